What follows belongs to an exercise in optimizing a design on an open flow for small area, a short achievable clock period and few clock cycles; a production flow would make more cautious choices.
Only simulation tests tie the RTL to the original design; equivalence was not proved.
The runs stand in the order in which they began. Some may have run side by side, so a run need not build on the results above it, and the first need not be the original design.
Some runs may be left out. An edit can pass the tests and still lose a function that they never use.

<file path="flow/run.sh">
#!/bin/bash
# synth_recipe.tcl (not shown) runs the flow's synth.tcl, then flattens the netlist and writes it again
# the make line also repeats each setting of config.mk as NAME=value (left out here)
make -C /OpenROAD-flow-scripts/flow DESIGN_CONFIG=/design/flow/config.mk WORK_HOME=/design/flow/orfs CLKGATE_MAP_FILE= SYNTH_SCRIPT=/design/flow/synth_recipe.tcl finish
</file>
<file path="flow/config.mk">
export PLATFORM = sky130hd
export DESIGN_NAME = matriz_determ5x5
export DESIGN_NICKNAME = matriz_determ5x5
export VERILOG_FILES = /design/flow/design.v
export SDC_FILE = /design/flow/constraint.sdc
export NUM_CORES = 4
export LEC_CHECK = 0
export CAP_MARGIN = 20
export CORE_MARGIN = 2
export CORE_UTILIZATION = 20
export PLACE_DENSITY = 0.3
export SLEW_MARGIN = 20
</file>
<file path="flow/constraint.sdc">
create_clock -name core_clock -period 30.0 [get_ports {clk}]
set_input_delay 6.0000 -clock core_clock [delete_from_list [all_inputs] [get_ports {clk}]]
set_output_delay 6.0000 -clock core_clock [all_outputs]
set_load 0.01 [all_outputs]
</file>
<file path="flow/design.v">
module matriz_determ5x5 (
	input wire [199:0] matriz_A,
	input clk,
	input start,
	output reg done,
	output reg [31:0] det
);
	wire [7:0] mat [4:0][4:0]; 
	reg [31:0] tp [4:0];
	reg [2:0] count;
	genvar i, j;
	function [31:0] det_4x4;
		input [7:0] a, b, c, d, e, f, g, h, i, j, k, l, m, n, o, p;
		begin
			det_4x4 = a * det_3x3(f, g, h, j, k, l, n, o, p) - 
						 b * det_3x3(e, g, h, i, k, l, m, o, p) + 
						 c * det_3x3(e, f, h, i, j, l, m, n, p) - 
						 d * det_3x3(e, f, g, i, j, k, m, n, o);
		end
	endfunction
	function [31:0] det_3x3;
		input [7:0] a, b, c, d, e, f, g, h, i;
		begin
			det_3x3 = a * (e * i - f * h) -
						 b * (d * i - f * g) +
						 c * (d * h - e * g);
		end
	endfunction
	generate begin
		for (i = 0; i < 5; i = i + 1) begin : asdasd
			for (j = 0; j < 5; j = j + 1) begin: aksdkaskd
				 assign mat[i][j] = matriz_A[(i * 40) + (j * 8) +: 8];
		end end end
	endgenerate
	always @(posedge clk) begin
		  if(start) begin
			  if (count < 5) begin
					tp[count] = mat[0][count] * det_4x4(
							mat[1][(count+1)%5], mat[1][(count+2)%5], mat[1][(count+3)%5], mat[1][(count+4)%5],
							mat[2][(count+1)%5], mat[2][(count+2)%5], mat[2][(count+3)%5], mat[2][(count+4)%5],
							mat[3][(count+1)%5], mat[3][(count+2)%5], mat[3][(count+3)%5], mat[3][(count+4)%5],
							mat[4][(count+1)%5], mat[4][(count+2)%5], mat[4][(count+3)%5], mat[4][(count+4)%5]
			      );
			  end else begin
					det = tp[0] + tp[1] + tp[2] + tp[3] + tp[4];
					done = 1;
			  end
			  count <= count + 1;
		  end else begin
			done = 0;
			det = 0;
			count = 0;
		  end
	end
endmodule
</file>
==> out/summary.md, run 1 <==
The tools report the relative slew slack as 0.0990. The overall die area was 0.756 mm2; the count of flip-flops with a built-in enable after synthesis was 160. Clock-pin slew was measured on the worst setup and hold paths at 90 ps. Leaving out fill and tap cells, the most frequent cells in the layout are sky130_fd_sc_hd__fa_1, sky130_fd_sc_hd__buf_4, sky130_fd_sc_hd__inv_1. Final period demand of the worst path: 29350 ps.

The detail route stage leaves a number of antenna-violating nets equal to 0. The number of standard cells in the layout, taps in and fillers out was 29900; the width of the die was 870 um. The flow ran to the end and the layout has no timing, DRC or antenna violations. Synthesized instance count: 17200.

The most prevalent standard cell on the critical path is sky130_fd_sc_hd__fa_1. The tree is rooted in a sky130_fd_sc_hd__clkbuf_16. The portion of the clock cycle consumed by the worst path in the final layout was 0.978; the share of synthesized flip-flops with an asynchronous set or reset was 0. After the last flow step, the layout net total stands at 24500.

The tools report the detailed router's first-iteration violation count as 15300. In this design, the stage delay of the slowest critical-path cell is 610 ps. For the final weighted congestion in routability-driven placement, the log shows 1.02. Counting the buffers created by CTS gives 25.

Setup violations remaining at the end of the flow were counted as 0. For the clock network latency to the later pin of the worst-skew pair, the log shows 520 ps. Fill cells in the final layout number 81400.

After detailed routing, the average wire length per cell comes to 36.7 um. The area of the core came out at 0.748 mm2. The tools report the initial core utilization as 0.200. Origin of the worst setup path: matriz_A[102]. The worst setup skew after layout was 27.0 ps. Class of the most critical setup path: in -> reg.

The clock net in this run drives a total of 196 sinks. For this run the aggregate overflow at the end of global routing stands at 0. The run gives 919000 um as the post-detailed-placement half-perimeter wirelength. The tool flagged a number of max-cap violations equal to 0. The most common cell after layout, fill and taps aside was sky130_fd_sc_hd__fa_1. Buffer depth of the longest clock path: 3.

In the routed design, unresolved DRC markers number 0. Vertical extent of the die: 870 um. The largest individual stage delay along the critical path comes from the cell sky130_fd_sc_hd__fa_1. The synthesized netlist contains 124 unique library cells. The first TritonRoute pass finished after 10 iterations. The logs give 0.150 mm2 for the netlist area before placement and 0 for the hold buffer count at cts. For this run, the leading register cell type out of synthesis is sky130_fd_sc_hd__edfxtp_1. The final-report max-slew violation count is 0. TritonCTS built the clock tree. The logs give 154000 for the via count of the first global-routing pass and 29700 for the number of instances in the placed design.

The logs give 0.285 for the global-route usage over all layers and 56 for the largest net degree at the start of global routing. Type of element launching the critical path: an input pin. The synthesized design contains 196 register bits.

STA classifies the critical path endpoint as a flip-flop. The measured slew at the worst slew-check pin was 1350 ps. The worst hold path begins at det[1]$_SDFFE_PN0P_. The run gives 148000 as the via count of the routed design. The tools report the startpoint of the lowest-slack register-to-register path as count[1]$_SDFF_PN0_. The initialized floorplan defines 318 standard-cell rows. The average vias per placed instance came out at 4.94.

The share of the core filled with cells in the final layout was 0.266; the mean cell area of the mapped netlist was 8.74 um2. Yosys printed 2 warnings. The class of the tightest hold or removal check was reg -> reg. For the number of antenna violations at the first check in global routing, the log shows 135.

I/O pin count: 235. Number of hold violations in the final report: 0. The depth of the CTS H-tree came out at 4. The share of layout cells above drive strength 1 was 0.227; the arrival time of the worst setup path was 29620 ps. Derived from the worst setup path, the maximum achievable clock frequency is 0.0341 GHz. From synthesis to final layout, the design area changed by 32.8%. For the total routed wirelength, the log shows 1100000 um. Hold is met by 462 ps.

The worst-path maximum fanout is 7. The fraction of the yosys area taken by sequential cells came out at 0.0369. Buffers placed on the I/O ports in this run total 234. The summed negative setup slack over all endpoints is 0 ps, and the global-route wire length before repair is 1470000 um. At the worst endpoint, the required time is 30270 ps.
==> per-stage QoR <==
step                      setup slack, ps  instance area, um2
after global routing                -66.5              199000
after global placement              -2320              194000
after CTS                           0.121              196000
final                                 655              199000
after floorplan                       454              150000
after detailed placement            -2090              194000
==> flip-flops by register name, summed over array words and instances (netlist names) <==
register / cells
count: 3
det: 32
done: 1
tp: 160
==> per-layer routing <==
metal / share of wire / GRT usage
met2: 0.43 / 0.433
met1: 0.44 / 0.389
met5: 0.00045 / 0.00219
met3: 0.064 / 0.0494
met4: 0.063 / 0.142
==> path summary, 6_finish.rpt <==
path	to	slack, ps	cells past startpoint
worst max-delay path	tp[3][31]$_DFFE_PP_	650	92
worst min-delay path	det[1]$_SDFFE_PN0P_	460	2
worst max register to register	tp[3][31]$_DFFE_PP_	1560	108
worst min register to register	det[1]$_SDFFE_PN0P_	460	2
==> worst max-delay path: cells and delay by family <==
kind / cells / cell delay (ps)
fa+ha+maj: 28 / 13430
buf+inv: 26 / 3640
compound gates: 20 / 3460
xor+xnor: 11 / 2080
simple gates: 7 / 900
==> cell families (layout without fill, tap and decap cells) <==
group | count (synthesis) | after routing | share of synthesized area
compound gates | 2649 | 2649 | 0.131
xor+xnor | 452 | 452 | 0.0284
simple gates | 5619 | 5619 | 0.168
other cells | 0 | 97 | 0
flops | 196 | 196 | 0.0369
fa+ha+maj | 4333 | 4333 | 0.533
mux | 103 | 103 | 0.00720
buf+inv | 3800 | 6575 | 0.0958
==> final cells by class <==
| cell class | instances | area [um2] | area share |
|---|---|---|---|
| diodes | 97 | 243 | 0.00122 |
| multi-input cells | 13200 | 134000 | 0.674 |
| repair buffers | 3912 | 36100 | 0.181 |
| inverters | 2630 | 9900 | 0.0497 |
| clock buffers | 30 | 644 | 0.00324 |
| clock inverters | 3 | 16.3 | 0.0000817 |
| well taps | 9920 | 12400 | 0.0623 |
| flip-flops and latches | 196 | 5530 | 0.0278 |
==> repair_timing <==
item                                    in CTS  in global routing
pin swaps                                   95                475
setup buffers                               19                 86
gates resized for setup                    174                540
endpoints found under the setup margin      55                 55
cloned                                       0                  0
==> cells in the mapped netlist (all sizes together) (237+ instances only) <==
cell type / number / area share
a21oi: 464 / 0.016
a22oi: 661 / 0.033
and2: 456 / 0.019
clkbuf: 992 / 0.025
fa: 3422 / 0.46
ha: 911 / 0.076
inv: 2612 / 0.065
nand2: 2206 / 0.055
nand3: 240 / 0.0080
nor2: 1657 / 0.042
o21ai: 237 / 0.0081
xnor2: 314 / 0.019
Testbench counts, summed over its fixed seeds: cycles 2,688.
Power of run 1 is left out: the tool's default activity adds up to more than one toggle a clock period on the data nets, which glitch-free logic cannot reach.
==> inputs of run 2 (changes only) <==
==> flow/design.v (replaced) <==
module matriz_determ5x5 (
	input wire [199:0] matriz_A,
	input clk,
	input start,
	output reg done,
	output reg [31:0] det
);
	reg [199:0] R;           
	reg [3:0] cnt;
	reg v1;                  
	reg signed [16:0] m01a, m01b, k34, k24, k23, k14, k13;
	reg signed [16:0] p01a, p01b;
	reg signed [26:0] q234a, q234b;
	function [7:0] e;
		input [199:0] m;
		input integer r, c;
		e = m[r*40 + c*8 +: 8];
	endfunction
	function signed [16:0] m2;
		input [7:0] a, b, c, d;    
		m2 = {9'd0, a} * {9'd0, d} - {9'd0, b} * {9'd0, c};
	endfunction
	wire signed [8:0] a21 = {1'b0, e(R, 2, 0)};
	wire signed [8:0] a22 = {1'b0, e(R, 2, 1)};
	wire signed [8:0] a23 = {1'b0, e(R, 2, 2)};
	wire signed [8:0] a24 = {1'b0, e(R, 2, 3)};
	wire [199:0] Rrot;
	genvar r, c;
	generate
		for (r = 0; r < 5; r = r + 1) begin : gr
			for (c = 0; c < 5; c = c + 1) begin : gc
				assign Rrot[r*40 + c*8 +: 8] = R[r*40 + ((c + 1) % 5)*8 +: 8];
			end
		end
	endgenerate
	wire signed [31:0] prod_a = p01a * q234a;
	wire signed [31:0] prod_b = p01b * q234b;
	always @(posedge clk) begin
		R <= (cnt == 4'd0) ? matriz_A : Rrot;
		m01a <= m2(e(R,0,0), e(R,0,1), e(R,1,0), e(R,1,1));
		m01b <= m2(e(R,0,2), e(R,0,0), e(R,1,2), e(R,1,0));
		k34  <= m2(e(R,3,3), e(R,3,4), e(R,4,3), e(R,4,4));
		k24  <= m2(e(R,3,2), e(R,3,4), e(R,4,2), e(R,4,4));
		k23  <= m2(e(R,3,2), e(R,3,3), e(R,4,2), e(R,4,3));
		k14  <= m2(e(R,3,1), e(R,3,4), e(R,4,1), e(R,4,4));
		k13  <= m2(e(R,3,1), e(R,3,3), e(R,4,1), e(R,4,3));
		p01a <= (start & v1) ? m01a : 17'sd0;
		p01b <= (start & v1) ? m01b : 17'sd0;
		q234a <= a22 * k34 - a23 * k24 + a24 * k23;
		q234b <= a21 * k34 - a23 * k14 + a24 * k13;
		if (!start) begin
			cnt <= 4'd0;
			v1 <= 1'b0;
			done <= 1'b0;
			det <= 32'd0;
		end else begin
			if (cnt != 4'd8) cnt <= cnt + 4'd1;
			v1 <= (cnt >= 4'd1) && (cnt <= 4'd5);
			done <= (cnt >= 4'd7);
			det <= det + prod_a + prod_b;
		end
	end
endmodule
==> out/summary.md, run 2 <==
The first global-routing pass estimated 507000 um of wire. The total clock buffers created by CTS was 78; the count of cells along the worst hold path was 1. The number of buffers and inverters on the critical path was 1. The relative slew slack is 0.273.

The peak per-stage delay on the critical path is 620 ps. In this run the critical register-to-register path is launched from p01b[10]$_SDFF_PN0_. Walking the worst path, the cells encountered are clkdlybuf4s50_1.

The via count of the routed design was 66100; the netlist area before placement was 0.0984 mm2. Entering global routing, the biggest net connects 77 pins. Type of element launching the critical path: a flip-flop. Ranked by total cell area, the synthesized netlist is headed by sky130_fd_sc_hd__fa_1, sky130_fd_sc_hd__ha_1, sky130_fd_sc_hd__inv_1. The run gives 0.136 as the global-route usage over all layers. The number of optimization iterations in the first detailed-route pass was 5. In this run the core area contains 257 standard-cell rows. The worst hold path belongs to the class reg -> reg. The CTS clock-pin slew for the worst setup and hold paths came out at 60 ps. The root buffer cell chosen for the clock tree is sky130_fd_sc_hd__clkbuf_16. For the worst-skew pair, the clock arrives at the later sink with an insertion delay of 820 ps.

The count of flip-flops with a built-in enable after synthesis is 0, and the number of antenna violations at the first check in global routing is 43. Yosys warning count: 1. The tools report the post-detailed-placement half-perimeter wirelength as 270000 um. The share of synthesized flip-flops with an asynchronous set or reset was 0. The share of layout cells above drive strength 1 is 0.0513. Among all cell types in the netlist, the one instantiated most often is sky130_fd_sc_hd__inv_1. From left edge to right edge, the die measures 706 um. The synthesis-to-layout area growth was 12.9%; the worst setup skew after layout was 61.5 ps. Gates resized during post-CTS repair numbered 0. For hold timing, the worst endpoint is R[17]$_DFF_P_.

The post-detailed-route count of antenna-violating nets came out at 0. Of all cell types, the one taking the most synthesized area is sky130_fd_sc_hd__fa_1. The portion of the clock cycle consumed by the worst path in the final layout was 0.267; the data required time at the worst endpoint was 24000 ps. Area of the core: 0.490 mm2. In the layout the commonest cells are sky130_fd_sc_hd__inv_1, sky130_fd_sc_hd__fa_1, sky130_fd_sc_hd__and2_1. The average vias per placed instance is 3.92. The register with the most flip-flops in the layout has 200 of them. Destination of the worst register-to-register timing path: det[31]$_SDFF_PN0_. The tools report the flop-to-flop setup slack as 22230 ps. Setup repair after global routing left no endpoint under its margin. The initial core utilization was 0.201; the worst-path maximum fanout was 2. The summed negative setup slack over all endpoints was 0 ps; the total routed wirelength was 332000 um. For this run, the post-layout net count is 13700.

For the total overflow reported by the global router, the log shows 0. The flow ran to the end and the layout has no timing, DRC or antenna violations. The die covers 0.498 mm2. The highest-delay cell along the critical path was sky130_fd_sc_hd__clkdlybuf4s50_1.

The commonest cells after synthesis are sky130_fd_sc_hd__inv_1, sky130_fd_sc_hd__fa_1, sky130_fd_sc_hd__and2_1. TritonCTS built the clock tree. Post-CTS timing repair inserted 0 buffers for setup.

The launch point of the worst hold path is R[25]$_DFF_P_. In this run the tool buffered the top-level ports with 234 buffer cells. For the via count of the first global-routing pass, the log shows 76600. Counting flops and latches in the post-synthesis netlist gives 445. Most common cell after layout, fill and taps aside: sky130_fd_sc_hd__inv_1. The mean cell area of the mapped netlist is 9.61 um2.

Measured in cells, the most critical reg-to-reg path has a length of 22. The tool flagged a number of max-cap violations equal to 0. Depth of the CTS H-tree: 3. Grouping stages by cell kind, the critical path spends the most delay in buffers and inverters. 235 I/O pins were placed. Synthesis produced a netlist whose cell count is 10200. The vertical extent of the die was 706 um. In the routed design, unresolved DRC markers number 0. Measured slew at the worst slew-check pin: 1090 ps. Routability-driven placement finished with a final weighted congestion of 0.767. In this run the deepest clock path goes through 4 buffers. The tree built by TritonCTS fans out to 445 sinks.

In the final routed layout, each cell accounts on average for 19.7 um. The routed design could run at a clock period as short as 8000 ps. The logs give 0.0905 for the fraction of the yosys area taken by sequential cells and 0 for the hold buffer count at cts. Final-report max-slew violation count: 0. Kind of end point of the critical path: an output pin. Class of the most critical setup path: reg -> out. Among all flip-flop cells after synthesis, the most frequent one is sky130_fd_sc_hd__dfxtp_1. The area share of the largest cell type after synthesis is 0.462, and the number of endpoints failing setup at the final stage is 0.

Based on the critical path, the design can be clocked at up to 0.125 GHz. The number of hold violations in the final report is 0, and the distinct cell type count of the synthesized netlist is 75. The first routing iteration left 2750 violations. Arrival time of the worst setup path: 2000 ps.
run 2: area by class of cell:
type                       count  area [um2]
fill                       53700      379000
multi-input combinational   6890       78600
inverter                    2533        9510
sequential                   445        8940
tap                         6475        8100
timing repair buffer         375        3400
clock buffer                 103        2210
clock inverter                30         400
antenna                        8        20.0
run 2: how the worst max path moves through the flow:
| stage | depth (start not counted) | slack, ps | start | to |
|---|---|---|---|---|
| 2_1_floorplan | 25 | 23140 | p01b[13]$_SDFF_PN0_ | det[31]$_SDFF_PN0_ |
| 3_3_place_gp | 21 | 22090 | p01a[8]$_SDFF_PN0_ | det[31]$_SDFF_PN0_ |
| 3_5_place_dp | 23 | 22040 | p01b[16]$_SDFF_PN0_ | det[31]$_SDFF_PN0_ |
| 6_report | 1 | 22000 | det[31]$_SDFF_PN0_ | det[31] |
| 4_1_cts | 1 | 21840 | det[31]$_SDFF_PN0_ | det[31] |
| 5_1_grt | 22 | 21830 | p01b[10]$_SDFF_PN0_ | det[31]$_SDFF_PN0_ |
run 2: logic make-up (layout without fill, tap and decap cells):
kind of cell | after synthesis | in the layout | synth area share
fa+ha+maj | 3181 | 3181 | 0.578
flops | 445 | 445 | 0.0905
simple gates | 2914 | 2914 | 0.152
mux | 203 | 203 | 0.0232
compound gates | 355 | 355 | 0.0246
other cells | 0 | 8 | 0
buf+inv | 2913 | 3041 | 0.111
xor+xnor | 237 | 237 | 0.0212
run 2: per-layer routing:
layer	track usage	routed length [um]	vias up
li1	-	-	30000
met1	0.185	152000	35100
met2	0.238	165000	871
met3	0.0133	9730	154
met4	0.0189	4480	8
met5	0	54	-
run 2: worst reg2reg max path, delay by kind of cell, from the launching register on:
family,cells,cell delay [ps]
flops,1,960
buf+inv,4,210
compound gates,5,1270
xor+xnor,1,140
fa+ha+maj,9,4390
simple gates,3,670
run 2: stage by stage:
step / hold slack (ps) / worst slack (ps) / instances / util / cell area (um2)
CTS: 422 / 21840 / 16900 / 0.227 / 111000
floorplan: 434 / 23140 / 10200 / - / 98400
global placement: 438 / 22090 / 16700 / 0.221 / 109000
detailed placement: 442 / 22040 / 16700 / 0.221 / 109000
global route: 438 / 21830 / 16900 / 0.227 / 111000
finish: 446 / 22000 / 16900 / 0.227 / 111000
Testbench counts for the RTL of run 2, summed over its fixed seeds: cycles 3,456.
Power of run 2 is left out for the same reason.
--- run 3: outline of the changes from run 2 ---
flow/design.v: 63 -> 7287 lines; modules unchanged: 0
  matriz_determ5x5: edited, 63 -> 7287 lines, shown in part
==> module matriz_determ5x5, changes in run 3, first 60 of 7301 lines <==
@@ -9,20 +9,7 @@
 	reg [3:0] cnt;
 	reg v1;                  
-	reg signed [16:0] m01a, m01b, k34, k24, k23, k14, k13;
-	reg signed [16:0] p01a, p01b;
-	reg signed [26:0] q234a, q234b;
-	function [7:0] e;
-		input [199:0] m;
-		input integer r, c;
-		e = m[r*40 + c*8 +: 8];
-	endfunction
-	function signed [16:0] m2;
-		input [7:0] a, b, c, d;    
-		m2 = {9'd0, a} * {9'd0, d} - {9'd0, b} * {9'd0, c};
-	endfunction
-	wire signed [8:0] a21 = {1'b0, e(R, 2, 0)};
-	wire signed [8:0] a22 = {1'b0, e(R, 2, 1)};
-	wire signed [8:0] a23 = {1'b0, e(R, 2, 2)};
-	wire signed [8:0] a24 = {1'b0, e(R, 2, 3)};
+	reg [16:0] m01a, m01b, k34, k24, k23, k14, k13;
+	reg [16:0] p01a, p01b;
+	reg [26:0] q234a, q234b;
 	wire [199:0] Rrot;
 	genvar r, c;
@@ -34,19 +21,7256 @@
 		end
 	endgenerate
-	wire signed [31:0] prod_a = p01a * q234a;
-	wire signed [31:0] prod_b = p01b * q234b;
+	wire [16:0] m01a_n;
+	wire [7:0] m01a_a = R[7:0];
+	wire [7:0] m01a_b = R[15:8];
+	wire [7:0] m01a_c = R[47:40];
+	wire [7:0] m01a_d = R[55:48];
+	wire [16:0] m01b_n;
+	wire [7:0] m01b_a = R[23:16];
+	wire [7:0] m01b_b = R[7:0];
+	wire [7:0] m01b_c = R[63:56];
+	wire [7:0] m01b_d = R[47:40];
+	wire [16:0] k34_n;
+	wire [7:0] k34_a = R[151:144];
+	wire [7:0] k34_b = R[159:152];
+	wire [7:0] k34_c = R[191:184];
+	wire [7:0] k34_d = R[199:192];
+	wire [16:0] k24_n;
+	wire [7:0] k24_a = R[143:136];
+	wire [7:0] k24_b = R[159:152];
+	wire [7:0] k24_c = R[183:176];
+	wire [7:0] k24_d = R[199:192];
+	wire [16:0] k23_n;
+	wire [7:0] k23_a = R[143:136];
+	wire [7:0] k23_b = R[151:144];
+	wire [7:0] k23_c = R[183:176];
+	wire [7:0] k23_d = R[191:184];
+	wire [16:0] k14_n;
+	wire [7:0] k14_a = R[135:128];
+	wire [7:0] k14_b = R[159:152];
+	wire [7:0] k14_c = R[175:168];
+	wire [7:0] k14_d = R[199:192];
+	wire [16:0] k13_n;
==> out/summary.md, run 3 <==
Traced cell by cell, the critical path runs through clkdlybuf4s50_1. The via count of the first global-routing pass was 67300; the initial core utilization was 0.201. Counting flops with a built-in enable in the synthesized netlist gives 0. The clock arrives with 71.3 ps of skew.

The area growth from synthesis to layout is 13.8%. For the share of the core filled with cells in the final layout, the log shows 0.228. The kind of end point of the critical path was an output pin. For the global-route track usage on met1, the log shows 0.228. The launch point of the worst hold path was R[37]$_DFF_P_. The arrival time of the worst setup path came out at 1980 ps.

Yosys attributes the largest share of cell area to sky130_fd_sc_hd__fa_1, sky130_fd_sc_hd__and2_1, sky130_fd_sc_hd__dfxtp_1. The total routed wirelength was 349000 um; the hold buffer count at cts was 0. For the relative slew slack, the log shows 0.263.

In the synthesized netlist the dominant register cell turns out to be sky130_fd_sc_hd__dfxtp_1. The highest attainable clock frequency is 0.125 GHz. Width of the die: 661 um. The congestion estimate from routability-driven global placement came to 0.800. The tools report the startpoint of the lowest-slack register-to-register path as q234a[13]$_DFF_P_. The number of max-cap violations is 0. The measured slew at the worst slew-check pin works out to 1100 ps.

The global-route wire length before repair is 506000 um. Peak per-stage delay on the critical path: 630 ps. Gates resized during post-CTS repair numbered 0. After synthesis, the most frequently instantiated cells are sky130_fd_sc_hd__fa_1, sky130_fd_sc_hd__and2_1, sky130_fd_sc_hd__inv_1. The number of endpoints failing setup at the final stage was 0; the number of buffer cells added on primary ports was 234. The tools report the clock root buffer as sky130_fd_sc_hd__clkbuf_16. Entering global routing, the biggest net connects 82 pins. In this run the vertical extent of the chip is 661 um. Broken down by cell family, the worst path's largest delay share belongs to buffers and inverters. The flop-to-flop setup slack is 22450 ps. After detailed routing, the number of vias per cell comes to 3.99.

The finished cells cover 0.0982 mm2. In this run, distinct cell masters in the synthesized netlist total 67. The critical path in this run is classified as reg -> out.

Pin placement for this block handled 235 I/O pins. The run gives 0 as the number of hold violations in the final report. The synthesized design spends more area on one cell type than any other, namely sky130_fd_sc_hd__fa_1. The number of buffers and inverters on the critical path is 1, and the buffer depth of the longest clock path is 4. The routed layout has 57600 vias. The logs give 0 ps for the summed negative setup slack over all endpoints and 50 for the number of antenna violations at the first check in global routing.

The area share of the largest cell type after synthesis was 0.493. In the post-synthesis netlist, the cell with the most instances is sky130_fd_sc_hd__fa_1. The tools report the placement-stage cell area as 0.0957 mm2. TritonCTS built the clock tree. The logs give 0.0165 for the global routing met3 resource utilization and 0 for the post-detailed-route count of antenna-violating nets.

The final net count was 11300. Of all nets on the critical path, the largest fanout is 2. Netlist area before placement: 0.0863 mm2. The global-route usage over all layers is 0.162. The worst path needs 7980 ps of the cycle, external delays included. In the routed design, unresolved DRC markers number 0.

The share of synthesized flip-flops with an asynchronous set or reset is 0. The endpoint identified for the worst register-to-register timing path is det[31]$_SDFF_PN0_. The average wire per cell in the routed design was 24.2 um. Routing usage on met2: 0.270. The die covers 0.437 mm2. The count of cells along the worst hold path works out to 1.

The flow ran to the end and the layout has no timing, DRC or antenna violations. The fraction of the yosys area taken by sequential cells came out at 0.103. Clock latency on the worst-skew pair, taken at its later pin, is 840 ps.

The most common cell after layout, fill and taps aside was sky130_fd_sc_hd__fa_1. After technology mapping, the gate count stands at 8547. Measured in cells, the most critical reg-to-reg path has a length of 21. In this run, synthesis produced a sequential element count of 445. Area of the core: 0.430 mm2. The tools report the Yosys warning count as 1. In this run the most used layer during global routing was met2. For the worst setup path, the data required time is 24000 ps. In this run the number of H-tree levels came out at 3. Clock-pin slew was measured on the worst setup and hold paths at 50 ps. The highest-delay cell along the critical path was sky130_fd_sc_hd__clkdlybuf4s50_1. Mean cell area of the mapped netlist: 10.1 um2.

The number of flip-flops under the largest register name came out at 200. The detailed router's first-iteration violation count was 2841; the total clock buffers created by CTS was 78. Setup repair after global routing left no endpoint under its margin. Type of element launching the critical path: a flip-flop.

The initialized floorplan defines 241 standard-cell rows. The first detailed-routing pass ran for 5 iterations. In the layout the commonest cells are sky130_fd_sc_hd__fa_1, sky130_fd_sc_hd__and2_1, sky130_fd_sc_hd__inv_1. For hold timing, the worst endpoint is R[29]$_DFF_P_.

Class of the tightest hold or removal check: reg -> reg. For this run the aggregate overflow at the end of global routing stands at 0. The clock net sink count was 445; the share of layout cells above drive strength 1 was 0.0632. Once the clock tree was built, the setup fixing pass inserted 0 buffers. Detailed placement finished with a half-perimeter wire length of 266000 um.

Portion of the clock cycle consumed by the worst path in the final layout: 0.266. The final-report max-slew violation count was 0.
## run 3: changes by cell type in the layout (fill, tap and decap cells not counted), moves of 17 or more
| cell | change |
|---|---|
| sky130_fd_sc_hd__a21o_1 | +17 |
| sky130_fd_sc_hd__and2_1 | +756 |
| sky130_fd_sc_hd__and3_1 | -17 |
| sky130_fd_sc_hd__buf_4 | +33 |
| sky130_fd_sc_hd__fa_1 | -149 |
| sky130_fd_sc_hd__ha_1 | -557 |
| sky130_fd_sc_hd__inv_1 | -948 |
| sky130_fd_sc_hd__nand2_1 | -716 |
| sky130_fd_sc_hd__nor2_1 | +19 |
| sky130_fd_sc_hd__nor2b_1 | -25 |
| sky130_fd_sc_hd__o21a_1 | +18 |
| sky130_fd_sc_hd__xor2_1 | -19 |
## run 3: how the worst max path moves through the flow
stage / cells past startpoint / from / end / slack (ps)
2_1_floorplan: 3 / start / v1$_SDFF_PN0_ / 23300
3_3_place_gp: 21 / p01a[10]$_SDFF_PN0_ / det[31]$_SDFF_PN0_ / 22240
3_5_place_dp: 21 / p01a[10]$_SDFF_PN0_ / det[29]$_SDFF_PN0_ / 22340
4_1_cts: 1 / det[14]$_SDFF_PN0_ / det[14] / 21940
5_1_grt: 1 / det[31]$_SDFF_PN0_ / det[31] / 21950
6_report: 1 / det[31]$_SDFF_PN0_ / det[31] / 22020
## run 3: layout make-up
class	instances	area, um2
tap	5710	7140
inverter	1585	5950
multi-input combinational	6146	70000
timing repair buffer	409	3660
clock inverter	35	369
clock buffer	101	2170
fill	46400	332000
sequential	445	8940
antenna	13	32.5
## run 3: metal layers
metal  vias up  wire, um
li1      25300         -
met1     31000    168000
met2      1011    163000
met3       262     11700
met4         4      6370
met5         -        25
## run 3: kinds of logic after synthesis
group | Yosys count | synth area share
xor+xnor | 202 | 0.0205
simple gates | 2886 | 0.190
mux | 203 | 0.0264
buf+inv | 1956 | 0.0864
flops | 445 | 0.103
fa+ha+maj | 2475 | 0.543
compound gates | 380 | 0.0295
## run 3: through the flow
stage,hold slack [ps],worst slack (ps),instances
finish,447,22020,14400
global route,459,21950,14400
global placement,438,22240,14300
detailed placement,442,22340,14300
floorplan,434,23300,8547
CTS,452,21940,14400
Testbench counts for the RTL of run 3, summed over its fixed seeds: cycles 3,456.
Power of run 3 is left out for the same reason.
==> inputs of run 4 (changes only) <==
--- a/flow/config.mk
+++ b/flow/config.mk
@@ -8,5 +8,5 @@
 export CAP_MARGIN = 20
 export CORE_MARGIN = 2
-export CORE_UTILIZATION = 20
-export PLACE_DENSITY = 0.3
+export CORE_UTILIZATION = 45
+export PLACE_DENSITY = 0.6
 export SLEW_MARGIN = 20
==> out/summary.md, run 4 <==
The number of hold violations in the final report is 0, and the buffer depth of the longest clock path is 3. Met1 wire length: 109000 um. The worst setup path is captured at an output pin. The number of gates resized after cts is 0, and the width of the die is 442 um.

TritonCTS built the clock tree. Entering global routing, the biggest net connects 74 pins. From bottom edge to top edge, the die measures 442 um.

The worst setup path is launched from a flip-flop. After technology mapping, the gate count stands at 8547. The first routing iteration left 3992 violations. Setup repair after global routing left no endpoint under its margin. The tree is rooted in a sky130_fd_sc_hd__clkbuf_16. The cell accounting for the most synthesized area was sky130_fd_sc_hd__fa_1. In the final layout, the multi-input gates occupy 0.0700 mm2. The first global-routing pass estimated 408000 um of wire. The area share of the largest cell type after synthesis is 0.493. The logs give 700 ps for the clock network latency to the later pin of the worst-skew pair and 125000 um for the total met2 wirelength after detailed routing. The register with the most flip-flops in the layout has 200 of them.

Number of optimization iterations in the first detailed-route pass: 8. The critical path goes through clkdlybuf4s50_1. Clock-pin slew was measured on the worst setup and hold paths at 60 ps. The worst setup skew after layout is 49.6 ps.

The total met3 wirelength after detailed routing came out at 19400 um. By count the netlist is led by sky130_fd_sc_hd__fa_1, sky130_fd_sc_hd__and2_1, sky130_fd_sc_hd__inv_1. Number of standard cells in the layout, taps in and fillers out: 11200. The tools report the DRC violation count after routing as 0. The run gives 0.453 as the initial core utilization.

The relative slew slack was 0.169. Leaving out fill and tap cells, the most frequent cell in the layout is sky130_fd_sc_hd__fa_1. From synthesis to final layout, the design area changed by 7.96%. The leading register cell type out of synthesis is sky130_fd_sc_hd__dfxtp_1. The tightest min-delay check is of the reg -> reg type.

For the number of max-cap violations, the log shows 0. Based on the critical path, the design can be clocked at up to 0.128 GHz. The routed design could run at a clock period as short as 7800 ps. Registers take 0.00893 mm2. The distinct cell type count of the synthesized netlist is 67. Clock net sink count: 445. The via count of the routed design is 58700, and the fraction of the yosys area taken by sequential cells is 0.103. The buffers inserted during post-CTS setup optimization was 0.

In the layout the commonest cells are sky130_fd_sc_hd__fa_1, sky130_fd_sc_hd__and2_1, sky130_fd_sc_hd__inv_1. The area of the core is 0.190 mm2, and the share of synthesized flip-flops with an asynchronous set or reset is 0. Averaged over all synthesized cells, the footprint is 10.1 um2. The share of layout cells above drive strength 1 is 0.0538.

The cell family contributing the most delay on the critical path is buffers and inverters. The floorplan step defined a die boundary enclosing 0.195 mm2. The tools report the data required time at the worst endpoint as 24000 ps. After synthesis, the cell types taking the most area are sky130_fd_sc_hd__fa_1, sky130_fd_sc_hd__and2_1, sky130_fd_sc_hd__dfxtp_1. Arrival time of the worst setup path: 1800 ps. The top metal layer carrying routed signals is met5. The run gives 0 as the post-detailed-route count of antenna-violating nets.

Peak per-stage delay on the critical path: 640 ps. The hold buffer count at cts was 0; the worst-path maximum fanout was 2. The logs give 0.277 for the global-route usage over all layers and 454 ps for the worst hold margin. Number of antenna violations at the first check in global routing: 9. The tools report the total number of placement rows as 160. The number of buffers and inverters on the critical path is 1, and the count of flip-flops with a built-in enable after synthesis is 0. The measured slew at the worst slew-check pin came out at 1240 ps. For the number of inserted filler cells in the final layout, the log shows 17800.

The via count of the first global-routing pass came out at 66700. The number of buffer cells added on primary ports was 234; the Yosys warning count was 1. The synthesized netlist occupies a cell area of 0.0863 mm2. The portion of the clock cycle consumed by the worst path in the final layout came out at 0.260. The highest-delay cell along the critical path was sky130_fd_sc_hd__clkdlybuf4s50_1. The total overflow reported by the global router is 0, and the flip-flop and latch count after synthesis is 445.

Among all cell types in the netlist, the one instantiated most often is sky130_fd_sc_hd__fa_1. Summed negative setup slack over all endpoints: 0 ps. The H-tree was split into 2 levels.

The average wire per cell in the routed design was 23.5 um; the total routed wirelength was 263000 um. Counting the buffers created by CTS gives 56. In this run, placement finished with an instance count of 11000.

The tools report the final-report max-slew violation count as 0. The final net count was 11300; the post-detailed-placement half-perimeter wirelength was 200000 um. The flow ran to the end and the layout has no timing, DRC or antenna violations. At the end of routability-driven placement, the weighted congestion stood at 0.934. The average vias per placed instance came out at 5.26.

Pin placement for this block handled 235 I/O pins. The worst setup path is of the reg -> out kind. For the number of endpoints failing setup at the final stage, the log shows 0.
-- run 4: layout make-up --
type,count,area share
Antenna cell,8,0.000215
Clock buffer,73,0.0171
Clock inverter,28,0.00348
Inverter,1585,0.0638
Multi-Input combinational cell,6146,0.751
Sequential cell,445,0.0958
Tap cell,2511,0.0337
Timing Repair Buffer,360,0.0352
-- run 4: per-layer routing --
layer	up-vias	global-route usage
li1	25100	-
met1	30800	0.367
met2	2231	0.463
met3	529	0.0444
met4	4	0.0886
met5	-	0
-- run 4: path summary, 6_finish.rpt --
check,depth (start not counted),slack (ps),startpoint,to
hold reg to reg,1,450,R[25]$_DFF_P_,R[17]$_DFF_P_
setup / recovery,1,22200,det[31]$_SDFF_PN0_,det[31]
setup reg to reg,21,22510,p01a[1]$_SDFF_PN0_,det[29]$_SDFF_PN0_
hold / removal,1,450,R[25]$_DFF_P_,R[17]$_DFF_P_
-- run 4: cell families (layout without fill, tap and decap cells) --
group | Yosys count | count (layout) | share of synthesized area
DFF | 445 | 445 | 0.103
xor gates and xnor gates | 202 | 202 | 0.0205
adders and majority gates | 2475 | 2475 | 0.543
and+or+nand+nor | 2886 | 2886 | 0.190
muxes | 203 | 203 | 0.0264
AOI/OAI and AO/OA | 380 | 380 | 0.0295
other | 0 | 8 | 0
buffers and inverters | 1956 | 2046 | 0.0864
-- run 4: through the flow --
step | instance area (um2) | worst slack (ps) | utilization
CTS | 93200 | 22120 | 0.489
finish | 93200 | 22200 | 0.490
floorplan | 86300 | 23300 | -
global placement | 91300 | 22480 | 0.479
global route | 93200 | 22140 | 0.489
detailed placement | 91300 | 22570 | 0.479
Power of run 4 is left out for the same reason.
==> run 5: too many edits to list; what changed since run 4 <==
flow/design.v: 7287 -> 6314 lines; modules unchanged: 0
  det_fa: new, 3 lines
  det_ha: new, 3 lines
  matriz_determ5x5: edited, 7287 -> 6308 lines, shown in part
==> module det_fa as of run 5 <==
module det_fa (input a, input b, input c, output s, output co);
	assign {co, s} = a + b + c;
endmodule
==> module det_ha as of run 5 <==
module det_ha (input a, input b, output s, output co);
	assign {co, s} = a + b;
endmodule
==> module matriz_determ5x5, changes in run 5, first 42 of 8186 lines <==
@@ -10,5 +10,5 @@
 	reg v1;                  
 	reg [16:0] m01a, m01b, k34, k24, k23, k14, k13;
-	reg [16:0] p01a, p01b;
+	reg [8:0] pa_neg, pa_one, pa_two, pb_neg, pb_one, pb_two;
 	reg [26:0] q234a, q234b;
 	wire [199:0] Rrot;
@@ -17,8 +17,23 @@
 		for (r = 0; r < 5; r = r + 1) begin : gr
 			for (c = 0; c < 5; c = c + 1) begin : gc
-				assign Rrot[r*40 + c*8 +: 8] = R[r*40 + ((c + 1) % 5)*8 +: 8];
+				assign Rrot[r*40 + c*8 + 7 -: 8] = R[r*40 + ((c + 1) % 5)*8 + 7 -: 8];
 			end
 		end
 	endgenerate
+	wire [18:0] xa = {m01a[16], m01a, 1'b0};
+	wire [18:0] xb = {m01b[16], m01b, 1'b0};
+	wire [8:0] da_neg, da_one, da_two, db_neg, db_one, db_two;
+	wire vs = v1;
+	genvar i;
+	generate
+		for (i = 0; i < 9; i = i + 1) begin : gb
+			assign da_neg[i] = vs & xa[2*i+2];
+			assign da_one[i] = vs & (xa[2*i+1] ^ xa[2*i]);
+			assign da_two[i] = vs & ((xa[2*i+2] & ~xa[2*i+1] & ~xa[2*i]) | (~xa[2*i+2] & xa[2*i+1] & xa[2*i]));
+			assign db_neg[i] = vs & xb[2*i+2];
+			assign db_one[i] = vs & (xb[2*i+1] ^ xb[2*i]);
+			assign db_two[i] = vs & ((xb[2*i+2] & ~xb[2*i+1] & ~xb[2*i]) | (~xb[2*i+2] & xb[2*i+1] & xb[2*i]));
+		end
+	endgenerate
 	wire [16:0] m01a_n;
 	wire [7:0] m01a_a = R[7:0];
@@ -191,233 +206,233 @@
 	wire h_m01a_128 = ~(m01a_b[7] & m01a_c[7]);
 	wire h_m01a_129, h_m01a_130;
-	assign {h_m01a_130, h_m01a_129} = h_m01a_43 + h_m01a_44 + h_m01a_45;
+	det_fa u_h_m01a_129 (.a(h_m01a_43), .b(h_m01a_44), .c(h_m01a_45), .s(h_m01a_129), .co(h_m01a_130));
 	wire h_m01a_131, h_m01a_132;
-	assign {h_m01a_132, h_m01a_131} = h_m01a_57 + h_m01a_58 + h_m01a_59;
+	det_fa u_h_m01a_131 (.a(h_m01a_57), .b(h_m01a_58), .c(h_m01a_59), .s(h_m01a_131), .co(h_m01a_132));
 	wire h_m01a_133, h_m01a_134;
-	assign {h_m01a_134, h_m01a_133} = h_m01a_60 + h_m01a_61 + h_m01a_62;
--- a/flow/config.mk
+++ b/flow/config.mk
@@ -8,5 +8,6 @@
 export CAP_MARGIN = 20
 export CORE_MARGIN = 2
-export CORE_UTILIZATION = 45
-export PLACE_DENSITY = 0.6
+export CORE_UTILIZATION = 20
+export PLACE_DENSITY = 0.3
 export SLEW_MARGIN = 20
+export SYNTH_HIERARCHICAL = 1
==> out/summary.md, run 5 <==
The share of layout cells above drive strength 1 is 0.0481, and the worst-path maximum fanout is 2. The Yosys step of the flow raised 7 warnings. The worst hold path passes through 2 cells. The initial core utilization is 0.201. Setup repair after global routing left no endpoint under its margin. Dividing the detail-routed via count by the number of cells gives 4.25.

After synthesis, the most frequently instantiated cells are sky130_fd_sc_hd__fa_1, sky130_fd_sc_hd__nand2_1, sky130_fd_sc_hd__and2_1. The hold buffer count at cts came out at 0. The clock passes through at most 4 buffers. The post-detailed-placement half-perimeter wirelength is 237000 um, and the peak per-stage delay on the critical path is 600 ps. The critical path's top delay family was buffers and inverters. The synthesized design spends more area on one cell type than any other, namely sky130_fd_sc_hd__fa_1. The floorplan step defined a die boundary enclosing 0.392 mm2. Setup violations remaining at the end of the flow were counted as 0. Class of the most critical setup path: reg -> out.

Registers take 0.00930 mm2. The number of antenna violations at the first check in global routing was 17. The cell count along the critical path was 1; the number of buffer cells added on primary ports was 234. The number of flip-flops under the largest register name is 200. The global-route wire length before repair was 462000 um; the number of gates resized after cts was 0. The vertical extent of the die was 626 um; the total overflow reported by the global router was 0. The tree is rooted in a sky130_fd_sc_hd__clkbuf_16.

The kind of end point of the critical path was an output pin. For the number of optimization iterations in the first detailed-route pass, the log shows 6. By instance count, the leading cell after synthesis is sky130_fd_sc_hd__fa_1. After filler insertion, the fill cell instance count of the layout stands at 41700.

In this run, the number of DRC markers left after iteration 0 of detailed routing was 3062. Type of element launching the critical path: a flip-flop. The total number of placement rows was 228. The worst path needs 7850 ps of the cycle, external delays included. The area share of the largest cell type after synthesis is 0.484. The final weighted congestion in routability-driven placement was 0.793. Most common cell after layout, fill and taps aside: sky130_fd_sc_hd__fa_1. The region available for standard cell placement spans 0.386 mm2. The run finished with no timing, DRC or antenna violations. Fraction of the yosys area taken by sequential cells: 0.120. For this run, the top clock speed supported by timing is 0.127 GHz. For the global-route usage over all layers, the log shows 0.162. In this run the horizontal extent of the chip is 626 um. TritonCTS built the clock tree. The final net count was 9868; the CTS clock-pin slew for the worst setup and hold paths was 60 ps. At the worst endpoint, the required time is 24000 ps.

Counting the buffers created by CTS gives 75. The post-detailed-route count of antenna-violating nets is 0. The netlist area before placement is 0.0775 mm2, and the DRC violation count after routing is 0. The run gives 0 as the number of max-cap violations. Via count of the first global-routing pass: 62700.

Wires add up to 316000 um. The number of buffers and inverters on the critical path came out at 1. Largest net degree at the start of global routing: 76.

The signal on the critical path passes through clkdlybuf4s50_1. The run gives 235 as the I/O pin count. The clock drives 463 sinks. The footprint of the multi-input gates came out at 0.0660 mm2. After synthesis, the netlist uses 66 different library cells.

The mean cell area of the mapped netlist was 10.4 um2; the share of synthesized flip-flops with an asynchronous set or reset was 0. For the worst setup skew after layout, the log shows 76.4 ps. Summing over every cut layer, the via total after detailed routing is 54100. CTS built an H-tree with a depth of 3. Final-report max-slew violation count: 0. Highest-delay cell along the critical path: sky130_fd_sc_hd__clkdlybuf4s50_1.

The portion of the clock cycle consumed by the worst path in the final layout came out at 0.262. The average wire per cell in the routed design works out to 24.9 um. At the pin with the least slew margin, the transition time is 1080 ps. Sorting the synthesized cells by area gives the leading types as sky130_fd_sc_hd__fa_1, sky130_fd_sc_hd__dfxtp_1, sky130_fd_sc_hd__and2_1.

The arrival time of the worst setup path is 1850 ps, and the relative slew slack is 0.276. The clock reaches the later pin of the worst-skew pair after 800 ps. For the worst flop-to-flop path, the logic depth is 18. The synthesized design contains 463 register bits.

The count of flip-flops with a built-in enable after synthesis works out to 0. The class of the tightest hold or removal check is reg -> reg. The area growth from synthesis to layout is 14.0%. The leading register cell type out of synthesis is sky130_fd_sc_hd__dfxtp_1. The tools report the synthesized instance count as 7475.

Post-CTS timing repair inserted 0 buffers for setup. The number of hold violations in the final report was 0. After routing, the total negative slack on setup checks comes to 0 ps. The library cells used most frequently in the layout, excluding fill and tap cells, are sky130_fd_sc_hd__fa_1, sky130_fd_sc_hd__nand2_1, sky130_fd_sc_hd__and2_1.
==> run 5: cell types whose count changed after synthesis, sizes merged, moves of 252 or more <==
cell	before	now
nand2	523	1476
inv	1585	63
a22oi	0	366
fa	2125	1873
xnor2	159	530
and2	2066	1037
==> run 5: per-layer routing <==
layer  vias to the layer above  GRT usage  share of wire
met5                         -          0              0
met4                         0     0.0397          0.025
met3                       323     0.0159          0.034
met2                      1210      0.271           0.47
met1                     29000      0.224           0.47
li1                      23500          -              -
==> run 5: cell families after synthesis <==
kind of cell	count (synthesis)	synth area share
AND/OR/NAND/NOR	2776	0.172
adder cells (fa/ha/maj)	2195	0.536
AO/OA/AOI/OAI	780	0.0701
buffers and inverters	649	0.0330
XOR/XNOR	606	0.0685
flip-flops	463	0.120
multiplexers	5	0.000646
other	1	0.0000484
==> run 5: final timing paths <==
check | end | start | slack (ps)
worst max-delay path | det[26] | det[26]$_SDFF_PP0_ | 22150
worst min-delay path | R[56]$_DFF_P_ | R[64]$_DFF_P_ | 370
worst max register to register | det[28]$_SDFF_PP0_ | pa_one[3]$_DFF_P_ | 22740
worst min register to register | R[56]$_DFF_P_ | R[64]$_DFF_P_ | 370
==> run 5: cell type report <==
class	instances	share of cell area
Clock buffer	97	0.0239
Antenna cell	7	0.000198
Timing Repair Buffer	425	0.0428
Tap cell	5175	0.0733
Multi-Input combinational cell	6443	0.747
Sequential cell	463	0.105
Inverter	63	0.00268
Clock inverter	33	0.00513
==> run 5: metrics by stage <==
step                utilization  hold WS, ps  std cells  cell area (um2)  setup slack, ps
floorplan                     -          384       7555            77800            23160
global placement          0.222          407      12600            85700            22020
detailed placement        0.222          403      12600            85700            22080
CTS                       0.229          374      12700            88300            22030
global route              0.229          401      12700            88300            22070
finish                    0.229          373      12700            88300            22150
==> run 5: worst min-delay path, stage by stage, from the launching register on <==
cell,delay [ps]
sky130_fd_sc_hd__dfxtp_1,300
sky130_fd_sc_hd__nand2_1,40
sky130_fd_sc_hd__nand2_1,50
==> run 5: per-module statistics from Yosys (local to each module, per instance) <==
module / area [um2] / cells inside
det_fa: 20.0 / 1
matriz_determ5x5: 38500 / 5481
det_ha: 12.5 / 1
Testbench counts for the RTL of run 5, summed over its fixed seeds: cycles 3,456.
Power of run 5 is left out for the same reason.
==> inputs of run 6 (changes only) <==
--- a/flow/config.mk
+++ b/flow/config.mk
@@ -8,6 +8,6 @@
 export CAP_MARGIN = 20
 export CORE_MARGIN = 2
-export CORE_UTILIZATION = 20
-export PLACE_DENSITY = 0.3
+export CORE_UTILIZATION = 45
+export PLACE_DENSITY = 0.6
 export SLEW_MARGIN = 20
 export SYNTH_HIERARCHICAL = 1
==> out/summary.md, run 6 <==
The logs give 242000 um for the total routed wirelength and 0 for the number of endpoints failing setup at the final stage. The critical path starts at det[31]$_SDFF_PP0_. In the routed design, unresolved DRC markers number 0. The logs give 0 for the post-detailed-route count of antenna-violating nets and 9802 for the final net count. The logs give 0 ps for the summed negative setup slack over all endpoints and 463 for the clock net sink count.

In the final routed layout, each cell accounts on average for 24.7 um. The class of the most critical setup path was reg -> out. Leaving out fill and tap cells, the most frequent cell in the layout is sky130_fd_sc_hd__fa_1. For the worst setup path, the data arrival time is 1780 ps. In this run the number of H-tree levels came out at 2. The tools report the clock root buffer as sky130_fd_sc_hd__clkbuf_16. The tools report the number of optimization iterations in the first detailed-route pass as 6. The share of layout cells above drive strength 1 works out to 0.0371. The worst setup skew after layout was 34.9 ps; the width of the die was 419 um. The number of buffers and inverters on the critical path is 1. The mean cell area of the mapped netlist is 10.4 um2, and the average vias per placed instance is 5.68.

After detailed placement, the design holds a cell count of 9655. The cell accounting for the most synthesized area is sky130_fd_sc_hd__fa_1. For the netlist area before placement, the log shows 0.0775 mm2. The synthesized instance count is 7475, and the flip-flop and latch count after synthesis is 463. The synthesis-to-layout area growth works out to 8.11%. Destination of the worst register-to-register timing path: det[28]$_SDFF_PP0_.

After clock tree synthesis, the clock-pin slew on the worst setup and hold paths is 60 ps. The global-route wire length before repair was 373000 um. The tools report the final cell area excluding filler cells as 0.0838 mm2.

The run finished with no timing, DRC or antenna violations. The area share of the largest cell type after synthesis is 0.484. Type of element launching the critical path: a flip-flop.

By area the synthesized netlist is led by sky130_fd_sc_hd__fa_1, sky130_fd_sc_hd__dfxtp_1, sky130_fd_sc_hd__and2_1. The library cell with the highest instance count after synthesis was sky130_fd_sc_hd__fa_1. The highest-delay cell along the critical path is sky130_fd_sc_hd__clkdlybuf4s50_1. The Yosys step of the flow raised 7 warnings. The logs give 10 for the number of antenna violations at the first check in global routing and 0 for the total overflow reported by the global router. STA puts the critical path data required time at 24000 ps. Setup repair after global routing left no endpoint under its margin. The number of hold violations in the final report is 0.

For the final-report max-slew violation count, the log shows 0. TritonCTS built the clock tree. In this design, the largest share of critical-path delay is due to buffers and inverters. The relative slew slack was 0.150. The I/O pin count is 235.

The worst setup path is captured at an output pin. The flop-to-flop setup slack was 22710 ps; the final period demand of the worst path was 7780 ps. The logs give 61400 for the via count of the first global-routing pass and 0.936 for the final weighted congestion in routability-driven placement.

For the pin with the worst max-slew slack, the measured transition is 1270 ps. The tools report the global-route usage over all layers as 0.281. The buffers inserted during post-CTS setup optimization is 0. The die is 419 um tall. The number of gates resized after cts is 0, and the area of the core is 0.171 mm2. The top cell types in the final layout, fill and taps aside, are sky130_fd_sc_hd__fa_1, sky130_fd_sc_hd__nand2_1, sky130_fd_sc_hd__and2_1. Leading register cell type out of synthesis: sky130_fd_sc_hd__dfxtp_1. The critical path ends at det[31]. The critical path goes through clkdlybuf4s50_1. Clock tree synthesis inserted a total of 58 buffers. Ranked by instance count, the synthesized netlist is headed by sky130_fd_sc_hd__fa_1, sky130_fd_sc_hd__nand2_1, sky130_fd_sc_hd__and2_1. The run gives 0.0818 mm2 as the placement-stage cell area.

Cell count along the critical path: 1. The overall die area was 0.175 mm2; the distinct cell type count of the synthesized netlist was 66. The tools report the post-detailed-placement half-perimeter wirelength as 179000 um. The run gives 0.452 as the initial core utilization. Class of the tightest hold or removal check: reg -> reg.

Count of flip-flops with a built-in enable after synthesis: 0. The peak per-stage delay on the critical path came out at 680 ps. The detailed router placed 55400 vias in this run.

The run gives 4703 as the detailed router's first-iteration violation count. The run gives 0 as the number of max-cap violations. In this run, post-CTS hold repair placed 0 buffers. Entering global routing, the biggest net connects 85 pins. The clock passes through at most 3 buffers. The portion of the clock cycle consumed by the worst path in the final layout works out to 0.259. The register with the most flip-flops in the layout has 200 of them. In this run the tool buffered the top-level ports with 234 buffer cells.

The number of standard cells in the layout, taps in and fillers out is 9761, and the total number of placement rows is 152. The highest attainable clock frequency is 0.129 GHz. The startpoint of the lowest-slack register-to-register path is pb_one[5]$_DFF_P_. Along the worst path, the maximum fanout reaches 2. For the fraction of the yosys area taken by sequential cells, the log shows 0.120.

The tightest hold path in the finished design has a slack of 413 ps. The share of synthesized flip-flops with an asynchronous set or reset works out to 0. The depth of the worst register-to-register path is 18.

Clock latency on the worst-skew pair, taken at its later pin, is 710 ps.
[run 6: layout make-up]
type / instances / area [um2]
fill: 15800 / 87600
multi-input combinational: 6443 / 66000
sequential: 463 / 9290
timing repair buffer: 376 / 3410
tap: 2310 / 2890
clock buffer: 70 / 1570
clock inverter: 32 / 402
inverter: 63 / 236
antenna: 4 / 10.0
[run 6: kinds of logic after synthesis]
logic type,synth area share
buf+inv,0.0330
fa+ha+maj,0.536
xor+xnor,0.0685
mux,0.000646
simple gates,0.172
compound gates,0.0701
flops,0.120
other cells,0.0000484
[run 6: per-module statistics from Yosys (local to each module, per instance)]
module	flops+latches	cells	copies in the design	area, um2
det_fa	0	1	1863	20.0
det_ha	0	1	131	12.5
matriz_determ5x5	463	5481	1	38500
[run 6: layer usage]
metal  track usage  up-vias  share of wire
met4         0.112        4          0.046
met2         0.447     2865           0.46
li1              -    23400              -
met3        0.0518      640          0.089
met1         0.380    28500           0.41
met5             0        -        0.00014
[run 6: through the flow]
step	util	setup slack, ps
floorplan	-	23160
global placement	0.477	22270
detailed placement	0.477	22280
CTS	0.489	22090
global route	0.489	22150
finish	0.489	22220
[run 6: how the worst min path moves through the flow]
| stage | from | end | slack [ps] | depth (start not counted) |
|---|---|---|---|---|
| after floorplan | m01a[0]$_DFF_P_ | pa_two[0]$_DFF_P_ | 380 | 1 |
| after global placement | m01b[0]$_DFF_P_ | pb_two[0]$_DFF_P_ | 400 | 1 |
| after detailed placement | m01b[0]$_DFF_P_ | pb_two[0]$_DFF_P_ | 400 | 1 |
| after CTS | m01b[0]$_DFF_P_ | pb_two[0]$_DFF_P_ | 420 | 1 |
| final | m01b[0]$_DFF_P_ | pb_two[0]$_DFF_P_ | 410 | 1 |
| after global routing | R[115]$_DFF_P_ | R[107]$_DFF_P_ | 430 | 2 |
Power of run 6 is left out for the same reason.
==> inputs of run 7 (changes only) <==
--- a/flow/config.mk
+++ b/flow/config.mk
@@ -6,4 +6,5 @@
 export NUM_CORES = 4
 export LEC_CHECK = 0
+export ABC_AREA = 1
 export CAP_MARGIN = 20
 export CORE_MARGIN = 2
==> out/summary.md, run 7 <==
Width of the die: 429 um. The final period demand of the worst path is 7650 ps, and the area share of the largest cell type after synthesis is 0.461. The number of cells on the worst reg-to-reg path is 20.

The share of synthesized flip-flops with an asynchronous set or reset was 0. The run finished with no timing, DRC or antenna violations. The number of max-cap violations was 0.

The final cell area excluding filler cells is 0.0871 mm2. For the worst setup path, the data required time is 24000 ps. After clock tree synthesis, the flow added hold-fix buffers numbering 0.

The destination of the worst register-to-register timing path was det[28]$_SDFF_PP0_. For this run, the top clock speed supported by timing is 0.131 GHz. Sorting the synthesized cells by how often they occur yields sky130_fd_sc_hd__nand2_1, sky130_fd_sc_hd__fa_1, sky130_fd_sc_hd__inv_1. For this design the top-level I/O count stands at 235. On the worst path, the slowest cell contributes a delay of 560 ps. Kind of end point of the critical path: an output pin. The die covers 0.184 mm2. Setup violations remaining at the end of the flow were counted as 0. Clock latency on the worst-skew pair, taken at its later pin, is 750 ps. The portion of the clock cycle consumed by the worst path in the final layout was 0.255. Summing every instance area after synthesis gives 0.0813 mm2.

The CTS clock-pin slew for the worst setup and hold paths is 60 ps, and the number of gates resized after cts is 0. The launch point of the worst hold path was m01a[0]$_DFF_P_. The fraction of the yosys area taken by sequential cells was 0.114.

The total clock buffers created by CTS was 59. The most common cell after layout, fill and taps aside is sky130_fd_sc_hd__nand2_1. Summed over all failing endpoints, the final setup total negative slack is 0 ps. In the final routed layout, each cell accounts on average for 23.4 um. The post-placement worst setup slack came out at 22620 ps. The synthesized design spends more area on one cell type than any other, namely sky130_fd_sc_hd__fa_1. The number of antenna violations at the first check in global routing is 6, and the Yosys warning count is 7. Of all nets on the critical path, the largest fanout is 2. Flip-flop and latch count after synthesis: 463. TritonCTS built the clock tree. The tools report the detailed router's first-iteration violation count as 5539. The library cells used most frequently in the layout, excluding fill and tap cells, are sky130_fd_sc_hd__nand2_1, sky130_fd_sc_hd__fa_1, sky130_fd_sc_hd__inv_1. The relative slew slack is 0.133, and the number of hold violations in the final report is 0. The most critical setup path has its startpoint at det[31]$_SDFF_PP0_.

The share of layout cells above drive strength 1 was 0.0535. After detailed routing, the number of remaining DRC violations is 0. The synthesized design contains 0 enable-type register cells. The run gives 0 as the post-detailed-route count of antenna-violating nets.

The initial core utilization was 0.451. Walking the worst path, the cells encountered are clkdlybuf4s50_1. Class of the most critical setup path: reg -> out. A synthesized cell averages 9.01 um2. Hold is met by 414 ps. In the final design database the tool counted 11300 nets.

For the post-detailed-placement half-perimeter wirelength, the log shows 202000 um. The via count of the first global-routing pass was 67200; the arrival time of the worst setup path was 1650 ps. The average vias per placed instance came out at 5.48. Type of element launching the critical path: a flip-flop. The largest individual stage delay along the critical path comes from the cell sky130_fd_sc_hd__clkdlybuf4s50_1.

Measured slew at the worst slew-check pin: 1290 ps. The min-delay analysis places its worst path in the category reg -> reg. The number of different library cells used by synthesis comes to 50.

The global-route usage over all layers was 0.291; the placement-stage cell area was 0.0850 mm2. Broken down by cell family, the worst path's largest delay share belongs to buffers and inverters. The worst setup skew after layout came out at 63.8 ps.

The tools report the final weighted congestion in routability-driven placement as 0.954. The largest net degree at the start of global routing is 83, and the global-route wire length before repair is 408000 um. The register with the most flip-flops in the layout has 200 of them. The run gives 9 as the number of optimization iterations in the first detailed-route pass. Startpoint of the lowest-slack register-to-register path: pa_one[1]$_DFF_P_. The run gives 17000 as the number of inserted filler cells in the final layout. In the post-synthesis netlist, the biggest area contributors are sky130_fd_sc_hd__fa_1, sky130_fd_sc_hd__dfxtp_1, sky130_fd_sc_hd__nand2_1. The number of buffers and inverters on the critical path is 1, and the depth of the CTS H-tree is 2. Yosys instantiated no cell more often than sky130_fd_sc_hd__nand2_1. From synthesis to final layout, the design area changed by 7.03%. The number of setup buffers added after CTS is 0. The clock net sink count was 463. Clock root buffer: sky130_fd_sc_hd__clkbuf_16. In this run the standard cell core region covers 0.180 mm2. For this run, the leading register cell type out of synthesis is sky130_fd_sc_hd__dfxtp_1. For this block, the via count after detailed routing is 61900. Setup repair after global routing left no endpoint under its margin. For this run the aggregate overflow at the end of global routing stands at 0. The post-layout worst setup margin was 22350 ps. The cell count after synthesis came out at 9026. From bottom edge to top edge, the die measures 429 um. In this run the tool buffered the top-level ports with 234 buffer cells.

For the total number of placement rows, the log shows 156. For the final-report max-slew violation count, the log shows 0. The total routed wirelength is 265000 um. The buffer depth of the longest clock path came out at 3. The setup check on the worst reg-to-reg path leaves a slack of 23340 ps. The worst hold path terminates at pa_two[0]$_DFF_P_.

The count of cells along the worst hold path came out at 1.
==> run 7: changes by cell type in the layout (fill, tap and decap cells not counted), sizes merged, moves of 71 or more <==
| cell | before | now |
|---|---|---|
| mux2 | 0 | 200 |
| xnor2 | 530 | 39 |
| a21oi | 129 | 200 |
| o22ai | 3 | 367 |
| nor2 | 117 | 198 |
| xor2 | 76 | 504 |
| a22oi | 366 | 2 |
| nand2 | 1476 | 2428 |
| and2 | 1037 | 5 |
| nand3 | 39 | 152 |
| inv | 72 | 1385 |
==> run 7: routing by layer <==
layer  routed length (um)  GRT usage  vias to the layer above  part of all wire
met5                   44    0.00156                        -           0.00017
met4                12000      0.118                        4             0.045
met3                24200     0.0579                      628             0.091
met2               124000      0.475                     3177              0.47
met1               104000      0.378                    31400              0.39
li1                     -          -                    26700                 -
==> run 7: worst max path at each step <==
stage                               to  depth (start not counted)
global placement    det[16]$_SDFF_PP0_                          4
finish                         det[31]                          1
CTS                             det[1]                          1
floorplan            det[5]$_SDFF_PP0_                          3
global route                    det[1]                          1
detailed placement  det[10]$_SDFF_PP0_                          4
==> run 7: area by class of cell <==
type	count	area [um2]	area share
tap	2370	2970	0.0341
sequential	463	9280	0.107
timing repair buffer	339	3130	0.0360
clock inverter	38	402	0.00461
multi-input combinational	6607	64400	0.740
inverter	1400	5260	0.0604
clock buffer	74	1610	0.0185
antenna	1	2.50	0.0000287
==> run 7: cells by family after synthesis <==
logic type	Yosys count	synth area share
compound gates	729	0.0538
xor+xnor	543	0.0585
fa+ha+maj	2195	0.511
buf+inv	2036	0.0980
flops	463	0.114
mux	200	0.0277
other cells	1	0.0000461
simple gates	2859	0.138
==> run 7: through the flow <==
| step | utilization | cells |
|---|---|---|
| after floorplan | - | 9106 |
| after global placement | 0.472 | 11200 |
| after detailed placement | 0.472 | 11200 |
| after CTS | 0.483 | 11300 |
| after global routing | 0.483 | 11300 |
| final | 0.483 | 11300 |
==> run 7: Yosys stat by module (local to each module, per instance) <==
module / times used / area [um2] / flip-flops and latches
det_fa: 1863 / 20.0 / 0
det_ha: 131 / 12.5 / 0
matriz_determ5x5: 1 / 42400 / 463
Power of run 7 is left out for the same reason.
==> inputs of run 8 (changes only) <==
==> flow/flow/run.sh (new file) <==
#!/bin/bash
# The standard layout (standard.sh: ORFS from synthesis to the final
# layout), with one change: the buffers that buffer_ports puts on every input
# and output port are sky130_fd_sc_hd__buf_2 cells instead of the delay-buffer
# cells it picks by default.
set -e
cp standard.sh standard_copy.sh.txt
export BUFFER_PORTS_ARGS="-buffer_cell sky130_fd_sc_hd__buf_2"
bash standard.sh > standard.log 2>&1
==> flow/standard.sh (new file) <==
#!/bin/bash
# synth_recipe.tcl (not shown) runs the flow's synth.tcl, then flattens the netlist and writes it again
# the make line also repeats each setting of config.mk as NAME=value (left out here)
make -C /OpenROAD-flow-scripts/flow DESIGN_CONFIG=/design/flow/config.mk WORK_HOME=/design/flow/orfs CLKGATE_MAP_FILE= SYNTH_SCRIPT=/design/flow/synth_recipe.tcl "${@:-finish}"
--- a/flow/config.mk
+++ b/flow/config.mk
@@ -6,5 +6,4 @@
 export NUM_CORES = 4
 export LEC_CHECK = 0
-export ABC_AREA = 1
 export CAP_MARGIN = 20
 export CORE_MARGIN = 2
removed: flow/run.sh
==> out/summary.md, run 8 <==
The worst-path maximum fanout works out to 2. Once layout is done, the placed cells without fillers occupy 0.0823 mm2. The area of the core was 0.171 mm2; the synthesis-to-layout area growth was 6.27%. After synthesis, the cell types taking the most area are sky130_fd_sc_hd__fa_1, sky130_fd_sc_hd__dfxtp_1, sky130_fd_sc_hd__and2_1. The number of max-cap violations came out at 0. Number of buffers and inverters on the critical path: 1.

The portion of the clock cycle consumed by the worst path in the final layout is 0.244, and the share of synthesized flip-flops with an asynchronous set or reset is 0. The clock net sink count is 463, and the number of antenna violations at the first check in global routing is 11. The class of the tightest hold or removal check is reg -> reg. The CTS clock-pin slew for the worst setup and hold paths came out at 70 ps. The DRC violation count after routing was 0. In the final timing run, aggregate negative setup slack is 0 ps. The measured slew at the worst slew-check pin is 1290 ps. The peak per-stage delay on the critical path was 450 ps.

For the via count of the first global-routing pass, the log shows 60900. For the final-report max-slew violation count, the log shows 0. During I/O placement, the number of pins put on the boundary was 235. The synthesized netlist contains 66 unique library cells.

The run gives 0.137 as the relative slew slack. Summed over all instances, the cell type with the most area after synthesis is sky130_fd_sc_hd__fa_1. For the worst setup path, the data arrival time is 1330 ps. The highest attainable clock frequency is 0.136 GHz. The congestion estimate from routability-driven global placement came to 0.933.

The final period demand of the worst path was 7330 ps. The fraction of the yosys area taken by sequential cells came out at 0.120. The final net count was 9771. The run finished with no timing, DRC or antenna violations.

The logs give 0 for the hold buffer count at cts and 3 for the buffer depth of the longest clock path. The die covers 0.175 mm2. Dividing the detail-routed via count by the number of cells gives 5.67. The average wire per cell in the routed design works out to 24.5 um.

The critical path's top delay family is flip-flops. The detailed router's first-iteration violation count came out at 5201. In the post-synthesis netlist, the cell with the most instances is sky130_fd_sc_hd__fa_1. Leaving out fill and tap cells, the most frequent cells in the layout are sky130_fd_sc_hd__fa_1, sky130_fd_sc_hd__nand2_1, sky130_fd_sc_hd__and2_1. The run gives 0.452 as the initial core utilization.

By startpoint and endpoint, the worst setup path is classified as reg -> out. The run gives 369000 um as the global-route wire length before repair. The share of layout cells above drive strength 1 is 0.0654, and the total routed wirelength is 239000 um. The post-detailed-route count of antenna-violating nets is 0, and the post-placement worst setup slack is 22750 ps. For the netlist area before placement, the log shows 0.0775 mm2. TritonCTS built the clock tree.

For this run, the leading register cell type out of synthesis is sky130_fd_sc_hd__dfxtp_1. Post-CTS repair changed the size of 0 cells. Summed over all layers, the global routing overflow is 0. The post-detailed-placement half-perimeter wirelength was 180000 um; the count of flip-flops with a built-in enable after synthesis was 0. In this run the vertical extent of the chip is 419 um. The initialized floorplan defines 152 standard-cell rows. The number of endpoints failing setup at the final stage came out at 0.

Post-CTS timing repair inserted 0 buffers for setup. Across all layers, the routed design uses 55200 vias. The signal on the critical path passes through buf_2. The worst path meets setup with 22670 ps of slack.

The number of clock buffers added by TritonCTS is 58. Among all stages on the critical path, the largest delay is contributed by sky130_fd_sc_hd__dfxtp_1. Counting instances in the post-synthesis netlist gives the leading cell types as sky130_fd_sc_hd__fa_1, sky130_fd_sc_hd__nand2_1, sky130_fd_sc_hd__and2_1.

Clock skew on the completed layout was measured at 103 ps. The number of hold violations in the final report came out at 0. In this run the tool buffered the top-level ports with 234 buffer cells. The area share of the largest cell type after synthesis was 0.484; the depth of the CTS H-tree was 2.

The number of optimization iterations in the first detailed-route pass is 6, and the placement-stage cell area is 0.0804 mm2. The number of flip-flops under the largest register name was 200; the Yosys warning count was 7. Flip-flop and latch count after synthesis: 463. The worst setup path is captured at an output pin.

The clock root buffer was sky130_fd_sc_hd__clkbuf_16. The global-route usage over all layers came out at 0.277. The most common cell after layout, fill and taps aside was sky130_fd_sc_hd__fa_1. For the data required time at the worst endpoint, the log shows 24000 ps.

Setup repair after global routing left no endpoint under its margin. The largest net degree at the start of global routing is 85, and the clock network latency to the later pin of the worst-skew pair is 760 ps. The mean cell area of the mapped netlist works out to 10.4 um2.

Synthesis handed over a netlist of 7475 instances. The floorplan step set the die width to 419 um. STA classifies the critical path startpoint as a flip-flop.
[run 8: per-module statistics from Yosys (local to each module, per instance)]
module	times used	cells	flops+latches	area [um2]
det_fa	1863	1	0	20.0
det_ha	131	1	0	12.5
matriz_determ5x5	1	5481	463	38500
[run 8: kinds of logic (layout without fill, tap and decap cells)]
| kind of cell | after synthesis | after routing | synth area share |
|---|---|---|---|
| compound gates | 780 | 780 | 0.0701 |
| mux | 5 | 5 | 0.000646 |
| fa+ha+maj | 2195 | 2195 | 0.536 |
| other cells | 1 | 85 | 0.0000484 |
| buf+inv | 649 | 515 | 0.0330 |
| flops | 463 | 463 | 0.120 |
| xor+xnor | 606 | 606 | 0.0685 |
| simple gates | 2776 | 2776 | 0.172 |
[run 8: cell type report]
cell class	instances	area, um2
clock buffers	69	1580
clock inverters	38	370
fillers	15800	89000
flip-flops and latches	463	9280
diodes	4	10.0
multi-input cells	6443	66000
inverters	63	236
well taps	2310	2890
repair buffers	345	2000
[run 8: through the flow]
step / utilization / instances / hold slack [ps]
final: 0.480 / 9735 / 413
after global routing: 0.480 / 9735 / 429
after CTS: 0.480 / 9731 / 415
after detailed placement: 0.469 / 9624 / 403
after global placement: 0.469 / 9624 / 397
after floorplan: - / 7555 / 384
[run 8: final timing paths]
path                           from            endpoint  slack, ps  depth (start not counted)
setup / recovery  det[9]$_SDFF_PP0_              det[9]      22670                          1
hold / removal        R[26]$_DFF_P_       R[18]$_DFF_P_        410                          2
setup reg to reg  pa_two[3]$_DFF_P_  det[28]$_SDFF_PP0_      22720                         18
hold reg to reg       R[26]$_DFF_P_       R[18]$_DFF_P_        410                          2
[run 8: routing by layer]
layer  up-vias  wire length, um  part of all wire  global-route usage
met2      2658           111000              0.46               0.443
met3       544            19800             0.083              0.0472
met1     28700            98500              0.41               0.380
met4         0             9390             0.039               0.101
met5         -                0                 0                   0
li1      23300                -                 -                   -
Power of run 8 is left out for the same reason.
--- run 9: outline of the changes from run 8 ---
flow/design.v: 6314 -> 7310 lines; modules unchanged: 2
  matriz_determ5x5: edited, 6308 -> 7304 lines, shown in part
==> module matriz_determ5x5, changes in run 9, first 54 of 2832 lines <==
@@ -9,5 +9,5 @@
 	reg [3:0] cnt;
 	reg v1;                  
-	reg [16:0] m01a, m01b, k34, k24, k23, k14, k13;
+	reg [16:0] k34, k24, k23, k14, k13;
 	reg [8:0] pa_neg, pa_one, pa_two, pb_neg, pb_one, pb_two;
 	reg [26:0] q234a, q234b;
@@ -21,29 +21,5 @@
 		end
 	endgenerate
-	wire [18:0] xa = {m01a[16], m01a, 1'b0};
-	wire [18:0] xb = {m01b[16], m01b, 1'b0};
-	wire [8:0] da_neg, da_one, da_two, db_neg, db_one, db_two;
-	wire vs = v1;
-	genvar i;
-	generate
-		for (i = 0; i < 9; i = i + 1) begin : gb
-			assign da_neg[i] = vs & xa[2*i+2];
-			assign da_one[i] = vs & (xa[2*i+1] ^ xa[2*i]);
-			assign da_two[i] = vs & ((xa[2*i+2] & ~xa[2*i+1] & ~xa[2*i]) | (~xa[2*i+2] & xa[2*i+1] & xa[2*i]));
-			assign db_neg[i] = vs & xb[2*i+2];
-			assign db_one[i] = vs & (xb[2*i+1] ^ xb[2*i]);
-			assign db_two[i] = vs & ((xb[2*i+2] & ~xb[2*i+1] & ~xb[2*i]) | (~xb[2*i+2] & xb[2*i+1] & xb[2*i]));
-		end
-	endgenerate
-	wire [16:0] m01a_n;
-	wire [7:0] m01a_a = R[7:0];
-	wire [7:0] m01a_b = R[15:8];
-	wire [7:0] m01a_c = R[47:40];
-	wire [7:0] m01a_d = R[55:48];
-	wire [16:0] m01b_n;
-	wire [7:0] m01b_a = R[23:16];
-	wire [7:0] m01b_b = R[7:0];
-	wire [7:0] m01b_c = R[63:56];
-	wire [7:0] m01b_d = R[47:40];
+	wire [31:0] det_in = det & {32{cnt != 4'd1}};
 	wire [16:0] k34_n;
 	wire [7:0] k34_a = R[151:144];
@@ -71,4 +47,14 @@
 	wire [7:0] k13_c = R[175:168];
 	wire [7:0] k13_d = R[191:184];
+	wire [16:0] m01a_n;
+	wire [7:0] m01a_a = R[39:32];
+	wire [7:0] m01a_b = R[7:0];
+	wire [7:0] m01a_c = R[79:72];
+	wire [7:0] m01a_d = R[47:40];
+	wire [16:0] m01b_n;
+	wire [7:0] m01b_a = R[15:8];
+	wire [7:0] m01b_b = R[39:32];
+	wire [7:0] m01b_c = R[55:48];
+	wire [7:0] m01b_d = R[79:72];
 	wire [7:0] a21 = R[87:80];
 	wire [7:0] a22 = R[95:88];
@@ -76,727 +62,117 @@
==> out/summary.md, run 9 <==
In the synthesized netlist the dominant register cell turns out to be sky130_fd_sc_hd__dfxtp_1. The first detailed-routing pass took 7 iterations. The run gives 448 ps as the worst hold margin. Synthesis handed over a netlist of 6782 instances. The via count of the routed design is 52500, and the post-detailed-placement half-perimeter wirelength is 186000 um. The kind of end point of the critical path is a flip-flop.

The area share of the largest cell type after synthesis is 0.511, and the worst setup skew after layout is 78.2 ps. Entering global routing, the biggest net connects 161 pins. The buffers inserted during post-CTS setup optimization is 0, and the total clock buffers created by CTS is 56. Leaving out fill and tap cells, the most frequent cells in the layout are sky130_fd_sc_hd__fa_1, sky130_fd_sc_hd__and2_1, sky130_fd_sc_hd__nand2_1. The number of flip-flops under the largest register name was 200; the portion of the clock cycle consumed by the worst path in the final layout was 0.251.

The hold buffer count at cts was 0; the number of hold violations in the final report was 0. The H-tree generated during clock tree synthesis spans 2 levels. The placement-stage cell area is 0.0794 mm2, and the post-layout worst setup margin is 22470 ps. Among the stages of the critical path, the cell type that occurs most often is sky130_fd_sc_hd__fa_1. The first global-routing pass estimated 375000 um of wire. The netlist uses 69 different library cells. The startpoint identified for the worst hold timing path is R[123]$_DFF_P_. In this run the deepest clock path goes through 3 buffers. The routed design could run at a clock period as short as 7530 ps.

Measured along the y axis, the die boundary spans 415 um. The average wire per cell in the routed design was 27.2 um; the share of layout cells above drive strength 1 was 0.103. The via count of the first global-routing pass is 59500. The flow ran to the end and the layout has no timing, DRC or antenna violations. CTS placed an instance of sky130_fd_sc_hd__clkbuf_16 at the clock tree root. By count the netlist is led by sky130_fd_sc_hd__fa_1, sky130_fd_sc_hd__and2_1, sky130_fd_sc_hd__nand2_1. The tools report the I/O pin count as 235. The peak per-stage delay on the critical path is 760 ps, and the number of buffer cells added on primary ports is 234.

The die is 415 um wide. The flop-to-flop setup slack was 22470 ps. The arrival time of the worst setup path is 8130 ps, and the overall die area is 0.173 mm2. The final weighted congestion in routability-driven placement was 0.931.

The final net count was 9218; the post-placement worst setup slack was 22610 ps. Traced cell by cell, the critical path runs through and2_1 > fa_1 > fa_1 > fa_1 > fa_1 > fa_1 > fa_1 > fa_1 > ha_1 > and4_1 > o2bb2ai_1 > a31oi_1 > o211ai_1 > a211o_1 > o2111ai_1 > o21ai_1 > or2_1 > fa_1 > xor2_1. Ranked by total cell area, the synthesized netlist is headed by sky130_fd_sc_hd__fa_1, sky130_fd_sc_hd__dfxtp_1, sky130_fd_sc_hd__and2_1. The average vias per placed instance was 5.83; the count of flip-flops with a built-in enable after synthesis was 0. The DRC violation count after routing was 0. Max-cap violations in this run came to 0. Class of the most critical setup path: reg -> reg.

The tools report the highest attainable clock frequency as 0.133 GHz. Most common cell after layout, fill and taps aside: sky130_fd_sc_hd__fa_1. The cell accounting for the most synthesized area was sky130_fd_sc_hd__fa_1. After floorplanning, the core was sized to cover 0.168 mm2.

The relative slew slack was 0.211; the final cell area excluding filler cells was 0.0815 mm2. After global routing the overflow that remains totals 0. The tools report the clock network latency to the later pin of the worst-skew pair as 750 ps. Yosys warning count: 7. Type of element launching the critical path: a flip-flop. The tools report the data required time at the worst endpoint as 30600 ps. The worst hold path belongs to the class reg -> reg.

The initial core utilization is 0.454. The worst-path maximum fanout is 16. Setup repair after global routing left no endpoint under its margin.

The synthesis-to-layout area growth works out to 6.99%. The clock net sink count came out at 429. For the fraction of the yosys area taken by sequential cells, the log shows 0.113. sky130_fd_sc_hd__fa_1 is the most common cell in the netlist. The run gives 10 as the number of antenna violations at the first check in global routing. For the global-route usage over all layers, the log shows 0.289.

The share of synthesized flip-flops with an asynchronous set or reset was 0; the final-report max-slew violation count was 0. After synthesis the cells add up to 0.0762 mm2. After synthesis the netlist holds a flip-flop and latch count of 429. The origin of the worst setup path is k34[4]$_DFF_P_. The worst register-to-register path begins at k34[4]$_DFF_P_. TritonCTS built the clock tree. The highest-delay cell along the critical path was sky130_fd_sc_hd__dfxtp_1. The mean cell area of the mapped netlist came out at 11.2 um2. The run gives 0 as the number of endpoints failing setup at the final stage. In this run, post-CTS repair resized a total of 0 instances. Once detail routing completed, the nets flagged for antenna violations numbered 0. Clock-pin slew was measured on the worst setup and hold paths at 70 ps. The first routing iteration left 4319 violations.

The run gives 150 as the total number of placement rows. The tools report the total routed wirelength as 245000 um. At the pin with the least slew margin, the transition time is 1180 ps. Summed negative setup slack over all endpoints: 0 ps.
==> run 9: cell types whose count changed in the layout (fill, tap and decap cells not counted), sizes merged, moves of 20 or more <==
| cell | previous run | this run |
|---|---|---|
| mux2 | 0 | 200 |
| dfxtp | 463 | 429 |
| xnor2 | 530 | 476 |
| and2 | 1037 | 998 |
| inv | 76 | 135 |
| o21bai | 36 | 11 |
| nand3 | 39 | 19 |
| a21oi | 129 | 81 |
| nor2b | 16 | 51 |
| nor2 | 117 | 71 |
| fa | 1873 | 1946 |
| o21ai | 72 | 51 |
| nand2 | 1476 | 817 |
==> run 9: worst max-delay path: cells and delay by family (launching register included) <==
kind,cells,cell delay (ps)
flip-flops,1,760
adder cells (fa/ha/maj),9,4090
XOR/XNOR,1,160
AO/OA/AOI/OAI,6,1650
AND/OR/NAND/NOR,3,730
==> run 9: per-layer routing <==
layer	part of all wire	vias to the layer above	global-route usage
li1	-	21400	-
met1	0.39	28000	0.364
met5	0.00029	-	0
met2	0.48	2474	0.479
met4	0.056	10	0.138
met3	0.077	671	0.0551
==> run 9: final timing paths <==
path / depth (start not counted) / to
worst max-delay path: 19 / q234b[25]$_DFF_P_
worst min-delay path: 1 / R[155]$_DFF_P_
worst max register to register: 19 / q234b[25]$_DFF_P_
worst min register to register: 1 / R[155]$_DFF_P_
==> run 9: Yosys stat by module, one instance, submodules excluded <==
| module | cells inside | copies in the design | flip-flops and latches | area [um2] |
|---|---|---|---|---|
| det_ha | 1 | 131 | 0 | 12.5 |
| det_fa | 1 | 1863 | 0 | 20.0 |
| matriz_determ5x5 | 4788 | 1 | 429 | 37200 |
==> run 9: logic make-up after synthesis <==
family                   synth area share
AO/OA/AOI/OAI                      0.0623
XOR/XNOR                           0.0616
adder cells (fa/ha/maj)             0.564
buffers and inverters              0.0325
flip-flops                          0.113
multiplexers                       0.0298
other                           0.0000492
AND/OR/NAND/NOR                     0.137
==> run 9: layout make-up <==
type / count / area [um2]
diodes: 3 / 7.51
clock buffers: 61 / 1470
clock inverters: 44 / 612
fillers: 15200 / 86100
inverters: 127 / 477
multi-input cells: 5777 / 65400
flip-flops and latches: 429 / 8610
well taps: 2204 / 2760
repair buffers: 362 / 2140
==> run 9: stage by stage <==
| step | util | std cells |
|---|---|---|
| after floorplan | - | 6862 |
| after global placement | 0.474 | 8899 |
| after detailed placement | 0.474 | 8899 |
| after CTS | 0.486 | 9004 |
| after global routing | 0.486 | 9007 |
| final | 0.486 | 9007 |
Testbench counts for the RTL of run 9, summed over its fixed seeds: cycles 3,456.
Power of run 9 is left out for the same reason.
==> inputs of run 10 (changes only) <==
==> flow/run.sh (new file) <==
#!/bin/bash
# synth_recipe.tcl (not shown) runs the flow's synth.tcl, then flattens the netlist and writes it again
# the make line also repeats each setting of config.mk as NAME=value (left out here)
make -C /OpenROAD-flow-scripts/flow DESIGN_CONFIG=/design/flow/config.mk WORK_HOME=/design/flow/orfs CLKGATE_MAP_FILE= SYNTH_SCRIPT=/design/flow/synth_recipe.tcl finish
removed: flow/flow/run.sh
removed: flow/standard.sh
==> out/summary.md, run 10 <==
For this run the aggregate overflow at the end of global routing stands at 0. The clock root buffer is sky130_fd_sc_hd__clkbuf_16. In this run, synthesis inferred 0 flip-flops with an integrated enable.

For the initial core utilization, the log shows 0.454. The tools report the buffers inserted during post-CTS setup optimization as 0. In the final routed layout, each cell accounts on average for 27.0 um. In the routed design, unresolved DRC markers number 0.

For the final cell area excluding filler cells, the log shows 0.0826 mm2. During I/O placement, the number of pins put on the boundary was 235. STA classifies the critical path endpoint as an output pin. The number of antenna violations at the first check in global routing was 4. In this run the horizontal extent of the chip is 415 um.

The portion of the clock cycle consumed by the worst path in the final layout was 0.259; the total number of placement rows was 150. For the worst setup path, the data required time is 24000 ps. TritonCTS built the clock tree. During placement, the flow inserted port buffers numbering 234. Measured slew at the worst slew-check pin: 1170 ps. The average vias per placed instance works out to 5.81. The tools report the number of max-cap violations as 0. The type of element launching the critical path was a flip-flop. The H-tree generated during clock tree synthesis spans 2 levels. The CTS clock-pin slew for the worst setup and hold paths is 90 ps. On the critical path the largest part of the delay comes from buffers and inverters. The path class of the tightest hold or removal check is reg -> reg.

Across all register-to-register paths, the minimum setup slack is 22550 ps. The signal on the critical path passes through clkdlybuf4s50_1. The via count of the routed design is 52400, and the number of buffers and inverters on the critical path is 1.

After technology mapping, the gate count stands at 6782. Measured along the y axis, the die boundary spans 415 um. In this run, post-CTS repair resized a total of 0 instances. Dividing the synthesized area by the synthesized cell count gives 11.2 um2. Final hold analysis gives a worst-case slack of 448 ps.

The tools report the area of the core as 0.168 mm2. Synthesis inferred 429 register bits. Library cell with the highest instance count after synthesis: sky130_fd_sc_hd__fa_1.

The clock passes through at most 3 buffers. Summing every instance area after synthesis gives 0.0762 mm2. Setup repair after global routing left no endpoint under its margin.

The worst setup path is of the reg -> out kind. The leading register cell type out of synthesis was sky130_fd_sc_hd__dfxtp_1. The run gives 9012 as the number of standard cells in the layout, taps in and fillers out. The count of nets left with antenna violations once routing finished came out at 0. In the final timing run, aggregate negative setup slack is 0 ps. The detailed router's first-iteration violation count is 4119.

By area the synthesized netlist is led by sky130_fd_sc_hd__fa_1, sky130_fd_sc_hd__dfxtp_1, sky130_fd_sc_hd__and2_1. The run gives 0 as the number of hold violations in the final report. Area share of the largest cell type after synthesis: 0.511.

The cell accounting for the most synthesized area was sky130_fd_sc_hd__fa_1. The worst setup skew after layout is 63.8 ps, and the highest attainable clock frequency is 0.129 GHz. After layout, the minimum clock period comes to 7770 ps. The tools report the clock net sink count as 429.

For the relative slew slack, the log shows 0.221. The tools report the arrival time of the worst setup path as 1770 ps. In the layout the commonest cells are sky130_fd_sc_hd__fa_1, sky130_fd_sc_hd__and2_1, sky130_fd_sc_hd__nand2_1. The floorplan step defined a die boundary enclosing 0.173 mm2.

The fraction of the yosys area taken by sequential cells was 0.113. The run gives 60300 as the via count of the first global-routing pass. For the post-detailed-placement half-perimeter wirelength, the log shows 182000 um. After detailed placement, the total cell area comes to 0.0806 mm2.

The global-route usage over all layers was 0.289. The peak per-stage delay on the critical path works out to 590 ps. During synthesis, Yosys emitted a total of 7 warnings.

The final net count came out at 9223. For the number of endpoints failing setup at the final stage, the log shows 0. For this run, the detailed router's first-pass iteration total came to 6. The number of flip-flops under the largest register name is 200, and the distinct cell type count of the synthesized netlist is 69.

Compared with the post-synthesis result, the final layout area differs by 8.40%. The run finished with no timing, DRC or antenna violations. Clock network latency to the later pin of the worst-skew pair: 740 ps. The worst-path maximum fanout works out to 3. The share of layout cells above drive strength 1 is 0.0691.

The share of synthesized flip-flops with an asynchronous set or reset was 0. The run gives 83 as the largest net degree at the start of global routing. The number of hold buffers added after CTS was 0. The run gives 243000 um as the total routed wirelength.

The final weighted congestion in routability-driven placement was 0.932. The number of instances in the placed design is 8905, and the final-report max-slew violation count is 0. The total clock buffers created by CTS is 55, and the global-route wire length before repair is 376000 um. The slowest stage of the critical path belongs to the cell sky130_fd_sc_hd__clkdlybuf4s50_1. Leaving out fill and tap cells, the most frequent cell in the layout is sky130_fd_sc_hd__fa_1.

Ranked by instance count, the synthesized netlist is headed by sky130_fd_sc_hd__fa_1, sky130_fd_sc_hd__and2_1, sky130_fd_sc_hd__nand2_1.
run 10: changes by cell type in the layout (fill, tap and decap cells not counted), sizes merged:
cell	before	now
clkinv	19	11
clkbuf	61	70
bufinv	10	7
inv	135	132
clkdlybuf4s50	0	234
clkinvlp	7	9
buf	362	134
diode	3	5
run 10: per-layer routing:
layer / wire, um / global-route usage / vias to the layer above
li1: - / - / 21400
met1: 96100 / 0.367 / 27800
met2: 117000 / 0.483 / 2482
met3: 18900 / 0.0572 / 703
met4: 11600 / 0.118 / 4
met5: 27 / 0 / -
run 10: kinds of logic after synthesis:
logic type,Yosys count,synth area share
xor+xnor,536,0.0616
buf+inv,656,0.0325
mux,202,0.0298
simple gates,2030,0.137
compound gates,665,0.0623
flops,429,0.113
fa+ha+maj,2263,0.564
other cells,1,0.0000492
run 10: cell type report:
class | instances | area, um2
tap | 2204 | 2760
multi-input combinational | 5777 | 65400
clock inverter | 32 | 463
clock buffer | 70 | 1470
antenna | 5 | 12.5
inverter | 127 | 477
sequential | 429 | 8620
fill | 15000 | 85000
timing repair buffer | 368 | 3350
run 10: path summary, 6_finish.rpt:
| kind | from | endpoint | depth (start not counted) |
|---|---|---|---|
| worst max register to register | R[98]$_DFF_P_ | q234a[25]$_DFF_P_ | 19 |
| worst min register to register | R[166]$_DFF_P_ | R[198]$_DFF_P_ | 1 |
| worst max-delay path | det[31]$_DFF_P_ | det[31] | 1 |
| worst min-delay path | R[166]$_DFF_P_ | R[198]$_DFF_P_ | 1 |
run 10: modules after synthesis, one instance, submodules excluded:
module	cells inside	area, um2
det_fa	1	20.0
det_ha	1	12.5
matriz_determ5x5	4788	37200
run 10: stage by stage:
step | util | setup WS (ps)
global placement | 0.481 | 22560
CTS | 0.493 | 22170
global route | 0.493 | 22170
detailed placement | 0.481 | 22620
floorplan | - | 23550
finish | 0.493 | 22230
Power of run 10 is left out for the same reason.
==> run 11: too many edits to list; what changed since run 10 <==
flow/design.v: 7310 -> 5953 lines; modules unchanged: 2
  matriz_determ5x5: edited, 7304 -> 5947 lines, shown in part
==> module matriz_determ5x5, changes in run 11, first 53 of 1475 lines <==
@@ -9,4 +9,5 @@
 	reg [3:0] cnt;
 	reg v1;                  
+	reg first;               
 	reg [16:0] k34, k24, k23, k14, k13;
 	reg [8:0] pa_neg, pa_one, pa_two, pb_neg, pb_one, pb_two;
@@ -21,5 +22,5 @@
 		end
 	endgenerate
-	wire [31:0] det_in = det & {32{cnt != 4'd1}};
+	wire [31:0] det_in = det & {32{~first}};
 	wire [16:0] k34_n;
 	wire [7:0] k34_a = R[151:144];
@@ -32,9 +33,4 @@
 	wire [7:0] k24_c = R[183:176];
 	wire [7:0] k24_d = R[199:192];
-	wire [16:0] k23_n;
-	wire [7:0] k23_a = R[143:136];
-	wire [7:0] k23_b = R[151:144];
-	wire [7:0] k23_c = R[183:176];
-	wire [7:0] k23_d = R[191:184];
 	wire [16:0] k14_n;
 	wire [7:0] k14_a = R[135:128];
@@ -42,19 +38,14 @@
 	wire [7:0] k14_c = R[175:168];
 	wire [7:0] k14_d = R[199:192];
-	wire [16:0] k13_n;
-	wire [7:0] k13_a = R[135:128];
-	wire [7:0] k13_b = R[151:144];
-	wire [7:0] k13_c = R[175:168];
-	wire [7:0] k13_d = R[191:184];
 	wire [16:0] m01a_n;
-	wire [7:0] m01a_a = R[39:32];
-	wire [7:0] m01a_b = R[7:0];
-	wire [7:0] m01a_c = R[79:72];
-	wire [7:0] m01a_d = R[47:40];
+	wire [7:0] m01a_a = (first ? R[143:136] : R[39:32]);
+	wire [7:0] m01a_b = (first ? R[151:144] : R[7:0]);
+	wire [7:0] m01a_c = (first ? R[183:176] : R[79:72]);
+	wire [7:0] m01a_d = (first ? R[191:184] : R[47:40]);
 	wire [16:0] m01b_n;
-	wire [7:0] m01b_a = R[15:8];
-	wire [7:0] m01b_b = R[39:32];
-	wire [7:0] m01b_c = R[55:48];
-	wire [7:0] m01b_d = R[79:72];
+	wire [7:0] m01b_a = (first ? R[135:128] : R[15:8]);
+	wire [7:0] m01b_b = (first ? R[151:144] : R[39:32]);
+	wire [7:0] m01b_c = (first ? R[175:168] : R[55:48]);
+	wire [7:0] m01b_d = (first ? R[191:184] : R[79:72]);
 	wire [7:0] a21 = R[87:80];
 	wire [7:0] a22 = R[95:88];
@@ -1069,451 +1060,4 @@
 	wire h_k24_446 = h_k24_392 & h_k24_422;
removed: flow/run.sh
==> flow/flow/run.sh (new file) <==
#!/bin/bash
# The standard layout (standard.sh: ORFS from synthesis to the final
# layout), with one change: the buffers that buffer_ports puts on every input
# and output port are sky130_fd_sc_hd__buf_2 cells instead of the delay-buffer
# cells it picks by default.
set -e
cp standard.sh standard_copy.sh.txt
export BUFFER_PORTS_ARGS="-buffer_cell sky130_fd_sc_hd__buf_2"
bash standard.sh > standard.log 2>&1
==> flow/standard.sh (new file) <==
#!/bin/bash
# synth_recipe.tcl (not shown) runs the flow's synth.tcl, then flattens the netlist and writes it again
# the make line also repeats each setting of config.mk as NAME=value (left out here)
make -C /OpenROAD-flow-scripts/flow DESIGN_CONFIG=/design/flow/config.mk WORK_HOME=/design/flow/orfs CLKGATE_MAP_FILE= SYNTH_SCRIPT=/design/flow/synth_recipe.tcl "${@:-finish}"
==> out/summary.md, run 11 <==
Hold repair after CTS inserted 0 buffers. Clock-pin slew was measured on the worst setup and hold paths at 60 ps. The clock period could shrink to 7820 ps. Derived from the worst setup path, the maximum achievable clock frequency is 0.128 GHz. The library cell with the highest instance count after synthesis is sky130_fd_sc_hd__fa_1. The run gives 0.0703 mm2 as the netlist area before placement.

The number of endpoints failing setup at the final stage came out at 0. The total clock buffers created by CTS is 55. The largest single stage delay on the critical path is 810 ps. Traced cell by cell, the critical path runs through buf_4 > buf_4 > mux2i_1 > nor2_1 > fa_1 > fa_1 > fa_1 > fa_1 > fa_1 > fa_1 > ha_1 > a21o_1 > a41oi_2 > o31a_1 > o21ai_4 > xor2_2 > or4b_1 > nand2_1. The tools report the number of antenna violations at the first check in global routing as 13. The number of buffer cells added on primary ports came out at 234. The congestion estimate from routability-driven global placement came to 0.938.

The clock reaches the later pin of the worst-skew pair after 710 ps. The most common cell after layout, fill and taps aside is sky130_fd_sc_hd__fa_1. Data arrives at the worst endpoint at 8440 ps. Counting both buffers and inverters, the worst setup path holds a total of 2. The number of instances in the placed design was 8462; the mean cell area of the mapped netlist was 11.0 um2. The I/O pin count is 235. The register with the most flip-flops in the layout has 200 of them. The average wire per cell in the routed design was 28.0 um.

The run finished with no timing, DRC or antenna violations. In this run the worst hold path is classified as reg -> reg. The H-tree was split into 2 levels. The share of layout cells above drive strength 1 was 0.113. The worst setup path is launched from a flip-flop. The synthesized design contains 430 register bits. Measured along the x axis, the die boundary spans 399 um.

The worst setup skew after layout was 80.7 ps. The first TritonRoute pass finished after 6 iterations. The routed layout has 50700 vias. The tools report the largest net degree at the start of global routing as 94.

In the final design database the tool counted 8616 nets. The via count of the first global-routing pass is 56900. TritonCTS built the clock tree. The final-report max-slew violation count was 0; the depth of the worst register-to-register path was 18.

For the number of hold violations in the final report, the log shows 0. The share of synthesized flip-flops with an asynchronous set or reset works out to 0. The number of setup buffers added after CTS is 0.

The run gives 0.452 as the initial core utilization. The tools report the kind of end point of the critical path as a flip-flop. The count of cells along the worst hold path is 1.

The area share of the largest cell type after synthesis was 0.479; the total number of placement rows was 145. Leaving out fill and tap cells, the most frequent cells in the layout are sky130_fd_sc_hd__fa_1, sky130_fd_sc_hd__and2_1, sky130_fd_sc_hd__nand2_1. Setup slack on the worst reg-to-reg path comes out at 22180 ps. For the synthesized instance count, the log shows 6417. The tools report the fraction of the yosys area taken by sequential cells as 0.122.

The slowest stage of the critical path is the sky130_fd_sc_hd__mux2i_1 cell. In the post-synthesis netlist, the biggest area contributors are sky130_fd_sc_hd__fa_1, sky130_fd_sc_hd__dfxtp_1, sky130_fd_sc_hd__and2_1. The logs give 0.156 mm2 for the area of the core and 0.159 mm2 for the overall die area. The vertical extent of the die is 399 um, and the portion of the clock cycle consumed by the worst path in the final layout is 0.261. The root buffer cell chosen for the clock tree is sky130_fd_sc_hd__clkbuf_16. Leaving out filler cells and counting taps, the final layout contains 8565. Of all cell types, the one taking the most synthesized area is sky130_fd_sc_hd__fa_1. Sorting the synthesized cells by how often they occur yields sky130_fd_sc_hd__fa_1, sky130_fd_sc_hd__and2_1, sky130_fd_sc_hd__nand2_1. The netlist uses 68 different library cells. In this run, the number of DRC markers left after iteration 0 of detailed routing was 4702.

No sink is reached through more buffers than the 3 on the longest clock path. In this run, synthesis inferred 0 flip-flops with an integrated enable. Average vias per placed instance: 5.92. Worst-path maximum fanout: 57. The relative slew slack was 0.247.

At the worst endpoint, the required time is 30620 ps. The measured slew at the worst slew-check pin works out to 1130 ps. The summed negative setup slack over all endpoints was 0 ps; the Yosys warning count was 7. For the number of max-cap violations, the log shows 0. The most prevalent standard cell on the critical path was sky130_fd_sc_hd__fa_1. Total routed wirelength: 240000 um.

The most used flip-flop cell after synthesis is sky130_fd_sc_hd__dfxtp_1. The critical path's top delay family is adder cells. The clock drives 430 sinks. The post-detailed-route count of antenna-violating nets came out at 0. The post-detailed-placement half-perimeter wirelength is 177000 um. Class of the most critical setup path: reg -> reg.

The first global-routing pass estimated 362000 um of wire. In this run, post-CTS repair resized a total of 0 instances. The DRC violation count after routing is 0.

The total overflow reported by the global router came out at 0. Setup repair after global routing left no endpoint under its margin. The synthesis-to-layout area growth works out to 7.59%.

The global-route usage over all layers was 0.307; the cell count along the critical path was 18.
==> run 11: cell count changes in the layout (fill, tap and decap cells not counted), sizes merged, moves of 34 or more <==
cell,change
fa,-264
and2,-250
buf,+250
clkdlybuf4s50,-234
nor2,+149
nand2,-80
ha,-46
o21ai,+38
mux2i,+36
xnor2,+34
==> run 11: path summary, 6_finish.rpt <==
| path | from | end |
|---|---|---|
| max | first$_SDFF_PN0_ | pb_two[7]$_DFF_P_ |
| min | R[19]$_DFF_P_ | R[11]$_DFF_P_ |
| max reg2reg | first$_SDFF_PN0_ | pb_two[7]$_DFF_P_ |
| min reg2reg | R[19]$_DFF_P_ | R[11]$_DFF_P_ |
==> run 11: per-stage QoR <==
stage                     utilization  worst slack, ps  area (um2)  hold slack, ps
after floorplan                     -            23640       70500             434
after global placement          0.474            22270       73700             436
after detailed placement        0.474            22140       73700             443
after CTS                       0.486            22150       75600             458
after global routing            0.486            21670       75600             462
final                           0.486            22180       75600             452
==> run 11: layout make-up <==
class | count | area (um2)
sequential | 430 | 8620
inverter | 103 | 387
timing repair buffer | 384 | 2300
fill | 14400 | 80000
clock buffer | 66 | 1490
tap | 2058 | 2570
antenna | 7 | 17.5
multi-input combinational | 5487 | 59800
clock inverter | 30 | 428
==> run 11: per-layer routing <==
metal / track usage / share of wire / vias up
met5: 0 / 0.000038 / -
met4: 0.138 / 0.053 / 2
met3: 0.0720 / 0.095 / 642
met2: 0.492 / 0.46 / 2745
met1: 0.397 / 0.39 / 26600
li1: - / - / 20700
==> run 11: modules after synthesis, one instance, submodules excluded <==
module            cells inside  cell area (um2)  copies in the design
matriz_determ5x5          4653            35800                     1
det_fa                       1             20.0                  1653
det_ha                       1             12.5                   111
==> run 11: logic make-up (layout without fill, tap and decap cells) <==
logic type,count (synthesis),after routing,share of synthesized area
AO/OA/AOI/OAI,753,753,0.0744
other,1,72,0.0000533
AND/OR/NAND/NOR,1894,1894,0.134
flip-flops,430,430,0.122
buffers and inverters,564,583,0.0301
XOR/XNOR,554,554,0.0692
adder cells (fa/ha/maj),1953,1953,0.527
multiplexers,268,268,0.0422
Testbench counts for the RTL of run 11, summed over its fixed seeds: cycles 3,456.
Power of run 11 is left out for the same reason.
==> inputs of run 12 (changes only) <==
--- a/flow/design.v
+++ b/flow/design.v
@@ -16,4 +16,5 @@
 	reg v1;                  
 	reg first;               
+	reg first_n;             
 	reg [16:0] k34, k24, k23, k14, k13;
 	reg [8:0] pa_neg, pa_one, pa_two, pb_neg, pb_one, pb_two;
@@ -28,5 +29,6 @@
 		end
 	endgenerate
-	wire [31:0] det_in = det & {32{~first}};
+	wire k_first = (cnt == 4'd1);
+	wire [31:0] det_in = det & {32{cnt != 4'd2}};
 	wire [16:0] k34_n;
 	wire [7:0] k34_a = R[151:144];
@@ -50,8 +52,8 @@
 	wire [7:0] m01a_d = (first ? R[191:184] : R[47:40]);
 	wire [16:0] m01b_n;
-	wire [7:0] m01b_a = (first ? R[135:128] : R[15:8]);
-	wire [7:0] m01b_b = (first ? R[151:144] : R[39:32]);
-	wire [7:0] m01b_c = (first ? R[175:168] : R[55:48]);
-	wire [7:0] m01b_d = (first ? R[191:184] : R[79:72]);
+	wire [7:0] m01b_a = (first_n ? R[15:8] : R[135:128]);
+	wire [7:0] m01b_b = (first_n ? R[39:32] : R[151:144]);
+	wire [7:0] m01b_c = (first_n ? R[55:48] : R[175:168]);
+	wire [7:0] m01b_d = (first_n ? R[79:72] : R[191:184]);
 	wire [7:0] a21 = R[87:80];
 	wire [7:0] a22 = R[95:88];
@@ -5927,7 +5929,7 @@
 		k34 <= k34_n;
 		k24 <= k24_n;
-		k23 <= first ? m01a_n : k34;
+		k23 <= k_first ? m01a_n : k34;
 		k14 <= k14_n;
-		k13 <= first ? m01b_n : k24;
+		k13 <= k_first ? m01b_n : k24;
 		pa_neg <= da_neg;
 		pa_one <= da_one;
@@ -5943,8 +5945,10 @@
 			v1 <= 1'b0;
 			first <= 1'b0;
+			first_n <= 1'b1;
 			done <= 1'b0;
 		end else begin
 			if (cnt != 4'd8) cnt <= cnt + 4'd1;
 			first <= (cnt == 4'd0);
+			first_n <= (cnt != 4'd0);
 			v1 <= (cnt >= 4'd1) && (cnt <= 4'd5);
 			done <= (cnt >= 4'd7);
==> out/summary.md, run 12 <==
The final-report max-slew violation count is 0, and the sequential cell area in the final layout is 0.00864 mm2. In this design, the largest share of critical-path delay is due to adder cells. For this run, the leading register cell type out of synthesis is sky130_fd_sc_hd__dfxtp_1.

The largest single stage delay on the critical path is 930 ps. After synthesis, the netlist uses 79 different library cells. For the number of hold violations in the final report, the log shows 0. Prior to clock tree synthesis, the placed netlist has a worst setup slack of 22850 ps. The number of antenna violations at the first check in global routing was 14. Setup slack closes at 22710 ps.

Entering global routing, the biggest net connects 78 pins. The register with the most flip-flops in the layout has 200 of them. The area of the core came out at 0.156 mm2. For the final database, setup skew stands at 63.6 ps. The initial core utilization came out at 0.452. The share of layout cells above drive strength 1 works out to 0.113. The tightest min-delay check is of the reg -> reg type. In this run the worst path has a maximum fanout of 32. For this run, the detailed router's first-pass iteration total came to 7. The portion of the clock cycle consumed by the worst path in the final layout was 0.243; the relative slew slack was 0.202. In the synthesized netlist, the number of instances is 6397. TritonCTS created 53 clock buffers. The worst hold margin came out at 450 ps.

In the synthesized netlist, the cells that appear most often are sky130_fd_sc_hd__fa_1, sky130_fd_sc_hd__and2_1, sky130_fd_sc_hd__nand2_1. The cell sitting at the root of the clock tree is a sky130_fd_sc_hd__clkbuf_16. The floorplan step defined a die boundary enclosing 0.160 mm2. TritonCTS built the clock tree.

The final net count is 8548, and the global-route wire length before repair is 353000 um. Traced cell by cell, the critical path runs through mux2i_1 > nor2_1 > fa_1 > fa_1 > fa_1 > fa_1 > fa_1 > fa_1 > ha_1 > and2_1 > and3_1 > a31oi_1 > a21oi_1 > xnor2_1 > nand3b_1 > o21ai_0. Area share of the largest cell type after synthesis: 0.478. The clock drives 431 sinks. Of all cell types, the one taking the most synthesized area is sky130_fd_sc_hd__fa_1. After detailed routing, the number of vias per cell comes to 5.89. The count of flip-flops with a built-in enable after synthesis came out at 0.

CTS built an H-tree with a depth of 2. The tools report the footprint of the multi-input gates as 0.0600 mm2. The tools report the netlist area before placement as 0.0704 mm2.

The average wire per cell in the routed design is 27.3 um. Sorting the synthesized cells by area gives the leading types as sky130_fd_sc_hd__fa_1, sky130_fd_sc_hd__dfxtp_1, sky130_fd_sc_hd__and2_1. The post-detailed-placement half-perimeter wirelength came out at 177000 um. After clock tree synthesis, the repair step resized 0 gates. Data on the critical path arrives at its endpoint at 7800 ps. Library cell with the highest instance count after synthesis: sky130_fd_sc_hd__fa_1.

The post-detailed-route count of antenna-violating nets is 0, and the width of the die is 400 um. Number of max-cap violations: 0. Setup repair after global routing left no endpoint under its margin. The final weighted congestion in routability-driven placement was 0.925. Pin placement for this block handled 235 I/O pins.

For the via count of the routed design, the log shows 50000. Highest-delay cell along the critical path: sky130_fd_sc_hd__mux2i_1. The run finished with no timing, DRC or antenna violations.

Port buffering added 234 buffers. Counting both buffers and inverters, the worst setup path holds a total of 0. The type of element launching the critical path is a flip-flop. The share of synthesized flip-flops with an asynchronous set or reset is 0, and the global-route usage over all layers is 0.297. The floorplan has 145 rows. Mean cell area of the mapped netlist: 11.0 um2. For the summed negative setup slack over all endpoints, the log shows 0 ps. Once the clock tree was built, the setup fixing pass inserted 0 buffers. The smallest clock period supported by the final layout is computed as 7290 ps. The later pin in the worst-skew pair is clocked with a latency of 700 ps. Based on the critical path, the design can be clocked at up to 0.137 GHz. The tools report the buffer depth of the longest clock path as 3. Leaving out fill and tap cells, the most frequent cells in the layout are sky130_fd_sc_hd__fa_1, sky130_fd_sc_hd__and2_1, sky130_fd_sc_hd__nand2_1.

The class of the most critical setup path was reg -> reg. The area growth from synthesis to layout is 7.01%. The tools report the via count of the first global-routing pass as 55500. Leaving out fill and tap cells, the most frequent cell in the layout is sky130_fd_sc_hd__fa_1. Clock-pin slew was measured on the worst setup and hold paths at 70 ps.

STA puts the critical path data required time at 30520 ps. The detailed router's first-iteration violation count came out at 4142. The number of endpoints failing setup at the final stage was 0; the vertical extent of the die was 400 um.

The run gives 7 as the Yosys warning count. For the pin with the worst max-slew slack, the measured transition is 1190 ps. The hold buffer count at cts was 0; the fraction of the yosys area taken by sequential cells was 0.122. By instance count, the cell type seen most on the critical path is sky130_fd_sc_hd__fa_1. The total overflow reported by the global router came out at 0. The flip-flop and latch count after synthesis is 431, and the DRC violation count after routing is 0. The final layout contains routed wiring with a total length of 232000 um.

The layout has 14200 filler cells. Kind of end point of the critical path: a flip-flop.
-- run 12: stage by stage --
stage | instance area [um2] | cells | util
4_1_cts | 75400 | 8491 | 0.484
3_5_place_dp | 73500 | 8394 | 0.472
6_report | 75400 | 8495 | 0.484
3_3_place_gp | 73500 | 8394 | 0.472
2_1_floorplan | 70700 | 6461 | -
5_1_grt | 75400 | 8492 | 0.484
-- run 12: per-module statistics from Yosys, one instance, submodules excluded --
module,times used,cells inside,flip-flops and latches,area (um2)
matriz_determ5x5,1,4633,431,36000
det_fa,1653,1,0,20.0
det_ha,111,1,0,12.5
-- run 12: cells by family (layout without fill, tap and decap cells) --
family / Yosys count / in the layout / share of synthesized area
xor gates and xnor gates: 556 / 556 / 0.0691
muxes: 283 / 283 / 0.0446
DFF: 431 / 431 / 0.122
AOI/OAI and AO/OA: 767 / 767 / 0.0767
other: 1 / 69 / 0.0000532
adders and majority gates: 1955 / 1955 / 0.527
buffers and inverters: 540 / 512 / 0.0288
and+or+nand+nor: 1864 / 1864 / 0.132
-- run 12: final timing paths --
| check | start | to | slack, ps | depth (start not counted) |
|---|---|---|---|---|
| worst max-delay path | first$_SDFF_PN0_ | pa_two[7]$_DFF_P_ | 22710 | 16 |
| worst min-delay path | R[161]$_DFF_P_ | R[193]$_DFF_P_ | 450 | 1 |
| worst max register to register | first$_SDFF_PN0_ | pa_two[7]$_DFF_P_ | 22710 | 16 |
| worst min register to register | R[161]$_DFF_P_ | R[193]$_DFF_P_ | 450 | 1 |
-- run 12: cell type report --
cell class,instances,share of cell area
Antenna cell,4,0.000133
Timing Repair Buffer,342,0.0263
Clock inverter,32,0.00573
Inverter,73,0.00364
Sequential cell,431,0.115
Multi-Input combinational cell,5490,0.796
Clock buffer,65,0.0190
Tap cell,2058,0.0342
-- run 12: routing by layer --
layer  vias to the layer above  global-route usage  routed length (um)
met1                     26200               0.386               91300
met5                         -                   0                  99
met4                        18               0.157               14700
li1                      20600                   -                   -
met3                       640              0.0515               17900
met2                      2519               0.477              108000
Testbench counts for the RTL of run 12, summed over its fixed seeds: cycles 3,456.
Power of run 12 is left out for the same reason.
==> inputs of run 13 (changes only) <==
--- a/flow/config.mk
+++ b/flow/config.mk
@@ -8,6 +8,6 @@
 export CAP_MARGIN = 20
 export CORE_MARGIN = 2
-export CORE_UTILIZATION = 45
-export PLACE_DENSITY = 0.6
+export CORE_UTILIZATION = 60
+export PLACE_DENSITY = 0.75
 export SLEW_MARGIN = 20
 export SYNTH_HIERARCHICAL = 1
==> out/summary.md, run 13 <==
During synthesis, Yosys emitted a total of 7 warnings. The final period demand of the worst path is 7170 ps, and the total clock buffers created by CTS is 52. The tools report the arrival time of the worst setup path as 1170 ps. STA classifies the critical path endpoint as an output pin.

The relative slew slack was 0.176; the data required time at the worst endpoint was 24000 ps. The netlist area before placement was 0.0704 mm2. The run gives 0.122 as the fraction of the yosys area taken by sequential cells. In this run the horizontal extent of the chip is 347 um. For the total overflow reported by the global router, the log shows 0. TritonCTS built the clock tree. Clock-pin slew was measured on the worst setup and hold paths at 60 ps. Of all cell types, the one taking the most synthesized area is sky130_fd_sc_hd__fa_1. Mean cell area of the mapped netlist: 11.0 um2. The number of optimization iterations in the first detailed-route pass came out at 7. Counting the fill cells in the layout gives 9120. The total routed wirelength was 218000 um.

The count of nets left with antenna violations once routing finished came out at 0. The leading register cell type out of synthesis was sky130_fd_sc_hd__dfxtp_1. After detailed routing, the number of vias per cell comes to 6.41. In the post-synthesis netlist, the biggest area contributors are sky130_fd_sc_hd__fa_1, sky130_fd_sc_hd__dfxtp_1, sky130_fd_sc_hd__and2_1.

The number of gates resized after cts was 0; the number of antenna violations at the first check in global routing was 16. The highest attainable clock frequency is 0.139 GHz. Relative to the synthesized area, the layout overhead comes to 5.91%. The floorplan has 125 rows. During I/O placement, the number of pins put on the boundary was 235. Counting every instance in the synthesized netlist gives 6397. The run gives 0 as the final-report max-slew violation count. The flow ran to the end and the layout has no timing, DRC or antenna violations. The via count of the first global-routing pass is 57100, and the clock network latency to the later pin of the worst-skew pair is 700 ps. The final layout contains 8537 nets. The portion of the clock cycle consumed by the worst path in the final layout was 0.239; the flip-flop and latch count after synthesis was 431. Placement-stage cell area: 0.0728 mm2. The worst setup path is launched from a flip-flop. The root buffer cell chosen for the clock tree is sky130_fd_sc_hd__clkbuf_16. The synthesized-area fraction occupied by ao, oa, aoi and oai cells was 0.0767. The first routing iteration left 5340 violations.

The xor and xnor fraction of the mapped netlist area was 0.0691. The H-tree generated during clock tree synthesis spans 2 levels. For this run, the slowest stage of the critical path takes 370 ps.

The simple logic cell fraction of the synthesized area was 0.132. The area share of the largest cell type after synthesis is 0.478, and the buffer depth of the longest clock path is 3. The proportion of synthesized area in mux cells came out at 0.0446.

The die is 347 um tall. For the DRC violation count after routing, the log shows 0. The number of endpoints failing setup at the final stage was 0; the final cell area excluding filler cells was 0.0746 mm2. For this block, the via count after detailed routing is 51000. Walking the worst path, the cells encountered are buf_2. After detailed routing, the average wire length per cell comes to 27.4 um. The tool flagged a number of max-cap violations equal to 0. At the end of routability-driven placement, the weighted congestion stood at 0.968.

The share of synthesized flip-flops with an asynchronous set or reset is 0. The adder-cell area share of the yosys netlist works out to 0.527. Leaving out fill and tap cells, the most frequent cell in the layout is sky130_fd_sc_hd__fa_1. The die covers 0.120 mm2.

Synthesis instantiated 79 different standard cells from the library. Counting instances in the post-synthesis netlist gives the leading cell types as sky130_fd_sc_hd__fa_1, sky130_fd_sc_hd__and2_1, sky130_fd_sc_hd__nand2_1. Buffers added to address setup during post-CTS repair amount to 0.

The main combinational cell family by area after synthesis was adder cells. The highest-delay cell along the critical path is sky130_fd_sc_hd__dfxtp_1. For the flop-to-flop setup slack, the log shows 22960 ps.

Setup repair after global routing left no endpoint under its margin. The number of flip-flops under the largest register name is 200. The logs give 339000 um for the global-route wire length before repair and 0 ps for the summed negative setup slack over all endpoints. The library cells used most frequently in the layout, excluding fill and tap cells, are sky130_fd_sc_hd__fa_1, sky130_fd_sc_hd__and2_1, sky130_fd_sc_hd__nand2_1.

The synthesized design contains 0 enable-type register cells. Port buffering added 234 buffers. The library cell with the highest instance count after synthesis was sky130_fd_sc_hd__fa_1. The number of hold violations in the final report was 0; the largest net degree at the start of global routing was 84. The core region is 0.116 mm2. Worst hold margin: 451 ps.

Critical path's top delay family: flip-flops. The measured slew at the worst slew-check pin was 1230 ps. Share of layout cells above drive strength 1: 0.110.

The number of hold buffers added after CTS was 0. Counting every sink on the clock net gives 431. The worst setup skew after layout is 65.3 ps. The number of buffers and inverters on the critical path came out at 1. The initial core utilization is 0.605. The class of the most critical setup path was reg -> out.

The post-detailed-placement half-perimeter wirelength came out at 165000 um. The tools report the global-route usage over all layers as 0.373. The worst hold path belongs to the class reg -> reg. Of all nets on the critical path, the largest fanout is 2.
==> run 13: cell count changes in the layout (fill, tap and decap cells not counted), sizes merged <==
cell / previous run / this run
buf: 342 / 332
diode: 4 / 5
inv: 80 / 79
clkbuf: 65 / 69
clkinv: 14 / 11
bufinv: 6 / 5
==> run 13: layout make-up <==
cell class,instances,area (um2),share of cell area
repair buffers,332,1910,0.0256
inverters,73,274,0.00367
flip-flops and latches,431,8640,0.116
diodes,5,12.5,0.000168
multi-input cells,5490,60000,0.805
clock buffers,69,1470,0.0197
clock inverters,27,369,0.00495
well taps,1524,1910,0.0256
==> run 13: routing by layer <==
metal | global-route usage | vias up | wire length [um]
li1 | - | 20600 | -
met1 | 0.466 | 25900 | 77300
met2 | 0.582 | 3447 | 98700
met3 | 0.0779 | 965 | 22000
met4 | 0.265 | 12 | 19400
met5 | 0 | - | 72
==> run 13: final timing paths <==
kind	start	to	cells after the start
max	det[6]$_DFF_P_	det[6]	1
min	R[119]$_DFF_P_	R[111]$_DFF_P_	1
max reg2reg	k34[8]$_DFF_P_	q234b[25]$_DFF_P_	17
min reg2reg	R[119]$_DFF_P_	R[111]$_DFF_P_	1
==> run 13: kinds of logic after synthesis <==
logic type               after synthesis
AO/OA/AOI/OAI                        767
XOR/XNOR                             556
adder cells (fa/ha/maj)             1955
buffers and inverters                540
flip-flops                           431
multiplexers                         283
other                                  1
AND/OR/NAND/NOR                     1864
==> run 13: per-stage QoR <==
| stage | instances | util | setup WS, ps |
|---|---|---|---|
| after CTS | 7946 | 0.641 | 22780 |
| after global placement | 7850 | 0.625 | 23170 |
| final | 7951 | 0.641 | 22830 |
| after detailed placement | 7850 | 0.625 | 23150 |
| after floorplan | 6461 | - | 23640 |
| after global routing | 7947 | 0.641 | 22750 |
==> run 13: per-module statistics from Yosys, one instance, submodules excluded <==
module	cells	copies in the design	flops+latches	cell area [um2]
matriz_determ5x5	4633	1	431	36000
det_ha	1	111	0	12.5
det_fa	1	1653	0	20.0
Power of run 13 is left out for the same reason.
==> inputs of run 14 (changes only) <==
--- a/flow/config.mk
+++ b/flow/config.mk
@@ -8,6 +8,6 @@
 export CAP_MARGIN = 20
 export CORE_MARGIN = 2
-export CORE_UTILIZATION = 60
-export PLACE_DENSITY = 0.75
-export SLEW_MARGIN = 20
+export CORE_UTILIZATION = 45
+export PLACE_DENSITY = 0.6
+export SLEW_MARGIN = 70
 export SYNTH_HIERARCHICAL = 1
==> out/summary.md, run 14 <==
Number of buffer cells added on primary ports: 234. Number of buffers and inverters on the critical path: 1. The routed design could run at a clock period as short as 7170 ps. The run gives 3 as the buffer depth of the longest clock path. In this run the cell area of the synthesized design comes to 0.0704 mm2. The signal on the critical path passes through buf_2. The CTS clock-pin slew for the worst setup and hold paths was 60 ps; the worst hold margin was 453 ps.

The filler cells instantiated in the layout total 14000. The register with the most flip-flops in the layout has 200 of them. The cell count along the critical path is 1, and the footprint of the multi-input gates is 0.0609 mm2.

The area growth from synthesis to layout is 9.62%. Pin placement for this block handled 235 I/O pins. The count of nets left with antenna violations once routing finished came out at 0. Distinct cell type count of the synthesized netlist: 79. The tightest min-delay check is of the reg -> reg type. STA puts the critical path data arrival time at 1170 ps. Clock tree synthesis inserted a total of 52 buffers. The tools report the global-route wire length before repair as 356000 um. Setup repair after global routing left no endpoint under its margin. The count of cells along the worst hold path is 1, and the post-layout worst setup margin is 22830 ps. After detailed routing, the number of remaining DRC violations is 0. The class of the most critical setup path is reg -> out.

The logs give 0.122 for the fraction of the yosys area taken by sequential cells and 24000 ps for the data required time at the worst endpoint. For this run, the leading register cell type out of synthesis is sky130_fd_sc_hd__dfxtp_1. Mean cell area of the mapped netlist: 11.0 um2.

The overall die area was 0.160 mm2; the number of hold violations in the final report was 0. In the post-synthesis netlist, the biggest area contributors are sky130_fd_sc_hd__fa_1, sky130_fd_sc_hd__dfxtp_1, sky130_fd_sc_hd__and2_1. Via count of the first global-routing pass: 56000.

Counting instances in the post-synthesis netlist gives the leading cell types as sky130_fd_sc_hd__fa_1, sky130_fd_sc_hd__and2_1, sky130_fd_sc_hd__nand2_1. The synthesized instance count was 6397. TritonCTS built the clock tree. Entering global routing, the biggest net connects 56 pins. Timing would allow up to 0.140 GHz. For this run, the detailed router's first-pass iteration total came to 8. Using the TritonRoute via totals, the vias-per-cell ratio works out to 5.87. Wires add up to 232000 um. At the end of the flow, the number of nets in the layout was 8584. The cell accounting for the most synthesized area is sky130_fd_sc_hd__fa_1.

The sequential cells in the finished layout cover a total of 0.00897 mm2. In this run the vertical extent of the chip is 400 um. The detailed router's first-iteration violation count was 4201; the depth of the worst register-to-register path was 21. STA classifies the critical path startpoint as a flip-flop.

Initial core utilization: 0.452. Most common cell after layout, fill and taps aside: sky130_fd_sc_hd__fa_1. The count of flip-flops with a built-in enable after synthesis works out to 0. From left edge to right edge, the die measures 400 um. The Yosys step of the flow raised 7 warnings.

For the global-route usage over all layers, the log shows 0.299. In the layout the commonest cells are sky130_fd_sc_hd__fa_1, sky130_fd_sc_hd__and2_1, sky130_fd_sc_hd__nand2_1. Critical path's top delay family: flip-flops.

The congestion estimate from routability-driven global placement came to 0.925. STA classifies the critical path endpoint as an output pin. The highest-delay cell along the critical path was sky130_fd_sc_hd__dfxtp_1.

The post-placement worst setup slack is 23330 ps, and the clock net sink count is 431. Clock skew on the completed layout was measured at 49.7 ps. The depth of the CTS H-tree was 2; the portion of the clock cycle consumed by the worst path in the final layout was 0.239.

Synthesis inferred 431 register bits. The summed negative setup slack over all endpoints came out at 0 ps. The number of gates resized after cts was 0; the number of antenna violations at the first check in global routing was 13. Via count of the routed design: 50100. Setup violations remaining at the end of the flow were counted as 0. The total number of placement rows is 145, and the share of synthesized flip-flops with an asynchronous set or reset is 0.

In this run the worst path has a maximum fanout of 2. Detailed placement ended at an HPWL of 178000 um. The peak per-stage delay on the critical path is 350 ps. The final-report max-slew violation count is 0, and the share of layout cells above drive strength 1 is 0.157.

Area share of the largest cell type after synthesis: 0.478. Buffers inserted to repair hold after CTS numbered 0. The floorplan step defined a core boundary enclosing 0.156 mm2. The buffers inserted during post-CTS setup optimization is 0. The run gives 0 as the number of max-cap violations. The flow ran to the end and the layout has no timing, DRC or antenna violations. In the final routed layout, each cell accounts on average for 27.3 um. Library cell with the highest instance count after synthesis: sky130_fd_sc_hd__fa_1. The clock reaches the later pin of the worst-skew pair after 690 ps. The total overflow left after global routing is 0.

The root buffer cell chosen for the clock tree is sky130_fd_sc_hd__clkbuf_16.
run 14: changes by cell type in the layout (fill, tap and decap cells not counted), sizes merged:
cell	previous run	this run
buf	332	375
inv	79	80
bufinv	5	3
clkinvlp	5	4
clkinv	11	14
clkdlybuf4s18	0	1
run 14: cell families (layout without fill, tap and decap cells):
family,after synthesis,after routing,synth area share
flip-flops,431,431,0.122
AO/OA/AOI/OAI,767,767,0.0767
buffers and inverters,540,546,0.0288
XOR/XNOR,556,556,0.0691
adder cells (fa/ha/maj),1955,1955,0.527
multiplexers,283,283,0.0446
other,1,70,0.0000532
AND/OR/NAND/NOR,1864,1864,0.132
run 14: through the flow:
| stage | cells | utilization | area (um2) |
|---|---|---|---|
| after floorplan | 6461 | - | 70700 |
| after global placement | 8394 | 0.472 | 73500 |
| after detailed placement | 8427 | 0.483 | 75300 |
| after CTS | 8521 | 0.494 | 77000 |
| after global routing | 8527 | 0.495 | 77200 |
| final | 8530 | 0.495 | 77200 |
run 14: modules after synthesis, one instance, submodules excluded:
module,cells,flops+latches,cell area [um2],times used
det_fa,1,0,20.0,1653
det_ha,1,0,12.5,111
matriz_determ5x5,4633,431,36000,1
run 14: layer usage:
layer	GRT usage	wire length, um
met5	0	103
met4	0.167	15600
met3	0.0575	18400
met2	0.477	108000
met1	0.382	90400
run 14: cell type report:
type | instances | area share
Antenna cell | 5 | 0.000162
Clock buffer | 66 | 0.0182
Clock inverter | 28 | 0.00438
Inverter | 73 | 0.00358
Multi-Input combinational cell | 5490 | 0.789
Sequential cell | 431 | 0.116
Tap cell | 2058 | 0.0333
Timing Repair Buffer | 379 | 0.0349
run 14: final timing paths:
kind | startpoint | to | slack (ps)
worst max-delay path | det[21]$_DFF_P_ | det[21] | 22830
worst min-delay path | R[64]$_DFF_P_ | R[56]$_DFF_P_ | 450
worst max register to register | cnt[0]$_SDFFE_PN0P_ | det[29]$_DFF_P_ | 23270
worst min register to register | R[64]$_DFF_P_ | R[56]$_DFF_P_ | 450
Power of run 14 is left out for the same reason.
==> inputs of run 15 (changes only) <==
--- a/flow/config.mk
+++ b/flow/config.mk
@@ -6,5 +6,5 @@
 export NUM_CORES = 4
 export LEC_CHECK = 0
-export CAP_MARGIN = 20
+export CAP_MARGIN = 60
 export CORE_MARGIN = 2
 export CORE_UTILIZATION = 45
==> out/summary.md, run 15 <==
The run finished with no timing, DRC or antenna violations. The number of antenna violations at the first check in global routing was 17. The die is 400 um wide.

The critical path goes through buf_2. The area share of the largest cell type after synthesis was 0.478; the number of max-cap violations was 0. The die is 400 um tall. The count of flip-flops with a built-in enable after synthesis was 0; the number of buffers and inverters on the critical path was 1. The routed layout has 50200 vias.

The I/O pin count came out at 235. Hold repair after CTS inserted 0 buffers. The fraction of the yosys area taken by sequential cells was 0.122.

For the worst setup path, the data required time is 24000 ps. The clock arrives with 66.1 ps of skew. For the initial core utilization, the log shows 0.452. The busiest layer in global routing is met2. The routing usage on met2 was 0.480; the number of buffer cells added on primary ports was 234.

The simple logic cell fraction of the synthesized area works out to 0.132. The main combinational cell family by area after synthesis is adder cells. The H-tree was split into 2 levels.

The count of cells along the worst hold path is 1. The cell count along the critical path is 1. Global-route wire length before repair: 355000 um. After synthesis the netlist holds a flip-flop and latch count of 431. The logs give 0 for the buffers inserted during post-CTS setup optimization and 0.384 for the global-route track usage on met1. Proportion of synthesized area in mux cells: 0.0446. The tools report the highest attainable clock frequency as 0.139 GHz. In this run the clock root is driven by a sky130_fd_sc_hd__clkbuf_16. The smallest clock period supported by the final layout is computed as 7200 ps. The tightest min-delay check is of the reg -> reg type. The initialized floorplan defines 145 standard-cell rows. The post-detailed-route count of antenna-violating nets was 0; the area of the core was 0.156 mm2.

The kind of cell with the highest combined delay along the critical path is flip-flops. The overall die area was 0.160 mm2. By startpoint and endpoint, the worst setup path is classified as reg -> out.

The worst setup path is captured at an output pin. The synthesized-area fraction occupied by ao, oa, aoi and oai cells is 0.0767. The xor and xnor fraction of the mapped netlist area was 0.0691.

The clock net sink count was 431. The commonest cells after synthesis are sky130_fd_sc_hd__fa_1, sky130_fd_sc_hd__and2_1, sky130_fd_sc_hd__nand2_1. The top cell types in the final layout, fill and taps aside, are sky130_fd_sc_hd__fa_1, sky130_fd_sc_hd__and2_1, sky130_fd_sc_hd__nand2_1. The most common cell in the synthesized netlist is sky130_fd_sc_hd__fa_1. Leading register cell type out of synthesis: sky130_fd_sc_hd__dfxtp_1. The most common cell after layout, fill and taps aside was sky130_fd_sc_hd__fa_1. Ranked by total cell area, the synthesized netlist is headed by sky130_fd_sc_hd__fa_1, sky130_fd_sc_hd__dfxtp_1, sky130_fd_sc_hd__and2_1.

The type of element launching the critical path was a flip-flop. The register with the most flip-flops in the layout has 200 of them. The share of layout cells above drive strength 1 is 0.159, and the summed negative setup slack over all endpoints is 0 ps. The Yosys step of the flow raised 7 warnings.

Setup repair after global routing left no endpoint under its margin. The share of synthesized flip-flops with an asynchronous set or reset was 0. The DRC violation count after routing came out at 0. Via count of the first global-routing pass: 55900. Dividing the synthesized area by the synthesized cell count gives 11.0 um2.

At the end of the flow, the number of nets in the layout was 8586. On the critical path, the stage with the largest delay is an instance of sky130_fd_sc_hd__dfxtp_1. After clock tree synthesis, the clock-pin slew on the worst setup and hold paths is 60 ps. The synthesized instance count was 6397. The number of different library cells used by synthesis comes to 79. The adder-cell area share of the yosys netlist was 0.527. TritonCTS built the clock tree. Summed over all nets, the half-perimeter wirelength after detailed placement is 179000 um. The number of hold violations in the final report was 0. With fillers left out, the area of the finished cells amounts to 0.0774 mm2. The run gives 54 as the total clock buffers created by CTS. The average vias per placed instance was 5.87. The synthesis-to-layout area growth works out to 9.89%. After synthesis the cells add up to 0.0704 mm2. In this run the cell area measured after placement is 0.0753 mm2. For the worst setup path, the data arrival time is 1200 ps.

Setup violations remaining at the end of the flow were counted as 0. After detailed routing, the total wire length is 232000 um. The average wire per cell in the routed design is 27.2 um.

sky130_fd_sc_hd__fa_1 takes more of the synthesized area than any other cell. The global-route usage over all layers was 0.299; the worst-path maximum fanout was 2. The portion of the clock cycle consumed by the worst path in the final layout was 0.240; the number of optimization iterations in the first detailed-route pass was 6.

Once the clock tree was built, the resizer swapped 0 gates to a different size. The clock passes through at most 3 buffers. The global routing met3 resource utilization was 0.0575; the largest net degree at the start of global routing was 56. The largest single stage delay on the critical path is 360 ps.

The clock network latency to the later pin of the worst-skew pair was 710 ps. The congestion estimate from routability-driven global placement came to 0.925. Summed over all layers, the global routing overflow is 0. The final-report max-slew violation count was 0; the depth of the worst register-to-register path was 21. The detailed router's first-iteration violation count was 4288.
## run 15: cell count changes in the layout (fill, tap and decap cells not counted), sizes merged
| cell | previous run | this run |
|---|---|---|
| diode | 5 | 8 |
| clkbuf | 69 | 73 |
| clkinvlp | 4 | 7 |
| clkdlybuf4s18 | 1 | 2 |
| buf | 375 | 373 |
| bufinv | 3 | 6 |
| clkinv | 14 | 11 |
## run 15: layout make-up
class | instances | area, um2
diodes | 8 | 20.0
well taps | 2058 | 2570
clock inverters | 31 | 419
repair buffers | 379 | 2680
multi-input cells | 5490 | 61000
inverters | 73 | 277
fillers | 14000 | 78400
clock buffers | 69 | 1510
flip-flops and latches | 431 | 8960
## run 15: logic make-up (layout without fill, tap and decap cells)
logic type,count (synthesis),in the layout
multiplexers,283,283
flip-flops,431,431
XOR/XNOR,556,556
adder cells (fa/ha/maj),1955,1955
AND/OR/NAND/NOR,1864,1864
buffers and inverters,540,552
other,1,73
AO/OA/AOI/OAI,767,767
## run 15: per-stage QoR
step / hold WS [ps] / cells / util / setup slack, ps
global placement: 439 / 8394 / 0.472 / 22870
floorplan: 434 / 6461 / - / 23640
global route: 464 / 8534 / 0.497 / 22740
finish: 444 / 8539 / 0.497 / 22800
detailed placement: 441 / 8427 / 0.483 / 23330
CTS: 438 / 8527 / 0.496 / 22750
## run 15: per-module statistics from Yosys (local to each module, per instance)
module            cells  times used
det_fa                1        1653
det_ha                1         111
matriz_determ5x5   4633           1
## run 15: per-layer routing
layer	vias up	part of all wire
met5	-	0.00045
met4	16	0.063
met3	619	0.079
met2	2512	0.47
met1	26300	0.39
li1	20700	-
## run 15: worst paths after layout
path                                           from              end  slack [ps]
worst min register to register       R[161]$_DFF_P_   R[193]$_DFF_P_         440
worst max-delay path                det[21]$_DFF_P_          det[21]       22800
worst min-delay path                 R[161]$_DFF_P_   R[193]$_DFF_P_         440
worst max register to register  cnt[0]$_SDFFE_PN0P_  det[29]$_DFF_P_       23260
Power of run 15 is left out for the same reason.
==> inputs of run 16 (changes only) <==
--- a/flow/config.mk
+++ b/flow/config.mk
@@ -6,8 +6,8 @@
 export NUM_CORES = 4
 export LEC_CHECK = 0
-export CAP_MARGIN = 60
+export CAP_MARGIN = 20
 export CORE_MARGIN = 2
-export CORE_UTILIZATION = 45
-export PLACE_DENSITY = 0.6
-export SLEW_MARGIN = 70
+export CORE_UTILIZATION = 70
+export PLACE_DENSITY = 0.85
+export SLEW_MARGIN = 20
 export SYNTH_HIERARCHICAL = 1
==> out/summary.md, run 16 <==
The congestion estimate from routability-driven global placement came to 1.01. Average vias per placed instance: 6.81. Walking the worst path, the cells encountered are and2_1 > fa_1 > fa_1 > fa_1 > fa_1 > fa_1 > fa_1 > fa_1 > ha_1 > a21oi_1 > o21ai_0 > or3b_2 > nor3_1 > nor3_1 > a31oi_1 > nor2_1 > a211oi_1. The worst-path maximum fanout works out to 17. For the worst setup skew after layout, the log shows 68.3 ps. The portion of the clock cycle consumed by the worst path in the final layout is 0.246, and the number of inserted filler cells in the final layout is 6573. In this run the horizontal extent of the chip is 321 um.

The number of endpoints failing setup at the final stage was 0. Cell accounting for the most synthesized area: sky130_fd_sc_hd__fa_1. The total overflow reported by the global router came out at 0. The H-tree was split into 2 levels. Final net count: 8547. The startpoint of the lowest-slack register-to-register path was k34[11]$_DFF_P_. The tools report the largest net degree at the start of global routing as 91.

The cell that appears most often on the critical path is sky130_fd_sc_hd__fa_1. A synthesized cell averages 11.0 um2. The area share of the largest cell type after synthesis came out at 0.478.

The run gives 0.00863 mm2 as the sequential cell area in the final layout. The wire-length estimate of the detail-placed layout is 165000 um. The tools report the fraction of the yosys area taken by sequential cells as 0.122. Class of the tightest hold or removal check: reg -> reg.

Across the run, the number of max-cap violations was 0. Share of synthesized flip-flops with an asynchronous set or reset: 0. Library cell with the highest instance count after synthesis: sky130_fd_sc_hd__fa_1. The leading register cell type out of synthesis is sky130_fd_sc_hd__dfxtp_1. The tools report the DRC violation count after routing as 0.

STA classifies the critical path endpoint as a flip-flop. The die is 321 um tall. For the area of the core, the log shows 0.0999 mm2. For the global-route usage over all layers, the log shows 0.443. CTS saw 431 sinks. The logs give 0 for the final-report max-slew violation count and 0.203 for the relative slew slack. The measured slew at the worst slew-check pin is 1190 ps, and the buffers inserted during post-CTS setup optimization is 0. The netlist area before placement was 0.0704 mm2; the final period demand of the worst path was 7370 ps. For the worst setup path, the data arrival time is 7960 ps. The summed negative setup slack over all endpoints is 0 ps, and the initial core utilization is 0.705. Leaving out fill and tap cells, the most frequent cells in the layout are sky130_fd_sc_hd__fa_1, sky130_fd_sc_hd__and2_1, sky130_fd_sc_hd__nand2_1. Port buffering added 234 buffers. Timing would allow up to 0.136 GHz. The first global-routing pass estimated 342000 um of wire.

The share of layout cells above drive strength 1 was 0.112. Following the worst setup path forward leads to its endpoint at q234a[26]$_DFF_P_. After routing the design area is 0.0744 mm2. Yosys mapped the design onto 79 distinct sky130hd cell types.

The number of hold violations in the final report was 0; the synthesis-to-layout area growth was 5.62%. The via count of the routed design came out at 52700. At the worst endpoint, the required time is 30580 ps. The flow ran to the end and the layout has no timing, DRC or antenna violations. TritonCTS built the clock tree.

Via count of the first global-routing pass: 58800. The class of the most critical setup path is reg -> reg. The floorplan step defined a die boundary enclosing 0.103 mm2. STA classifies the critical path startpoint as a flip-flop. The total clock buffers created by CTS was 53.

The hold buffer count at cts is 0, and the number of optimization iterations in the first detailed-route pass is 13. Clock-pin slew was measured on the worst setup and hold paths at 70 ps. The register with the most flip-flops in the layout has 200 of them. The clock reaches the later pin of the worst-skew pair after 730 ps.

In the final routed layout, each cell accounts on average for 28.4 um. In the final layout, the multi-input gates occupy 0.0600 mm2. Synthesis handed over a netlist of 6397 instances.

The number of antenna violations at the first check in global routing is 17, and the total number of placement rows is 116. In this run, synthesis produced a sequential element count of 431. The Yosys step of the flow raised 7 warnings.

Sorting the synthesized cells by area gives the leading types as sky130_fd_sc_hd__fa_1, sky130_fd_sc_hd__dfxtp_1, sky130_fd_sc_hd__and2_1. The detailed router finished its first iteration with 6278 violations. The run gives 0 as the number of gates resized after cts. The most critical setup path has its startpoint at k34[11]$_DFF_P_.

Setup repair after global routing left no endpoint under its margin. Once detail routing completed, the nets flagged for antenna violations numbered 0. 235 I/O pins were placed.

The library cell used most frequently in the layout, excluding fill and tap cells, is sky130_fd_sc_hd__fa_1. The endpoint identified for the worst register-to-register timing path is q234a[26]$_DFF_P_. The highest-delay cell along the critical path is sky130_fd_sc_hd__dfxtp_1.

The depth of the worst register-to-register path is 17. The setup check on the worst reg-to-reg path leaves a slack of 22630 ps. The count of flip-flops with a built-in enable after synthesis was 0; the placement-stage cell area was 0.0725 mm2.

Counting instances in the post-synthesis netlist gives the leading cell types as sky130_fd_sc_hd__fa_1, sky130_fd_sc_hd__and2_1, sky130_fd_sc_hd__nand2_1. The tree is rooted in a sky130_fd_sc_hd__clkbuf_16. Counting along the longest clock path gives a buffer depth of 3. The tools report the total routed wirelength as 220000 um. In this design, the stage delay of the slowest critical-path cell is 920 ps.
==> run 16: critical path: cells and delay by family, from the launching register on <==
family | cells | cell delay (ps)
simple gates | 5 | 1280
fa+ha+maj | 8 | 3890
flops | 1 | 920
compound gates | 4 | 1180
==> run 16: per-module statistics from Yosys (local to each module, per instance) <==
module / area [um2] / flops+latches
det_fa: 20.0 / 0
det_ha: 12.5 / 0
matriz_determ5x5: 36000 / 431
==> run 16: worst min-delay path by stage <==
stage / depth (start not counted) / to / slack (ps) / start
after floorplan: 1 / R[104]$_DFF_P_ / 430 / R[112]$_DFF_P_
after global placement: 1 / R[60]$_DFF_P_ / 440 / R[68]$_DFF_P_
after detailed placement: 1 / R[23]$_DFF_P_ / 440 / R[31]$_DFF_P_
after CTS: 1 / R[9]$_DFF_P_ / 460 / R[17]$_DFF_P_
after global routing: 1 / R[9]$_DFF_P_ / 460 / R[17]$_DFF_P_
final: 1 / R[51]$_DFF_P_ / 460 / R[59]$_DFF_P_
==> run 16: cell families after synthesis <==
kind of cell	synth area share
compound gates	0.0767
other cells	0.0000532
xor+xnor	0.0691
mux	0.0446
fa+ha+maj	0.527
buf+inv	0.0288
flops	0.122
simple gates	0.132
==> run 16: stage by stage <==
stage | utilization | setup WS, ps | instances | hold slack [ps]
after floorplan | - | 23640 | 6461 | 434
after global placement | 0.726 | 23060 | 7633 | 436
after detailed placement | 0.726 | 22960 | 7633 | 440
after CTS | 0.745 | 22720 | 7732 | 457
after global routing | 0.745 | 22590 | 7733 | 465
final | 0.745 | 22630 | 7738 | 456
==> run 16: layout make-up <==
class,count,share of cell area
diodes,6,0.000202
clock buffers,64,0.0192
clock inverters,35,0.00555
inverters,73,0.00368
multi-input cells,5490,0.807
flip-flops and latches,431,0.116
well taps,1298,0.0218
repair buffers,341,0.0265
==> run 16: routing by layer <==
| metal | global-route usage | vias up | part of all wire |
|---|---|---|---|
| met1 | 0.536 | 26300 | 0.32 |
| li1 | - | 20600 | - |
| met4 | 0.347 | 16 | 0.10 |
| met2 | 0.672 | 4341 | 0.45 |
| met5 | 0 | - | 0.00048 |
| met3 | 0.126 | 1390 | 0.13 |
Power of run 16 is left out for the same reason.
--- run 17: outline of the changes from run 16 ---
flow/design.v: 5957 -> 5941 lines; modules unchanged: 2
  matriz_determ5x5: edited, 5951 -> 5935 lines, shown in part
==> module matriz_determ5x5, changes in run 17, first 20 of 1486 lines <==
@@ -13,5 +13,5 @@
 	reg [16:0] k34, k24, k23, k14, k13;
 	reg [8:0] pa_neg, pa_one, pa_two, pb_neg, pb_one, pb_two;
-	reg [26:0] q234a, q234b;
+	reg [25:0] q234a, q234b;    
 	wire [199:0] Rrot;
 	genvar r, c;
@@ -54,5 +54,5 @@
 	wire [7:0] a23 = R[103:96];
 	wire [7:0] a24 = R[111:104];
-	wire [26:0] q234a_n, q234b_n;
+	wire [25:0] q234a_n, q234b_n;
 	wire [3:0] bd_pa21_neg, bd_pa21_one, bd_pa21_two;
 	wire [8:0] bd_pa21_x = {a21[7:0], 1'b0};
@@ -3403,6 +3403,6 @@
 	wire h_qa_1171, h_qa_1172;
 	det_fa u_h_qa_1171 (.a(h_qa_1072), .b(h_qa_1120), .c(h_qa_1121), .s(h_qa_1171), .co(h_qa_1172));
-	wire [26:0] h_qa_x = {1'b1, h_qa_1122, h_qa_1170, h_qa_1168, h_qa_1166, h_qa_1164, h_qa_1162, h_qa_1160, h_qa_1158, h_qa_1156, h_qa_1154, h_qa_1152, h_qa_1150, h_qa_1148, h_qa_1146, h_qa_1144, h_qa_1142, h_qa_1140, h_qa_1138, h_qa_1136, h_qa_1134, h_qa_1132, h_qa_1130, h_qa_1128, h_qa_1126, h_qa_1124, h_qa_1073};
-	wire [26:0] h_qa_y = {1'b0, h_qa_1172, h_qa_1171, h_qa_1169, h_qa_1167, h_qa_1165, h_qa_1163, h_qa_1161, h_qa_1159, h_qa_1157, h_qa_1155, h_qa_1153, h_qa_1151, h_qa_1149, h_qa_1147, h_qa_1145, h_qa_1143, h_qa_1141, h_qa_1139, h_qa_1137, h_qa_1135, h_qa_1133, h_qa_1131, h_qa_1129, h_qa_1127, h_qa_1125, h_qa_1123};
+	wire [25:0] h_qa_x = {h_qa_1122, h_qa_1170, h_qa_1168, h_qa_1166, h_qa_1164, h_qa_1162, h_qa_1160, h_qa_1158, h_qa_1156, h_qa_1154, h_qa_1152, h_qa_1150, h_qa_1148, h_qa_1146, h_qa_1144, h_qa_1142, h_qa_1140, h_qa_1138, h_qa_1136, h_qa_1134, h_qa_1132, h_qa_1130, h_qa_1128, h_qa_1126, h_qa_1124, h_qa_1073};
--- a/flow/config.mk
+++ b/flow/config.mk
@@ -8,6 +8,6 @@
 export CAP_MARGIN = 20
 export CORE_MARGIN = 2
-export CORE_UTILIZATION = 70
-export PLACE_DENSITY = 0.85
+export CORE_UTILIZATION = 60
+export PLACE_DENSITY = 0.75
 export SLEW_MARGIN = 20
 export SYNTH_HIERARCHICAL = 1
==> out/summary.md, run 17 <==
From left edge to right edge, the die measures 346 um. The I/O pin count is 235, and the relative slew slack is 0.180. The share of layout cells above drive strength 1 was 0.108. Data on the critical path arrives at its endpoint at 1320 ps. Summed over all layers, the routed wires come to 219000 um. The run gives 0 as the post-detailed-route count of antenna-violating nets.

The via count of the routed design is 50700. In the final routed layout, each cell accounts on average for 27.6 um. The logs give 0.123 for the fraction of the yosys area taken by sequential cells and 6 for the number of optimization iterations in the first detailed-route pass. The total area inside the core boundary comes to 0.116 mm2.

In the routed layout, each cell is associated on average with a via count of 6.39. The total number of placement rows is 125. Number of buffers and inverters on the critical path: 1. The class of the tightest hold or removal check is reg -> reg. Across the routed clock network, the largest skew measured is 27.6 ps. The count of flip-flops with a built-in enable after synthesis is 0, and the buffer depth of the longest clock path is 3. TritonCTS built the clock tree. Ranked by instance count, the synthesized netlist is headed by sky130_fd_sc_hd__fa_1, sky130_fd_sc_hd__nand2_1, sky130_fd_sc_hd__and2_1.

In this run, CTS created clock tree buffers numbering 51. Depth of the CTS H-tree: 2. Initial core utilization: 0.604.

In the post-synthesis netlist, the biggest area contributors are sky130_fd_sc_hd__fa_1, sky130_fd_sc_hd__dfxtp_1, sky130_fd_sc_hd__and2_1. The data required time at the worst endpoint came out at 24000 ps. The die covers 0.119 mm2. Summed over all failing endpoints, the final setup total negative slack is 0 ps. Detailed router's first-iteration violation count: 5086.

For this run the aggregate overflow at the end of global routing stands at 0. Buffers placed on the I/O ports in this run total 234. The area share of the largest cell type after synthesis is 0.480, and the clock network latency to the later pin of the worst-skew pair is 680 ps.

Setup violations remaining at the end of the flow were counted as 0. The tools report the kind of end point of the critical path as an output pin. At the pin with the least slew margin, the transition time is 1230 ps.

The register with the most flip-flops in the layout has 200 of them. The final period demand of the worst path is 7320 ps. The flow ran to the end and the layout has no timing, DRC or antenna violations. The tools report the clock root buffer as sky130_fd_sc_hd__clkbuf_16. Walking the worst path, the cells encountered are buf_2. The post-detailed-placement half-perimeter wirelength came out at 167000 um.

Broken down by cell family, the worst path's largest delay share belongs to flip-flops. The DRC violation count after routing was 0; the Yosys warning count was 7. The logs give 0.968 for the final weighted congestion in routability-driven placement and 0 for the number of gates resized after cts. The first global-routing pass estimated 341000 um of wire. Entering global routing, the biggest net connects 78 pins. The run gives 0 as the number of hold violations in the final report. After detailed placement, the total cell area comes to 0.0723 mm2. Clock-pin slew was measured on the worst setup and hold paths at 60 ps. The number of max-cap violations is 0. The global-route usage over all layers was 0.378. The buffers inserted during post-CTS setup optimization came out at 0. The highest attainable clock frequency was 0.137 GHz; the number of antenna violations at the first check in global routing was 7. The synthesis-to-layout area growth was 5.87%; the netlist area before placement was 0.0700 mm2. Buffers inserted to repair hold after CTS numbered 0. The top cell types in the final layout, fill and taps aside, are sky130_fd_sc_hd__fa_1, sky130_fd_sc_hd__nand2_1, sky130_fd_sc_hd__and2_1. Summed over all instances, the cell type with the most area after synthesis is sky130_fd_sc_hd__fa_1. The worst setup path is launched from a flip-flop. From bottom edge to top edge, the die measures 346 um. The tools report the final-report max-slew violation count as 0. The tightest hold path in the finished design has a slack of 451 ps.

With fillers left out, the area of the finished cells amounts to 0.0741 mm2. After synthesis the netlist holds a flip-flop and latch count of 429. The leading register cell type out of synthesis is sky130_fd_sc_hd__dfxtp_1.

The library cell used most frequently in the layout, excluding fill and tap cells, is sky130_fd_sc_hd__fa_1. Library cell with the highest instance count after synthesis: sky130_fd_sc_hd__fa_1. Setup repair after global routing left no endpoint under its margin. Yosys mapped the design onto 72 distinct sky130hd cell types. The tree built by TritonCTS fans out to 429 sinks. The via count of the first global-routing pass is 57000, and the mean cell area of the mapped netlist is 11.0 um2. In the synthesized netlist, the number of instances is 6385.

At the end of the flow, the number of nets in the layout was 8516. The critical path in this run is classified as reg -> out. On the worst path, the slowest cell contributes a delay of 470 ps. The share of synthesized flip-flops with an asynchronous set or reset is 0, and the portion of the clock cycle consumed by the worst path in the final layout is 0.244. In this run the worst path has a maximum fanout of 2. The highest-delay cell along the critical path was sky130_fd_sc_hd__dfxtp_1.
[run 17: cells by family after synthesis]
family / count (synthesis) / synth area share
muxes: 278 / 0.0441
adders and majority gates: 1948 / 0.528
AOI/OAI and AO/OA: 715 / 0.0715
buffers and inverters: 554 / 0.0298
DFF: 429 / 0.123
xor gates and xnor gates: 556 / 0.0697
other: 1 / 0.0000536
and+or+nand+nor: 1904 / 0.134
[run 17: per-stage QoR]
stage	cells	utilization	worst slack [ps]
after global routing	7931	0.640	22510
after floorplan	6449	-	23640
after global placement	7837	0.624	22910
after detailed placement	7837	0.624	22890
after CTS	7931	0.640	22680
final	7932	0.640	22680
[run 17: modules after synthesis, one instance, submodules excluded]
module            times used  flip-flops and latches  cells
det_ha                   110                       0      1
matriz_determ5x5           1                     429   4626
det_fa                  1649                       0      1
[run 17: final cells by class]
type	instances	area, um2
tap	1524	1910
clock buffer	65	1380
timing repair buffer	331	1900
sequential	429	8600
antenna	1	2.50
clock inverter	29	425
fill	9110	41800
multi-input combinational	5466	59600
inverter	87	327
[run 17: worst paths after layout]
| path | endpoint | slack (ps) | cells past startpoint | startpoint |
|---|---|---|---|---|
| setup reg to reg | pb_two[5]$_DFF_P_ | 22760 | 14 | first_n$_SDFF_PN1_ |
| hold / removal | R[49]$_DFF_P_ | 450 | 1 | R[57]$_DFF_P_ |
| setup / recovery | det[20] | 22680 | 1 | det[20]$_DFF_P_ |
| hold reg to reg | R[49]$_DFF_P_ | 450 | 1 | R[57]$_DFF_P_ |
[run 17: worst reg2reg max path, stage by stage (launching register included)]
cell and delay, ps:
sky130_fd_sc_hd__dfxtp_2 900, sky130_fd_sc_hd__mux2i_1 1030, sky130_fd_sc_hd__nor2_1 180, sky130_fd_sc_hd__fa_1 600
sky130_fd_sc_hd__fa_1 460, sky130_fd_sc_hd__fa_1 460, sky130_fd_sc_hd__fa_1 400, sky130_fd_sc_hd__fa_1 530
sky130_fd_sc_hd__fa_1 420, sky130_fd_sc_hd__ha_1 370, sky130_fd_sc_hd__a21oi_1 260, sky130_fd_sc_hd__o21ai_0 210
sky130_fd_sc_hd__xnor2_1 910, sky130_fd_sc_hd__nand3_1 190, sky130_fd_sc_hd__a21oi_1 230
[run 17: per-layer routing]
layer	routed length, um	track usage	up-vias
li1	-	-	20500
met1	77300	0.468	25800
met2	99400	0.588	3396
met3	23100	0.0893	963
met4	19000	0.265	8
met5	51	0	-
Testbench counts for the RTL of run 17, summed over its fixed seeds: cycles 3,456.
Power of run 17 is left out for the same reason.
==> inputs of run 18 (changes only) <==
--- a/flow/config.mk
+++ b/flow/config.mk
@@ -8,6 +8,6 @@
 export CAP_MARGIN = 20
 export CORE_MARGIN = 2
-export CORE_UTILIZATION = 60
-export PLACE_DENSITY = 0.75
+export CORE_UTILIZATION = 55
+export PLACE_DENSITY = 0.7
 export SLEW_MARGIN = 20
 export SYNTH_HIERARCHICAL = 1
==> out/summary.md, run 18 <==
Wires add up to 219000 um. The class of the tightest hold or removal check is reg -> reg. STA puts the critical path data required time at 30550 ps. The busiest layer in global routing was met2.

By instance count, the cell type seen most on the critical path is sky130_fd_sc_hd__fa_1. The routing usage on met2 was 0.540. Traced cell by cell, the critical path runs through mux2i_1 > nor2_1 > fa_1 > fa_1 > fa_1 > fa_1 > fa_1 > fa_1 > ha_1 > nand3_1 > o31ai_1 > a31oi_1 > o21ai_0 > xor2_1 > nor2_1.

The number of optimization iterations in the first detailed-route pass was 8. In the final timing run, aggregate negative setup slack is 0 ps. After legalization and detailed placement, the total HPWL measured 166000 um.

The clock network latency to the later pin of the worst-skew pair came out at 680 ps. The detailed router's first-iteration violation count was 4940; the CTS clock-pin slew for the worst setup and hold paths was 70 ps. The via count of the first global-routing pass was 55900; the DRC violation count after routing was 0. Among all stages on the critical path, the largest delay is contributed by sky130_fd_sc_hd__dfxtp_2. In this run, distinct cell masters in the synthesized netlist total 72.

The area growth from synthesis to layout is 6.07%. In this run the mean area of a mapped cell was 11.0 um2. The share of synthesized flip-flops with an asynchronous set or reset was 0; the number of standard cells in the layout, taps in and fillers out was 8064.

The main combinational cell family by area after synthesis is adder cells. At the end of routability-driven placement, the weighted congestion stood at 0.977. Number of endpoints failing setup at the final stage: 0.

Ranked by total cell area, the synthesized netlist is headed by sky130_fd_sc_hd__fa_1, sky130_fd_sc_hd__dfxtp_1, sky130_fd_sc_hd__and2_1. The run finished with no timing, DRC or antenna violations. The synthesized design contains 0 enable-type register cells. The placement-stage cell area came out at 0.0725 mm2. The run gives 0.346 as the global-route usage over all layers. Dividing the detail-routed wire length by the instance count gives 27.1 um. The cell accounting for the most synthesized area is sky130_fd_sc_hd__fa_1. Max-cap violations in this run came to 0. The worst-path maximum fanout works out to 32.

Counting flops and latches in the post-synthesis netlist gives 429. The run gives 51 as the total clock buffers created by CTS. The worst setup path is launched from a flip-flop. Total number of placement rows: 130. The buffer depth of the longest clock path was 3; the number of antenna violations at the first check in global routing was 5. The peak per-stage delay on the critical path works out to 950 ps.

The floorplan step defined a die boundary enclosing 0.130 mm2. The tools report the relative slew slack as 0.192. Measured along the y axis, the die boundary spans 361 um.

The tools report the global-route wire length before repair as 340000 um. STA classifies the critical path endpoint as a flip-flop. The footprint of the multi-input gates was 0.0596 mm2; the adder-cell area share of the yosys netlist was 0.528. TritonCTS built the clock tree.

Fill cells in the final layout number 10500. The simple logic cell fraction of the synthesized area works out to 0.134. The routed design could run at a clock period as short as 7240 ps.

The average vias per placed instance works out to 6.20. The share of layout cells above drive strength 1 is 0.110, and the measured slew at the worst slew-check pin is 1210 ps. The number of buffer cells added on primary ports came out at 234. The depth of the CTS H-tree came out at 2. The sequential cell area in the final layout is 0.00860 mm2, and the number of flip-flops under the largest register name is 200.

The fraction of the yosys area taken by sequential cells was 0.123. The proportion of synthesized area in mux cells is 0.0441, and the global-route track usage on met1 is 0.440. Counting every instance in the synthesized netlist gives 6385. The run gives 0 as the total overflow reported by the global router. The post-detailed-route count of antenna-violating nets is 0. Setup repair after global routing left no endpoint under its margin.

STA puts the critical path data arrival time at 7780 ps. The xor and xnor fraction of the mapped netlist area is 0.0697, and the hold buffer count at cts is 0. For this block, the via count after detailed routing is 50000. The worst setup path is of the reg -> reg kind. For this run, the leading register cell type out of synthesis is sky130_fd_sc_hd__dfxtp_1. The die is 361 um wide.

Final-report max-slew violation count: 0. The commonest cells after synthesis are sky130_fd_sc_hd__fa_1, sky130_fd_sc_hd__nand2_1, sky130_fd_sc_hd__and2_1. The root buffer cell chosen for the clock tree is sky130_fd_sc_hd__clkbuf_16. The largest net degree at the start of global routing was 82; the area of the core was 0.126 mm2. The run gives 235 as the I/O pin count. The tools report the initial core utilization as 0.556. Clock skew on the completed layout was measured at 55.9 ps.

The Yosys step of the flow raised 7 warnings. sky130_fd_sc_hd__fa_1 is the most common cell in the netlist. After the last flow step, the layout net total stands at 8520.

The portion of the clock cycle consumed by the worst path in the final layout was 0.241; the final cell area excluding filler cells was 0.0743 mm2. The synthesized netlist occupies a cell area of 0.0700 mm2. The number of hold violations in the final report was 0; the synthesized-area fraction occupied by ao, oa, aoi and oai cells was 0.0715.

Leaving out fill and tap cells, the most frequent cells in the layout are sky130_fd_sc_hd__fa_1, sky130_fd_sc_hd__nand2_1, sky130_fd_sc_hd__and2_1. The logs give 0.138 GHz for the highest attainable clock frequency and 0 for the number of gates resized after cts. Most common cell after layout, fill and taps aside: sky130_fd_sc_hd__fa_1.

The number of placed instances, taps included, is 7967. The area share of the largest cell type after synthesis works out to 0.480. The global routing met3 resource utilization was 0.0734. The clock drives 429 sinks. For the buffers inserted during post-CTS setup optimization, the log shows 0.
==> run 18: cell count changes in the layout (fill, tap and decap cells not counted), moves of 2 or more <==
cell	before	now
sky130_fd_sc_hd__clkinv_4	2	4
sky130_fd_sc_hd__clkbuf_1	9	3
sky130_fd_sc_hd__clkinv_2	4	12
sky130_fd_sc_hd__clkinvlp_4	3	7
sky130_fd_sc_hd__buf_4	97	101
sky130_fd_sc_hd__clkbuf_8	5	3
sky130_fd_sc_hd__diode_2	1	3
sky130_fd_sc_hd__inv_6	8	4
==> run 18: worst max-delay path: cells and delay by family (launching register included) <==
family,cells,cell delay (ps)
flip-flops,1,950
AO/OA/AOI/OAI,3,1280
multiplexers,1,930
XOR/XNOR,1,190
adder cells (fa/ha/maj),7,3350
AND/OR/NAND/NOR,3,350
==> run 18: layer usage <==
metal	part of all wire	routed length, um	vias up
li1	-	-	20500
met1	0.37	81500	25700
met2	0.46	99500	2945
met3	0.094	20600	855
met4	0.078	17000	4
met5	0.00019	42	-
==> run 18: modules after synthesis (local to each module, per instance) <==
module	times used	cells inside	area [um2]
det_ha	110	1	12.5
det_fa	1649	1	20.0
matriz_determ5x5	1	4626	35600
==> run 18: path summary, 6_finish.rpt <==
kind | start | endpoint | slack, ps | cells after the start
max | first$_SDFF_PN0_ | pa_one[8]$_DFF_P_ | 22760 | 15
min | R[162]$_DFF_P_ | R[194]$_DFF_P_ | 450 | 1
max reg2reg | first$_SDFF_PN0_ | pa_one[8]$_DFF_P_ | 22760 | 15
min reg2reg | R[162]$_DFF_P_ | R[194]$_DFF_P_ | 450 | 1
==> run 18: cell type report <==
cell class / instances / area share
Clock buffer: 58 / 0.0182
Timing Repair Buffer: 335 / 0.0260
Multi-Input combinational cell: 5466 / 0.802
Clock inverter: 36 / 0.00541
Sequential cell: 429 / 0.116
Inverter: 87 / 0.00440
Antenna cell: 3 / 0.000101
Tap cell: 1650 / 0.0278
==> run 18: metrics by stage <==
stage	hold slack [ps]	util	worst slack, ps
2_1_floorplan	434	-	23640
3_3_place_gp	437	0.576	22790
3_5_place_dp	441	0.576	22740
4_1_cts	446	0.590	22740
5_1_grt	461	0.590	22390
6_report	448	0.590	22760
==> run 18: kinds of logic after synthesis <==
kind of cell             count (synthesis)
adder cells (fa/ha/maj)               1948
AND/OR/NAND/NOR                       1904
AO/OA/AOI/OAI                          715
XOR/XNOR                               556
buffers and inverters                  554
flip-flops                             429
multiplexers                           278
other                                    1
Power of run 18 is left out for the same reason.
==> inputs of run 19 (changes only) <==
--- a/flow/config.mk
+++ b/flow/config.mk
@@ -8,6 +8,6 @@
 export CAP_MARGIN = 20
 export CORE_MARGIN = 2
-export CORE_UTILIZATION = 55
-export PLACE_DENSITY = 0.7
+export CORE_UTILIZATION = 65
+export PLACE_DENSITY = 0.8
 export SLEW_MARGIN = 20
 export SYNTH_HIERARCHICAL = 1
==> out/summary.md, run 19 <==
The run finished with no timing, DRC or antenna violations. The buffer depth of the longest clock path is 3, and the worst-path maximum fanout is 2. The most critical setup path has its startpoint at det[20]$_DFF_P_. The total routed wirelength is 219000 um. The final-report max-slew violation count came out at 0.

The path class of the tightest hold or removal check is reg -> reg. After synthesis, the largest family of logic cells by area is adder cells. Number of hold violations in the final report: 0. For the worst-skew pair, the clock arrives at the later sink with an insertion delay of 730 ps. The die covers 0.110 mm2. Entering global routing, the biggest net connects 86 pins.

The cell family contributing the most delay on the critical path is flip-flops. Walking the worst path, the cells encountered are buf_2. The count of nets left with antenna violations once routing finished came out at 0.

The number of flip-flops under the largest register name was 200; the depth of the CTS H-tree was 2. The kind of end point of the critical path was an output pin. The run gives 0 as the number of gates resized after cts.

Clock-pin slew was measured on the worst setup and hold paths at 70 ps. After detailed routing, the average wire length per cell comes to 28.0 um. The summed negative setup slack over all endpoints is 0 ps, and the simple logic cell fraction of the synthesized area is 0.134. The highest-delay cell along the critical path is sky130_fd_sc_hd__dfxtp_1. Leaving out fill and tap cells, the most frequent cell in the layout is sky130_fd_sc_hd__fa_1. The initialized floorplan defines 120 standard-cell rows.

Share of the core filled with cells in the final layout: 0.692. The proportion of synthesized area in mux cells was 0.0441; the relative slew slack was 0.198. The startpoint identified for the worst register-to-register timing path is R[84]$_DFF_P_. The wire-length estimate of the detail-placed layout is 165000 um.

The tree is rooted in a sky130_fd_sc_hd__clkbuf_16. Relative to the synthesized area, the layout overhead comes to 5.73%. The first TritonRoute pass finished after 9 iterations. For this run, design rule violations remaining after detail routing come to 0. The data required time at the worst endpoint was 24000 ps. The total overflow reported by the global router was 0; the arrival time of the worst setup path was 1350 ps. The run gives 0.123 as the fraction of the yosys area taken by sequential cells. The share of synthesized flip-flops with an asynchronous set or reset was 0. The tree built by TritonCTS fans out to 429 sinks. The area share of the largest cell type after synthesis was 0.480. The via count of the first global-routing pass is 57900. The run gives 0.989 as the final weighted congestion in routability-driven placement. The peak per-stage delay on the critical path is 450 ps. The number of buffer cells added on primary ports came out at 234. The type of element launching the critical path is a flip-flop. Measured slew at the worst slew-check pin: 1200 ps.

The buffers inserted during post-CTS setup optimization is 0. The final layout contains 8515 nets. The tools report the number of max-cap violations as 0.

The top cell types in the final layout, fill and taps aside, are sky130_fd_sc_hd__fa_1, sky130_fd_sc_hd__nand2_1, sky130_fd_sc_hd__and2_1. The xor and xnor fraction of the mapped netlist area was 0.0697. The average vias per placed instance is 6.58. The core region is 0.107 mm2.

The width of the die is 332 um. After the first detailed-routing iteration, the DRC count stood at 6085. The share of layout cells above drive strength 1 was 0.108; the number of endpoints failing setup at the final stage was 0. The number of different library cells used by synthesis comes to 72. The count of flip-flops with a built-in enable after synthesis is 0, and the highest attainable clock frequency is 0.136 GHz. The first global-routing pass estimated 341000 um of wire. Initial core utilization: 0.655. The class of the most critical setup path was reg -> out. Pin placement for this block handled 235 I/O pins.

Worst setup skew after layout: 69.9 ps. The flip-flop and latch count after synthesis was 429; the synthesized-area fraction occupied by ao, oa, aoi and oai cells was 0.0715. The portion of the clock cycle consumed by the worst path in the final layout is 0.245. The final route contains 51400 vias.

The adder-cell area share of the yosys netlist was 0.528. The startpoint identified for the worst hold timing path is R[125]$_DFF_P_. The worst path needs 7350 ps of the cycle, external delays included. Leading register cell type out of synthesis: sky130_fd_sc_hd__dfxtp_1. The number of clock buffers added by TritonCTS is 50. Setup repair after global routing left no endpoint under its margin. Sorting the synthesized cells by area gives the leading types as sky130_fd_sc_hd__fa_1, sky130_fd_sc_hd__dfxtp_1, sky130_fd_sc_hd__and2_1.

The hold buffer count at cts was 0. The global-route usage over all layers was 0.411. Synthesis produced a netlist whose cell count is 6385.

The floorplan step set the die height to 332 um. Summing every instance area after synthesis gives 0.0700 mm2. The Yosys warning count is 7. The library cell with the highest instance count after synthesis was sky130_fd_sc_hd__fa_1. The cell accounting for the most synthesized area was sky130_fd_sc_hd__fa_1. By count the netlist is led by sky130_fd_sc_hd__fa_1, sky130_fd_sc_hd__nand2_1, sky130_fd_sc_hd__and2_1. The mean cell area of the mapped netlist was 11.0 um2. The number of buffers and inverters on the critical path came out at 1. TritonCTS built the clock tree. The number of antenna violations at the first check in global routing came out at 9.
## run 19: cell count changes in the layout (fill, tap and decap cells not counted), moves of 4 or more
cell                         previous run  this run
sky130_fd_sc_hd__clkbuf_8               3         8
sky130_fd_sc_hd__buf_4                101        97
sky130_fd_sc_hd__clkinvlp_4             7         3
sky130_fd_sc_hd__clkinv_2              12         5
## run 19: final cells by class
cell class                 count  area, um2
multi-input combinational   5466      59600
fill                        7772      32900
sequential                   429       8590
timing repair buffer         331       1900
tap                         1403       1760
clock buffer                  63       1380
clock inverter                30        464
inverter                      87        327
antenna                        2       5.00
## run 19: stage by stage
step                      cells  hold WS (ps)  instance area [um2]  worst slack, ps
after floorplan            6449           434                70200            23640
after global routing       7809           456                74000            22630
after global placement     7716           435                72200            23020
after detailed placement   7716           441                72200            22950
final                      7811           446                74000            22650
after CTS                  7809           448                74000            22660
## run 19: per-module statistics from Yosys (local to each module, per instance)
module            times used  flops+latches  area (um2)
det_fa                  1649              0        20.0
det_ha                   110              0        12.5
matriz_determ5x5           1            429       35600
## run 19: final timing paths
kind,slack (ps),end,cells after the start
hold / removal,450,R[157]$_DFF_P_,1
setup reg to reg,22820,q234b[23]$_DFF_P_,16
hold reg to reg,450,R[157]$_DFF_P_,1
setup / recovery,22650,det[20],1
## run 19: kinds of logic after synthesis
logic type	Yosys count
XOR/XNOR	556
AND/OR/NAND/NOR	1904
multiplexers	278
AO/OA/AOI/OAI	715
adder cells (fa/ha/maj)	1948
other	1
buffers and inverters	554
flip-flops	429
## run 19: per-layer routing
layer,global-route usage,routed length (um)
met4,0.299,19900
met2,0.631,99000
met3,0.114,26300
met5,0,51
met1,0.500,73400
Power of run 19 is left out for the same reason.

[afterwards: timing with drivers on the ports]
How much do the figures lean on ideal ports? The routed layouts below were timed once more, with nothing changed but the port constraints.
Step 1 sets driving cells, clkbuf_16 on the clock port and buf_2 on the other inputs (assumed; they add their load-dependent delay and slew).
Step 2 adds t to the input delays and takes it off the output delays; t is the mean of the earliest and latest rising clock arrival at the registers after step 1. Input paths then give back, and output paths get back, about the clock's delay inside the block.
a / b / c = ideal ports / drivers / drivers and shift; a / b = the first two.
run | t (ns) | setup slack, ns | worst register clock-pin slew, ns
run 1 | 0.543 | 0.655 / 0.632 / 0.089 | 0.09 / 0.09
run 2 | 0.895 | 21.996 / 21.897 / 22.232 | 0.08 / 0.08
run 3 | 0.913 | 22.020 / 21.915 / 22.451 | 0.07 / 0.07
run 4 | 0.766 | 22.197 / 22.109 / 22.515 | 0.07 / 0.07
run 5 | 0.867 | 22.151 / 22.044 / 22.175 | 0.06 / 0.06
run 6 | 0.771 | 22.222 / 22.139 / 22.287 | 0.08 / 0.08
run 7 | 0.795 | 22.352 / 22.271 / 22.579 | 0.09 / 0.09
run 8 | 0.796 | 22.667 / 22.582 / 22.719 | 0.07 / 0.07
run 9 | 0.792 | 22.471 / 22.471 / 22.471 | 0.08 / 0.08
run 10 | 0.793 | 22.231 / 22.143 / 22.555 | 0.09 / 0.09
run 11 | 0.762 | 22.182 / 22.182 / 22.182 | 0.07 / 0.07
run 12 | 0.754 | 22.713 / 22.700 / 22.713 | 0.08 / 0.08
run 13 | 0.744 | 22.828 / 22.754 / 22.960 | 0.09 / 0.09
run 14 | 0.749 | 22.835 / 22.755 / 23.266 | 0.07 / 0.07
run 15 | 0.754 | 22.796 / 22.715 / 23.265 | 0.07 / 0.07
run 16 | 0.774 | 22.627 / 22.627 / 22.627 | 0.07 / 0.07
run 17 | 0.745 | 22.677 / 22.602 / 22.763 | 0.08 / 0.08
run 18 | 0.729 | 22.764 / 22.764 / 22.764 | 0.08 / 0.08
run 19 | 0.771 | 22.649 / 22.573 / 22.817 | 0.08 / 0.08
After both steps every run listed still meets setup and hold. For run 1, which loses most, drivers alone change the setup slack by -0.023 ns; drivers and shift together by -0.566 ns.
